What follows belongs to an exercise in optimizing a design on an open flow for small area, a short achievable clock period and few clock cycles per item; a production flow would make more cautious choices.
RTL that was checked went through simulation tests only; none was proved equivalent to the original.
Order is by start time. A run may have started before the one above it ended, and the first run may already hold edits.
The series may have gaps, and a smaller design here may also do less where the tests do not look.
For runs 2, 3, 7 to 9, 11 and 14, only the layout was checked, not whether the RTL still works.

==> flow/design.v <==
module euler3( input logic clk,
	       input logic 	  reset,
	       input logic 	  enable,
	       input logic [63:0] max_value,
	       output logic 	  results_valid,
	       output logic [63:0] results
	       );
   logic 			   results_valid_int;
   logic [63:0] 		   product;
   logic [63:0] 		   roots;
   logic [63:0] 		   y;
   logic [63:0] 		   x;
   assign results_valid = results_valid_int;
   assign results_valid_int = (product == max_value);
   assign results = roots;
   always @(posedge clk) begin
      if (reset == 1 || enable == 0) begin
	 roots <= 0;
	 product <= 1;
	 x <= 2;
	 y <= max_value;
      end else if (enable == 1 && results_valid_int == 0) begin
	 if (y % x == 0) begin
	    roots <= x;
	    product <= product * x;
	    y <= y / x;
	 end else begin
	   x <= x + 1;
	 end
      end else if (enable == 0) begin
      end
   end
endmodule 
==> flow/run.sh <==
#!/bin/bash
# synth_recipe.tcl (not shown) runs the flow's synth.tcl, then flattens the netlist and writes it again
# the make line also repeats each setting of config.mk as NAME=value (left out here)
make -C /OpenROAD-flow-scripts/flow DESIGN_CONFIG=/design/flow/config.mk WORK_HOME=/design/flow/orfs CLKGATE_MAP_FILE= SYNTH_SCRIPT=/design/flow/synth_recipe.tcl finish
==> flow/config.mk <==
export PLATFORM = sky130hd
export DESIGN_NAME = euler3
export DESIGN_NICKNAME = euler3
export VERILOG_FILES = /design/flow/design.v
export SDC_FILE = /design/flow/constraint.sdc
export NUM_CORES = 8
export LEC_CHECK = 0
export ABC_CLOCK_PERIOD_IN_PS = 200000
export CAP_MARGIN = 20
export CORE_MARGIN = 2
export CORE_UTILIZATION = 40
export SLEW_MARGIN = 20
==> flow/constraint.sdc <==
create_clock -name core_clock -period 250.0 [get_ports {clk}]
set_input_delay 50.0000 -clock core_clock [delete_from_list [all_inputs] [get_ports {clk}]]
set_output_delay 50.0000 -clock core_clock [all_outputs]
set_load 0.01 [all_outputs]
==> flow_metrics.env, run 1 <==
export IMPL_min_period_ns=241.48
export IMPL_grt_pass1_vias=203033
export IMPL_ys_ff_latch=256
export IMPL_worstPathMaxFanout=59
export IMPL_design_core_area_mm2=0.482
export IMPL_relSlewSlack=0.0813
export IMPL_cts_buffer_depth=3
export IMPL_cts_root_buffer="clkbuf_16"
export IMPL_synth_most_common_cell="nand2_1"
export IMPL_hold_viol=0
export IMPL_cts_setup_buffers=0
export IMPL_synthFlopType="dfxtp_1"
export IMPL_routed_wl_mm=1040
export IMPL_dieHeight_um=699
export IMPL_netlist_top_cells_area="fa_1, ha_1, nand2_1"
export IMPL_yosysSeqAreaShare=0.0298
export IMPL_crit_arrival_ns=241.77
export IMPL_dp_hpwl_mm=829
export IMPL_final_nets=30656
export IMPL_required_ns=250.29
export IMPL_place_congestion=1.13
export IMPL_fin_crit_sh=0.966
export IMPL_wl_per_cell_um=31.6
export IMPL_antenna_found_initial=83
export IMPL_tritoncts="built"
export IMPL_worst_slew_pin_transition_ns=1.37
export IMPL_start_util=0.401
export IMPL_syn_inst=26817
export IMPL_vias=212465
export IMPL_synth_edff_count=64
export IMPL_cp_startpoint="x[61]$_SDFFE_PP0P_"
export IMPL_clkSlewWorstSetupHoldPaths_ns=0.07
export IMPL_die_w_um=699
export IMPL_slowest_stage="nor4_1"
export IMPL_pre_cts_ws_ns=19.35
export IMPL_maxCapViolCount=0
export IMPL_async_flop_share=0
export IMPL_rsz0062_at_grt="no"
export IMPL_min_delay_worst_endpoint="roots[14]$_SDFFE_PP0P_"
export IMPL_tns_ns=0
export IMPL_crit_reg2reg_launch="x[61]$_SDFFE_PP0P_"
export IMPL_outcome="finished clean"
export IMPL_fin_skew_ns=0.0543
export IMPL_rrSetupSlack_ns=8.52
export IMPL_worstSkewPairLatency_ns=0.70
export IMPL_viasPerCell=6.47
export IMPL_cts_buffers=40
export IMPL_clock_sinks=256
export IMPL_rows=255
export IMPL_final_max_slew_viol_count=0
export IMPL_drtPass1Iterations=9
export IMPL_synth_top_area_cell="fa_1"
export IMPL_maxClockFrequency_ghz=0.00414
export IMPL_cp_start_kind="flip-flop"
export IMPL_worstRegToRegCells=769
export IMPL_yosys_warnings=1
export IMPL_crit_cells=933
export IMPL_critPathMaxStageDelay_ns=1.09
export IMPL_avgSynthCellArea_um2=7.21
export IMPL_synthDistinctLibCells=108
export IMPL_htreeDepth=2
export IMPL_drcViolationCount=0
export IMPL_synth_cell_area_mm2=0.193
export IMPL_hp_start="roots[14]$_SDFFE_PP0P_"
export IMPL_yosys_top_cells_count="nand2_1, ha_1, inv_1"
export IMPL_cts_hold_repair_buffers=0
export IMPL_final_setup_worst_slack_ns=8.52
export IMPL_grt_usage=0.408
export IMPL_setup_viol=0
export IMPL_critPathKind="reg -> reg"
export IMPL_netlist_area_leader_share=0.190
export IMPL_hp_class="reg -> reg"
export IMPL_drive_gt1_frac=0.0509
export IMPL_n_fill_cell=50223
export IMPL_cp_common_cell="a21oi_1"
export IMPL_area_growth_pct=6.07
export IMPL_path_buf_inv=77
export IMPL_ios=132
export IMPL_grt_max_degree=123
export IMPL_port_buffers=131
export IMPL_drtAntennaViolNets=0
export IMPL_reg2reg_to="y[50]$_DFFE_PP_"
export IMPL_end_kind="flip-flop"
export IMPL_grt_pass1_wl_mm=1460
export IMPL_path_delay_family="compound AO/OA/AOI/OAI gates"
export IMPL_cts_resized=0
export IMPL_endpoint="y[50]$_DFFE_PP_"
export IMPL_die_area_mm2=0.489
export IMPL_grt_ovfl_total=0
export IMPL_hold_depth=2
export IMPL_drt_iter0_markers=27541
==> metrics by stage <==
step | hold WS, ns | instance area (µm²) | instances | util
after floorplan | 0.475 | 193000 | 26817 | -
after global placement | 0.460 | 203000 | 32734 | 0.422
after detailed placement | 0.466 | 204000 | 32746 | 0.422
after CTS | 0.474 | 205000 | 32820 | 0.425
after global routing | 0.499 | 205000 | 32823 | 0.425
final | 0.473 | 205000 | 32861 | 0.425
==> registers in the layout, summed over array words and instances (netlist names) <==
signal   flops
product     64
roots       64
y           64
x           64
==> per-layer routing <==
| layer | GRT usage | routed length [µm] | up-vias | share of wire |
|---|---|---|---|---|
| met5 | 0.00216 | 601 | - | 0.00058 |
| met4 | 0.288 | 89600 | 70 | 0.086 |
| met3 | 0.115 | 126000 | 3532 | 0.12 |
| met2 | 0.608 | 429000 | 13945 | 0.41 |
| met1 | 0.507 | 391000 | 102994 | 0.38 |
| li1 | - | - | 91924 | - |
==> layout by cell type, fill, tap and decap left out, types with 66 or more instances in the layout <==
cell,instances
o21ai_1,66
o31a_1,66
o31ai_1,167
o21a_1,402
fa_1,1832
and2_1,624
nor3_1,487
nor2b_1,330
dfxtp_1,115
nand3_1,671
o211ai_1,208
mux2i_1,97
ha_1,2393
inv_1,2222
nor2_1,2192
nand2_1,4074
a21oi_1,2016
xor2_1,630
or4_1,70
and3_1,169
a31o_2,68
or3_1,230
or2_2,146
nand4_1,274
xnor2_1,1161
and4_1,72
dfxtp_2,70
o21bai_1,203
o21ai_0,1405
mux2_2,109
a21boi_0,78
nand2b_1,228
a21o_1,898
clkdlybuf4s50_1,131
nor4_1,94
a211oi_1,186
a31oi_1,310
buf_4,589
==> logic make-up (layout without fill, tap and decap cells) <==
group | after synthesis | in the layout | share of synthesized area
adders and majority gates | 4225 | 4225 | 0.345
muxes | 210 | 210 | 0.0116
buffers and inverters | 3500 | 3079 | 0.0682
AOI/OAI and AO/OA | 6995 | 6995 | 0.232
DFF | 256 | 256 | 0.0298
xor gates and xnor gates | 1791 | 1791 | 0.0812
and+or+nand+nor | 9840 | 9840 | 0.232
other | 0 | 40 | 0
==> cell type report <==
type / count / area, µm² / share of cell area
multi-input combinational: 23061 / 175000 / 0.854
inverter: 2269 / 8570 / 0.0418
tap: 6425 / 8040 / 0.0392
timing repair buffer: 736 / 5960 / 0.0291
sequential: 256 / 5880 / 0.0287
clock buffer: 48 / 1090 / 0.00533
clock inverter: 26 / 258 / 0.00126
antenna: 40 / 100 / 0.000488
Testbench counts, summed over its fixed seeds: cycles 1,138,029, items 192.
Power of run 1 is not shown: the default activity estimate is doubtful for this run.
==> run 2, diff against run 1 <==
==> flow/design.v (replaced) <==
module e3_fa(input a, input b, input c, output s, output co);
  assign s = a ^ b ^ c;
  assign co = (a & b) | (a & c) | (b & c);
endmodule
module e3_seln(input s1, input s2, input s3, input a, input b, input c, output yn);
  assign yn = ~((s1 & a) | (s2 & b) | (s3 & c));
endmodule
module e3_low(input rn0, input rn1, input dn, input yn0, input yn1, input x1,
              output s1, output s2, output s3, output cinn, output dno, output qn0, output qn1);
  wire un0, un1, wn0, wn1;
  e3_fa f1(.a(rn0), .b(dn), .c(yn0), .s(un0), .co(un1));
  e3_fa f2(.a(un1), .b(rn1), .c(yn1), .s(wn0), .co(wn1));
  wire b = ~wn0 ^ x1;
  assign s1 = ~un0 & b;
  assign s3 = ~un0 & ~b;
  assign s2 = un0 & ~wn0;
  assign cinn = un0 & wn0 & wn1;
  assign dno = wn1 | (wn0 & un0);
  assign qn0 = un0;
  assign qn1 = ~(s2 | s3);
endmodule
module e3_row(input [12:0] rn, input dn, input yn0, input yn1,
              input [12:0] x, input [14:0] x3,
              output [12:0] rno, output dno, output [1:0] qn);
  wire s1, s2, s3;
  wire [14:2] c;
  e3_low lo(.rn0(rn[0]), .rn1(rn[1]), .dn(dn), .yn0(yn0), .yn1(yn1), .x1(x[1]),
            .s1(s1), .s2(s2), .s3(s3), .cinn(c[2]), .dno(dno), .qn0(qn[0]), .qn1(qn[1]));
  wire [14:2] mn;
  genvar j;
  generate for (j = 2; j <= 12; j = j + 1) begin : sl
    e3_seln u(.s1(s1), .s2(s2), .s3(s3), .a(x[j]), .b(x[j-1]), .c(x3[j]), .yn(mn[j]));
  end endgenerate
  assign mn[13] = ~((s2 & x[12]) | (s3 & x3[13]));
  assign mn[14] = ~(s3 & x3[14]);
  generate for (j = 2; j <= 12; j = j + 1) begin : ad
    if (j < 12) begin : f
      e3_fa u(.a(rn[j]), .b(mn[j]), .c(c[j]), .s(rno[j-2]), .co(c[j+1]));
    end else begin : l
      e3_fa u(.a(rn[j]), .b(mn[j]), .c(c[j]), .s(rno[j-2]), .co(c[j+1]));
    end
  end endgenerate
  assign rno[11] = ~(mn[13] ^ c[13]);
  assign c[14] = mn[13] | c[13];
  assign rno[12] = ~(mn[14] ^ c[14]);
endmodule
module e3_chain(input [12:0] x, input [25:0] ycn, input first,
                input [12:0] srn, input sdn,
                output [12:0] orn, output odn,
                output [25:0] qn, output div);
  wire [14:0] x3;
  wire [13:1] k;
  assign x3[0] = x[0];
  assign x3[1] = x[1] ^ x[0];
  assign k[2] = x[1] & x[0];
  genvar i;
  generate for (i = 2; i <= 12; i = i + 1) begin : tx
    e3_fa u(.a(x[i]), .b(x[i-1]), .c(k[i]), .s(x3[i]), .co(k[i+1]));
  end endgenerate
  assign x3[13] = x[12] ^ k[13];
  assign x3[14] = x[12] & k[13];
  wire [12:0] rn [0:13];
  wire        dn [0:13];
  assign rn[0] = first ? ~x : srn;
  assign dn[0] = sdn | first;
  generate for (i = 0; i < 13; i = i + 1) begin : r
    e3_row u(.rn(rn[i]), .dn(dn[i]), .yn0(ycn[2*i]), .yn1(ycn[2*i+1]), .x(x), .x3(x3),
             .rno(rn[i+1]), .dno(dn[i+1]), .qn(qn[2*i+1:2*i]));
  end endgenerate
  assign orn = rn[13];
  assign odn = dn[13];
  assign div = (&(orn[12:1] ^ x[12:1])) & (orn[0] ^ odn);
endmodule
module e3_rom(input [7:0] a, output reg [103:0] d);
  always @(*) begin
    case (a)
      8'd0: d = 104'hb804c02200d005801c00a003;
      8'd1: d = 104'h1d80d405e02b014809403e01d;
      8'd2: d = 104'h3081640a604f024811c08603d;
      8'd3: d = 104'h44820c0fe07103681ac0ce065;
      8'd4: d = 104'h5982b414e0a304e825c12a08b;
      8'd5: d = 104'h71837c1a60c7062830417e0b5;
      8'd6: d = 104'h86841c2020fb07883bc1d20e5;
      8'd7: d = 104'h9c84dc26612508d846422a10f;
      8'd8: d = 104'hb7859c2c215d0ad854429613d;
      8'd9: d = 104'hd1866432218d0c285fc2f6175;
      8'd10: d = 104'he687243821bb0db86c435e1a5;
      8'd11: d = 104'hfe87dc3e61eb0f3877c3a61cf;
      8'd12: d = 104'h11d88e446622d1118874416209;
      8'd13: d = 104'h13489944be25912b8944496241;
      8'd14: d = 104'h14a8a4c51a2871418a044ee26b;
      8'd15: d = 104'h16b8b3c58a2bd1598aac54a2a1;
      8'd16: d = 104'h1828c045f22f51778b9c5c62dd;
      8'd17: d = 104'h19e8cec66e3351958ca463a313;
      8'd18: d = 104'h1b98dc46da35f1ad8d646aa347;
      8'd19: d = 104'h1d98eb47523a11cb8e3c716377;
      8'd20: d = 104'h1f88f947be3d71e88f2c78e3b9;
      8'd21: d = 104'h20d906481e4092038ff47f63f5;
      8'd22: d = 104'h227912488a44321f90b484e425;
      8'd23: d = 104'h249922c90247f234918c8ba455;
      8'd24: d = 104'h266931c9824bd25892a494649d;
      8'd25: d = 104'h284940c9fe4fd27593849aa4cf;
      8'd26: d = 104'h29794a4a4e51b28b9454a2250b;
      8'd27: d = 104'h2c9963cb025772b29574aae551;
      8'd28: d = 104'h2df96ccb5a5ab2d3967cb32595;
      8'd29: d = 104'h2f9979cbb65d52e8973cb965c9;
      8'd30: d = 104'h315988cc3e6173089834c0e5fb;
      8'd31: d = 104'h32a994cc9a6493239904c7a62f;
      8'd32: d = 104'h3509a74d0a68333f99e4cca65b;
      8'd33: d = 104'h36c9b4cd9a6c535d9ae4d5a6a3;
      8'd34: d = 104'h38f9c4ce126fd37d9bdcde26df;
      8'd35: d = 104'h3ab9d54ea274f3a59d14e6e727;
      8'd36: d = 104'h3cf9e74f1a78b3bc9dcceda761;
      8'd37: d = 104'h3ed9f4cf9e7cd3e49f0cf767b5;
      8'd38: d = 104'h410a05501e8053fb9fb4fd67e1;
      8'd39: d = 104'h429a14508283f419a0a504e823;
      8'd40: d = 104'h44fa26d106871434a17d0ba859;
      8'd41: d = 104'h46ea36d1968c345fa2f515a8a5;
      8'd42: d = 104'h48ea41d20a8f947aa3bd1d28e1;
      8'd43: d = 104'h4a6a525286935497a4ad24a923;
      8'd44: d = 104'h4c2a5dd2e296b4afa5652aa94f;
      8'd45: d = 104'h4eca71d35a9a94d1a66d31e989;
      8'd46: d = 104'h50fa84d3fa9f74faa7bd3d69e3;
      8'd47: d = 104'h531a9854aea4951ea8e5462a21;
      8'd48: d = 104'h545aa15502a7f53da9d54dea67;
      8'd49: d = 104'h55eaad5556aa954faa6552ea93;
      8'd50: d = 104'h579abc55daae7572ab6559eac1;
      8'd51: d = 104'h59facb5652b2358dac55622b03;
      8'd52: d = 104'h5c4aded6deb655aead5d6a2b47;
      8'd53: d = 104'h5e5af0d772bb75cdae65726b8d;
      8'd54: d = 104'h605b01d7f6bf55f4af857babcf;
      8'd55: d = 104'h630b17d8b6c41618b0bd84ac11;
      8'd56: d = 104'h64eb255922c89641b1dd8e6c6d;
      8'd57: d = 104'h675b3959c6cc765db2e596acb3;
      8'd58: d = 104'h68fb44da1ed03680b3ed9eecf1;
      8'd59: d = 104'h6b4b555a9ed3f69eb4b5a56d21;
      8'd60: d = 104'h6d5b68db1ad8b6c3b615b02d79;
      8'd61: d = 104'h6edb755ba6dcd6e4b71db7adb7;
      8'd62: d = 104'h70eb85dc12dff6feb7cdbcede5;
      8'd63: d = 104'h72cb95dc96e3b71ab8bdc4ee21;
      8'd64: d = 104'h74aba3dd0ee7d73ab9c5cd6e5d;
      8'd65: d = 104'h76dbb55da2ec375cbaddd62e9b;
      8'd66: d = 104'h792bc5de1af0b783bbe5ddeeed;
      8'd67: d = 104'h7acbd4de9ef4d7a3bd0de62f29;
      8'd68: d = 104'h7d3be8df42f957bfbdadecef5b;
      8'd69: d = 104'h7f4bf65fa6fd17ddbed5f66fad;
      8'd70: d = 104'h812c08603f00f801bff5ff6fef;
      8'd71: d = 104'h83cc1ce0d305181fc0f607302b;
      8'd72: d = 104'h852c28e13b093848c21e10b07b;
      8'd73: d = 104'h879c3c61cf0c9860c2ee1630af;
      8'd74: d = 104'h8a2c4e625b12788ac42e20b0fd;
      8'd75: d = 104'h8c1c6062df1698b1c57e2b3147;
      8'd76: d = 104'h8e2c70e3571a78d2c68633718d;
      8'd77: d = 104'h90ec8363f71f58f7c79e3af1d1;
      8'd78: d = 104'h923c90646f231915c8a644721f;
      8'd79: d = 104'h94bca3e4fb279939c9c64bf253;
      8'd80: d = 104'h968cb365832bf95ccad65672af;
      8'd81: d = 104'h99bccb664f319986cc1e5fb2df;
      8'd82: d = 104'h9b4cd9e6bb3579a7cd2668b343;
      8'd83: d = 104'h9cece4e72338b9c3ce066f736d;
      8'd84: d = 104'h9f5cf7e7b33d59e1ceee75f39f;
      8'd85: d = 104'ha19d0be84341b9ffcfe67e73ed;
      8'd86: d = 104'ha3ad1c68df46ba2cd13688b43b;
      8'd87: d = 104'ha65d2f696f4b1a50d27e93348d;
      8'd88: d = 104'ha8fd45ea2350ba82d39e9c74d5;
      8'd89: d = 104'haa4d50ea8353da9bd4aea53525;
      8'd90: d = 104'hac7d60eaff57dab5d59eacb55f;
      8'd91: d = 104'hae6d716b835bbadad66eb2f591;
      8'd92: d = 104'hb0cd856c2760fb04d81ebef5d7;
      8'd93: d = 104'hb2ad93ec8b63db1cd8cec4b61b;
      8'd94: d = 104'hb54da7ed2f693b3ad9becdb669;
      8'd95: d = 104'hb6ddb66da76cfb61daf6d6b6af;
      8'd96: d = 104'hb87dc26df36f7b76dbaedcb6e1;
      8'd97: d = 104'hbbddddeec775dba0dccee4f723;
      8'd98: d = 104'hbdfdee6f677a5bcfde6ef2b78d;
      8'd99: d = 104'hbffdfd6fe77e9bf0df56f977c9;
      8'd100: d = 104'hc24e10f077837c1ae077027807;
      8'd101: d = 104'hc42e1ff0fb877c38e19f0ab84d;
      8'd102: d = 104'hc60e2e71678adc53e27713788f;
      8'd103: d = 104'hc7ae3af1cb8dfc6ce35f1a38c7;
      8'd104: d = 104'hca8e52728b933c98e46f22b8fd;
      8'd105: d = 104'hcd4e68f333997cc9e6072f395b;
      8'd106: d = 104'hcfee7b73b79cfce3e6d73639ab;
      8'd107: d = 104'hd17e8b7447a21d0be84740ba03;
      8'd108: d = 104'hd3ee9ef4d7a69d28e93747fa35;
      8'd109: d = 104'hd5ceac755baabd53ea4f513a87;
      8'd110: d = 104'hd7febef5e7ae3d6beb5759fac9;
      8'd111: d = 104'hda0ecef66fb31d97ec97647b05;
      8'd112: d = 104'hdbfedcf6d7b65daced5769fb47;
      8'd113: d = 104'hdebef4778bbbfdd3ee77723b83;
      8'd114: d = 104'he15f09f833c13e04efdf7dfbd9;
      8'd115: d = 104'he39f15789fc4be22f0f7867c2d;
      8'd116: d = 104'he5bf2d794bca3e4cf237917c81;
      8'd117: d = 104'he91f487a37d09e7cf3cf9c3cc9;
      8'd118: d = 104'heb1f577aa7d4bea0f4ffa73d35;
      8'd119: d = 104'hecaf627b0fd7debdf5d7ae3d69;
      8'd120: d = 104'heebf717b6fdb3ed3f697b3fd99;
      8'd121: d = 104'hf09f82fc0fe01efcf7d7bc3ddb;
      8'd122: d = 104'hf27f937c93e3df17f8afc4be17;
      8'd123: d = 104'hf5dfab7d43e95f47fa27ce3e6d;
      8'd124: d = 104'hf7bfbbfdc7eddf65fb1fd8bec1;
      8'd125: d = 104'hfa5fd27e73f1bf87fc37e03efd;
      8'd126: d = 104'hfccfe5ff23f85fbdfdd7ecff51;
      8'd127: d = 104'hff3ff87fa7fbbfdafebff4bf9d;
      8'd128: d = 104'hfffffffffffffffffffffe7feb;
      default: d = 104'hffffffffffffffffffffffffff;
    endcase
  end
endmodule
module euler3( input logic clk,
               input logic        reset,
               input logic        enable,
               input logic [63:0] max_value,
               output logic       results_valid,
               output logic [63:0] results
               );
  localparam C = 8;
  reg [63:0] y;
  reg        done;
  reg [1:0]  p;         
  reg        dv;        
  reg [C-1:0] fr;       
  reg        wide;      
  reg [7:0] addr;
  reg [32:0] x0;        
  reg [12:0] x1;
  reg [12:0] x2;
  reg [12:0] x3;
  reg [12:0] x4;
  reg [12:0] x5;
  reg [12:0] x6;
  reg [12:0] x7;
  reg [12:0] srn0; reg sdn0;
  reg [12:0] srn1; reg sdn1;
  reg [12:0] srn2; reg sdn2;
  reg [12:0] srn3; reg sdn3;
  reg [12:0] srn4; reg sdn4;
  reg [12:0] srn5; reg sdn5;
  reg [12:0] srn6; reg sdn6;
  reg [12:0] srn7; reg sdn7;
  reg [32:0] wr;        
  reg [5:0]  wcnt;
  reg        wrun, wp2;
  assign results = y;
  assign results_valid = done;
  wire idle = reset | ~enable;
  wire hi2 = |y[63:52];
  wire hi1 = |y[51:26];
  wire first = (p == 2'd0);
  wire last = hi2 ? (p == 2'd2) : hi1 ? (p == 2'd1) : 1'b1;
  wire [25:0] ycn = ~((p == 2'd0) ? y[25:0] : (p == 2'd1) ? y[51:26] : {14'b0, y[63:52]});
  wire [C-1:0] div;
  wire [12:0] orn0; wire odn0; wire [25:0] qn0;
  e3_chain ch0(.x(x0[12:0]), .ycn(ycn), .first(first), .srn(srn0), .sdn(sdn0),
               .orn(orn0), .odn(odn0), .qn(qn0), .div(div[0]));
  wire [12:0] orn1; wire odn1; wire [25:0] qn1;
  e3_chain ch1(.x(x1), .ycn(ycn), .first(first), .srn(srn1), .sdn(sdn1),
               .orn(orn1), .odn(odn1), .qn(qn1), .div(div[1]));
  wire [12:0] orn2; wire odn2; wire [25:0] qn2;
  e3_chain ch2(.x(x2), .ycn(ycn), .first(first), .srn(srn2), .sdn(sdn2),
               .orn(orn2), .odn(odn2), .qn(qn2), .div(div[2]));
  wire [12:0] orn3; wire odn3; wire [25:0] qn3;
  e3_chain ch3(.x(x3), .ycn(ycn), .first(first), .srn(srn3), .sdn(sdn3),
               .orn(orn3), .odn(odn3), .qn(qn3), .div(div[3]));
  wire [12:0] orn4; wire odn4; wire [25:0] qn4;
  e3_chain ch4(.x(x4), .ycn(ycn), .first(first), .srn(srn4), .sdn(sdn4),
               .orn(orn4), .odn(odn4), .qn(qn4), .div(div[4]));
  wire [12:0] orn5; wire odn5; wire [25:0] qn5;
  e3_chain ch5(.x(x5), .ycn(ycn), .first(first), .srn(srn5), .sdn(sdn5),
               .orn(orn5), .odn(odn5), .qn(qn5), .div(div[5]));
  wire [12:0] orn6; wire odn6; wire [25:0] qn6;
  e3_chain ch6(.x(x6), .ycn(ycn), .first(first), .srn(srn6), .sdn(sdn6),
               .orn(orn6), .odn(odn6), .qn(qn6), .div(div[6]));
  wire [12:0] orn7; wire odn7; wire [25:0] qn7;
  e3_chain ch7(.x(x7), .ycn(ycn), .first(first), .srn(srn7), .sdn(sdn7),
               .orn(orn7), .odn(odn7), .qn(qn7), .div(div[7]));
  wire divany = |div;
  wire [C-1:0] fsel = div & ~(div - 1'b1);    
  wire [C-1:0] usel = dv ? fr : fsel;
  reg  [25:0] qn;              
  always @(*) begin
    qn = 0;
    if (usel[0]) qn = qn | qn0;
    if (usel[1]) qn = qn | qn1;
    if (usel[2]) qn = qn | qn2;
    if (usel[3]) qn = qn | qn3;
    if (usel[4]) qn = qn | qn4;
    if (usel[5]) qn = qn | qn5;
    if (usel[6]) qn = qn | qn6;
    if (usel[7]) qn = qn | qn7;
  end
  wire qone = (qn == 26'd1);
  wire [32:1] z;
  genvar g;
  generate for (g = 1; g <= 32; g = g + 1) begin : zz
    if (g == 32) begin : t assign z[g] = 1'b1; end
    else begin : n assign z[g] = z[g+1] & ~y[2*g+1] & ~y[2*g]; end
  end endgenerate
  wire yevbig = ~y[0] & (|y[63:2]);
  wire stop = (|(x0[32:1] & z)) & ~yevbig;
  wire [103:0] rom;
  e3_rom ur(.a(addr), .d(rom));
  wire wq = wr[0] ^ y[0];
  wire [32:0] wadd = wr[32:1] + (x0[32:1] & {32{wq}}) + {32'b0, wr[0] | y[0]};
  wire wmatch = (wadd == x0);
  wire winb = wp2 ? ~wq : y[0];
  always @(posedge clk) begin
    srn0 <= orn0; sdn0 <= odn0;
    srn1 <= orn1; sdn1 <= odn1;
    srn2 <= orn2; sdn2 <= odn2;
    srn3 <= orn3; sdn3 <= odn3;
    srn4 <= orn4; sdn4 <= odn4;
    srn5 <= orn5; sdn5 <= odn5;
    srn6 <= orn6; sdn6 <= odn6;
    srn7 <= orn7; sdn7 <= odn7;
    if (idle) begin
      y <= max_value;
      done <= 1'b0;
      p <= 2'd0;
      dv <= 1'b0;
      wide <= 1'b0;
      wrun <= 1'b0;
      wp2 <= 1'b0;
      addr <= 8'd1;
      x0 <= 33'd3;
      x1 <= 13'd5;
      x2 <= 13'd7;
      x3 <= 13'd11;
      x4 <= 13'd13;
      x5 <= 13'd17;
      x6 <= 13'd19;
      x7 <= 13'd23;
    end else if (!done) begin
      if (!wide) begin
        if (dv) begin
          case (p)
            2'd0: y[25:0] <= qn;
            2'd1: y[51:26] <= qn;
            default: y[63:52] <= qn[11:0];
          endcase
          if (last) begin dv <= 1'b0; p <= 2'd0; end
          else p <= p + 2'd1;
        end else if (first && stop) begin
          done <= 1'b1;
        end else if (!last) begin
          p <= p + 2'd1;
        end else begin
          p <= 2'd0;
          if (divany && yevbig) begin
            y <= {1'b0, y[63:1]};    
          end else if (divany) begin
            if (first) begin
              if (qone) done <= 1'b1;
              else y[25:0] <= qn;
            end else begin
              dv <= 1'b1;
              fr <= fsel;
            end
          end else begin
            if (addr == 8'd129) begin
              wide <= 1'b1;
              x0 <= 33'd8193;
            end else begin
              addr <= addr + 1'b1;
              x0 <= {20'b0, rom[12:0]};
              x1 <= rom[25:13];
              x2 <= rom[38:26];
              x3 <= rom[51:39];
              x4 <= rom[64:52];
              x5 <= rom[77:65];
              x6 <= rom[90:78];
              x7 <= rom[103:91];
            end
            if (yevbig) y <= {1'b0, y[63:1]};
          end
        end
      end else begin
        if (!wrun) begin
          if (stop) done <= 1'b1;
          else begin
            wrun <= 1'b1;
            wcnt <= 6'd0;
            wr <= x0;
          end
        end else begin
          wr <= wadd;
          y <= {winb, y[63:1]};
          wcnt <= wcnt + 6'd1;
          if (wcnt == 6'd63) begin
            if (!wp2) begin
              if (wmatch) begin wp2 <= 1'b1; wr <= x0; end
              else begin wrun <= 1'b0; x0 <= x0 + 33'd2; end
            end else begin
              wp2 <= 1'b0;
              wrun <= 1'b0;
            end
          end
        end
      end
    end
  end
endmodule
--- a/flow/config.mk
+++ b/flow/config.mk
@@ -10,3 +10,6 @@
 export CORE_MARGIN = 2
 export CORE_UTILIZATION = 40
 export SLEW_MARGIN = 20
+export SYNTH_HIERARCHICAL = 1
+export SYNTH_MEMORY_MAX_BITS = 65536
+export SYNTH_MINIMUM_KEEP_SIZE = 0
==> flow_metrics.env, run 2 <==
export IMPL_outcome="finished clean"
export IMPL_wl_per_cell_um=34.9
export IMPL_vias=80885
export IMPL_use_met2=0.526
export IMPL_pre_cts_ws_ns=197.13
export IMPL_tritoncts="built"
export IMPL_yosys_warnings=9
export IMPL_ys_ff_latch=362
export IMPL_min_period_ns=52.22
export IMPL_fin_crit_sh=0.209
export IMPL_seqCellArea_mm2=0.00839
export IMPL_synth_fa_ha_area_frac=0.375
export IMPL_yosys_top_cells_count="fa_1, a222oi_1, nand2_1"
export IMPL_synthDistinctLibCells=116
export IMPL_antenna_found_initial=18
export IMPL_dp_hpwl_mm=276
export IMPL_netlist_top_cells_area="fa_1, a222oi_1, dfxtp_1"
export IMPL_critPathMaxStageDelay_ns=0.83
export IMPL_final_setup_worst_slack_ns=197.78
export IMPL_avgSynthCellArea_um2=10.1
export IMPL_synth_top_area_cell="fa_1"
export IMPL_grt_pass1_vias=79801
export IMPL_reg_top3="y (64), wr (33), x0 (33)"
export IMPL_reg2reg_to="y[16]$_DFFE_PP_"
export IMPL_drtAntennaViolNets=0
export IMPL_final_nets=9971
export IMPL_synth_edff_count=111
export IMPL_cts_root_buffer="clkbuf_16"
export IMPL_setup_viol=0
export IMPL_cts_buffer_depth=3
export IMPL_drive_gt1_frac=0.121
export IMPL_ios=132
export IMPL_rows=167
export IMPL_cp_startpoint="reset"
export IMPL_end_kind="flip-flop"
export IMPL_cts_hold_repair_buffers=0
export IMPL_yosys_area_share_simple=0.139
export IMPL_maxClockFrequency_ghz=0.0192
export IMPL_multi_input_area_mm2=0.0715
export IMPL_grt_pass1_wl_mm=562
export IMPL_clkSlewWorstSetupHoldPaths_ns=0.07
export IMPL_critPathKind="in -> reg"
export IMPL_n_fill_cell=19976
export IMPL_final_common_cell="fa_1"
export IMPL_die_area_mm2=0.211
export IMPL_yosysSeqAreaShare=0.101
export IMPL_drcViolationCount=0
export IMPL_worstPathMaxFanout=74
export IMPL_cts_setup_buffers=0
export IMPL_worstRegToRegCells=110
export IMPL_hp_class="reg -> reg"
export IMPL_grt_ovfl_total=0
export IMPL_cp_start_kind="input port"
export IMPL_required_ns=250.60
export IMPL_endpoint="x0[8]$_SDFFE_PP0P_"
export IMPL_rsz0062_at_grt="no"
export IMPL_drtPass1Iterations=17
export IMPL_slowest_stage="buf_4"
export IMPL_hold_viol=0
export IMPL_busiest_layer="met2"
export IMPL_worst_slew_pin_transition_ns=1.39
export IMPL_syn_inst=8237
export IMPL_port_buffers=131
export IMPL_worstSkewPairLatency_ns=0.72
export IMPL_start_util=0.401
export IMPL_area_growth_pct=8.42
export IMPL_synth_top_family_by_area="adder cells"
export IMPL_crit_arrival_ns=52.82
export IMPL_hold_ws_ns=0.494
export IMPL_fin_skew_ns=0.0594
export IMPL_viasPerCell=7.33
export IMPL_routed_wl_mm=385
export IMPL_clock_sinks=362
export IMPL_synth_xor_area_share=0.0542
export IMPL_tns_ns=0
export IMPL_final_max_slew_viol_count=0
export IMPL_final_cell_mix="fa_1, a222oi_1, nand2_1, nor2_1, inv_1"
export IMPL_hp_start="x3[0]$_SDFFE_PP1P_"
export IMPL_grt_usage=0.356
export IMPL_grt_max_degree=173
export IMPL_die_w_um=459
export IMPL_synth_cell_area_mm2=0.0830
export IMPL_htreeDepth=2
export IMPL_synth_most_common_cell="fa_1"
export IMPL_maxCapViolCount=0
export IMPL_grtUsageMet3=0.131
export IMPL_path_cells="clkdlybuf4s50_1 > nand2b_4 > buf_4 > nor2_1 > o311a_1 > a211o_1"
export IMPL_synthFlopType="dfxtp_1"
export IMPL_netlist_area_leader_share=0.348
export IMPL_crit_reg2reg_launch="p[0]$_SDFFE_PP0P_"
export IMPL_design_core_area_mm2=0.207
export IMPL_drt_iter0_markers=17575
export IMPL_async_flop_share=0
export IMPL_synth_compound_area_share=0.262
export IMPL_cts_buffers=52
export IMPL_place_congestion=1.07
export IMPL_rrSetupSlack_ns=201.15
export IMPL_dieHeight_um=459
export IMPL_largest_register="y"
export IMPL_yosys_mux_area_fraction=0.0275
export IMPL_use_met1=0.455
export IMPL_cts_resized=0
export IMPL_relSlewSlack=0.0755
export IMPL_largest_reg_flops=64
run 2: changes by cell type in the layout (fill, tap and decap cells not counted), sizes merged, moves of 390 or more:
cell / before / now
a21o: 901 / 131
a21oi: 2023 / 372
a222oi: 4 / 1171
and2: 635 / 57
fa: 1832 / 1442
ha: 2393 / 182
inv: 2263 / 355
nand2: 4082 / 704
nand3: 672 / 117
nor2: 2204 / 536
o21ai: 1480 / 248
xnor2: 1161 / 149
run 2: cell families (layout without fill, tap and decap cells):
kind of cell,Yosys count,in the layout
buf+inv,784,863
mux,205,205
compound gates,2604,2604
xor+xnor,496,496
other cells,1,19
simple gates,2161,2161
fa+ha+maj,1624,1624
flops,362,362
run 2: worst min path at each step:
| stage | to | cells past startpoint |
|---|---|---|
| 3_3_place_gp | x3[0]$_SDFFE_PP1P_ | 2 |
| 6_report | x3[0]$_SDFFE_PP1P_ | 2 |
| 2_1_floorplan | x1[0]$_SDFFE_PP1P_ | 2 |
| 4_1_cts | x3[0]$_SDFFE_PP1P_ | 2 |
| 3_5_place_dp | x3[0]$_SDFFE_PP1P_ | 2 |
| 5_1_grt | x3[0]$_SDFFE_PP1P_ | 2 |
run 2: worst max-delay path: cells and delay by family:
kind	cells	cell delay, ns
AOI/OAI and AO/OA	2	0.48
buffers and inverters	2	1.36
and+or+nand+nor	2	0.92
run 2: layout make-up:
cell class	count	area share
Clock inverter	31	0.00359
Multi-Input combinational cell	7098	0.795
Timing Repair Buffer	416	0.0390
Antenna cell	11	0.000306
Sequential cell	362	0.0933
Inverter	350	0.0146
Clock buffer	66	0.0163
Tap cell	2704	0.0376
run 2: through the flow:
step                std cells  instance area, µm²  utilization
floorplan                8244               83000            -
finish                  11038               90000        0.435
global route            11027               89900        0.435
CTS                     11026               89900        0.435
detailed placement      10929               88100        0.426
global placement        10927               88100        0.426
run 2: layer usage:
layer	wire length [µm]	share of wire
met1	142000	0.37
met2	164000	0.43
met3	55300	0.14
met4	23000	0.060
met5	326	0.00085
run 2: Yosys stat by module, one instance, submodules excluded, a selection:
module    flip-flops and latches  copies in the design  cells inside  cell area, µm²
e3_fa                          0                  1440             1            20.0
euler3                       362                     1          2166           19200
e3_row                         0                   104             6            41.3
e3_chain                       0                     8            49             373
e3_seln                        0                  1144             1            10.0
e3_rom                         0                     1          1639            9620
Power of run 2 is left out: the tool's default activity adds up to more than one toggle a clock period on the data nets, which glitch-free logic cannot reach.
==> run 3, diff against run 2 <==
==> flow/design.v (replaced) <==
module e3_fa(input a, input b, input c, output s, output co);
  assign s = a ^ b ^ c;
  assign co = (a & b) | (a & c) | (b & c);
endmodule
module e3_seln(input s1, input s2, input s3, input a, input b, input c, output yn);
  assign yn = ~((s1 & a) | (s2 & b) | (s3 & c));
endmodule
module e3_low(input rn0, input rn1, input dn, input yn0, input yn1, input x1,
              output s1, output s2, output s3, output cinn, output dno, output qn0, output qn1);
  wire un0, un1, wn0, wn1;
  e3_fa f1(.a(rn0), .b(dn), .c(yn0), .s(un0), .co(un1));
  e3_fa f2(.a(un1), .b(rn1), .c(yn1), .s(wn0), .co(wn1));
  wire b = ~wn0 ^ x1;
  assign s1 = ~un0 & b;
  assign s3 = ~un0 & ~b;
  assign s2 = un0 & ~wn0;
  assign cinn = un0 & wn0 & wn1;
  assign dno = wn1 | (wn0 & un0);
  assign qn0 = un0;
  assign qn1 = ~(s2 | s3);
endmodule
module e3_row(input [12:0] rn, input dn, input yn0, input yn1,
              input [12:0] x, input [14:0] x3,
              output [12:0] rno, output dno, output [1:0] qn);
  wire s1, s2, s3;
  wire [14:2] c;
  e3_low lo(.rn0(rn[0]), .rn1(rn[1]), .dn(dn), .yn0(yn0), .yn1(yn1), .x1(x[1]),
            .s1(s1), .s2(s2), .s3(s3), .cinn(c[2]), .dno(dno), .qn0(qn[0]), .qn1(qn[1]));
  wire [14:2] mn;
  genvar j;
  generate for (j = 2; j <= 12; j = j + 1) begin : sl
    e3_seln u(.s1(s1), .s2(s2), .s3(s3), .a(x[j]), .b(x[j-1]), .c(x3[j]), .yn(mn[j]));
  end endgenerate
  assign mn[13] = ~((s2 & x[12]) | (s3 & x3[13]));
  assign mn[14] = ~(s3 & x3[14]);
  generate for (j = 2; j <= 12; j = j + 1) begin : ad
    if (j < 12) begin : f
      e3_fa u(.a(rn[j]), .b(mn[j]), .c(c[j]), .s(rno[j-2]), .co(c[j+1]));
    end else begin : l
      e3_fa u(.a(rn[j]), .b(mn[j]), .c(c[j]), .s(rno[j-2]), .co(c[j+1]));
    end
  end endgenerate
  assign rno[11] = ~(mn[13] ^ c[13]);
  assign c[14] = mn[13] | c[13];
  assign rno[12] = ~(mn[14] ^ c[14]);
endmodule
module e3_chain(input [12:0] x, input [25:0] ycn, input first,
                input [12:0] srn, input sdn,
                output [12:0] orn, output odn,
                output [25:0] qn, output div);
  wire [14:0] x3;
  wire [13:1] k;
  assign x3[0] = x[0];
  assign x3[1] = x[1] ^ x[0];
  assign k[2] = x[1] & x[0];
  genvar i;
  generate for (i = 2; i <= 12; i = i + 1) begin : tx
    e3_fa u(.a(x[i]), .b(x[i-1]), .c(k[i]), .s(x3[i]), .co(k[i+1]));
  end endgenerate
  assign x3[13] = x[12] ^ k[13];
  assign x3[14] = x[12] & k[13];
  wire [12:0] rn [0:13];
  wire        dn [0:13];
  assign rn[0] = first ? ~x : srn;
  assign dn[0] = sdn | first;
  generate for (i = 0; i < 13; i = i + 1) begin : r
    e3_row u(.rn(rn[i]), .dn(dn[i]), .yn0(ycn[2*i]), .yn1(ycn[2*i+1]), .x(x), .x3(x3),
             .rno(rn[i+1]), .dno(dn[i+1]), .qn(qn[2*i+1:2*i]));
  end endgenerate
  assign orn = rn[13];
  assign odn = dn[13];
  assign div = (&(orn[12:1] ^ x[12:1])) & (orn[0] ^ odn);
endmodule
module e3_rom(input [7:0] a, output reg [31:0] g);
  always @(*) begin
    case (a)
      8'd1: g = 32'h22101202;
      8'd2: g = 32'h32120120;
      8'd3: g = 32'h21610101;
      8'd4: g = 32'h22122040;
      8'd5: g = 32'h15501040;
      8'd6: g = 32'h22240210;
      8'd7: g = 32'h1640120;
      8'd8: g = 32'h32104261;
      8'd9: g = 32'h43132122;
      8'd10: g = 32'h13212040;
      8'd11: g = 32'h21313510;
      8'd12: g = 32'h2242805;
      8'd13: g = 32'h12202242;
      8'd14: g = 32'h2210450;
      8'd15: g = 32'h34343215;
      8'd16: g = 32'h13123122;
      8'd17: g = 32'h1040546;
      8'd18: g = 32'h1610164;
      8'd19: g = 32'h21343191;
      8'd20: g = 32'h52322162;
      8'd21: g = 32'h4204021;
      8'd22: g = 32'h21018204;
      8'd23: g = 32'h340a2232;
      8'd24: g = 32'h22153224;
      8'd25: g = 32'h21084520;
      8'd26: g = 32'h20510120;
      8'd27: g = 32'h6483220f;
      8'd28: g = 32'h20132101;
      8'd29: g = 32'h52101045;
      8'd30: g = 32'h13212535;
      8'd31: g = 32'h21021613;
      8'd32: g = 32'hb0129420;
      8'd33: g = 32'h23405401;
      8'd34: g = 32'h45012822;
      8'd35: g = 32'h10126735;
      8'd36: g = 32'h70822540;
      8'd37: g = 32'h101232a0;
      8'd38: g = 32'h24640423;
      8'd39: g = 32'h70540105;
      8'd40: g = 32'hb8340120;
      8'd41: g = 32'h73107321;
      8'd42: g = 32'h5122310;
      8'd43: g = 32'h2621202a;
      8'd44: g = 32'h22521201;
      8'd45: g = 32'hc1235216;
      8'd46: g = 32'ha2021348;
      8'd47: g = 32'h46513705;
      8'd48: g = 32'h10122310;
      8'd49: g = 32'h40420132;
      8'd50: g = 32'h12054613;
      8'd51: g = 32'h12321670;
      8'd52: g = 32'h54322438;
      8'd53: g = 32'h40d02216;
      8'd54: g = 32'h52531613;
      8'd55: g = 32'h1c704921;
      8'd56: g = 32'h13251250;
      8'd57: g = 32'hd5010a3;
      8'd58: g = 32'h15021222;
      8'd59: g = 32'h27070405;
      8'd60: g = 32'ha0101379;
      8'd61: g = 32'h2104253;
      8'd62: g = 32'h64045042;
      8'd63: g = 32'h57223212;
      8'd64: g = 32'h34312610;
      8'd65: g = 32'h16402a22;
      8'd66: g = 32'h40164082;
      8'd67: g = 32'h10218316;
      8'd68: g = 32'h5a91502;
      8'd69: g = 32'h20a20221;
      8'd70: g = 32'h7520527;
      8'd71: g = 32'h4b801621;
      8'd72: g = 32'h24040402;
      8'd73: g = 32'h4e324040;
      8'd74: g = 32'h52842340;
      8'd75: g = 32'h82212805;
      8'd76: g = 32'hb1012640;
      8'd77: g = 32'h82237250;
      8'd78: g = 32'h42202107;
      8'd79: g = 32'h81208552;
      8'd80: g = 32'h502101b3;
      8'd81: g = 32'h26524e61;
      8'd82: g = 32'h42321054;
      8'd83: g = 32'h2122610;
      8'd84: g = 32'h21835704;
      8'd85: g = 32'h62d22205;
      8'd86: g = 32'h1853431;
      8'd87: g = 32'h227025b1;
      8'd88: g = 32'h222e1646;
      8'd89: g = 32'h1250123;
      8'd90: g = 32'h108102a2;
      8'd91: g = 32'h122c1205;
      8'd92: g = 32'h1207f43;
      8'd93: g = 32'h43126401;
      8'd94: g = 32'h31e20192;
      8'd95: g = 32'h21523224;
      8'd96: g = 32'h70402120;
      8'd97: g = 32'h92d65192;
      8'd98: g = 32'h26212381;
      8'd99: g = 32'h4354042;
      8'd100: g = 32'h310b4534;
      8'd101: g = 32'h2248312;
      8'd102: g = 32'h22240542;
      8'd103: g = 32'h22202423;
      8'd104: g = 32'h180a2b34;
      8'd105: g = 32'h40183e43;
      8'd106: g = 32'h85381202;
      8'd107: g = 32'h40425027;
      8'd108: g = 32'h70b16420;
      8'd109: g = 32'h10194040;
      8'd110: g = 32'h37502273;
      8'd111: g = 32'h12040e21;
      8'd112: g = 32'h32512322;
      8'd113: g = 32'h52b45615;
      8'd114: g = 32'h62483a02;
      8'd115: g = 32'h21234201;
      8'd116: g = 32'h7045046e;
      8'd117: g = 32'h28728b80;
      8'd118: g = 32'h43402180;
      8'd119: g = 32'h4021322;
      8'd120: g = 32'h61502215;
      8'd121: g = 32'h12319218;
      8'd122: g = 32'h15612613;
      8'd123: g = 32'h5522b1e0;
      8'd124: g = 32'h52810126;
      8'd125: g = 32'h7e505123;
      8'd126: g = 32'h25426a20;
      8'd127: g = 32'h6b224310;
      8'd128: g = 32'h10015312;
      default: g = 32'h0;
    endcase
  end
endmodule
module e3_gadd(input [12:0] prev, input [3:0] g, output [12:0] nxt);
  wire [4:0] k;
  assign k[0] = 1'b1;
  genvar i;
  generate for (i = 0; i < 4; i = i + 1) begin : f
    e3_fa u(.a(prev[i+1]), .b(g[i]), .c(k[i]), .s(nxt[i+1]), .co(k[i+1]));
  end endgenerate
  wire [12:5] h;
  assign h[5] = k[4];
  generate for (i = 5; i < 12; i = i + 1) begin : hh
    assign h[i+1] = h[i] & prev[i];
  end endgenerate
  assign nxt[12:5] = prev[12:5] ^ h[12:5];
  assign nxt[0] = prev[0];
endmodule
module euler3( input logic clk,
               input logic        reset,
               input logic        enable,
               input logic [63:0] max_value,
               output logic       results_valid,
               output logic [63:0] results
               );
  localparam C = 8;
  reg [63:0] y;
  reg        done;
  reg [1:0]  p;         
  reg        dv;        
  reg [C-1:0] fr;       
  reg        wide;      
  reg [7:0] addr;
  reg [12:0] x0;        
  reg [12:0] x1;        
  reg [12:0] x2;        
  reg [12:0] x3;        
  reg [12:0] x4;        
  reg [12:0] x5;        
  reg [12:0] x6;        
  reg [12:0] x7;        
  wire [32:0] xw = {x2[6:0], x1, x0};    
  reg [12:0] srn0; reg sdn0;
  reg [12:0] srn1; reg sdn1;
  reg [12:0] srn2; reg sdn2;
  reg [12:0] srn3; reg sdn3;
  reg [12:0] srn4; reg sdn4;
  reg [12:0] srn5; reg sdn5;
  reg [12:0] srn6; reg sdn6;
  reg [12:0] srn7; reg sdn7;
  wire [32:0] wr = {srn2[6:0], srn1, srn0};   
  reg        wrun, wp2, winc;
  assign results = y;
  assign results_valid = done;
  wire idle = reset | ~enable;
  wire hi2 = |y[63:52];
  wire hi1 = |y[51:26];
  wire first = (p == 2'd0);
  wire last = hi2 ? (p == 2'd2) : hi1 ? (p == 2'd1) : 1'b1;
  wire [25:0] ycn = ~((p == 2'd0) ? y[25:0] : (p == 2'd1) ? y[51:26] : {14'b0, y[63:52]});
  wire [C-1:0] div;
  wire [12:0] orn0; wire odn0; wire [25:0] qn0;
  e3_chain ch0(.x(x0), .ycn(ycn), .first(first), .srn(srn0), .sdn(sdn0),
               .orn(orn0), .odn(odn0), .qn(qn0), .div(div[0]));
  wire [12:0] orn1; wire odn1; wire [25:0] qn1;
  e3_chain ch1(.x(x1), .ycn(ycn), .first(first), .srn(srn1), .sdn(sdn1),
               .orn(orn1), .odn(odn1), .qn(qn1), .div(div[1]));
  wire [12:0] orn2; wire odn2; wire [25:0] qn2;
  e3_chain ch2(.x(x2), .ycn(ycn), .first(first), .srn(srn2), .sdn(sdn2),
               .orn(orn2), .odn(odn2), .qn(qn2), .div(div[2]));
  wire [12:0] orn3; wire odn3; wire [25:0] qn3;
  e3_chain ch3(.x(x3), .ycn(ycn), .first(first), .srn(srn3), .sdn(sdn3),
               .orn(orn3), .odn(odn3), .qn(qn3), .div(div[3]));
  wire [12:0] orn4; wire odn4; wire [25:0] qn4;
  e3_chain ch4(.x(x4), .ycn(ycn), .first(first), .srn(srn4), .sdn(sdn4),
               .orn(orn4), .odn(odn4), .qn(qn4), .div(div[4]));
  wire [12:0] orn5; wire odn5; wire [25:0] qn5;
  e3_chain ch5(.x(x5), .ycn(ycn), .first(first), .srn(srn5), .sdn(sdn5),
               .orn(orn5), .odn(odn5), .qn(qn5), .div(div[5]));
  wire [12:0] orn6; wire odn6; wire [25:0] qn6;
  e3_chain ch6(.x(x6), .ycn(ycn), .first(first), .srn(srn6), .sdn(sdn6),
               .orn(orn6), .odn(odn6), .qn(qn6), .div(div[6]));
  wire [12:0] orn7; wire odn7; wire [25:0] qn7;
  e3_chain ch7(.x(x7), .ycn(ycn), .first(first), .srn(srn7), .sdn(sdn7),
               .orn(orn7), .odn(odn7), .qn(qn7), .div(div[7]));
  wire divany = |div;
  wire [C-1:0] fsel = div & ~(div - 1'b1);    
  wire [C-1:0] usel = dv ? fr : fsel;
  reg  [25:0] qn;              
  always @(*) begin
    qn = 0;
    if (usel[0]) qn = qn | qn0;
    if (usel[1]) qn = qn | qn1;
    if (usel[2]) qn = qn | qn2;
    if (usel[3]) qn = qn | qn3;
    if (usel[4]) qn = qn | qn4;
    if (usel[5]) qn = qn | qn5;
    if (usel[6]) qn = qn | qn6;
    if (usel[7]) qn = qn | qn7;
  end
  wire qone = (qn == 26'd1);
  wire [32:1] z;
  genvar g;
  generate for (g = 1; g <= 32; g = g + 1) begin : zz
    if (g == 32) begin : t assign z[g] = 1'b1; end
    else begin : n assign z[g] = z[g+1] & ~y[2*g+1] & ~y[2*g]; end
  end endgenerate
  wire yevbig = ~y[0] & (|y[63:2]);
  wire stop = ((|(x0[12:1] & z[12:1])) | (wide & (|({x2[6:0], x1} & z[32:13])))) & ~yevbig;
  wire [31:0] rg;
  e3_rom ur(.a(addr), .g(rg));
  wire [12:0] nx [0:7];
  e3_gadd ga0(.prev(x7), .g(rg[3:0]), .nxt(nx[0]));
  e3_gadd ga1(.prev(nx[0]), .g(rg[7:4]), .nxt(nx[1]));
  e3_gadd ga2(.prev(nx[1]), .g(rg[11:8]), .nxt(nx[2]));
  e3_gadd ga3(.prev(nx[2]), .g(rg[15:12]), .nxt(nx[3]));
  e3_gadd ga4(.prev(nx[3]), .g(rg[19:16]), .nxt(nx[4]));
  e3_gadd ga5(.prev(nx[4]), .g(rg[23:20]), .nxt(nx[5]));
  e3_gadd ga6(.prev(nx[5]), .g(rg[27:24]), .nxt(nx[6]));
  e3_gadd ga7(.prev(nx[6]), .g(rg[31:28]), .nxt(nx[7]));
  wire wq = wr[0] ^ y[0];
  wire [31:0] wa = wr[32:1] & {32{~winc}};
  wire [31:0] wb = xw[32:1] & {32{wq | winc}};
  wire [32:0] wk;
  wire [32:0] wadd;
  assign wk[0] = winc | wr[0] | y[0];
  genvar h;
  generate for (h = 0; h < 32; h = h + 1) begin : wa_
    e3_fa u(.a(wa[h]), .b(wb[h]), .c(wk[h]), .s(wadd[h]), .co(wk[h+1]));
  end endgenerate
  assign wadd[32] = wk[32];
  wire wmatch = (wadd == xw);
  wire winb = wp2 ? ~wq : y[0];
  always @(posedge clk) begin
    if (!wide) srn0 <= orn0;
    sdn0 <= odn0;
    if (!wide) srn1 <= orn1;
    sdn1 <= odn1;
    if (!wide) srn2 <= orn2;
    sdn2 <= odn2;
    srn3 <= orn3;
    sdn3 <= odn3;
    srn4 <= orn4;
    sdn4 <= odn4;
    srn5 <= orn5;
    sdn5 <= odn5;
    srn6 <= orn6;
    sdn6 <= odn6;
    srn7 <= orn7;
    sdn7 <= odn7;
    if (idle) begin
      y <= max_value;
      done <= 1'b0;
      p <= 2'd0;
      dv <= 1'b0;
      wide <= 1'b0;
      wrun <= 1'b0;
      wp2 <= 1'b0;
      winc <= 1'b0;
      addr <= 8'd1;
      x0 <= 13'd3;
      x1 <= 13'd5;
      x2 <= 13'd7;
      x3 <= 13'd11;
      x4 <= 13'd13;
      x5 <= 13'd17;
      x6 <= 13'd19;
      x7 <= 13'd23;
    end else if (!done) begin
      if (!wide) begin
        if (dv) begin
          case (p)
            2'd0: y[25:0] <= qn;
            2'd1: y[51:26] <= qn;
            default: y[63:52] <= qn[11:0];
          endcase
          if (last) begin dv <= 1'b0; p <= 2'd0; end
          else p <= p + 2'd1;
        end else if (first && stop) begin
          done <= 1'b1;
        end else if (!last) begin
          p <= p + 2'd1;
        end else begin
          p <= 2'd0;
          if (divany && yevbig) begin
            y <= {1'b0, y[63:1]};    
          end else if (divany) begin
            if (first) begin
              if (qone) done <= 1'b1;
              else y[25:0] <= qn;
            end else begin
              dv <= 1'b1;
              fr <= fsel;
            end
          end else begin
            if (addr == 8'd129) begin
              wide <= 1'b1;
              {x2[6:0], x1, x0} <= 33'd8193;
            end else begin
              addr <= addr + 1'b1;
              x0 <= nx[0];
              x1 <= nx[1];
              x2 <= nx[2];
              x3 <= nx[3];
              x4 <= nx[4];
              x5 <= nx[5];
              x6 <= nx[6];
              x7 <= nx[7];
            end
            if (yevbig) y <= {1'b0, y[63:1]};
          end
        end
      end else begin
        if (winc) begin
          winc <= 1'b0;
          {x2[6:0], x1, x0} <= {wadd[31:0], 1'b1};
        end else if (!wrun) begin
          if (stop) done <= 1'b1;
          else begin
            wrun <= 1'b1;
            addr <= 0;
            {srn2[6:0], srn1, srn0} <= xw;
          end
        end else begin
          {srn2[6:0], srn1, srn0} <= wadd;
          y <= {winb, y[63:1]};
          addr <= addr + 1'b1;
          if (addr[5:0] == 6'd63) begin
            if (!wp2) begin
              if (wmatch) begin wp2 <= 1'b1; {srn2[6:0], srn1, srn0} <= xw; end
              else begin wrun <= 1'b0; winc <= 1'b1; end
            end else begin
              wp2 <= 1'b0;
              wrun <= 1'b0;
            end
          end
        end
      end
    end
  end
endmodule
--- a/flow/config.mk
+++ b/flow/config.mk
@@ -9,6 +9,7 @@
 export CAP_MARGIN = 20
 export CORE_MARGIN = 2
 export CORE_UTILIZATION = 40
+export PLACE_DENSITY = 0.45
 export SLEW_MARGIN = 20
 export SYNTH_HIERARCHICAL = 1
 export SYNTH_MEMORY_MAX_BITS = 65536
==> flow_metrics.env, run 3 <==
export IMPL_outcome="finished clean"
export IMPL_fin_skew_ns=0.0814
export IMPL_cp_startpoint="reset"
export IMPL_crit_reg2reg_launch="p[1]$_SDFFE_PN0P_"
export IMPL_min_period_ns=52.69
export IMPL_largest_reg_flops=64
export IMPL_required_ns=250.61
export IMPL_drt_iter0_markers=13542
export IMPL_cts_resized=0
export IMPL_synth_most_common_cell="fa_1"
export IMPL_final_cell_mix="fa_1, a222oi_1, nand2_1, nor2_1, xor2_1"
export IMPL_wl_met2_mm=158
export IMPL_setup_viol=0
export IMPL_synth_top_area_cell="fa_1"
export IMPL_worstSkewPairLatency_ns=0.73
export IMPL_relSlewSlack=0.161
export IMPL_grt_pass1_wl_mm=516
export IMPL_worstPathMaxFanout=22
export IMPL_final_util=0.443
export IMPL_fin_crit_sh=0.211
export IMPL_cts_buffers=46
export IMPL_dp_cells=9753
export IMPL_maxCapViolCount=0
export IMPL_slowest_stage="nor3_2"
export IMPL_final_nets=9059
export IMPL_cts_buffer_depth=3
export IMPL_topRoutingLayerUsed="met4"
export IMPL_dp_hpwl_mm=266
export IMPL_routed_wl_mm=358
export IMPL_yosys_warnings=9
export IMPL_crit_arrival_ns=53.30
export IMPL_cts_setup_buffers=0
export IMPL_grt_usage=0.363
export IMPL_wl_met3_mm=37.0
export IMPL_drtAntennaViolNets=0
export IMPL_post_dp_cell_area_mm2=0.0823
export IMPL_drcViolationCount=0
export IMPL_cp_common_cell="o21a_1"
export IMPL_critPathMaxStageDelay_ns=0.81
export IMPL_cts_hold_repair_buffers=0
export IMPL_netlist_area_leader_share=0.394
export IMPL_cp_start_kind="input port"
export IMPL_end_kind="flip-flop"
export IMPL_hp_class="reg -> reg"
export IMPL_path_cells="clkdlybuf4s50_1 > nand2b_4 > nor3_2 > o21a_1 > o21a_1 > a221o_1"
export IMPL_dieHeight_um=441
export IMPL_endpoint="srn2[1]$_DFF_P_"
export IMPL_ios=132
export IMPL_drive_gt1_frac=0.132
export IMPL_yosys_mux_area_fraction=0.0276
export IMPL_rrSetupSlack_ns=202.10
export IMPL_synthFlopType="dfxtp_1"
export IMPL_critPathKind="in -> reg"
export IMPL_design_core_area_mm2=0.190
export IMPL_synth_xor_area_share=0.0536
export IMPL_start_util=0.402
export IMPL_hold_viol=0
export IMPL_wl_met1_mm=141
export IMPL_worstRegToRegCells=110
export IMPL_grt_max_degree=172
export IMPL_synth_top_family_by_area="adder cells"
export IMPL_drtPass1Iterations=14
export IMPL_fin_cells=9855
export IMPL_avgSynthCellArea_um2=10.8
export IMPL_yosys_area_share_simple=0.124
export IMPL_htreeDepth=2
export IMPL_synthDistinctLibCells=104
export IMPL_die_w_um=441
export IMPL_final_area_mm2=0.0841
export IMPL_n_fill_cell=18304
export IMPL_final_max_slew_viol_count=0
export IMPL_largest_register="y"
export IMPL_viasPerCell=7.12
export IMPL_vias=70165
export IMPL_grt_pass1_vias=70161
export IMPL_clock_sinks=304
export IMPL_clkSlewWorstSetupHoldPaths_ns=0.07
export IMPL_maxClockFrequency_ghz=0.0190
export IMPL_antenna_found_initial=11
export IMPL_synth_fa_ha_area_frac=0.426
export IMPL_tritoncts="built"
export IMPL_netlist_top_cells_area="fa_1, a222oi_1, dfxtp_1"
export IMPL_area_growth_pct=9.99
export IMPL_synth_edff_count=78
export IMPL_wl_per_cell_um=36.3
export IMPL_cts_root_buffer="clkbuf_16"
export IMPL_reg2reg_to="y[21]$_DFFE_PP_"
export IMPL_ys_ff_latch=304
export IMPL_rsz0062_at_grt="no"
export IMPL_rows=160
export IMPL_synth_cell_area_mm2=0.0765
export IMPL_grt_ovfl_total=0
export IMPL_synth_compound_area_share=0.246
export IMPL_die_area_mm2=0.195
export IMPL_tns_ns=0
export IMPL_place_congestion=0.991
export IMPL_yosys_top_cells_count="fa_1, a222oi_1, nand2_1"
export IMPL_port_buffers=131
export IMPL_syn_inst=7074
export IMPL_final_common_cell="fa_1"
export IMPL_async_flop_share=0
export IMPL_yosysSeqAreaShare=0.0898
export IMPL_worst_slew_pin_transition_ns=1.25
## run 3: cell count changes after synthesis, moves of 62 or more
cell / previous run / this run
fa_1: 1442 / 1504
nor2_1: 529 / 426
o21ai_0: 234 / 124
a21oi_1: 367 / 219
buf_2: 147 / 58
nand2_1: 699 / 454
## run 3: area by class of cell
cell class | instances | area, µm² | share of cell area
Sequential cell | 304 | 6890 | 0.0820
Clock buffer | 51 | 1240 | 0.0148
Multi-Input combinational cell | 6185 | 67500 | 0.803
Antenna cell | 13 | 32.5 | 0.000387
Inverter | 330 | 1240 | 0.0147
Tap cell | 2511 | 3140 | 0.0374
Timing Repair Buffer | 426 | 3580 | 0.0426
Clock inverter | 35 | 437 | 0.00519
## run 3: logic make-up (layout without fill, tap and decap cells)
logic type / Yosys count / in the layout
AO/OA/AOI/OAI: 2141 / 2141
XOR/XNOR: 461 / 461
adder cells (fa/ha/maj): 1699 / 1699
buffers and inverters: 585 / 842
flip-flops: 304 / 304
multiplexers: 201 / 201
other: 8 / 21
AND/OR/NAND/NOR: 1675 / 1675
## run 3: through the flow
stage / setup slack (ns) / hold slack, ns
final: 197.31 / 0.491
after CTS: 197.33 / 0.492
after floorplan: 197.65 / 0.465
after global routing: 197.16 / 0.531
after global placement: 196.67 / 0.481
after detailed placement: 196.63 / 0.483
## run 3: how the worst min path moves through the flow
stage                         endpoint  depth (start not counted)  slack [ns]               start
finish              x5[1]$_SDFFE_PN0P_                          2        0.49  x5[1]$_SDFFE_PN0P_
floorplan           x3[0]$_SDFFE_PN1P_                          2        0.46  x3[0]$_SDFFE_PN1P_
global route        x5[1]$_SDFFE_PN0P_                          2        0.53  x5[1]$_SDFFE_PN0P_
global placement    x5[1]$_SDFFE_PN0P_                          2        0.48  x5[1]$_SDFFE_PN0P_
CTS                 x5[1]$_SDFFE_PN0P_                          2        0.49  x5[1]$_SDFFE_PN0P_
detailed placement  x5[1]$_SDFFE_PN0P_                          2        0.48  x5[1]$_SDFFE_PN0P_
## run 3: modules after synthesis (local to each module, per instance)
module,copies in the design,flip-flops and latches
euler3,1,304
e3_rom,1,0
e3_chain,8,0
e3_gadd,8,0
e3_low,104,0
e3_row,104,0
e3_fa,1504,0
e3_seln,1144,0
## run 3: critical path, delay by kind of cell
family | cells | cell delay (ns)
simple gates | 2 | 0.98
compound gates | 3 | 1.83
buf+inv | 1 | 0.46
## run 3: per-layer routing
metal	GRT usage	vias to the layer above
li1	-	28527
met1	0.482	36503
met2	0.552	4513
met3	0.0817	622
met4	0.189	0
met5	0	-
Power of run 3 is left out for the same reason.
==> run 4, diff against run 3 <==
--- a/flow/design.v
+++ b/flow/design.v
@@ -257,7 +257,7 @@
   reg        wrun, wp2, winc;
   assign results = y;
   assign results_valid = done;
-  wire idle = reset | ~enable;
+  reg idle;
   wire hi2 = |y[63:52];
   wire hi1 = |y[51:26];
   wire first = (p == 2'd0);
@@ -336,7 +336,15 @@
   assign wadd[32] = wk[32];
   wire wmatch = (wadd == xw);
   wire winb = wp2 ? ~wq : y[0];
+  wire stop_adv = ~yevbig & (|(nx[0][12:1] & z[12:1]));
+  wire [12:1] zq;
+  generate for (g = 1; g <= 12; g = g + 1) begin : zqq
+    if (g == 12) begin : t assign zq[g] = ~qn[25] & ~qn[24]; end
+    else begin : n assign zq[g] = zq[g+1] & ~qn[2*g+1] & ~qn[2*g]; end
+  end endgenerate
+  wire stop_div = |(x0[12:1] & zq);
   always @(posedge clk) begin
+    idle <= reset | ~enable;
     if (!wide) srn0 <= orn0;
     sdn0 <= odn0;
     if (!wide) srn1 <= orn1;
@@ -392,7 +400,10 @@
           end else if (divany) begin
             if (first) begin
               if (qone) done <= 1'b1;
-              else y[25:0] <= qn;
+              else begin
+                y[25:0] <= qn;
+                if (stop_div) done <= 1'b1;
+              end
             end else begin
               dv <= 1'b1;
               fr <= fsel;
@@ -411,6 +422,7 @@
               x5 <= nx[5];
               x6 <= nx[6];
               x7 <= nx[7];
+              if (stop_adv) done <= 1'b1;
             end
             if (yevbig) y <= {1'b0, y[63:1]};
           end
==> flow_metrics.env, run 4 <==
export IMPL_tritoncts="built"
export IMPL_slowest_stage="edfxtp_1"
export IMPL_cts_root_buffer="clkbuf_16"
export IMPL_cts_resized=0
export IMPL_hp_start="p[0]$_SDFFE_PP0P_"
export IMPL_final_area_mm2=0.0842
export IMPL_path_cells="clkdlybuf4s50_1"
export IMPL_critPathKind="reg -> out"
export IMPL_wl_per_cell_um=37.3
export IMPL_drt_iter0_markers=14271
export IMPL_final_nets=9101
export IMPL_rsz0062_at_grt="no"
export IMPL_yosys_top_cells_count="fa_1, a222oi_1, nand2_1"
export IMPL_place_congestion=1.01
export IMPL_drtPass1Iterations=15
export IMPL_ys_ff_latch=305
export IMPL_die_w_um=441
export IMPL_hp_class="reg -> reg"
export IMPL_fin_crit_sh=0.209
export IMPL_netlist_top_cells_area="fa_1, a222oi_1, dfxtp_1"
export IMPL_syn_inst=7093
export IMPL_maxCapViolCount=0
export IMPL_cts_setup_buffers=0
export IMPL_viasPerCell=7.19
export IMPL_area_growth_pct=10.2
export IMPL_relSlewSlack=0.134
export IMPL_rrSetupSlack_ns=201.63
export IMPL_yosysSeqAreaShare=0.0901
export IMPL_maxClockFrequency_ghz=0.0192
export IMPL_drcViolationCount=0
export IMPL_cp_start_kind="flip-flop"
export IMPL_final_common_cell="fa_1"
export IMPL_worst_slew_pin_transition_ns=1.29
export IMPL_n_fill_cell=18317
export IMPL_setup_viol=0
export IMPL_synth_most_common_cell="fa_1"
export IMPL_clkSlewWorstSetupHoldPaths_ns=0.06
export IMPL_final_cell_mix="fa_1, a222oi_1, nand2_1, nor2_1, inv_1"
export IMPL_final_max_slew_viol_count=0
export IMPL_hold_depth=2
export IMPL_routed_wl_mm=369
export IMPL_antenna_found_initial=18
export IMPL_yosys_warnings=9
export IMPL_rows=160
export IMPL_path_delay_family="flip-flops"
export IMPL_netlist_area_leader_share=0.394
export IMPL_post_dp_cell_area_mm2=0.0824
export IMPL_hold_viol=0
export IMPL_synth_edff_count=78
export IMPL_worstPathMaxFanout=5
export IMPL_fin_skew_ns=0.0758
export IMPL_start_util=0.402
export IMPL_path_buf_inv=1
export IMPL_ios=132
export IMPL_required_ns=200.00
export IMPL_synth_cell_area_mm2=0.0764
export IMPL_drtAntennaViolNets=0
export IMPL_port_buffers=131
export IMPL_critPathMaxStageDelay_ns=0.79
export IMPL_grt_pass1_wl_mm=529
export IMPL_worstRegToRegCells=110
export IMPL_crit_arrival_ns=2.19
export IMPL_tns_ns=0
export IMPL_outcome="finished clean"
export IMPL_drive_gt1_frac=0.134
export IMPL_cts_buffers=51
export IMPL_htreeDepth=2
export IMPL_min_delay_worst_endpoint="p[0]$_SDFFE_PP0P_"
export IMPL_vias=71231
export IMPL_avgSynthCellArea_um2=10.8
export IMPL_crit_reg2reg_launch="p[0]$_SDFFE_PP0P_"
export IMPL_min_period_ns=52.19
export IMPL_multi_input_area_mm2=0.0674
export IMPL_grt_usage=0.374
export IMPL_grt_ovfl_total=0
export IMPL_synthFlopType="dfxtp_1"
export IMPL_worstSkewPairLatency_ns=0.74
export IMPL_synth_top_area_cell="fa_1"
export IMPL_seqCellArea_mm2=0.00692
export IMPL_cts_hold_repair_buffers=0
export IMPL_dieHeight_um=441
export IMPL_end_kind="primary output"
export IMPL_die_area_mm2=0.195
export IMPL_grt_pass1_vias=71174
export IMPL_async_flop_share=0
export IMPL_hold_ws_ns=0.478
export IMPL_dp_hpwl_mm=273
export IMPL_synthDistinctLibCells=96
export IMPL_largest_register="y"
export IMPL_clock_sinks=305
export IMPL_cts_buffer_depth=3
export IMPL_largest_reg_flops=64
export IMPL_design_core_area_mm2=0.190
export IMPL_reg2reg_to="y[14]$_DFFE_PP_"
export IMPL_grt_max_degree=96
==> run 4: modules after synthesis (local to each module, per instance) <==
module	area (µm²)	cells	flip-flops and latches
e3_chain	373	49	0
e3_fa	20.0	1	0
e3_gadd	108	10	0
e3_low	63.8	8	0
e3_rom	4890	806	0
e3_row	41.3	6	0
e3_seln	10.0	1	0
euler3	15200	1711	305
==> run 4: final cells by class <==
type,count,share of cell area
tap,2511,0.0373
inverter,336,0.0150
clock buffer,69,0.0175
clock inverter,27,0.00316
antenna,16,0.000475
multi-input combinational,6197,0.801
timing repair buffer,444,0.0435
sequential,305,0.0821
==> run 4: worst max path at each step <==
stage,startpoint,endpoint,slack (ns),cells past startpoint
final,y[51]$_DFFE_PP_,results[51],197.81,1
after floorplan,y[0]$_DFFE_PP_,results[0],199.52,0
after global routing,y[51]$_DFFE_PP_,results[51],197.78,1
after detailed placement,y[51]$_DFFE_PP_,results[51],198.54,1
after global placement,y[51]$_DFFE_PP_,results[51],198.55,1
after CTS,y[51]$_DFFE_PP_,results[51],197.74,1
==> run 4: through the flow <==
| step | instances | utilization | setup WS [ns] |
|---|---|---|---|
| finish | 9905 | 0.443 | 197.81 |
| global route | 9899 | 0.443 | 197.78 |
| global placement | 9789 | 0.434 | 198.55 |
| CTS | 9887 | 0.443 | 197.74 |
| detailed placement | 9791 | 0.434 | 198.54 |
| floorplan | 7093 | - | 199.52 |
==> run 4: kinds of logic (layout without fill, tap and decap cells) <==
group / Yosys count / in the layout / synth area share
AO/OA/AOI/OAI: 2174 / 2174 / 0.249
adder cells (fa/ha/maj): 1699 / 1699 / 0.426
AND/OR/NAND/NOR: 1663 / 1663 / 0.123
buffers and inverters: 591 / 876 / 0.0319
XOR/XNOR: 461 / 461 / 0.0536
flip-flops: 305 / 305 / 0.0901
multiplexers: 192 / 192 / 0.0264
other: 8 / 24 / 0.000393
==> run 4: per-layer routing <==
layer	share of wire	track usage	vias to the layer above
li1	-	-	28659
met2	0.46	0.600	4472
met5	0.00012	0	-
met3	0.095	0.0703	845
met4	0.076	0.241	8
met1	0.36	0.462	37247
Testbench counts for the RTL of run 4, summed over its fixed seeds: cycles 22,952, items 192.
Power of run 4 is left out for the same reason.
==> run 5, diff against run 4 <==
--- a/flow/design.v
+++ b/flow/design.v
@@ -234,6 +234,7 @@
   reg [1:0]  p;         
   reg        dv;        
   reg [C-1:0] fr;       
+  reg [1:0]  rl;        
   reg        wide;      
   reg [7:0] addr;
   reg [12:0] x0;        
@@ -324,8 +325,8 @@
   e3_gadd ga6(.prev(nx[5]), .g(rg[27:24]), .nxt(nx[6]));
   e3_gadd ga7(.prev(nx[6]), .g(rg[31:28]), .nxt(nx[7]));
   wire wq = wr[0] ^ y[0];
-  wire [31:0] wa = wr[32:1] & {32{~winc}};
-  wire [31:0] wb = xw[32:1] & {32{wq | winc}};
+  wire [31:0] wa = wr[32:1];
+  wire [31:0] wb = xw[32:1] & {32{wq & ~winc}};
   wire [32:0] wk;
   wire [32:0] wadd;
   assign wk[0] = winc | wr[0] | y[0];
@@ -387,7 +388,7 @@
             2'd1: y[51:26] <= qn;
             default: y[63:52] <= qn[11:0];
           endcase
-          if (last) begin dv <= 1'b0; p <= 2'd0; end
+          if (p == rl) begin dv <= 1'b0; p <= 2'd0; end
           else p <= p + 2'd1;
         end else if (first && stop) begin
           done <= 1'b1;
@@ -405,8 +406,13 @@
                 if (stop_div) done <= 1'b1;
               end
             end else begin
+              case (p)
+                2'd1: y[51:26] <= qn;
+                default: y[63:52] <= qn[11:0];
+              endcase
               dv <= 1'b1;
               fr <= fsel;
+              rl <= p - 2'd1;
             end
           end else begin
             if (addr == 8'd129) begin
@@ -444,7 +450,8 @@
           addr <= addr + 1'b1;
           if (addr[5:0] == 6'd63) begin
             if (!wp2) begin
-              if (wmatch) begin wp2 <= 1'b1; {srn2[6:0], srn1, srn0} <= xw; end
+              {srn2[6:0], srn1, srn0} <= xw;
+              if (wmatch) wp2 <= 1'b1;
               else begin wrun <= 1'b0; winc <= 1'b1; end
             end else begin
               wp2 <= 1'b0;
==> flow/config.mk (replaced) <==
export PLATFORM = sky130hd
export DESIGN_NAME = euler3
export DESIGN_NICKNAME = euler3
export VERILOG_FILES = /design/flow/design.v
export SDC_FILE = /design/flow/constraint.sdc
export NUM_CORES = 8
export LEC_CHECK = 0
export ABC_CLOCK_PERIOD_IN_PS = 200000
export CAP_MARGIN = 0
export CORE_MARGIN = 2
export CORE_UTILIZATION = 55
export PLACE_DENSITY = 0.6
export SLEW_MARGIN = 0
export SYNTH_HIERARCHICAL = 1
export SYNTH_MEMORY_MAX_BITS = 65536
export SYNTH_MINIMUM_KEEP_SIZE = 0
==> flow_metrics.env, run 5 <==
export IMPL_drt_iter0_markers=18098
export IMPL_critPathKind="reg -> out"
export IMPL_worstSkewPairLatency_ns=0.66
export IMPL_drtAntennaViolNets=0
export IMPL_relSlewSlack=-0.171
export IMPL_yosys_top_cells_count="fa_1, a222oi_1, nand2_1"
export IMPL_post_dp_cell_area_mm2=0.0810
export IMPL_cp_startpoint="done$_SDFF_PP0_"
export IMPL_avgSynthCellArea_um2=10.7
export IMPL_htreeDepth=2
export IMPL_so_violations="max-slew violations"
export IMPL_start_util=0.556
export IMPL_final_nets=9083
export IMPL_crit_arrival_ns=2.08
export IMPL_path_delay_family="buffers and inverters"
export IMPL_min_delay_worst_endpoint="x4[0]$_SDFFE_PP1P_"
export IMPL_largest_reg_flops=64
export IMPL_ys_ff_latch=307
export IMPL_cts_setup_buffers=0
export IMPL_final_util=0.598
export IMPL_area_growth_pct=7.58
export IMPL_vias=73359
export IMPL_netlist_top_cells_area="fa_1, a222oi_1, dfxtp_1"
export IMPL_synth_edff_count=80
export IMPL_cts_buffer_depth=3
export IMPL_cts_buffers=43
export IMPL_viasPerCell=8.02
export IMPL_hold_depth=2
export IMPL_yosysSeqAreaShare=0.0906
export IMPL_cts_root_buffer="clkbuf_16"
export IMPL_port_buffers=131
export IMPL_ios=132
export IMPL_min_period_ns=52.07
export IMPL_synth_most_common_cell="fa_1"
export IMPL_cp_start_kind="flip-flop"
export IMPL_reg2reg_to="y[16]$_DFFE_PP_"
export IMPL_yosys_warnings=9
export IMPL_grt_pass1_wl_mm=488
export IMPL_rows=136
export IMPL_required_ns=200.00
export IMPL_drcViolationCount=0
export IMPL_synthFlopType="dfxtp_1"
export IMPL_path_cells="clkdlybuf4s50_1"
export IMPL_largest_register="y"
export IMPL_synth_cell_area_mm2=0.0766
export IMPL_final_area_mm2=0.0825
export IMPL_synthDistinctLibCells=97
export IMPL_slowest_stage="clkdlybuf4s50_1"
export IMPL_grt_max_degree=97
export IMPL_final_common_cell="fa_1"
export IMPL_pre_cts_ws_ns=198.66
export IMPL_worst_slew_pin_transition_ns=1.76
export IMPL_netlist_area_leader_share=0.393
export IMPL_fin_crit_sh=0.208
export IMPL_tns_ns=0
export IMPL_wl_per_cell_um=36.3
export IMPL_clock_sinks=307
export IMPL_grt_pass1_vias=71204
export IMPL_setup_viol=0
export IMPL_design_core_area_mm2=0.138
export IMPL_outcome="finished with violations"
export IMPL_antenna_found_initial=14
export IMPL_fin_skew_ns=0.0360
export IMPL_cts_resized=0
export IMPL_path_buf_inv=1
export IMPL_synth_top_area_cell="fa_1"
export IMPL_final_setup_worst_slack_ns=197.93
export IMPL_maxClockFrequency_ghz=0.0192
export IMPL_routed_wl_mm=332
export IMPL_hold_viol=0
export IMPL_hp_class="reg -> reg"
export IMPL_drive_gt1_frac=0.114
export IMPL_critPathMaxStageDelay_ns=0.89
export IMPL_async_flop_share=0
export IMPL_clkSlewWorstSetupHoldPaths_ns=0.06
export IMPL_die_w_um=377
export IMPL_tritoncts="built"
export IMPL_syn_inst=7163
export IMPL_die_area_mm2=0.142
export IMPL_place_congestion=1.03
export IMPL_rsz0062_at_grt="no"
export IMPL_drtPass1Iterations=17
export IMPL_final_cell_mix="fa_1, a222oi_1, nand2_1, nor2_1, inv_1"
export IMPL_maxCapViolCount=0
export IMPL_dp_hpwl_mm=241
export IMPL_worstPathMaxFanout=7
export IMPL_grt_ovfl_total=0
export IMPL_hp_start="x4[0]$_SDFFE_PP1P_"
export IMPL_end_kind="primary output"
export IMPL_cts_hold_repair_buffers=0
export IMPL_worstRegToRegCells=109
export IMPL_grt_usage=0.462
export IMPL_final_max_slew_viol_count=1
export IMPL_rrSetupSlack_ns=201.80
export IMPL_crit_reg2reg_launch="p[0]$_SDFFE_PP0P_"
export IMPL_dieHeight_um=377
==> run 5: cell count changes after synthesis, sizes merged, moves of 19 or more <==
cell	change
nand3	-34
a311oi	+19
a31oi	+22
a32o	+35
o211ai	-21
clkbuf	+25
o21ai	-29
a211oi	+34
nor3	+42
and2	+19
nor2b	-57
inv	+25
==> run 5: routing by layer <==
layer,track usage,vias to the layer above,wire (µm)
met3,0.179,1084,55500
met4,0.274,12,24000
li1,-,28801,-
met2,0.645,6614,135000
met5,0,-,139
met1,0.605,36848,118000
==> run 5: stage by stage <==
step / hold slack (ns) / cells
CTS: 0.503 / 9138
global placement: 0.487 / 9059
finish: 0.509 / 9151
floorplan: 0.465 / 7163
global route: 0.551 / 9138
detailed placement: 0.498 / 9059
==> run 5: how the worst max path moves through the flow <==
stage	endpoint	slack [ns]	cells after the start
after floorplan	results[0]	199.52	0
after global placement	results_valid	198.67	1
after detailed placement	results_valid	198.66	1
after CTS	results_valid	197.97	1
after global routing	results_valid	197.90	1
final	results_valid	197.93	1
==> run 5: area by class of cell <==
| class | count | area, µm² |
|---|---|---|
| fill | 11920 | 55400 |
| antenna | 13 | 32.5 |
| clock buffer | 57 | 1200 |
| multi-input combinational | 6225 | 67300 |
| inverter | 360 | 1350 |
| clock inverter | 22 | 220 |
| timing repair buffer | 373 | 3130 |
| sequential | 307 | 6980 |
| tap | 1794 | 2240 |
==> run 5: modules after synthesis, one instance, submodules excluded <==
module	flip-flops and latches	times used	area [µm²]	cells
e3_rom	0	1	4760	773
e3_chain	0	8	373	49
e3_fa	0	1504	20.0	1
e3_seln	0	1144	10.0	1
euler3	307	1	15500	1814
e3_gadd	0	8	108	10
e3_low	0	104	63.8	8
e3_row	0	104	41.3	6
==> run 5: logic make-up after synthesis <==
group,Yosys count,share of synthesized area
compound gates,2214,0.251
xor+xnor,463,0.0537
fa+ha+maj,1706,0.426
buf+inv,631,0.0335
flops,307,0.0906
mux,171,0.0232
other cells,8,0.000392
simple gates,1663,0.122
Testbench counts for the RTL of run 5, summed over its fixed seeds: cycles 22,634, items 192.
Power of run 5 is left out for the same reason.
==> run 6, diff against run 5 <==
==> flow/flow/run.sh (new file) <==
#!/bin/bash
# The standard layout (standard.sh, unchanged synthesis and steps), with one
# difference: the port buffers that buffer_ports inserts are sky130_fd_sc_hd__buf_2
# cells instead of the delay buffers it picks by default.
set -euo pipefail
export BUFFER_PORTS_ARGS="-buffer_cell sky130_fd_sc_hd__buf_2"
bash standard.sh > standard.log 2>&1
==> flow/standard.sh (new file) <==
#!/bin/bash
# synth_recipe.tcl (not shown) runs the flow's synth.tcl, then flattens the netlist and writes it again
# the make line also repeats each setting of config.mk as NAME=value (left out here)
make -C /OpenROAD-flow-scripts/flow DESIGN_CONFIG=/design/flow/config.mk WORK_HOME=/design/flow/orfs CLKGATE_MAP_FILE= SYNTH_SCRIPT=/design/flow/synth_recipe.tcl "${@:-finish}"
==> flow/config.mk (replaced) <==
export PLATFORM = sky130hd
export DESIGN_NAME = euler3
export DESIGN_NICKNAME = euler3
export VERILOG_FILES = /design/flow/design.v
export SDC_FILE = /design/flow/constraint.sdc
export NUM_CORES = 8
export LEC_CHECK = 0
export ABC_CLOCK_PERIOD_IN_PS = 200000
export CAP_MARGIN = 10
export CORE_MARGIN = 2
export CORE_UTILIZATION = 40
export CTS_BUF_LIST = sky130_fd_sc_hd__clkbuf_16
export CTS_CLUSTER_DIAMETER = 80
export CTS_CLUSTER_SIZE = 20
export PLACE_DENSITY = 0.45
export SLEW_MARGIN = 10
export SYNTH_HIERARCHICAL = 1
export SYNTH_MEMORY_MAX_BITS = 65536
export SYNTH_MINIMUM_KEEP_SIZE = 0
removed: flow/run.sh
==> flow_metrics.env, run 6 <==
export IMPL_outcome="finished clean"
export IMPL_required_ns=200.00
export IMPL_cts_buffer_depth=3
export IMPL_drtAntennaViolNets=0
export IMPL_synth_top_area_cell="fa_1"
export IMPL_cts_hold_repair_buffers=0
export IMPL_cts_resized=0
export IMPL_relSlewSlack=0.108
export IMPL_avgSynthCellArea_um2=10.7
export IMPL_port_buffers=131
export IMPL_wl_per_cell_um=37.8
export IMPL_antenna_found_initial=26
export IMPL_vias=72126
export IMPL_netlist_area_leader_share=0.393
export IMPL_final_max_slew_viol_count=0
export IMPL_start_util=0.403
export IMPL_grt_ovfl_total=0
export IMPL_end_kind="primary output"
export IMPL_synth_cell_area_mm2=0.0766
export IMPL_cts_root_buffer="clkbuf_16"
export IMPL_hp_class="reg -> reg"
export IMPL_grt_max_degree=86
export IMPL_die_w_um=442
export IMPL_grt_usage=0.374
export IMPL_synthFlopType="dfxtp_1"
export IMPL_tns_ns=0
export IMPL_grt_pass1_vias=70866
export IMPL_ys_ff_latch=307
export IMPL_fin_crit_sh=0.207
export IMPL_die_area_mm2=0.195
export IMPL_worstRegToRegCells=109
export IMPL_largest_register="y"
export IMPL_routed_wl_mm=375
export IMPL_cts_setup_buffers=0
export IMPL_maxClockFrequency_ghz=0.0194
export IMPL_syn_inst=7163
export IMPL_final_nets=9137
export IMPL_tritoncts="built"
export IMPL_final_cell_mix="fa_1, a222oi_1, nand2_1, nor2_1, inv_1"
export IMPL_rsz0062_at_grt="no"
export IMPL_path_cells="buf_2"
export IMPL_grt_pass1_wl_mm=536
export IMPL_synth_most_common_cell="fa_1"
export IMPL_netlist_top_cells_area="fa_1, a222oi_1, dfxtp_1"
export IMPL_synthDistinctLibCells=97
export IMPL_worst_slew_pin_transition_ns=1.34
export IMPL_hold_viol=0
export IMPL_htreeDepth=2
export IMPL_worstPathMaxFanout=5
export IMPL_yosys_warnings=9
export IMPL_largest_reg_flops=64
export IMPL_cts_buffers=39
export IMPL_path_buf_inv=1
export IMPL_ios=132
export IMPL_area_growth_pct=8.64
export IMPL_design_core_area_mm2=0.190
export IMPL_rows=160
export IMPL_viasPerCell=7.27
export IMPL_setup_viol=0
export IMPL_place_congestion=1.03
export IMPL_cp_start_kind="flip-flop"
export IMPL_yosys_top_cells_count="fa_1, a222oi_1, nand2_1"
export IMPL_critPathMaxStageDelay_ns=0.77
export IMPL_worstSkewPairLatency_ns=0.66
export IMPL_drcViolationCount=0
export IMPL_critPathKind="reg -> out"
export IMPL_crit_cells=1
export IMPL_min_period_ns=51.65
export IMPL_clkSlewWorstSetupHoldPaths_ns=0.07
export IMPL_drtPass1Iterations=15
export IMPL_slowest_stage="edfxtp_1"
export IMPL_crit_arrival_ns=1.65
export IMPL_clock_sinks=307
export IMPL_dieHeight_um=442
export IMPL_async_flop_share=0
export IMPL_yosysSeqAreaShare=0.0906
export IMPL_maxCapViolCount=0
export IMPL_drive_gt1_frac=0.140
export IMPL_final_common_cell="fa_1"
export IMPL_fin_skew_ns=0.0435
export IMPL_dp_hpwl_mm=277
export IMPL_path_delay_family="flip-flops"
export IMPL_drt_iter0_markers=15251
export IMPL_hold_depth=2
export IMPL_synth_edff_count=80
run 6: area by class of cell:
type | instances | area (µm²)
fill | 18566 | 107000
multi-input combinational | 6225 | 67500
sequential | 307 | 6980
tap | 2511 | 3140
timing repair buffer | 431 | 2910
inverter | 360 | 1350
clock buffer | 42 | 1050
clock inverter | 29 | 314
antenna | 18 | 45.0
run 6: per-stage QoR:
step / utilization / cell area [µm²] / setup slack (ns) / hold WS [ns] / std cells
2_1_floorplan: - / 76600 / 199.52 / 0.465 / 7163
3_3_place_gp: 0.430 / 81800 / 199.07 / 0.448 / 9834
3_5_place_dp: 0.430 / 81800 / 199.04 / 0.451 / 9834
4_1_cts: 0.438 / 83200 / 198.36 / 0.459 / 9905
5_1_grt: 0.438 / 83200 / 198.34 / 0.494 / 9906
6_report: 0.438 / 83300 / 198.35 / 0.460 / 9923
run 6: final timing paths:
check,from,to,slack [ns]
max,y[17]$_DFFE_PP_,results[17],198.35
min,x3[12]$_SDFFE_PP0P_,x3[12]$_SDFFE_PP0P_,0.46
max reg2reg,p[0]$_SDFFE_PP0P_,y[12]$_DFFE_PP_,201.42
min reg2reg,x3[12]$_SDFFE_PP0P_,x3[12]$_SDFFE_PP0P_,0.46
run 6: logic make-up after synthesis:
| group | synth area share |
|---|---|
| AO/OA/AOI/OAI | 0.251 |
| adder cells (fa/ha/maj) | 0.426 |
| AND/OR/NAND/NOR | 0.122 |
| buffers and inverters | 0.0335 |
| XOR/XNOR | 0.0537 |
| flip-flops | 0.0906 |
| multiplexers | 0.0232 |
| other | 0.000392 |
run 6: Yosys stat by module, one instance, submodules excluded:
module / flops+latches / cell area (µm²) / times used
e3_fa: 0 / 20.0 / 1504
e3_row: 0 / 41.3 / 104
e3_seln: 0 / 10.0 / 1144
euler3: 307 / 15500 / 1
e3_low: 0 / 63.8 / 104
e3_gadd: 0 / 108 / 8
e3_chain: 0 / 373 / 8
e3_rom: 0 / 4760 / 1
run 6: routing by layer:
metal	track usage	up-vias	share of wire
met4	0.194	14	0.061
met5	0	-	0.00039
met3	0.0794	762	0.11
met2	0.571	4878	0.44
li1	-	28919	-
met1	0.501	37553	0.39
Power of run 6 is left out for the same reason.
==> run 7, diff against run 6 <==
--- a/flow/design.v
+++ b/flow/design.v
@@ -5,6 +5,12 @@
 module e3_seln(input s1, input s2, input s3, input a, input b, input c, output yn);
   assign yn = ~((s1 & a) | (s2 & b) | (s3 & c));
 endmodule
+module e3_xnor2(input a, input b, output y);
+  assign y = ~(a ^ b);
+endmodule
+module e3_p14(input mn13, input cn13, input mn14, output y);
+  assign y = ~(mn14 ^ (mn13 | cn13));
+endmodule
 module e3_low(input rn0, input rn1, input dn, input yn0, input yn1, input x1,
               output s1, output s2, output s3, output cinn, output dno, output qn0, output qn1);
   wire un0, un1, wn0, wn1;
@@ -23,7 +29,7 @@
               input [12:0] x, input [14:0] x3,
               output [12:0] rno, output dno, output [1:0] qn);
   wire s1, s2, s3;
-  wire [14:2] c;
+  wire [13:2] c;
   e3_low lo(.rn0(rn[0]), .rn1(rn[1]), .dn(dn), .yn0(yn0), .yn1(yn1), .x1(x[1]),
             .s1(s1), .s2(s2), .s3(s3), .cinn(c[2]), .dno(dno), .qn0(qn[0]), .qn1(qn[1]));
   wire [14:2] mn;
@@ -40,9 +46,8 @@
       e3_fa u(.a(rn[j]), .b(mn[j]), .c(c[j]), .s(rno[j-2]), .co(c[j+1]));
     end
   end endgenerate
-  assign rno[11] = ~(mn[13] ^ c[13]);
-  assign c[14] = mn[13] | c[13];
-  assign rno[12] = ~(mn[14] ^ c[14]);
+  e3_xnor2 p13(.a(mn[13]), .b(c[13]), .y(rno[11]));
+  e3_p14 p14(.mn13(mn[13]), .cn13(c[13]), .mn14(mn[14]), .y(rno[12]));
 endmodule
 module e3_chain(input [12:0] x, input [25:0] ycn, input first,
                 input [12:0] srn, input sdn,
==> flow_metrics.env, run 7 <==
export IMPL_post_dp_cell_area_mm2=0.0815
export IMPL_grt_usage=0.376
export IMPL_place_congestion=1.04
export IMPL_fin_skew_ns=0.0849
export IMPL_die_area_mm2=0.194
export IMPL_cp_startpoint="y[0]$_DFFE_PP_"
export IMPL_die_w_um=441
export IMPL_synthDistinctLibCells=98
export IMPL_final_common_cell="fa_1"
export IMPL_setup_viol=0
export IMPL_final_max_slew_viol_count=0
export IMPL_avgSynthCellArea_um2=10.8
export IMPL_endpoint="results[0]"
export IMPL_fin_crit_sh=0.207
export IMPL_viasPerCell=7.30
export IMPL_drive_gt1_frac=0.159
export IMPL_cts_root_buffer="clkbuf_16"
export IMPL_dp_hpwl_mm=275
export IMPL_worstSkewPairLatency_ns=0.72
export IMPL_port_buffers=131
export IMPL_path_delay_family="flip-flops"
export IMPL_yosysSeqAreaShare=0.0911
export IMPL_rsz0062_at_grt="no"
export IMPL_final_util=0.438
export IMPL_rrSetupSlack_ns=200.37
export IMPL_start_util=0.402
export IMPL_path_cells="buf_2"
export IMPL_wl_per_cell_um=37.7
export IMPL_cts_resized=0
export IMPL_rows=160
export IMPL_cts_buffer_depth=3
export IMPL_maxClockFrequency_ghz=0.0193
export IMPL_outcome="finished clean"
export IMPL_maxCapViolCount=0
export IMPL_routed_wl_mm=371
export IMPL_cp_start_kind="flip-flop"
export IMPL_worst_slew_pin_transition_ns=1.32
export IMPL_worstRegToRegCells=108
export IMPL_yosys_top_cells_count="fa_1, a222oi_1, nor2_1"
export IMPL_synth_most_common_cell="fa_1"
export IMPL_synth_edff_count=80
export IMPL_end_kind="primary output"
export IMPL_pre_cts_ws_ns=198.92
export IMPL_synth_top_area_cell="fa_1"
export IMPL_area_growth_pct=9.12
export IMPL_cts_setup_buffers=0
export IMPL_synthFlopType="dfxtp_1"
export IMPL_largest_register="y"
export IMPL_min_period_ns=51.85
export IMPL_drt_iter0_markers=15382
export IMPL_design_core_area_mm2=0.190
export IMPL_final_nets=8945
export IMPL_largest_reg_flops=64
export IMPL_cts_hold_repair_buffers=0
export IMPL_htreeDepth=2
export IMPL_worstPathMaxFanout=7
export IMPL_ys_ff_latch=307
export IMPL_crit_reg2reg_launch="p[0]$_SDFFE_PP0P_"
export IMPL_path_buf_inv=1
export IMPL_grt_pass1_vias=70471
export IMPL_hp_start="x5[9]$_SDFFE_PP0P_"
export IMPL_async_flop_share=0
export IMPL_tns_ns=0
export IMPL_crit_cells=1
export IMPL_slowest_stage="edfxtp_1"
export IMPL_critPathMaxStageDelay_ns=0.88
export IMPL_clkSlewWorstSetupHoldPaths_ns=0.08
export IMPL_critPathKind="reg -> out"
export IMPL_netlist_area_leader_share=0.395
export IMPL_grt_pass1_wl_mm=533
export IMPL_cts_buffers=44
export IMPL_drcViolationCount=0
export IMPL_netlist_top_cells_area="fa_1, a222oi_1, dfxtp_1"
export IMPL_hp_class="reg -> reg"
export IMPL_relSlewSlack=0.116
export IMPL_synth_cell_area_mm2=0.0763
export IMPL_drtAntennaViolNets=0
export IMPL_hold_viol=0
export IMPL_final_setup_worst_slack_ns=198.15
export IMPL_grt_ovfl_total=0
export IMPL_tritoncts="built"
export IMPL_grt_max_degree=168
export IMPL_reg2reg_to="y[24]$_DFFE_PP_"
export IMPL_syn_inst=7059
export IMPL_ios=132
export IMPL_dieHeight_um=441
export IMPL_drtPass1Iterations=13
export IMPL_vias=71813
export IMPL_final_area_mm2=0.0832
export IMPL_clock_sinks=307
export IMPL_antenna_found_initial=32
export IMPL_yosys_warnings=9
export IMPL_final_cell_mix="fa_1, a222oi_1, nor2_1, nand2_1, xor2_1"
export IMPL_crit_arrival_ns=1.85
export IMPL_required_ns=200.00
[run 7: worst min-delay path: stages (launching register included)]
cell	delay (ns)
dfxtp_1	0.32
nand2_1	0.05
a21oi_1	0.05
[run 7: logic make-up after synthesis]
| logic type | synth area share |
|---|---|
| xor gates and xnor gates | 0.0659 |
| and+or+nand+nor | 0.128 |
| DFF | 0.0911 |
| AOI/OAI and AO/OA | 0.257 |
| buffers and inverters | 0.0234 |
| other | 0.000394 |
| adders and majority gates | 0.411 |
| muxes | 0.0233 |
[run 7: per-layer routing]
| layer | track usage | share of wire | vias to the layer above |
|---|---|---|---|
| li1 | - | - | 28737 |
| met1 | 0.525 | 0.40 | 37287 |
| met2 | 0.545 | 0.42 | 5003 |
| met3 | 0.0741 | 0.11 | 772 |
| met4 | 0.206 | 0.064 | 14 |
| met5 | 0 | 0.00027 | - |
[run 7: worst min path at each step]
stage                               to  slack, ns  depth (start not counted)
global route        x5[9]$_SDFFE_PP0P_       0.50                          2
floorplan           x3[0]$_SDFFE_PP1P_       0.46                          2
global placement    x5[9]$_SDFFE_PP0P_       0.45                          2
CTS                 x5[9]$_SDFFE_PP0P_       0.47                          2
finish              x5[9]$_SDFFE_PP0P_       0.47                          2
detailed placement  x5[9]$_SDFFE_PP0P_       0.46                          2
[run 7: stage by stage]
stage               cells  hold WS (ns)
floorplan            7059         0.465
global placement     9740         0.447
CTS                  9822         0.468
global route         9826         0.505
detailed placement   9740         0.457
finish               9843         0.469
[run 7: modules after synthesis, one instance, submodules excluded]
module    copies in the design  area, µm²  cells inside  flip-flops and latches
e3_chain                     8        373            49                       0
e3_fa                     1504       20.0             1                       0
e3_gadd                      8        108            10                       0
e3_low                     104       63.8             8                       0
e3_p14                     104       12.5             2                       0
e3_rom                       1       4760           773                       0
e3_row                     104       16.3             2                       0
e3_seln                   1144       10.0             1                       0
e3_xnor2                   104       8.76             1                       0
euler3                       1      15500          1814                     307
[run 7: cell type report]
class                      count  area (µm²)
fill                       18355      107000
multi-input combinational   6329       67900
sequential                   307        6990
tap                         2511        3140
timing repair buffer         442        3000
clock buffer                  44        1100
inverter                     152         571
clock inverter                38         488
antenna                       20        50.0
Power of run 7 is left out for the same reason.
==> run 8, diff against run 7 <==
--- a/flow/design.v
+++ b/flow/design.v
@@ -76,138 +76,112 @@
   assign odn = dn[13];
   assign div = (&(orn[12:1] ^ x[12:1])) & (orn[0] ^ odn);
 endmodule
-module e3_rom(input [7:0] a, output reg [31:0] g);
+module e3_rom(input [6:0] a, output reg [39:0] g);
   always @(*) begin
     case (a)
-      8'd1: g = 32'h22101202;
-      8'd2: g = 32'h32120120;
-      8'd3: g = 32'h21610101;
-      8'd4: g = 32'h22122040;
-      8'd5: g = 32'h15501040;
-      8'd6: g = 32'h22240210;
-      8'd7: g = 32'h1640120;
-      8'd8: g = 32'h32104261;
-      8'd9: g = 32'h43132122;
-      8'd10: g = 32'h13212040;
-      8'd11: g = 32'h21313510;
-      8'd12: g = 32'h2242805;
-      8'd13: g = 32'h12202242;
-      8'd14: g = 32'h2210450;
-      8'd15: g = 32'h34343215;
-      8'd16: g = 32'h13123122;
-      8'd17: g = 32'h1040546;
-      8'd18: g = 32'h1610164;
-      8'd19: g = 32'h21343191;
-      8'd20: g = 32'h52322162;
-      8'd21: g = 32'h4204021;
-      8'd22: g = 32'h21018204;
-      8'd23: g = 32'h340a2232;
-      8'd24: g = 32'h22153224;
-      8'd25: g = 32'h21084520;
-      8'd26: g = 32'h20510120;
-      8'd27: g = 32'h6483220f;
-      8'd28: g = 32'h20132101;
-      8'd29: g = 32'h52101045;
-      8'd30: g = 32'h13212535;
-      8'd31: g = 32'h21021613;
-      8'd32: g = 32'hb0129420;
-      8'd33: g = 32'h23405401;
-      8'd34: g = 32'h45012822;
-      8'd35: g = 32'h10126735;
-      8'd36: g = 32'h70822540;
-      8'd37: g = 32'h101232a0;
-      8'd38: g = 32'h24640423;
-      8'd39: g = 32'h70540105;
-      8'd40: g = 32'hb8340120;
-      8'd41: g = 32'h73107321;
-      8'd42: g = 32'h5122310;
-      8'd43: g = 32'h2621202a;
-      8'd44: g = 32'h22521201;
-      8'd45: g = 32'hc1235216;
-      8'd46: g = 32'ha2021348;
-      8'd47: g = 32'h46513705;
-      8'd48: g = 32'h10122310;
-      8'd49: g = 32'h40420132;
-      8'd50: g = 32'h12054613;
-      8'd51: g = 32'h12321670;
-      8'd52: g = 32'h54322438;
-      8'd53: g = 32'h40d02216;
-      8'd54: g = 32'h52531613;
-      8'd55: g = 32'h1c704921;
-      8'd56: g = 32'h13251250;
-      8'd57: g = 32'hd5010a3;
-      8'd58: g = 32'h15021222;
-      8'd59: g = 32'h27070405;
-      8'd60: g = 32'ha0101379;
-      8'd61: g = 32'h2104253;
-      8'd62: g = 32'h64045042;
-      8'd63: g = 32'h57223212;
-      8'd64: g = 32'h34312610;
-      8'd65: g = 32'h16402a22;
-      8'd66: g = 32'h40164082;
-      8'd67: g = 32'h10218316;
-      8'd68: g = 32'h5a91502;
-      8'd69: g = 32'h20a20221;
-      8'd70: g = 32'h7520527;
-      8'd71: g = 32'h4b801621;
-      8'd72: g = 32'h24040402;
-      8'd73: g = 32'h4e324040;
-      8'd74: g = 32'h52842340;
-      8'd75: g = 32'h82212805;
-      8'd76: g = 32'hb1012640;
-      8'd77: g = 32'h82237250;
-      8'd78: g = 32'h42202107;
-      8'd79: g = 32'h81208552;
-      8'd80: g = 32'h502101b3;
-      8'd81: g = 32'h26524e61;
-      8'd82: g = 32'h42321054;
-      8'd83: g = 32'h2122610;
-      8'd84: g = 32'h21835704;
-      8'd85: g = 32'h62d22205;
-      8'd86: g = 32'h1853431;
-      8'd87: g = 32'h227025b1;
-      8'd88: g = 32'h222e1646;
-      8'd89: g = 32'h1250123;
-      8'd90: g = 32'h108102a2;
-      8'd91: g = 32'h122c1205;
-      8'd92: g = 32'h1207f43;
-      8'd93: g = 32'h43126401;
-      8'd94: g = 32'h31e20192;
-      8'd95: g = 32'h21523224;
-      8'd96: g = 32'h70402120;
-      8'd97: g = 32'h92d65192;
-      8'd98: g = 32'h26212381;
-      8'd99: g = 32'h4354042;
-      8'd100: g = 32'h310b4534;
-      8'd101: g = 32'h2248312;
-      8'd102: g = 32'h22240542;
-      8'd103: g = 32'h22202423;
-      8'd104: g = 32'h180a2b34;
-      8'd105: g = 32'h40183e43;
-      8'd106: g = 32'h85381202;
-      8'd107: g = 32'h40425027;
-      8'd108: g = 32'h70b16420;
-      8'd109: g = 32'h10194040;
-      8'd110: g = 32'h37502273;
-      8'd111: g = 32'h12040e21;
-      8'd112: g = 32'h32512322;
-      8'd113: g = 32'h52b45615;
-      8'd114: g = 32'h62483a02;
-      8'd115: g = 32'h21234201;
-      8'd116: g = 32'h7045046e;
-      8'd117: g = 32'h28728b80;
-      8'd118: g = 32'h43402180;
-      8'd119: g = 32'h4021322;
-      8'd120: g = 32'h61502215;
-      8'd121: g = 32'h12319218;
-      8'd122: g = 32'h15612613;
-      8'd123: g = 32'h5522b1e0;
-      8'd124: g = 32'h52810126;
-      8'd125: g = 32'h7e505123;
-      8'd126: g = 32'h25426a20;
-      8'd127: g = 32'h6b224310;
-      8'd128: g = 32'h10015312;
-      default: g = 32'h0;
+      7'd1: g = 40'h120221012;
+      7'd2: g = 40'h6101013212;
+      7'd3: g = 40'h2212204021;
+      7'd4: g = 40'h1015501040;
+      7'd5: g = 40'h120222402;
+      7'd6: g = 40'h1042610164;
+      7'd7: g = 40'h4313212232;
+      7'd8: g = 40'h1013212040;
+      7'd9: g = 40'h2805213135;
+      7'd10: g = 40'h2022420224;
+      7'd11: g = 40'h221045012;
+      7'd12: g = 40'h2234343215;
+      7'd13: g = 40'h546131231;
+      7'd14: g = 40'h6101640104;
+      7'd15: g = 40'h2134319101;
+      7'd16: g = 40'h2152322162;
+      7'd17: g = 40'h8204042040;
+      7'd18: g = 40'ha22322101;
+      7'd19: g = 40'h2215322434;
+      7'd20: g = 40'h2021084520;
+      7'd21: g = 40'h220f205101;
+      7'd22: g = 40'h1321016483;
+      7'd23: g = 40'h5210104520;
+      7'd24: g = 40'h1313212535;
+      7'd25: g = 40'h9420210216;
+      7'd26: g = 40'h405401b012;
+      7'd27: g = 40'h4501282223;
+      7'd28: g = 40'h4010126735;
+      7'd29: g = 40'h32a0708225;
+      7'd30: g = 40'h6404231012;
+      7'd31: g = 40'h7054010524;
+      7'd32: g = 40'h21b8340120;
+      7'd33: g = 40'h2310731073;
+      7'd34: g = 40'h21202a0512;
+      7'd35: g = 40'h2252120126;
+      7'd36: g = 40'h48c1235216;
+      7'd37: g = 40'h3705a20213;
+      7'd38: g = 40'h1223104651;
+      7'd39: g = 40'h4042013210;
+      7'd40: g = 40'h7012054613;
+      7'd41: g = 40'h2438123216;
+      7'd42: g = 40'hd022165432;
+      7'd43: g = 40'h5253161340;
+      7'd44: g = 40'h501c704921;
+      7'd45: g = 40'h10a3132512;
+      7'd46: g = 40'h212220d50;
+      7'd47: g = 40'h2707040515;
+      7'd48: g = 40'h53a0101379;
+      7'd49: g = 40'h5042021042;
+      7'd50: g = 40'h2232126404;
+      7'd51: g = 40'h3431261057;
+      7'd52: g = 40'h8216402a22;
+      7'd53: g = 40'h8316401640;
+      7'd54: g = 40'ha915021021;
+      7'd55: g = 40'h20a2022105;
+      7'd56: g = 40'h2107520527;
+      7'd57: g = 40'h4024b8016;
+      7'd58: g = 40'h3240402404;
+      7'd59: g = 40'h528423404e;
+      7'd60: g = 40'h4082212805;
+      7'd61: g = 40'h7250b10126;
+      7'd62: g = 40'h2021078223;
+      7'd63: g = 40'h8120855242;
+      7'd64: g = 40'h61502101b3;
+      7'd65: g = 40'h105426524e;
+      7'd66: g = 40'h1226104232;
+      7'd67: g = 40'h2183570402;
+      7'd68: g = 40'h3162d22205;
+      7'd69: g = 40'h25b1018534;
+      7'd70: g = 40'h2e16462270;
+      7'd71: g = 40'h125012322;
+      7'd72: g = 40'h5108102a2;
+      7'd73: g = 40'h7f43122c12;
+      7'd74: g = 40'h1264010120;
+      7'd75: g = 40'h31e2019243;
+      7'd76: g = 40'h2021523224;
+      7'd77: g = 40'h5192704021;
+      7'd78: g = 40'h21238192d6;
+      7'd79: g = 40'h435404226;
+      7'd80: g = 40'h12310b4534;
+      7'd81: g = 40'h542022483;
+      7'd82: g = 40'h2024232224;
+      7'd83: g = 40'h180a2b3422;
+      7'd84: g = 40'h240183e43;
+      7'd85: g = 40'h5027853812;
+      7'd86: g = 40'hb164204042;
+      7'd87: g = 40'h1019404070;
+      7'd88: g = 40'h2137502273;
+      7'd89: g = 40'h232212040e;
+      7'd90: g = 40'hb456153251;
+      7'd91: g = 40'h62483a0252;
+      7'd92: g = 40'h6e21234201;
+      7'd93: g = 40'h8b80704504;
+      7'd94: g = 40'h4021802872;
+      7'd95: g = 40'h402132243;
+      7'd96: g = 40'h1861502215;
+      7'd97: g = 40'h2613123192;
+      7'd98: g = 40'h22b1e01561;
+      7'd99: g = 40'h5281012655;
+      7'd100: g = 40'h207e505123;
+      7'd101: g = 40'h431025426a;
+      7'd102: g = 40'h153126b22;
+      default: g = 40'h0;
     endcase
   end
 endmodule
@@ -233,7 +207,7 @@
                output logic       results_valid,
                output logic [63:0] results
                );
-  localparam C = 8;
+  localparam C = 10;
   reg [63:0] y;
   reg        done;
   reg [1:0]  p;         
@@ -241,7 +215,7 @@
   reg [C-1:0] fr;       
   reg [1:0]  rl;        
   reg        wide;      
-  reg [7:0] addr;
+  reg [6:0] addr;
   reg [12:0] x0;        
   reg [12:0] x1;        
   reg [12:0] x2;        
@@ -250,6 +224,8 @@
   reg [12:0] x5;        
   reg [12:0] x6;        
   reg [12:0] x7;        
+  reg [12:0] x8;        
+  reg [12:0] x9;        
   wire [32:0] xw = {x2[6:0], x1, x0};    
   reg [12:0] srn0; reg sdn0;
   reg [12:0] srn1; reg sdn1;
@@ -259,6 +235,8 @@
   reg [12:0] srn5; reg sdn5;
   reg [12:0] srn6; reg sdn6;
   reg [12:0] srn7; reg sdn7;
+  reg [12:0] srn8; reg sdn8;
+  reg [12:0] srn9; reg sdn9;
   wire [32:0] wr = {srn2[6:0], srn1, srn0};   
   reg        wrun, wp2, winc;
   assign results = y;
@@ -294,6 +272,12 @@
   wire [12:0] orn7; wire odn7; wire [25:0] qn7;
   e3_chain ch7(.x(x7), .ycn(ycn), .first(first), .srn(srn7), .sdn(sdn7),
                .orn(orn7), .odn(odn7), .qn(qn7), .div(div[7]));
+  wire [12:0] orn8; wire odn8; wire [25:0] qn8;
+  e3_chain ch8(.x(x8), .ycn(ycn), .first(first), .srn(srn8), .sdn(sdn8),
+               .orn(orn8), .odn(odn8), .qn(qn8), .div(div[8]));
+  wire [12:0] orn9; wire odn9; wire [25:0] qn9;
+  e3_chain ch9(.x(x9), .ycn(ycn), .first(first), .srn(srn9), .sdn(sdn9),
+               .orn(orn9), .odn(odn9), .qn(qn9), .div(div[9]));
   wire divany = |div;
   wire [C-1:0] fsel = div & ~(div - 1'b1);    
   wire [C-1:0] usel = dv ? fr : fsel;
@@ -308,6 +292,8 @@
     if (usel[5]) qn = qn | qn5;
     if (usel[6]) qn = qn | qn6;
     if (usel[7]) qn = qn | qn7;
+    if (usel[8]) qn = qn | qn8;
+    if (usel[9]) qn = qn | qn9;
   end
   wire qone = (qn == 26'd1);
   wire [32:1] z;
@@ -318,10 +304,10 @@
   end endgenerate
   wire yevbig = ~y[0] & (|y[63:2]);
   wire stop = ((|(x0[12:1] & z[12:1])) | (wide & (|({x2[6:0], x1} & z[32:13])))) & ~yevbig;
-  wire [31:0] rg;
+  wire [39:0] rg;
   e3_rom ur(.a(addr), .g(rg));
-  wire [12:0] nx [0:7];
-  e3_gadd ga0(.prev(x7), .g(rg[3:0]), .nxt(nx[0]));
+  wire [12:0] nx [0:9];
+  e3_gadd ga0(.prev(x9), .g(rg[3:0]), .nxt(nx[0]));
   e3_gadd ga1(.prev(nx[0]), .g(rg[7:4]), .nxt(nx[1]));
   e3_gadd ga2(.prev(nx[1]), .g(rg[11:8]), .nxt(nx[2]));
   e3_gadd ga3(.prev(nx[2]), .g(rg[15:12]), .nxt(nx[3]));
@@ -329,6 +315,8 @@
   e3_gadd ga5(.prev(nx[4]), .g(rg[23:20]), .nxt(nx[5]));
   e3_gadd ga6(.prev(nx[5]), .g(rg[27:24]), .nxt(nx[6]));
   e3_gadd ga7(.prev(nx[6]), .g(rg[31:28]), .nxt(nx[7]));
+  e3_gadd ga8(.prev(nx[7]), .g(rg[35:32]), .nxt(nx[8]));
+  e3_gadd ga9(.prev(nx[8]), .g(rg[39:36]), .nxt(nx[9]));
   wire wq = wr[0] ^ y[0];
   wire [31:0] wa = wr[32:1];
   wire [31:0] wb = xw[32:1] & {32{wq & ~winc}};
@@ -367,6 +355,10 @@
     sdn6 <= odn6;
     srn7 <= orn7;
     sdn7 <= odn7;
+    srn8 <= orn8;
+    sdn8 <= odn8;
+    srn9 <= orn9;
+    sdn9 <= odn9;
     if (idle) begin
       y <= max_value;
       done <= 1'b0;
@@ -376,7 +368,7 @@
       wrun <= 1'b0;
       wp2 <= 1'b0;
       winc <= 1'b0;
-      addr <= 8'd1;
+      addr <= 7'd1;
       x0 <= 13'd3;
       x1 <= 13'd5;
       x2 <= 13'd7;
@@ -385,6 +377,8 @@
       x5 <= 13'd17;
       x6 <= 13'd19;
       x7 <= 13'd23;
+      x8 <= 13'd29;
+      x9 <= 13'd31;
     end else if (!done) begin
       if (!wide) begin
         if (dv) begin
@@ -420,7 +414,7 @@
               rl <= p - 2'd1;
             end
           end else begin
-            if (addr == 8'd129) begin
+            if (addr == 7'd103) begin
               wide <= 1'b1;
               {x2[6:0], x1, x0} <= 33'd8193;
             end else begin
@@ -433,6 +427,8 @@
               x5 <= nx[5];
               x6 <= nx[6];
               x7 <= nx[7];
+              x8 <= nx[8];
+              x9 <= nx[9];
               if (stop_adv) done <= 1'b1;
             end
             if (yevbig) y <= {1'b0, y[63:1]};
==> flow_metrics.env, run 8 <==
export IMPL_critPathKind="reg -> out"
export IMPL_drtPass1Iterations=17
export IMPL_path_cells="buf_2"
export IMPL_synthFlopType="dfxtp_1"
export IMPL_largest_register="y"
export IMPL_ios=132
export IMPL_synth_xor_area_share=0.0665
export IMPL_required_ns=200.00
export IMPL_worstSkewPairLatency_ns=0.80
export IMPL_vias=88176
export IMPL_end_kind="primary output"
export IMPL_final_area_mm2=0.102
export IMPL_drcViolationCount=0
export IMPL_htreeDepth=2
export IMPL_ys_ff_latch=362
export IMPL_avgSynthCellArea_um2=10.9
export IMPL_synth_most_common_cell="fa_1"
export IMPL_relSlewSlack=0.152
export IMPL_viasPerCell=7.40
export IMPL_synth_cell_area_mm2=0.0932
export IMPL_worst_slew_pin_transition_ns=1.27
export IMPL_final_common_cell="fa_1"
export IMPL_critPathMaxStageDelay_ns=0.86
export IMPL_clock_sinks=362
export IMPL_final_max_slew_viol_count=0
export IMPL_synth_compound_area_share=0.258
export IMPL_hold_viol=0
export IMPL_cts_hold_repair_buffers=0
export IMPL_place_congestion=1.02
export IMPL_tritoncts="built"
export IMPL_maxClockFrequency_ghz=0.0193
export IMPL_crit_reg2reg_launch="p[1]$_SDFFE_PP0P_"
export IMPL_rrSetupSlack_ns=199.46
export IMPL_cp_start_kind="flip-flop"
export IMPL_multi_input_area_mm2=0.0835
export IMPL_fin_skew_ns=0.0839
export IMPL_cts_resized=0
export IMPL_drt_iter0_markers=18950
export IMPL_path_delay_family="flip-flops"
export IMPL_n_fill_cell=22258
export IMPL_start_util=0.402
export IMPL_setup_viol=0
export IMPL_path_buf_inv=1
export IMPL_netlist_area_leader_share=0.402
export IMPL_synthDistinctLibCells=110
export IMPL_clkSlewWorstSetupHoldPaths_ns=0.08
export IMPL_slowest_stage="edfxtp_1"
export IMPL_synth_edff_count=82
export IMPL_cts_root_buffer="clkbuf_16"
export IMPL_outcome="finished clean"
export IMPL_dp_hpwl_mm=355
export IMPL_synth_top_area_cell="fa_1"
export IMPL_synth_top_family_by_area="adder cells"
export IMPL_wl_per_cell_um=39.8
export IMPL_fin_crit_sh=0.208
export IMPL_drive_gt1_frac=0.162
export IMPL_yosys_area_share_simple=0.124
export IMPL_yosys_warnings=9
export IMPL_final_nets=10845
export IMPL_worstPathMaxFanout=5
export IMPL_grt_pass1_vias=87036
export IMPL_drtAntennaViolNets=0
export IMPL_yosys_mux_area_fraction=0.0259
export IMPL_antenna_found_initial=35
export IMPL_crit_arrival_ns=1.92
export IMPL_final_cell_mix="fa_1, a222oi_1, nor2_1, nand2_1, xor2_1"
export IMPL_final_setup_worst_slack_ns=198.08
export IMPL_grt_usage=0.393
export IMPL_port_buffers=131
export IMPL_yosysSeqAreaShare=0.0866
export IMPL_rsz0062_at_grt="no"
export IMPL_dieHeight_um=487
export IMPL_routed_wl_mm=474
export IMPL_grt_ovfl_total=0
export IMPL_die_area_mm2=0.237
export IMPL_hp_class="reg -> reg"
export IMPL_die_w_um=487
export IMPL_cts_buffers=52
export IMPL_rows=177
export IMPL_largest_reg_flops=64
export IMPL_cts_buffer_depth=3
export IMPL_design_core_area_mm2=0.232
export IMPL_maxCapViolCount=0
export IMPL_cts_setup_buffers=0
export IMPL_synth_fa_ha_area_frac=0.416
export IMPL_tns_ns=0
export IMPL_yosys_top_cells_count="fa_1, a222oi_1, nor2_1"
export IMPL_pre_cts_ws_ns=198.93
export IMPL_min_period_ns=51.92
export IMPL_final_util=0.438
export IMPL_grt_max_degree=79
export IMPL_seqCellArea_mm2=0.00811
export IMPL_grt_pass1_wl_mm=674
export IMPL_area_growth_pct=9.10
export IMPL_syn_inst=8532
export IMPL_cp_startpoint="y[38]$_DFFE_PP_"
export IMPL_post_dp_cell_area_mm2=0.0998
export IMPL_hp_start="x5[0]$_SDFFE_PP1P_"
export IMPL_async_flop_share=0
export IMPL_netlist_top_cells_area="fa_1, a222oi_1, dfxtp_1"
-- run 8: changes by cell type after synthesis, moves of 53 or more --
cell / before / now
fa_1: 1504 / 1872
a222oi_1: 1187 / 1467
nor2_1: 534 / 642
xor2_1: 329 / 410
mux2i_1: 161 / 225
nand2_1: 460 / 518
dfxtp_1: 227 / 280
-- run 8: metal layers --
metal | global-route usage | share of wire
met1 | 0.510 | 0.38
met2 | 0.593 | 0.44
met3 | 0.104 | 0.11
met4 | 0.221 | 0.066
met5 | 0 | 0.00038
-- run 8: cell families (layout without fill, tap and decap cells) --
kind of cell               Yosys count  after routing
muxes                              237            237
AOI/OAI and AO/OA                 2710           2710
xor gates and xnor gates           699            699
buffers and inverters              492            808
other                               10             33
and+or+nand+nor                   2048           2048
DFF                                362            362
adders and majority gates         1974           1974
-- run 8: per-stage QoR --
| step | instances | hold WS (ns) |
|---|---|---|
| final | 11914 | 0.501 |
| after global placement | 11793 | 0.482 |
| after floorplan | 8532 | 0.462 |
| after global routing | 11893 | 0.540 |
| after detailed placement | 11793 | 0.497 |
| after CTS | 11891 | 0.501 |
-- run 8: area by class of cell --
cell class,instances,area share
Sequential cell,362,0.0797
Inverter,175,0.00646
Antenna cell,23,0.000566
Clock buffer,52,0.0128
Multi-Input combinational cell,7678,0.821
Timing Repair Buffer,535,0.0364
Tap cell,3043,0.0374
Clock inverter,46,0.00567
-- run 8: Yosys stat by module (local to each module, per instance), a selection --
module,flip-flops and latches,area [µm²],times used,cells inside
e3_rom,0,4920,1,810
euler3,362,18500,1,2140
e3_p14,0,12.5,130,2
e3_low,0,63.8,130,8
e3_gadd,0,108,10,10
e3_row,0,16.3,130,2
e3_seln,0,10.0,1430,1
-- run 8: worst paths after layout --
path | endpoint | cells after the start
worst max register to register | y[12]$_DFFE_PP_ | 111
worst min register to register | x5[0]$_SDFFE_PP1P_ | 2
worst max-delay path | results[38] | 1
worst min-delay path | x5[0]$_SDFFE_PP1P_ | 2
Power of run 8 is left out for the same reason.
==> run 9, diff against run 8 <==
==> flow/design.v: back to that of run 7 <==
--- a/flow/config.mk
+++ b/flow/config.mk
@@ -12,6 +12,7 @@
 export CTS_BUF_LIST = sky130_fd_sc_hd__clkbuf_16
 export CTS_CLUSTER_DIAMETER = 80
 export CTS_CLUSTER_SIZE = 20
+export GPL_TIMING_DRIVEN = 0
 export PLACE_DENSITY = 0.45
 export SLEW_MARGIN = 10
 export SYNTH_HIERARCHICAL = 1
==> flow_metrics.env, run 9 <==
export IMPL_outcome="finished clean"
export IMPL_critPathKind="reg -> out"
export IMPL_dp_cells=9784
export IMPL_netlist_area_leader_share=0.395
export IMPL_crit_arrival_ns=1.90
export IMPL_synth_top_area_cell="fa_1"
export IMPL_cts_resized=0
export IMPL_wl_met1_mm=148
export IMPL_yosys_warnings=9
export IMPL_wl_met3_mm=41.3
export IMPL_maxClockFrequency_ghz=0.0193
export IMPL_min_period_ns=51.90
export IMPL_n_fill_cell=18414
export IMPL_final_util=0.439
export IMPL_final_cell_mix="fa_1, a222oi_1, nor2_1, nand2_1, xor2_1"
export IMPL_antenna_found_initial=19
export IMPL_wl_per_cell_um=38.9
export IMPL_port_buffers=131
export IMPL_htreeDepth=1
export IMPL_clkSlewWorstSetupHoldPaths_ns=0.08
export IMPL_pre_cts_ws_ns=198.85
export IMPL_final_common_cell="fa_1"
export IMPL_area_growth_pct=9.24
export IMPL_drtPass1Iterations=14
export IMPL_tritoncts="built"
export IMPL_drcViolationCount=0
export IMPL_worst_slew_pin_transition_ns=1.49
export IMPL_fin_cells=9850
export IMPL_drt_iter0_markers=14788
export IMPL_path_delay_family="flip-flops"
export IMPL_path_buf_inv=1
export IMPL_rsz0062_at_grt="no"
export IMPL_fin_skew_ns=0.0868
export IMPL_synthDistinctLibCells=98
export IMPL_grt_ovfl_total=0
export IMPL_ys_ff_latch=307
export IMPL_place_congestion=1.06
export IMPL_required_ns=200.00
export IMPL_clock_sinks=307
export IMPL_cts_root_buffer="clkbuf_16"
export IMPL_relSlewSlack=0.00546
export IMPL_routed_wl_mm=383
export IMPL_die_w_um=441
export IMPL_largest_register="y"
export IMPL_dp_hpwl_mm=290
export IMPL_critPathMaxStageDelay_ns=0.91
export IMPL_worstSkewPairLatency_ns=0.74
export IMPL_syn_inst=7059
export IMPL_rrSetupSlack_ns=200.42
export IMPL_grt_pass1_wl_mm=542
export IMPL_path_cells="buf_2"
export IMPL_dieHeight_um=441
export IMPL_grt_usage=0.386
export IMPL_drive_gt1_frac=0.147
export IMPL_largest_reg_flops=64
export IMPL_maxCapViolCount=0
export IMPL_synthFlopType="dfxtp_1"
export IMPL_worstPathMaxFanout=7
export IMPL_slowest_stage="edfxtp_1"
export IMPL_cp_start_kind="flip-flop"
export IMPL_netlist_top_cells_area="fa_1, a222oi_1, dfxtp_1"
export IMPL_rows=160
export IMPL_cts_buffer_depth=3
export IMPL_die_area_mm2=0.194
export IMPL_cts_hold_repair_buffers=0
export IMPL_start_util=0.402
export IMPL_design_core_area_mm2=0.190
export IMPL_tns_ns=0
export IMPL_topRoutingLayerUsed="met5"
export IMPL_synth_edff_count=80
export IMPL_synth_cell_area_mm2=0.0763
export IMPL_hp_class="reg -> reg"
export IMPL_setup_viol=0
export IMPL_final_setup_worst_slack_ns=198.10
export IMPL_yosysSeqAreaShare=0.0911
export IMPL_grt_max_degree=51
export IMPL_async_flop_share=0
export IMPL_cts_setup_buffers=0
export IMPL_hold_viol=0
export IMPL_cts_buffers=30
export IMPL_end_kind="primary output"
export IMPL_final_nets=8978
export IMPL_yosys_top_cells_count="fa_1, a222oi_1, nor2_1"
export IMPL_vias=72274
export IMPL_synth_most_common_cell="fa_1"
export IMPL_avgSynthCellArea_um2=10.8
export IMPL_viasPerCell=7.34
export IMPL_fin_crit_sh=0.208
export IMPL_final_max_slew_viol_count=0
export IMPL_grt_pass1_vias=71185
export IMPL_wl_met2_mm=168
export IMPL_ios=132
export IMPL_drtAntennaViolNets=0
run 9: metal layers:
layer | vias up | global-route usage
met4 | 10 | 0.211
li1 | 28798 | -
met5 | - | 0.00124
met2 | 4914 | 0.582
met3 | 796 | 0.0897
met1 | 37756 | 0.511
run 9: cell families after synthesis:
kind of cell	share of synthesized area
AO/OA/AOI/OAI	0.257
XOR/XNOR	0.0659
adder cells (fa/ha/maj)	0.411
buffers and inverters	0.0234
flip-flops	0.0911
multiplexers	0.0233
other	0.000394
AND/OR/NAND/NOR	0.128
run 9: Yosys stat by module, one instance, submodules excluded:
module,copies in the design,flip-flops and latches,cells,area (µm²)
e3_chain,8,0,49,373
e3_fa,1504,0,1,20.0
e3_gadd,8,0,10,108
e3_low,104,0,8,63.8
e3_p14,104,0,2,12.5
e3_rom,1,0,773,4760
e3_row,104,0,2,16.3
e3_seln,1144,0,1,10.0
e3_xnor2,104,0,1,8.76
euler3,1,307,1814,15500
run 9: path summary, 6_finish.rpt:
check / from / endpoint / cells past startpoint
max: y[0]$_DFFE_PP_ / results[0] / 1
min: x5[12]$_SDFFE_PP0P_ / x5[12]$_SDFFE_PP0P_ / 2
max reg2reg: p[0]$_SDFFE_PP0P_ / y[2]$_DFFE_PP_ / 109
min reg2reg: x5[12]$_SDFFE_PP0P_ / x5[12]$_SDFFE_PP0P_ / 2
run 9: cell type report:
cell class,instances,area [µm²],area share
diodes,6,15.0,0.000180
plain buffers,271,1220,0.0146
clock buffers,30,751,0.00901
clock inverters,26,289,0.00347
inverters,152,571,0.00685
multi-input cells,6329,67900,0.815
flip-flops and latches,307,7080,0.0850
well taps,2511,3140,0.0377
repair buffers,218,2370,0.0285
run 9: worst register-to-register path: cells and delay by family, from the launching register on:
family | cells | cell delay, ns
simple gates | 23 | 12.74
fa+ha+maj | 50 | 26.73
xor+xnor | 15 | 2.20
compound gates | 15 | 4.89
buf+inv | 6 | 2.32
flops | 1 | 0.37
run 9: metrics by stage:
stage / hold WS, ns / area [µm²]
2_1_floorplan: 0.465 / 76300
3_3_place_gp: 0.509 / 80000
3_5_place_dp: 0.468 / 82200
4_1_cts: 0.480 / 83200
5_1_grt: 0.502 / 83300
6_report: 0.477 / 83300
Power of run 9 is left out for the same reason.
==> run 10, diff against run 9 <==
--- a/flow/design.v
+++ b/flow/design.v
@@ -49,7 +49,40 @@
   e3_xnor2 p13(.a(mn[13]), .b(c[13]), .y(rno[11]));
   e3_p14 p14(.mn13(mn[13]), .cn13(c[13]), .mn14(mn[14]), .y(rno[12]));
 endmodule
-module e3_chain(input [12:0] x, input [25:0] ycn, input first,
+module e3_or2(input a, input b, output y);
+  assign y = a | b;
+endmodule
+module e3_rowt(input [12:0] rn, input dn, input yn0, input yn1,
+               input [12:0] x, input [14:0] x3, input [12:0] ytn,
+               output [13:0] rno, output dno, output [1:0] qn);
+  wire s1, s2, s3, cinn;
+  e3_low lo(.rn0(rn[0]), .rn1(rn[1]), .dn(dn), .yn0(yn0), .yn1(yn1), .x1(x[1]),
+            .s1(s1), .s2(s2), .s3(s3), .cinn(cinn), .dno(dno), .qn0(qn[0]), .qn1(qn[1]));
+  wire [14:2] mn;
+  genvar j;
+  generate for (j = 2; j <= 12; j = j + 1) begin : sl
+    e3_seln u(.s1(s1), .s2(s2), .s3(s3), .a(x[j]), .b(x[j-1]), .c(x3[j]), .yn(mn[j]));
+  end endgenerate
+  assign mn[13] = ~((s2 & x[12]) | (s3 & x3[13]));
+  assign mn[14] = ~(s3 & x3[14]);
+  wire [14:2] sn;
+  wire [15:3] kn;
+  generate for (j = 2; j <= 12; j = j + 1) begin : cs
+    e3_fa u(.a(rn[j]), .b(mn[j]), .c(ytn[j-2]), .s(sn[j]), .co(kn[j+1]));
+  end endgenerate
+  e3_xnor2 s13(.a(mn[13]), .b(ytn[11]), .y(sn[13]));
+  e3_or2   k14(.a(mn[13]), .b(ytn[11]), .y(kn[14]));
+  e3_xnor2 s14(.a(mn[14]), .b(ytn[12]), .y(sn[14]));
+  e3_or2   k15(.a(mn[14]), .b(ytn[12]), .y(kn[15]));
+  wire [15:3] c;
+  e3_xnor2 r2(.a(sn[2]), .b(cinn), .y(rno[0]));
+  e3_or2   c3(.a(sn[2]), .b(cinn), .y(c[3]));
+  generate for (j = 3; j <= 14; j = j + 1) begin : ad
+    e3_fa u(.a(sn[j]), .b(kn[j]), .c(c[j]), .s(rno[j-2]), .co(c[j+1]));
+  end endgenerate
+  e3_xnor2 r15(.a(kn[15]), .b(c[15]), .y(rno[13]));
+endmodule
+module e3_chain(input [12:0] x, input [25:0] ycn, input [12:0] ytn, input first,
                 input [12:0] srn, input sdn,
                 output [12:0] orn, output odn,
                 output [25:0] qn, output div);
@@ -68,13 +101,16 @@
   wire        dn [0:13];
   assign rn[0] = first ? ~x : srn;
   assign dn[0] = sdn | first;
-  generate for (i = 0; i < 13; i = i + 1) begin : r
+  generate for (i = 0; i < 12; i = i + 1) begin : r
     e3_row u(.rn(rn[i]), .dn(dn[i]), .yn0(ycn[2*i]), .yn1(ycn[2*i+1]), .x(x), .x3(x3),
              .rno(rn[i+1]), .dno(dn[i+1]), .qn(qn[2*i+1:2*i]));
   end endgenerate
-  assign orn = rn[13];
+  wire [13:0] rt;
+  e3_rowt ul(.rn(rn[12]), .dn(dn[12]), .yn0(ycn[24]), .yn1(ycn[25]), .x(x), .x3(x3), .ytn(ytn),
+             .rno(rt), .dno(dn[13]), .qn(qn[25:24]));
+  assign orn = rt[12:0];
   assign odn = dn[13];
-  assign div = (&(orn[12:1] ^ x[12:1])) & (orn[0] ^ odn);
+  assign div = rt[13] & (&(rt[12:1] ^ x[12:1])) & (rt[0] ^ odn);
 endmodule
 module e3_rom(input [7:0] a, output reg [31:0] g);
   always @(*) begin
@@ -264,35 +300,37 @@
   assign results = y;
   assign results_valid = done;
   reg idle;
-  wire hi2 = |y[63:52];
-  wire hi1 = |y[51:26];
+  wire n1 = ~(|y[63:39]) & (y[38:26] < x0);
+  wire n2 = ({1'b0, y[63:52]} < x0);
   wire first = (p == 2'd0);
-  wire last = hi2 ? (p == 2'd2) : hi1 ? (p == 2'd1) : 1'b1;
+  wire last = n1 ? (p == 2'd0) : n2 ? (p == 2'd1) : (p == 2'd2);
+  wire [12:0] yt = (last & ~dv) ? ((p == 2'd0) ? y[38:26] : (p == 2'd1) ? {1'b0, y[63:52]} : 13'd0) : 13'd0;
+  wire [12:0] ytn = ~yt;
   wire [25:0] ycn = ~((p == 2'd0) ? y[25:0] : (p == 2'd1) ? y[51:26] : {14'b0, y[63:52]});
   wire [C-1:0] div;
   wire [12:0] orn0; wire odn0; wire [25:0] qn0;
-  e3_chain ch0(.x(x0), .ycn(ycn), .first(first), .srn(srn0), .sdn(sdn0),
+  e3_chain ch0(.x(x0), .ycn(ycn), .ytn(ytn), .first(first), .srn(srn0), .sdn(sdn0),
                .orn(orn0), .odn(odn0), .qn(qn0), .div(div[0]));
   wire [12:0] orn1; wire odn1; wire [25:0] qn1;
-  e3_chain ch1(.x(x1), .ycn(ycn), .first(first), .srn(srn1), .sdn(sdn1),
+  e3_chain ch1(.x(x1), .ycn(ycn), .ytn(ytn), .first(first), .srn(srn1), .sdn(sdn1),
                .orn(orn1), .odn(odn1), .qn(qn1), .div(div[1]));
   wire [12:0] orn2; wire odn2; wire [25:0] qn2;
-  e3_chain ch2(.x(x2), .ycn(ycn), .first(first), .srn(srn2), .sdn(sdn2),
+  e3_chain ch2(.x(x2), .ycn(ycn), .ytn(ytn), .first(first), .srn(srn2), .sdn(sdn2),
                .orn(orn2), .odn(odn2), .qn(qn2), .div(div[2]));
   wire [12:0] orn3; wire odn3; wire [25:0] qn3;
-  e3_chain ch3(.x(x3), .ycn(ycn), .first(first), .srn(srn3), .sdn(sdn3),
+  e3_chain ch3(.x(x3), .ycn(ycn), .ytn(ytn), .first(first), .srn(srn3), .sdn(sdn3),
                .orn(orn3), .odn(odn3), .qn(qn3), .div(div[3]));
   wire [12:0] orn4; wire odn4; wire [25:0] qn4;
-  e3_chain ch4(.x(x4), .ycn(ycn), .first(first), .srn(srn4), .sdn(sdn4),
+  e3_chain ch4(.x(x4), .ycn(ycn), .ytn(ytn), .first(first), .srn(srn4), .sdn(sdn4),
                .orn(orn4), .odn(odn4), .qn(qn4), .div(div[4]));
   wire [12:0] orn5; wire odn5; wire [25:0] qn5;
-  e3_chain ch5(.x(x5), .ycn(ycn), .first(first), .srn(srn5), .sdn(sdn5),
+  e3_chain ch5(.x(x5), .ycn(ycn), .ytn(ytn), .first(first), .srn(srn5), .sdn(sdn5),
                .orn(orn5), .odn(odn5), .qn(qn5), .div(div[5]));
   wire [12:0] orn6; wire odn6; wire [25:0] qn6;
-  e3_chain ch6(.x(x6), .ycn(ycn), .first(first), .srn(srn6), .sdn(sdn6),
+  e3_chain ch6(.x(x6), .ycn(ycn), .ytn(ytn), .first(first), .srn(srn6), .sdn(sdn6),
                .orn(orn6), .odn(odn6), .qn(qn6), .div(div[6]));
   wire [12:0] orn7; wire odn7; wire [25:0] qn7;
-  e3_chain ch7(.x(x7), .ycn(ycn), .first(first), .srn(srn7), .sdn(sdn7),
+  e3_chain ch7(.x(x7), .ycn(ycn), .ytn(ytn), .first(first), .srn(srn7), .sdn(sdn7),
                .orn(orn7), .odn(odn7), .qn(qn7), .div(div[7]));
   wire divany = |div;
   wire [C-1:0] fsel = div & ~(div - 1'b1);    
@@ -408,11 +446,12 @@
               if (qone) done <= 1'b1;
               else begin
                 y[25:0] <= qn;
+                y[38:26] <= 0;
                 if (stop_div) done <= 1'b1;
               end
             end else begin
               case (p)
-                2'd1: y[51:26] <= qn;
+                2'd1: begin y[51:26] <= qn; y[63:52] <= 0; end
                 default: y[63:52] <= qn[11:0];
               endcase
               dv <= 1'b1;
--- a/flow/config.mk
+++ b/flow/config.mk
@@ -12,7 +12,6 @@
 export CTS_BUF_LIST = sky130_fd_sc_hd__clkbuf_16
 export CTS_CLUSTER_DIAMETER = 80
 export CTS_CLUSTER_SIZE = 20
-export GPL_TIMING_DRIVEN = 0
 export PLACE_DENSITY = 0.45
 export SLEW_MARGIN = 10
 export SYNTH_HIERARCHICAL = 1
==> flow_metrics.env, run 10 <==
export IMPL_cts_root_buffer="clkbuf_16"
export IMPL_antenna_found_initial=30
export IMPL_setup_viol=0
export IMPL_netlist_top_cells_area="fa_1, a222oi_1, dfxtp_1"
export IMPL_design_core_area_mm2=0.197
export IMPL_reg2reg_to="y[25]$_DFFE_PP_"
export IMPL_fin_crit_sh=0.207
export IMPL_grt_max_degree=98
export IMPL_fin_skew_ns=0.0692
export IMPL_start_util=0.402
export IMPL_drcViolationCount=0
export IMPL_worstRegToRegCells=110
export IMPL_cts_setup_buffers=0
export IMPL_die_area_mm2=0.202
export IMPL_vias=74149
export IMPL_drt_iter0_markers=16216
export IMPL_dieHeight_um=449
export IMPL_hold_depth=2
export IMPL_worst_slew_pin_transition_ns=1.45
export IMPL_viasPerCell=7.27
export IMPL_async_flop_share=0
export IMPL_cts_hold_repair_buffers=0
export IMPL_drtPass1Iterations=13
export IMPL_relSlewSlack=0.0326
export IMPL_final_nets=9275
export IMPL_clock_sinks=307
export IMPL_area_growth_pct=8.91
export IMPL_place_congestion=1.02
export IMPL_final_util=0.438
export IMPL_final_max_slew_viol_count=0
export IMPL_crit_arrival_ns=1.79
export IMPL_ios=132
export IMPL_hold_viol=0
export IMPL_tritoncts="built"
export IMPL_clkSlewWorstSetupHoldPaths_ns=0.07
export IMPL_htreeDepth=2
export IMPL_tns_ns=0
export IMPL_grt_ovfl_total=0
export IMPL_rrSetupSlack_ns=200.80
export IMPL_cts_buffers=39
export IMPL_ys_ff_latch=307
export IMPL_final_common_cell="fa_1"
export IMPL_critPathMaxStageDelay_ns=0.85
export IMPL_critPathKind="reg -> out"
export IMPL_rows=163
export IMPL_worstSkewPairLatency_ns=0.68
export IMPL_maxClockFrequency_ghz=0.0193
export IMPL_rsz0062_at_grt="no"
export IMPL_final_cell_mix="fa_1, a222oi_1, nor2_1, nand2_1, buf_4"
export IMPL_dp_cells=10091
export IMPL_yosysSeqAreaShare=0.0877
export IMPL_drtAntennaViolNets=0
export IMPL_n_fill_cell=19054
export IMPL_routed_wl_mm=407
export IMPL_cts_buffer_depth=3
export IMPL_wl_per_cell_um=40.0
export IMPL_worstPathMaxFanout=6
export IMPL_path_cells="buf_2"
export IMPL_dp_hpwl_mm=304
export IMPL_yosys_top_cells_count="fa_1, a222oi_1, nor2_1"
export IMPL_required_ns=200.00
export IMPL_yosys_warnings=9
export IMPL_netlist_area_leader_share=0.404
export IMPL_path_buf_inv=1
export IMPL_maxCapViolCount=0
export IMPL_hp_start="x7[4]$_SDFFE_PP1P_"
export IMPL_min_delay_worst_endpoint="x7[4]$_SDFFE_PP1P_"
export IMPL_die_w_um=449
export IMPL_synth_cell_area_mm2=0.0792
export IMPL_avgSynthCellArea_um2=10.9
export IMPL_hp_class="reg -> reg"
export IMPL_largest_register="y"
export IMPL_min_period_ns=51.79
export IMPL_end_kind="primary output"
export IMPL_syn_inst=7243
export IMPL_grt_pass1_wl_mm=575
export IMPL_cp_start_kind="flip-flop"
export IMPL_path_delay_family="flip-flops"
export IMPL_synth_edff_count=80
export IMPL_synth_top_area_cell="fa_1"
export IMPL_synthFlopType="dfxtp_1"
export IMPL_grt_usage=0.396
export IMPL_slowest_stage="edfxtp_1"
export IMPL_outcome="finished clean"
export IMPL_port_buffers=131
export IMPL_crit_reg2reg_launch="p[0]$_SDFFE_PP0P_"
export IMPL_cts_resized=0
export IMPL_fin_cells=10193
export IMPL_synth_most_common_cell="fa_1"
export IMPL_grt_pass1_vias=72871
export IMPL_drive_gt1_frac=0.164
export IMPL_synthDistinctLibCells=109
export IMPL_largest_reg_flops=64
run 10: cell types whose count changed in the layout (fill, tap and decap cells not counted), sizes merged, moves of 28 or more:
cell / before / now
buf: 318 / 482
mux2i: 161 / 192
o21ai: 112 / 141
or2: 16 / 45
fa: 1504 / 1600
a32o: 38 / 8
nand2: 461 / 422
o22ai: 12 / 40
clkbuf: 201 / 41
run 10: cells by family after synthesis:
logic type | Yosys count | synth area share
XOR/XNOR | 588 | 0.0658
AO/OA/AOI/OAI | 2221 | 0.247
flip-flops | 307 | 0.0877
adder cells (fa/ha/maj) | 1714 | 0.422
other | 8 | 0.000379
buffers and inverters | 434 | 0.0248
AND/OR/NAND/NOR | 1755 | 0.123
multiplexers | 216 | 0.0287
run 10: layer usage:
| metal | global-route usage | vias up | share of wire |
|---|---|---|---|
| met5 | 0 | - | 0.00021 |
| met4 | 0.288 | 10 | 0.088 |
| met3 | 0.0911 | 939 | 0.11 |
| met2 | 0.592 | 5237 | 0.44 |
| met1 | 0.502 | 38523 | 0.37 |
| li1 | - | 29440 | - |
run 10: stage by stage:
| step | hold slack (ns) | instance area [µm²] | setup WS, ns |
|---|---|---|---|
| after floorplan | 0.465 | 79200 | 199.52 |
| after global routing | 0.540 | 86200 | 198.23 |
| after detailed placement | 0.490 | 84800 | 198.91 |
| after CTS | 0.506 | 86200 | 198.21 |
| after global placement | 0.479 | 84800 | 198.92 |
| final | 0.499 | 86300 | 198.21 |
run 10: final cells by class:
cell class / instances / area, µm² / area share
multi-input cells: 6502 / 70700 / 0.819
flip-flops and latches: 307 / 6980 / 0.0809
diodes: 28 / 70.1 / 0.000812
repair buffers: 483 / 3300 / 0.0382
clock inverters: 32 / 322 / 0.00373
clock buffers: 40 / 1000 / 0.0116
well taps: 2640 / 3300 / 0.0383
inverters: 161 / 604 / 0.00701
run 10: per-module statistics from Yosys, one instance, submodules excluded, excerpt:
module	times used	area (µm²)	flops+latches	cells
e3_rom	1	4830	0	778
euler3	1	16200	307	1865
e3_fa	1600	20.0	0	1
e3_p14	96	12.5	0	2
e3_chain	8	374	0	49
e3_rowt	8	16.3	0	2
e3_gadd	8	108	0	10
e3_or2	24	6.26	0	1
run 10: how the worst max path moves through the flow:
stage                               start          end  slack (ns)  cells past startpoint
after floorplan            y[0]$_DFFE_PP_   results[0]      199.52                      0
final                      y[0]$_DFFE_PP_   results[0]      198.21                      1
after detailed placement  y[45]$_DFFE_PP_  results[45]      198.91                      1
after global routing       y[0]$_DFFE_PP_   results[0]      198.23                      1
after global placement    y[45]$_DFFE_PP_  results[45]      198.92                      1
after CTS                 y[45]$_DFFE_PP_  results[45]      198.21                      1
run 10: worst min-delay path: stages (launching register included):
cell and delay, ns:
dfxtp_1 0.33, nand2_1 0.06, nand3_1 0.07
Testbench counts for the RTL of run 10, summed over its fixed seeds: cycles 19,068, items 192.
Power of run 10 is left out for the same reason.
==> run 11, diff against run 10 <==
--- a/flow/design.v
+++ b/flow/design.v
@@ -53,8 +53,8 @@
   assign y = a | b;
 endmodule
 module e3_rowt(input [12:0] rn, input dn, input yn0, input yn1,
-               input [12:0] x, input [14:0] x3, input [12:0] ytn,
-               output [13:0] rno, output dno, output [1:0] qn);
+               input [12:0] x, input [14:0] x3, input [13:0] ytn,
+               output [14:0] rno, output dno, output [1:0] qn);
   wire s1, s2, s3, cinn;
   e3_low lo(.rn0(rn[0]), .rn1(rn[1]), .dn(dn), .yn0(yn0), .yn1(yn1), .x1(x[1]),
             .s1(s1), .s2(s2), .s3(s3), .cinn(cinn), .dno(dno), .qn0(qn[0]), .qn1(qn[1]));
@@ -65,7 +65,7 @@
   end endgenerate
   assign mn[13] = ~((s2 & x[12]) | (s3 & x3[13]));
   assign mn[14] = ~(s3 & x3[14]);
-  wire [14:2] sn;
+  wire [15:2] sn;
   wire [15:3] kn;
   generate for (j = 2; j <= 12; j = j + 1) begin : cs
     e3_fa u(.a(rn[j]), .b(mn[j]), .c(ytn[j-2]), .s(sn[j]), .co(kn[j+1]));
@@ -74,18 +74,19 @@
   e3_or2   k14(.a(mn[13]), .b(ytn[11]), .y(kn[14]));
   e3_xnor2 s14(.a(mn[14]), .b(ytn[12]), .y(sn[14]));
   e3_or2   k15(.a(mn[14]), .b(ytn[12]), .y(kn[15]));
-  wire [15:3] c;
+  assign sn[15] = ytn[13];
+  wire [16:3] c;
   e3_xnor2 r2(.a(sn[2]), .b(cinn), .y(rno[0]));
   e3_or2   c3(.a(sn[2]), .b(cinn), .y(c[3]));
-  generate for (j = 3; j <= 14; j = j + 1) begin : ad
+  generate for (j = 3; j <= 15; j = j + 1) begin : ad
     e3_fa u(.a(sn[j]), .b(kn[j]), .c(c[j]), .s(rno[j-2]), .co(c[j+1]));
   end endgenerate
-  e3_xnor2 r15(.a(kn[15]), .b(c[15]), .y(rno[13]));
+  assign rno[14] = c[16];
 endmodule
-module e3_chain(input [12:0] x, input [25:0] ycn, input [12:0] ytn, input first,
+module e3_chain(input [12:0] x, input [25:0] ycn, input [13:0] ytn, input first,
                 input [12:0] srn, input sdn,
                 output [12:0] orn, output odn,
-                output [25:0] qn, output div);
+                output [25:0] qn, output div, output k2);
   wire [14:0] x3;
   wire [13:1] k;
   assign x3[0] = x[0];
@@ -105,12 +106,14 @@
     e3_row u(.rn(rn[i]), .dn(dn[i]), .yn0(ycn[2*i]), .yn1(ycn[2*i+1]), .x(x), .x3(x3),
              .rno(rn[i+1]), .dno(dn[i+1]), .qn(qn[2*i+1:2*i]));
   end endgenerate
-  wire [13:0] rt;
+  wire [14:0] rt;
   e3_rowt ul(.rn(rn[12]), .dn(dn[12]), .yn0(ycn[24]), .yn1(ycn[25]), .x(x), .x3(x3), .ytn(ytn),
              .rno(rt), .dno(dn[13]), .qn(qn[25:24]));
   assign orn = rt[12:0];
   assign odn = dn[13];
-  assign div = rt[13] & (&(rt[12:1] ^ x[12:1])) & (rt[0] ^ odn);
+  wire k1 = rt[14] & rt[13] & (&(rt[12:1] ^ x[12:1])) & (rt[0] ^ odn);
+  assign k2 = rt[14] & (&(rt[13:2] ^ x[12:1])) & (rt[1] ^ odn) & ~(rt[0] ^ odn);
+  assign div = k1 | k2;
 endmodule
 module e3_rom(input [7:0] a, output reg [31:0] g);
   always @(*) begin
@@ -273,6 +276,7 @@
   reg [63:0] y;
   reg        done;
   reg [1:0]  p;         
+  reg        f0;        
   reg        dv;        
   reg [C-1:0] fr;       
   reg [1:0]  rl;        
@@ -300,38 +304,38 @@
   assign results = y;
   assign results_valid = done;
   reg idle;
-  wire n1 = ~(|y[63:39]) & (y[38:26] < x0);
-  wire n2 = ({1'b0, y[63:52]} < x0);
-  wire first = (p == 2'd0);
+  wire n1 = ~(|y[63:40]) & (y[39:27] < x0);    
+  wire n2 = ({2'b0, y[63:53]} < x0);           
+  wire first = f0;
   wire last = n1 ? (p == 2'd0) : n2 ? (p == 2'd1) : (p == 2'd2);
-  wire [12:0] yt = (last & ~dv) ? ((p == 2'd0) ? y[38:26] : (p == 2'd1) ? {1'b0, y[63:52]} : 13'd0) : 13'd0;
-  wire [12:0] ytn = ~yt;
+  wire [13:0] yt = (last & ~dv) ? ((p == 2'd0) ? y[39:26] : (p == 2'd1) ? {2'b0, y[63:52]} : 14'd0) : 14'd0;
+  wire [13:0] ytn = ~yt;
   wire [25:0] ycn = ~((p == 2'd0) ? y[25:0] : (p == 2'd1) ? y[51:26] : {14'b0, y[63:52]});
-  wire [C-1:0] div;
+  wire [C-1:0] div, k2;
   wire [12:0] orn0; wire odn0; wire [25:0] qn0;
   e3_chain ch0(.x(x0), .ycn(ycn), .ytn(ytn), .first(first), .srn(srn0), .sdn(sdn0),
-               .orn(orn0), .odn(odn0), .qn(qn0), .div(div[0]));
+               .orn(orn0), .odn(odn0), .qn(qn0), .div(div[0]), .k2(k2[0]));
   wire [12:0] orn1; wire odn1; wire [25:0] qn1;
   e3_chain ch1(.x(x1), .ycn(ycn), .ytn(ytn), .first(first), .srn(srn1), .sdn(sdn1),
-               .orn(orn1), .odn(odn1), .qn(qn1), .div(div[1]));
+               .orn(orn1), .odn(odn1), .qn(qn1), .div(div[1]), .k2(k2[1]));
   wire [12:0] orn2; wire odn2; wire [25:0] qn2;
   e3_chain ch2(.x(x2), .ycn(ycn), .ytn(ytn), .first(first), .srn(srn2), .sdn(sdn2),
-               .orn(orn2), .odn(odn2), .qn(qn2), .div(div[2]));
+               .orn(orn2), .odn(odn2), .qn(qn2), .div(div[2]), .k2(k2[2]));
   wire [12:0] orn3; wire odn3; wire [25:0] qn3;
   e3_chain ch3(.x(x3), .ycn(ycn), .ytn(ytn), .first(first), .srn(srn3), .sdn(sdn3),
-               .orn(orn3), .odn(odn3), .qn(qn3), .div(div[3]));
+               .orn(orn3), .odn(odn3), .qn(qn3), .div(div[3]), .k2(k2[3]));
   wire [12:0] orn4; wire odn4; wire [25:0] qn4;
   e3_chain ch4(.x(x4), .ycn(ycn), .ytn(ytn), .first(first), .srn(srn4), .sdn(sdn4),
-               .orn(orn4), .odn(odn4), .qn(qn4), .div(div[4]));
+               .orn(orn4), .odn(odn4), .qn(qn4), .div(div[4]), .k2(k2[4]));
   wire [12:0] orn5; wire odn5; wire [25:0] qn5;
   e3_chain ch5(.x(x5), .ycn(ycn), .ytn(ytn), .first(first), .srn(srn5), .sdn(sdn5),
-               .orn(orn5), .odn(odn5), .qn(qn5), .div(div[5]));
+               .orn(orn5), .odn(odn5), .qn(qn5), .div(div[5]), .k2(k2[5]));
   wire [12:0] orn6; wire odn6; wire [25:0] qn6;
   e3_chain ch6(.x(x6), .ycn(ycn), .ytn(ytn), .first(first), .srn(srn6), .sdn(sdn6),
-               .orn(orn6), .odn(odn6), .qn(qn6), .div(div[6]));
+               .orn(orn6), .odn(odn6), .qn(qn6), .div(div[6]), .k2(k2[6]));
   wire [12:0] orn7; wire odn7; wire [25:0] qn7;
   e3_chain ch7(.x(x7), .ycn(ycn), .ytn(ytn), .first(first), .srn(srn7), .sdn(sdn7),
-               .orn(orn7), .odn(odn7), .qn(qn7), .div(div[7]));
+               .orn(orn7), .odn(odn7), .qn(qn7), .div(div[7]), .k2(k2[7]));
   wire divany = |div;
   wire [C-1:0] fsel = div & ~(div - 1'b1);    
   wire [C-1:0] usel = dv ? fr : fsel;
@@ -347,7 +351,44 @@
     if (usel[6]) qn = qn | qn6;
     if (usel[7]) qn = qn | qn7;
   end
-  wire qone = (qn == 26'd1);
+  wire qk2 = |(usel & k2);     
+  reg [4:0] lpf5;
+  always @(*) begin
+    case (y[4:0])
+      5'd0: lpf5 = 5'd0;
+      5'd1: lpf5 = 5'd1;
+      5'd2: lpf5 = 5'd2;
+      5'd3: lpf5 = 5'd3;
+      5'd4: lpf5 = 5'd2;
+      5'd5: lpf5 = 5'd5;
+      5'd6: lpf5 = 5'd3;
+      5'd7: lpf5 = 5'd7;
+      5'd8: lpf5 = 5'd2;
+      5'd9: lpf5 = 5'd3;
+      5'd10: lpf5 = 5'd5;
+      5'd11: lpf5 = 5'd11;
+      5'd12: lpf5 = 5'd3;
+      5'd13: lpf5 = 5'd13;
+      5'd14: lpf5 = 5'd7;
+      5'd15: lpf5 = 5'd5;
+      5'd16: lpf5 = 5'd2;
+      5'd17: lpf5 = 5'd17;
+      5'd18: lpf5 = 5'd3;
+      5'd19: lpf5 = 5'd19;
+      5'd20: lpf5 = 5'd5;
+      5'd21: lpf5 = 5'd7;
+      5'd22: lpf5 = 5'd11;
+      5'd23: lpf5 = 5'd23;
+      5'd24: lpf5 = 5'd3;
+      5'd25: lpf5 = 5'd5;
+      5'd26: lpf5 = 5'd13;
+      5'd27: lpf5 = 5'd3;
+      5'd28: lpf5 = 5'd7;
+      5'd29: lpf5 = 5'd29;
+      5'd30: lpf5 = 5'd5;
+      5'd31: lpf5 = 5'd31;
+    endcase
+  end
   wire [32:1] z;
   genvar g;
   generate for (g = 1; g <= 32; g = g + 1) begin : zz
@@ -355,6 +396,7 @@
     else begin : n assign z[g] = z[g+1] & ~y[2*g+1] & ~y[2*g]; end
   end endgenerate
   wire yevbig = ~y[0] & (|y[63:2]);
+  wire ysmall = z[3] & ~y[5];           
   wire stop = ((|(x0[12:1] & z[12:1])) | (wide & (|({x2[6:0], x1} & z[32:13])))) & ~yevbig;
   wire [31:0] rg;
   e3_rom ur(.a(addr), .g(rg));
@@ -386,7 +428,7 @@
     if (g == 12) begin : t assign zq[g] = ~qn[25] & ~qn[24]; end
     else begin : n assign zq[g] = zq[g+1] & ~qn[2*g+1] & ~qn[2*g]; end
   end endgenerate
-  wire stop_div = |(x0[12:1] & zq);
+  wire stop_div = (|(x0[12:1] & zq)) & ~qk2;
   always @(posedge clk) begin
     idle <= reset | ~enable;
     if (!wide) srn0 <= orn0;
@@ -409,6 +451,7 @@
       y <= max_value;
       done <= 1'b0;
       p <= 2'd0;
+      f0 <= 1'b1;
       dv <= 1'b0;
       wide <= 1'b0;
       wrun <= 1'b0;
@@ -431,27 +474,30 @@
             2'd1: y[51:26] <= qn;
             default: y[63:52] <= qn[11:0];
           endcase
-          if (p == rl) begin dv <= 1'b0; p <= 2'd0; end
-          else p <= p + 2'd1;
-        end else if (first && stop) begin
+          if (p == rl) begin dv <= 1'b0; p <= 2'd0; f0 <= 1'b1; end
+          else begin p <= p + 2'd1; f0 <= 1'b0; end
+        end else if (first && (stop || (ysmall && addr == 8'd1))) begin
           done <= 1'b1;
+          if (ysmall) y[4:0] <= lpf5;    
         end else if (!last) begin
           p <= p + 2'd1;
+          f0 <= 1'b0;
         end else begin
           p <= 2'd0;
+          f0 <= 1'b1;
           if (divany && yevbig) begin
             y <= {1'b0, y[63:1]};    
           end else if (divany) begin
             if (first) begin
-              if (qone) done <= 1'b1;
-              else begin
+              begin
                 y[25:0] <= qn;
-                y[38:26] <= 0;
+                y[26] <= qk2;
+                y[39:27] <= 0;
                 if (stop_div) done <= 1'b1;
               end
             end else begin
               case (p)
-                2'd1: begin y[51:26] <= qn; y[63:52] <= 0; end
+                2'd1: begin y[51:26] <= qn; y[52] <= qk2; y[63:53] <= 0; end
                 default: y[63:52] <= qn[11:0];
               endcase
               dv <= 1'b1;
--- a/flow/config.mk
+++ b/flow/config.mk
@@ -6,14 +6,14 @@
 export NUM_CORES = 8
 export LEC_CHECK = 0
 export ABC_CLOCK_PERIOD_IN_PS = 200000
-export CAP_MARGIN = 10
+export CAP_MARGIN = 20
 export CORE_MARGIN = 2
 export CORE_UTILIZATION = 40
 export CTS_BUF_LIST = sky130_fd_sc_hd__clkbuf_16
 export CTS_CLUSTER_DIAMETER = 80
 export CTS_CLUSTER_SIZE = 20
 export PLACE_DENSITY = 0.45
-export SLEW_MARGIN = 10
+export SLEW_MARGIN = 20
 export SYNTH_HIERARCHICAL = 1
 export SYNTH_MEMORY_MAX_BITS = 65536
 export SYNTH_MINIMUM_KEEP_SIZE = 0
==> flow_metrics.env, run 11 <==
export IMPL_outcome="finished clean"
export IMPL_grt_pass1_vias=75358
export IMPL_multi_input_area_mm2=0.0732
export IMPL_htreeDepth=2
export IMPL_routed_wl_mm=424
export IMPL_die_area_mm2=0.208
export IMPL_worstPathMaxFanout=8
export IMPL_fin_crit_sh=0.207
export IMPL_end_kind="primary output"
export IMPL_cts_resized=0
export IMPL_clkSlewWorstSetupHoldPaths_ns=0.08
export IMPL_async_flop_share=0
export IMPL_start_util=0.403
export IMPL_place_congestion=1.08
export IMPL_vias=76823
export IMPL_grt_pass1_wl_mm=599
export IMPL_yosys_warnings=9
export IMPL_synthDistinctLibCells=110
export IMPL_port_buffers=131
export IMPL_hp_class="reg -> reg"
export IMPL_cts_root_buffer="clkbuf_16"
export IMPL_grt_usage=0.400
export IMPL_rsz0062_at_grt="no"
export IMPL_n_fill_cell=19528
export IMPL_ys_ff_latch=313
export IMPL_worstSkewPairLatency_ns=0.69
export IMPL_seqCellArea_mm2=0.00711
export IMPL_netlist_area_leader_share=0.394
export IMPL_dp_hpwl_mm=320
export IMPL_tritoncts="built"
export IMPL_path_cells="buf_2"
export IMPL_drcViolationCount=0
export IMPL_dieHeight_um=456
export IMPL_crit_arrival_ns=1.84
export IMPL_avgSynthCellArea_um2=10.7
export IMPL_drive_gt1_frac=0.164
export IMPL_synth_top_area_cell="fa_1"
export IMPL_ios=132
export IMPL_critPathKind="reg -> out"
export IMPL_synth_most_common_cell="fa_1"
export IMPL_drt_iter0_markers=17383
export IMPL_critPathMaxStageDelay_ns=0.84
export IMPL_drtAntennaViolNets=0
export IMPL_relSlewSlack=0.138
export IMPL_final_max_slew_viol_count=0
export IMPL_hold_viol=0
export IMPL_design_core_area_mm2=0.203
export IMPL_syn_inst=7605
export IMPL_tns_ns=0
export IMPL_synth_cell_area_mm2=0.0817
export IMPL_yosys_top_cells_count="fa_1, a222oi_1, nor2_1"
export IMPL_final_cell_mix="fa_1, a222oi_1, nor2_1, nand2_1, buf_4"
export IMPL_grt_ovfl_total=0
export IMPL_viasPerCell=7.26
export IMPL_area_growth_pct=9.09
export IMPL_maxCapViolCount=0
export IMPL_grt_max_degree=114
export IMPL_path_buf_inv=1
export IMPL_drtPass1Iterations=14
export IMPL_yosysSeqAreaShare=0.0865
export IMPL_cts_hold_repair_buffers=0
export IMPL_required_ns=200.00
export IMPL_setup_viol=0
export IMPL_clock_sinks=313
export IMPL_maxClockFrequency_ghz=0.0193
export IMPL_rows=165
export IMPL_wl_per_cell_um=40.1
export IMPL_path_delay_family="flip-flops"
export IMPL_netlist_top_cells_area="fa_1, a222oi_1, dfxtp_1"
export IMPL_largest_register="y"
export IMPL_worst_slew_pin_transition_ns=1.28
export IMPL_antenna_found_initial=33
export IMPL_fin_skew_ns=0.0407
export IMPL_slowest_stage="edfxtp_1"
export IMPL_final_nets=9655
export IMPL_cts_setup_buffers=0
export IMPL_synth_edff_count=80
export IMPL_cts_buffer_depth=3
export IMPL_cts_buffers=38
export IMPL_synthFlopType="dfxtp_1"
export IMPL_min_period_ns=51.84
export IMPL_cp_start_kind="flip-flop"
export IMPL_final_common_cell="fa_1"
export IMPL_largest_reg_flops=64
export IMPL_die_w_um=456
## run 11: cell types whose count changed in the layout (fill, tap and decap cells not counted), moves of 21 or more
| cell | change |
|---|---|
| a221o_1 | +22 |
| nand2_1 | +88 |
| a21oi_1 | +29 |
| nor4_1 | +27 |
| o21ai_0 | +49 |
| a31oi_1 | -35 |
| mux2_2 | +28 |
| xnor2_1 | +91 |
| a222oi_1 | -28 |
| mux2i_1 | -21 |
## run 11: cell type report
cell class | count | share of cell area
repair buffers | 497 | 0.0387
well taps | 2672 | 0.0375
clock buffers | 42 | 0.0118
clock inverters | 28 | 0.00359
inverters | 157 | 0.00661
flip-flops and latches | 313 | 0.0798
diodes | 20 | 0.000562
multi-input cells | 6853 | 0.821
## run 11: final timing paths
kind,slack (ns),from,end,depth (start not counted)
hold reg to reg,0.49,x3[12]$_SDFFE_PP0P_,x3[12]$_SDFFE_PP0P_,2
setup reg to reg,199.38,p[1]$_SDFFE_PP0P_,lpf5[1]$_DFF_P_,117
hold / removal,0.49,x3[12]$_SDFFE_PP0P_,x3[12]$_SDFFE_PP0P_,2
setup / recovery,198.16,y[0]$_DFFE_PN_,results[0],1
## run 11: metrics by stage
step | hold WS [ns] | instance area [µm²] | instances | util | setup WS (ns)
final | 0.486 | 89100 | 10582 | 0.440 | 198.16
after global routing | 0.518 | 89100 | 10570 | 0.440 | 196.86
after CTS | 0.485 | 88900 | 10558 | 0.439 | 198.15
after detailed placement | 0.474 | 87600 | 10488 | 0.432 | 197.74
after global placement | 0.457 | 87600 | 10488 | 0.432 | 197.73
after floorplan | 0.465 | 81700 | 7605 | - | 198.28
## run 11: cells by family (layout without fill, tap and decap cells)
group	Yosys count	count (layout)	share of synthesized area
xor+xnor	678	678	0.0727
other cells	8	28	0.000368
mux	222	222	0.0290
simple gates	1922	1922	0.131
fa+ha+maj	1728	1728	0.412
compound gates	2295	2295	0.245
buf+inv	439	724	0.0232
flops	313	313	0.0865
## run 11: worst min-delay path, delay by kind of cell, from the launching register on
family             cells  cell delay, ns
AOI/OAI and AO/OA      1            0.06
DFF                    1            0.32
and+or+nand+nor        1            0.06
## run 11: metal layers
layer	up-vias	GRT usage	routed length (µm)
met4	12	0.252	33100
met1	39892	0.536	164000
met2	5444	0.571	177000
met3	836	0.105	49700
met5	-	0	330
li1	30639	-	-
## run 11: per-module statistics from Yosys, one instance, submodules excluded
module    cells inside  copies in the design
euler3            2040                     1
e3_rom             805                     1
e3_chain            68                     8
e3_gadd             10                     8
e3_low               8                   104
e3_rowt              3                     8
e3_fa                1                  1608
e3_row               2                    96
e3_p14               2                    96
e3_seln              1                  1144
e3_xnor2             1                   120
e3_or2               1                    24
Power of run 11 is left out for the same reason.
==> run 12, diff against run 11 <==
--- a/flow/design.v
+++ b/flow/design.v
@@ -352,43 +352,6 @@
     if (usel[7]) qn = qn | qn7;
   end
   wire qk2 = |(usel & k2);     
-  reg [4:0] lpf5;
-  always @(*) begin
-    case (y[4:0])
-      5'd0: lpf5 = 5'd0;
-      5'd1: lpf5 = 5'd1;
-      5'd2: lpf5 = 5'd2;
-      5'd3: lpf5 = 5'd3;
-      5'd4: lpf5 = 5'd2;
-      5'd5: lpf5 = 5'd5;
-      5'd6: lpf5 = 5'd3;
-      5'd7: lpf5 = 5'd7;
-      5'd8: lpf5 = 5'd2;
-      5'd9: lpf5 = 5'd3;
-      5'd10: lpf5 = 5'd5;
-      5'd11: lpf5 = 5'd11;
-      5'd12: lpf5 = 5'd3;
-      5'd13: lpf5 = 5'd13;
-      5'd14: lpf5 = 5'd7;
-      5'd15: lpf5 = 5'd5;
-      5'd16: lpf5 = 5'd2;
-      5'd17: lpf5 = 5'd17;
-      5'd18: lpf5 = 5'd3;
-      5'd19: lpf5 = 5'd19;
-      5'd20: lpf5 = 5'd5;
-      5'd21: lpf5 = 5'd7;
-      5'd22: lpf5 = 5'd11;
-      5'd23: lpf5 = 5'd23;
-      5'd24: lpf5 = 5'd3;
-      5'd25: lpf5 = 5'd5;
-      5'd26: lpf5 = 5'd13;
-      5'd27: lpf5 = 5'd3;
-      5'd28: lpf5 = 5'd7;
-      5'd29: lpf5 = 5'd29;
-      5'd30: lpf5 = 5'd5;
-      5'd31: lpf5 = 5'd31;
-    endcase
-  end
   wire [32:1] z;
   genvar g;
   generate for (g = 1; g <= 32; g = g + 1) begin : zz
@@ -397,6 +360,8 @@
   end endgenerate
   wire yevbig = ~y[0] & (|y[63:2]);
   wire ysmall = z[3] & ~y[5];           
+  wire [31:0] pm32 = 32'ha08a28ac;         
+  wire yprime32 = ysmall & pm32[y[4:0]];
   wire stop = ((|(x0[12:1] & z[12:1])) | (wide & (|({x2[6:0], x1} & z[32:13])))) & ~yevbig;
   wire [31:0] rg;
   e3_rom ur(.a(addr), .g(rg));
@@ -476,9 +441,8 @@
           endcase
           if (p == rl) begin dv <= 1'b0; p <= 2'd0; f0 <= 1'b1; end
           else begin p <= p + 2'd1; f0 <= 1'b0; end
-        end else if (first && (stop || (ysmall && addr == 8'd1))) begin
+        end else if (first && (stop || (yprime32 && addr == 8'd1))) begin
           done <= 1'b1;
-          if (ysmall) y[4:0] <= lpf5;    
         end else if (!last) begin
           p <= p + 2'd1;
           f0 <= 1'b0;
--- a/flow/config.mk
+++ b/flow/config.mk
@@ -6,14 +6,14 @@
 export NUM_CORES = 8
 export LEC_CHECK = 0
 export ABC_CLOCK_PERIOD_IN_PS = 200000
-export CAP_MARGIN = 20
+export CAP_MARGIN = 10
 export CORE_MARGIN = 2
 export CORE_UTILIZATION = 40
 export CTS_BUF_LIST = sky130_fd_sc_hd__clkbuf_16
 export CTS_CLUSTER_DIAMETER = 80
 export CTS_CLUSTER_SIZE = 20
 export PLACE_DENSITY = 0.45
-export SLEW_MARGIN = 20
+export SLEW_MARGIN = 10
 export SYNTH_HIERARCHICAL = 1
 export SYNTH_MEMORY_MAX_BITS = 65536
 export SYNTH_MINIMUM_KEEP_SIZE = 0
==> flow_metrics.env, run 12 <==
export IMPL_final_area_mm2=0.0878
export IMPL_cts_resized=0
export IMPL_multi_input_area_mm2=0.0726
export IMPL_grt_pass1_wl_mm=589
export IMPL_antenna_found_initial=23
export IMPL_worstSkewPairLatency_ns=0.71
export IMPL_async_flop_share=0
export IMPL_clkSlewWorstSetupHoldPaths_ns=0.09
export IMPL_rsz0062_at_grt="no"
export IMPL_worstPathMaxFanout=4
export IMPL_hold_viol=0
export IMPL_final_common_cell="fa_1"
export IMPL_crit_arrival_ns=1.91
export IMPL_fin_crit_sh=0.208
export IMPL_min_period_ns=51.91
export IMPL_synth_edff_count=80
export IMPL_path_delay_family="flip-flops"
export IMPL_yosys_top_cells_count="fa_1, a222oi_1, nor2_1"
export IMPL_design_core_area_mm2=0.202
export IMPL_cp_start_kind="flip-flop"
export IMPL_drcViolationCount=0
export IMPL_required_ns=200.00
export IMPL_drt_iter0_markers=16295
export IMPL_grt_usage=0.397
export IMPL_place_congestion=1.04
export IMPL_cts_buffers=29
export IMPL_final_nets=9571
export IMPL_routed_wl_mm=417
export IMPL_syn_inst=7565
export IMPL_vias=76604
export IMPL_avgSynthCellArea_um2=10.7
export IMPL_path_buf_inv=1
export IMPL_netlist_area_leader_share=0.396
export IMPL_grt_ovfl_total=0
export IMPL_cts_root_buffer="clkbuf_16"
export IMPL_yosysSeqAreaShare=0.0858
export IMPL_synth_cell_area_mm2=0.0812
export IMPL_die_w_um=455
export IMPL_post_dp_cell_area_mm2=0.0868
export IMPL_largest_register="y"
export IMPL_port_buffers=131
export IMPL_cts_buffer_depth=3
export IMPL_fin_skew_ns=0.0366
export IMPL_dp_cells=10422
export IMPL_ios=132
export IMPL_relSlewSlack=0.0718
export IMPL_drtPass1Iterations=15
export IMPL_slowest_stage="edfxtp_1"
export IMPL_grt_max_degree=131
export IMPL_seqCellArea_mm2=0.00701
export IMPL_critPathKind="reg -> out"
export IMPL_final_max_slew_viol_count=0
export IMPL_dieHeight_um=455
export IMPL_tritoncts="built"
export IMPL_cts_setup_buffers=0
export IMPL_tns_ns=0
export IMPL_synth_most_common_cell="fa_1"
export IMPL_rows=165
export IMPL_maxCapViolCount=0
export IMPL_largest_reg_flops=64
export IMPL_path_cells="buf_2"
export IMPL_ys_ff_latch=308
export IMPL_final_cell_mix="fa_1, a222oi_1, nor2_1, nand2_1, buf_4"
export IMPL_synthFlopType="dfxtp_1"
export IMPL_fin_cells=10487
export IMPL_start_util=0.402
export IMPL_synthDistinctLibCells=104
export IMPL_synth_top_area_cell="fa_1"
export IMPL_cts_hold_repair_buffers=0
export IMPL_setup_viol=0
export IMPL_clock_sinks=308
export IMPL_maxClockFrequency_ghz=0.0193
export IMPL_wl_per_cell_um=39.8
export IMPL_outcome="finished clean"
export IMPL_netlist_top_cells_area="fa_1, a222oi_1, dfxtp_1"
export IMPL_n_fill_cell=19554
export IMPL_worst_slew_pin_transition_ns=1.39
export IMPL_area_growth_pct=8.16
export IMPL_drtAntennaViolNets=0
export IMPL_grt_pass1_vias=74945
export IMPL_yosys_warnings=9
export IMPL_die_area_mm2=0.207
export IMPL_critPathMaxStageDelay_ns=0.95
export IMPL_htreeDepth=1
export IMPL_dp_hpwl_mm=313
export IMPL_drive_gt1_frac=0.151
export IMPL_hp_class="reg -> reg"
export IMPL_end_kind="primary output"
export IMPL_viasPerCell=7.30
run 12: cell types whose count changed after synthesis, sizes merged, moves of 24 or more:
cell and delta:
and3 -28, a221o -24, o21ai -30, mux2 -28, a21oi +65, or3 +34
nor2 -40, a221oi +44
run 12: area by class of cell:
| type | count | area share |
|---|---|---|
| diodes | 11 | 0.000313 |
| clock buffers | 29 | 0.00826 |
| clock inverters | 24 | 0.00303 |
| inverters | 158 | 0.00675 |
| multi-input cells | 6813 | 0.827 |
| flip-flops and latches | 308 | 0.0798 |
| well taps | 2672 | 0.0381 |
| repair buffers | 472 | 0.0368 |
run 12: cell families (layout without fill, tap and decap cells):
| kind of cell | after synthesis | in the layout | synth area share |
|---|---|---|---|
| other | 8 | 19 | 0.000370 |
| AOI/OAI and AO/OA | 2329 | 2329 | 0.248 |
| adders and majority gates | 1722 | 1722 | 0.414 |
| xor gates and xnor gates | 670 | 670 | 0.0723 |
| muxes | 210 | 210 | 0.0263 |
| DFF | 308 | 308 | 0.0858 |
| and+or+nand+nor | 1874 | 1874 | 0.128 |
| buffers and inverters | 444 | 683 | 0.0246 |
run 12: path summary, 6_finish.rpt:
check	cells past startpoint	slack, ns	start	to
min reg2reg	2	0.47	x4[4]$_SDFFE_PP0P_	x4[4]$_SDFFE_PP0P_
max reg2reg	113	199.74	p[1]$_SDFFE_PP0P_	done$_SDFF_PP0_
min	2	0.47	x4[4]$_SDFFE_PP0P_	x4[4]$_SDFFE_PP0P_
max	1	198.09	y[24]$_DFFE_PP_	results[24]
run 12: routing by layer:
metal,routed length [µm],GRT usage
met3,46800,0.0935
met5,100,0
met4,34100,0.265
met1,160000,0.526
met2,177000,0.577
run 12: stage by stage:
step | hold WS [ns] | util | setup slack (ns)
3_5_place_dp | 0.450 | 0.430 | 198.86
2_1_floorplan | 0.465 | - | 199.52
6_report | 0.473 | 0.435 | 198.09
3_3_place_gp | 0.444 | 0.430 | 198.87
4_1_cts | 0.469 | 0.435 | 198.13
5_1_grt | 0.502 | 0.435 | 197.89
run 12: per-module statistics from Yosys (local to each module, per instance), a selection:
| module | flops+latches | cell area, µm² | cells |
|---|---|---|---|
| e3_rom | 0 | 5010 | 813 |
| e3_chain | 0 | 523 | 68 |
| e3_low | 0 | 63.8 | 8 |
| e3_rowt | 0 | 23.8 | 3 |
| e3_fa | 0 | 20.0 | 1 |
| e3_row | 0 | 16.3 | 2 |
| e3_seln | 0 | 10.0 | 1 |
| e3_xnor2 | 0 | 8.76 | 1 |
| e3_or2 | 0 | 6.26 | 1 |
Testbench counts for the RTL of run 12, summed over its fixed seeds: cycles 18,181, items 192.
Power of run 12 is left out for the same reason.
==> run 13, diff against run 12 <==
--- a/flow/config.mk
+++ b/flow/config.mk
@@ -6,14 +6,14 @@
 export NUM_CORES = 8
 export LEC_CHECK = 0
 export ABC_CLOCK_PERIOD_IN_PS = 200000
-export CAP_MARGIN = 10
+export CAP_MARGIN = 20
 export CORE_MARGIN = 2
 export CORE_UTILIZATION = 40
 export CTS_BUF_LIST = sky130_fd_sc_hd__clkbuf_16
 export CTS_CLUSTER_DIAMETER = 80
 export CTS_CLUSTER_SIZE = 20
 export PLACE_DENSITY = 0.45
-export SLEW_MARGIN = 10
+export SLEW_MARGIN = 20
 export SYNTH_HIERARCHICAL = 1
 export SYNTH_MEMORY_MAX_BITS = 65536
 export SYNTH_MINIMUM_KEEP_SIZE = 0
==> flow_metrics.env, run 13 <==
export IMPL_outcome="finished clean"
export IMPL_grt_pass1_wl_mm=589
export IMPL_pre_cts_ws_ns=198.86
export IMPL_drt_iter0_markers=16466
export IMPL_yosys_warnings=9
export IMPL_drive_gt1_frac=0.151
export IMPL_hold_viol=0
export IMPL_fin_crit_sh=0.208
export IMPL_final_nets=9571
export IMPL_routed_wl_mm=417
export IMPL_hp_class="reg -> reg"
export IMPL_tns_ns=0
export IMPL_place_congestion=1.04
export IMPL_drtAntennaViolNets=0
export IMPL_path_cells="buf_2"
export IMPL_die_area_mm2=0.207
export IMPL_dp_hpwl_mm=313
export IMPL_slowest_stage="edfxtp_1"
export IMPL_synth_cell_area_mm2=0.0812
export IMPL_cts_buffers=28
export IMPL_grt_ovfl_total=0
export IMPL_vias=76663
export IMPL_syn_inst=7565
export IMPL_rows=165
export IMPL_largest_reg_flops=64
export IMPL_final_cell_mix="fa_1, a222oi_1, nor2_1, nand2_1, buf_4"
export IMPL_drcViolationCount=0
export IMPL_relSlewSlack=0.133
export IMPL_cts_resized=0
export IMPL_setup_viol=0
export IMPL_synthFlopType="dfxtp_1"
export IMPL_maxClockFrequency_ghz=0.0192
export IMPL_crit_arrival_ns=1.97
export IMPL_synth_top_area_cell="fa_1"
export IMPL_drtPass1Iterations=15
export IMPL_synth_most_common_cell="fa_1"
export IMPL_required_ns=200.00
export IMPL_fin_cells=10487
export IMPL_rsz0062_at_grt="no"
export IMPL_cts_setup_buffers=0
export IMPL_netlist_area_leader_share=0.396
export IMPL_critPathKind="reg -> out"
export IMPL_worstSkewPairLatency_ns=0.70
export IMPL_final_area_mm2=0.0878
export IMPL_post_dp_cell_area_mm2=0.0868
export IMPL_largest_register="y"
export IMPL_yosysSeqAreaShare=0.0858
export IMPL_ys_ff_latch=308
export IMPL_design_core_area_mm2=0.202
export IMPL_yosys_top_cells_count="fa_1, a222oi_1, nor2_1"
export IMPL_dieHeight_um=455
export IMPL_cts_buffer_depth=3
export IMPL_viasPerCell=7.31
export IMPL_avgSynthCellArea_um2=10.7
export IMPL_n_fill_cell=19588
export IMPL_synthDistinctLibCells=104
export IMPL_htreeDepth=1
export IMPL_worst_slew_pin_transition_ns=1.30
export IMPL_path_delay_family="flip-flops"
export IMPL_ios=132
export IMPL_path_buf_inv=1
export IMPL_critPathMaxStageDelay_ns=1.01
export IMPL_tritoncts="built"
export IMPL_clkSlewWorstSetupHoldPaths_ns=0.09
export IMPL_end_kind="primary output"
export IMPL_port_buffers=131
export IMPL_clock_sinks=308
export IMPL_grt_max_degree=131
export IMPL_worstPathMaxFanout=4
export IMPL_final_common_cell="fa_1"
export IMPL_maxCapViolCount=0
export IMPL_cp_start_kind="flip-flop"
export IMPL_dp_cells=10423
export IMPL_final_max_slew_viol_count=0
export IMPL_fin_skew_ns=0.0431
export IMPL_antenna_found_initial=25
export IMPL_final_setup_worst_slack_ns=198.03
export IMPL_cts_root_buffer="clkbuf_16"
export IMPL_wl_per_cell_um=39.8
export IMPL_cts_hold_repair_buffers=0
export IMPL_start_util=0.402
export IMPL_grt_usage=0.397
export IMPL_min_period_ns=51.97
export IMPL_grt_pass1_vias=74545
export IMPL_die_w_um=455
export IMPL_synth_edff_count=80
export IMPL_netlist_top_cells_area="fa_1, a222oi_1, dfxtp_1"
export IMPL_async_flop_share=0
export IMPL_area_growth_pct=8.18
## run 13: changes by cell type in the layout (fill, tap and decap cells not counted), moves of 2 or more
cell      before  now
inv_1        159  157
inv_6          4    2
inv_12         3    1
clkinv_1       3    5
clkinv_8       3    6
## run 13: cells by family (layout without fill, tap and decap cells)
logic type	count (synthesis)	in the layout	share of synthesized area
and+or+nand+nor	1874	1874	0.128
xor gates and xnor gates	670	670	0.0723
adders and majority gates	1722	1722	0.414
muxes	210	210	0.0263
DFF	308	308	0.0858
buffers and inverters	444	683	0.0246
other	8	19	0.000370
AOI/OAI and AO/OA	2329	2329	0.248
## run 13: metrics by stage
stage / util / hold WS, ns
detailed placement: 0.430 / 0.449
finish: 0.435 / 0.476
floorplan: - / 0.465
global route: 0.435 / 0.508
global placement: 0.430 / 0.444
CTS: 0.435 / 0.471
## run 13: modules after synthesis (local to each module, per instance)
module	copies in the design	area, µm²	flip-flops and latches
e3_chain	8	523	0
e3_fa	1608	20.0	0
e3_gadd	8	108	0
e3_low	104	63.8	0
e3_or2	24	6.26	0
e3_p14	96	12.5	0
e3_rom	1	5010	0
e3_row	96	16.3	0
e3_rowt	8	23.8	0
e3_seln	1144	10.0	0
e3_xnor2	120	8.76	0
euler3	1	16700	308
## run 13: final cells by class
type	instances	area, µm²	area share
multi-input combinational	6813	72600	0.827
sequential	308	7010	0.0798
tap	2672	3340	0.0381
timing repair buffer	473	3240	0.0369
clock buffer	29	726	0.00826
inverter	158	593	0.00675
clock inverter	23	265	0.00302
antenna	11	27.5	0.000313
## run 13: final timing paths
check	slack, ns	cells past startpoint	endpoint	from
worst min register to register	0.48	2	x5[5]$_SDFFE_PP0P_	x5[5]$_SDFFE_PP0P_
worst min-delay path	0.48	2	x5[5]$_SDFFE_PP0P_	x5[5]$_SDFFE_PP0P_
worst max register to register	199.58	113	done$_SDFF_PP0_	p[1]$_SDFFE_PP0P_
worst max-delay path	198.03	1	results[24]	y[24]$_DFFE_PP_
## run 13: layer usage
metal | share of wire | GRT usage | vias to the layer above
met3 | 0.11 | 0.0866 | 964
li1 | - | - | 30489
met2 | 0.43 | 0.582 | 5470
met5 | 0.00033 | 0 | -
met1 | 0.39 | 0.532 | 39720
met4 | 0.079 | 0.250 | 20
Power of run 13 is left out for the same reason.
==> run 14, diff against run 13 <==
--- a/flow/design.v
+++ b/flow/design.v
@@ -115,138 +115,112 @@
   assign k2 = rt[14] & (&(rt[13:2] ^ x[12:1])) & (rt[1] ^ odn) & ~(rt[0] ^ odn);
   assign div = k1 | k2;
 endmodule
-module e3_rom(input [7:0] a, output reg [31:0] g);
+module e3_rom(input [6:0] a, output reg [39:0] g);
   always @(*) begin
     case (a)
-      8'd1: g = 32'h22101202;
-      8'd2: g = 32'h32120120;
-      8'd3: g = 32'h21610101;
-      8'd4: g = 32'h22122040;
-      8'd5: g = 32'h15501040;
-      8'd6: g = 32'h22240210;
-      8'd7: g = 32'h1640120;
-      8'd8: g = 32'h32104261;
-      8'd9: g = 32'h43132122;
-      8'd10: g = 32'h13212040;
-      8'd11: g = 32'h21313510;
-      8'd12: g = 32'h2242805;
-      8'd13: g = 32'h12202242;
-      8'd14: g = 32'h2210450;
-      8'd15: g = 32'h34343215;
-      8'd16: g = 32'h13123122;
-      8'd17: g = 32'h1040546;
-      8'd18: g = 32'h1610164;
-      8'd19: g = 32'h21343191;
-      8'd20: g = 32'h52322162;
-      8'd21: g = 32'h4204021;
-      8'd22: g = 32'h21018204;
-      8'd23: g = 32'h340a2232;
-      8'd24: g = 32'h22153224;
-      8'd25: g = 32'h21084520;
-      8'd26: g = 32'h20510120;
-      8'd27: g = 32'h6483220f;
-      8'd28: g = 32'h20132101;
-      8'd29: g = 32'h52101045;
-      8'd30: g = 32'h13212535;
-      8'd31: g = 32'h21021613;
-      8'd32: g = 32'hb0129420;
-      8'd33: g = 32'h23405401;
-      8'd34: g = 32'h45012822;
-      8'd35: g = 32'h10126735;
-      8'd36: g = 32'h70822540;
-      8'd37: g = 32'h101232a0;
-      8'd38: g = 32'h24640423;
-      8'd39: g = 32'h70540105;
-      8'd40: g = 32'hb8340120;
-      8'd41: g = 32'h73107321;
-      8'd42: g = 32'h5122310;
-      8'd43: g = 32'h2621202a;
-      8'd44: g = 32'h22521201;
-      8'd45: g = 32'hc1235216;
-      8'd46: g = 32'ha2021348;
-      8'd47: g = 32'h46513705;
-      8'd48: g = 32'h10122310;
-      8'd49: g = 32'h40420132;
-      8'd50: g = 32'h12054613;
-      8'd51: g = 32'h12321670;
-      8'd52: g = 32'h54322438;
-      8'd53: g = 32'h40d02216;
-      8'd54: g = 32'h52531613;
-      8'd55: g = 32'h1c704921;
-      8'd56: g = 32'h13251250;
-      8'd57: g = 32'hd5010a3;
-      8'd58: g = 32'h15021222;
-      8'd59: g = 32'h27070405;
-      8'd60: g = 32'ha0101379;
-      8'd61: g = 32'h2104253;
-      8'd62: g = 32'h64045042;
-      8'd63: g = 32'h57223212;
-      8'd64: g = 32'h34312610;
-      8'd65: g = 32'h16402a22;
-      8'd66: g = 32'h40164082;
-      8'd67: g = 32'h10218316;
-      8'd68: g = 32'h5a91502;
-      8'd69: g = 32'h20a20221;
-      8'd70: g = 32'h7520527;
-      8'd71: g = 32'h4b801621;
-      8'd72: g = 32'h24040402;
-      8'd73: g = 32'h4e324040;
-      8'd74: g = 32'h52842340;
-      8'd75: g = 32'h82212805;
-      8'd76: g = 32'hb1012640;
-      8'd77: g = 32'h82237250;
-      8'd78: g = 32'h42202107;
-      8'd79: g = 32'h81208552;
-      8'd80: g = 32'h502101b3;
-      8'd81: g = 32'h26524e61;
-      8'd82: g = 32'h42321054;
-      8'd83: g = 32'h2122610;
-      8'd84: g = 32'h21835704;
-      8'd85: g = 32'h62d22205;
-      8'd86: g = 32'h1853431;
-      8'd87: g = 32'h227025b1;
-      8'd88: g = 32'h222e1646;
-      8'd89: g = 32'h1250123;
-      8'd90: g = 32'h108102a2;
-      8'd91: g = 32'h122c1205;
-      8'd92: g = 32'h1207f43;
-      8'd93: g = 32'h43126401;
-      8'd94: g = 32'h31e20192;
-      8'd95: g = 32'h21523224;
-      8'd96: g = 32'h70402120;
-      8'd97: g = 32'h92d65192;
-      8'd98: g = 32'h26212381;
-      8'd99: g = 32'h4354042;
-      8'd100: g = 32'h310b4534;
-      8'd101: g = 32'h2248312;
-      8'd102: g = 32'h22240542;
-      8'd103: g = 32'h22202423;
-      8'd104: g = 32'h180a2b34;
-      8'd105: g = 32'h40183e43;
-      8'd106: g = 32'h85381202;
-      8'd107: g = 32'h40425027;
-      8'd108: g = 32'h70b16420;
-      8'd109: g = 32'h10194040;
-      8'd110: g = 32'h37502273;
-      8'd111: g = 32'h12040e21;
-      8'd112: g = 32'h32512322;
-      8'd113: g = 32'h52b45615;
-      8'd114: g = 32'h62483a02;
-      8'd115: g = 32'h21234201;
-      8'd116: g = 32'h7045046e;
-      8'd117: g = 32'h28728b80;
-      8'd118: g = 32'h43402180;
-      8'd119: g = 32'h4021322;
-      8'd120: g = 32'h61502215;
-      8'd121: g = 32'h12319218;
-      8'd122: g = 32'h15612613;
-      8'd123: g = 32'h5522b1e0;
-      8'd124: g = 32'h52810126;
-      8'd125: g = 32'h7e505123;
-      8'd126: g = 32'h25426a20;
-      8'd127: g = 32'h6b224310;
-      8'd128: g = 32'h10015312;
-      default: g = 32'h0;
+      7'd1: g = 40'h120221012;
+      7'd2: g = 40'h6101013212;
+      7'd3: g = 40'h2212204021;
+      7'd4: g = 40'h1015501040;
+      7'd5: g = 40'h120222402;
+      7'd6: g = 40'h1042610164;
+      7'd7: g = 40'h4313212232;
+      7'd8: g = 40'h1013212040;
+      7'd9: g = 40'h2805213135;
+      7'd10: g = 40'h2022420224;
+      7'd11: g = 40'h221045012;
+      7'd12: g = 40'h2234343215;
+      7'd13: g = 40'h546131231;
+      7'd14: g = 40'h6101640104;
+      7'd15: g = 40'h2134319101;
+      7'd16: g = 40'h2152322162;
+      7'd17: g = 40'h8204042040;
+      7'd18: g = 40'ha22322101;
+      7'd19: g = 40'h2215322434;
+      7'd20: g = 40'h2021084520;
+      7'd21: g = 40'h220f205101;
+      7'd22: g = 40'h1321016483;
+      7'd23: g = 40'h5210104520;
+      7'd24: g = 40'h1313212535;
+      7'd25: g = 40'h9420210216;
+      7'd26: g = 40'h405401b012;
+      7'd27: g = 40'h4501282223;
+      7'd28: g = 40'h4010126735;
+      7'd29: g = 40'h32a0708225;
+      7'd30: g = 40'h6404231012;
+      7'd31: g = 40'h7054010524;
+      7'd32: g = 40'h21b8340120;
+      7'd33: g = 40'h2310731073;
+      7'd34: g = 40'h21202a0512;
+      7'd35: g = 40'h2252120126;
+      7'd36: g = 40'h48c1235216;
+      7'd37: g = 40'h3705a20213;
+      7'd38: g = 40'h1223104651;
+      7'd39: g = 40'h4042013210;
+      7'd40: g = 40'h7012054613;
+      7'd41: g = 40'h2438123216;
+      7'd42: g = 40'hd022165432;
+      7'd43: g = 40'h5253161340;
+      7'd44: g = 40'h501c704921;
+      7'd45: g = 40'h10a3132512;
+      7'd46: g = 40'h212220d50;
+      7'd47: g = 40'h2707040515;
+      7'd48: g = 40'h53a0101379;
+      7'd49: g = 40'h5042021042;
+      7'd50: g = 40'h2232126404;
+      7'd51: g = 40'h3431261057;
+      7'd52: g = 40'h8216402a22;
+      7'd53: g = 40'h8316401640;
+      7'd54: g = 40'ha915021021;
+      7'd55: g = 40'h20a2022105;
+      7'd56: g = 40'h2107520527;
+      7'd57: g = 40'h4024b8016;
+      7'd58: g = 40'h3240402404;
+      7'd59: g = 40'h528423404e;
+      7'd60: g = 40'h4082212805;
+      7'd61: g = 40'h7250b10126;
+      7'd62: g = 40'h2021078223;
+      7'd63: g = 40'h8120855242;
+      7'd64: g = 40'h61502101b3;
+      7'd65: g = 40'h105426524e;
+      7'd66: g = 40'h1226104232;
+      7'd67: g = 40'h2183570402;
+      7'd68: g = 40'h3162d22205;
+      7'd69: g = 40'h25b1018534;
+      7'd70: g = 40'h2e16462270;
+      7'd71: g = 40'h125012322;
+      7'd72: g = 40'h5108102a2;
+      7'd73: g = 40'h7f43122c12;
+      7'd74: g = 40'h1264010120;
+      7'd75: g = 40'h31e2019243;
+      7'd76: g = 40'h2021523224;
+      7'd77: g = 40'h5192704021;
+      7'd78: g = 40'h21238192d6;
+      7'd79: g = 40'h435404226;
+      7'd80: g = 40'h12310b4534;
+      7'd81: g = 40'h542022483;
+      7'd82: g = 40'h2024232224;
+      7'd83: g = 40'h180a2b3422;
+      7'd84: g = 40'h240183e43;
+      7'd85: g = 40'h5027853812;
+      7'd86: g = 40'hb164204042;
+      7'd87: g = 40'h1019404070;
+      7'd88: g = 40'h2137502273;
+      7'd89: g = 40'h232212040e;
+      7'd90: g = 40'hb456153251;
+      7'd91: g = 40'h62483a0252;
+      7'd92: g = 40'h6e21234201;
+      7'd93: g = 40'h8b80704504;
+      7'd94: g = 40'h4021802872;
+      7'd95: g = 40'h402132243;
+      7'd96: g = 40'h1861502215;
+      7'd97: g = 40'h2613123192;
+      7'd98: g = 40'h22b1e01561;
+      7'd99: g = 40'h5281012655;
+      7'd100: g = 40'h207e505123;
+      7'd101: g = 40'h431025426a;
+      7'd102: g = 40'h153126b22;
+      default: g = 40'h0;
     endcase
   end
 endmodule
@@ -272,7 +246,7 @@
                output logic       results_valid,
                output logic [63:0] results
                );
-  localparam C = 8;
+  localparam C = 10;
   reg [63:0] y;
   reg        done;
   reg [1:0]  p;         
@@ -281,7 +255,7 @@
   reg [C-1:0] fr;       
   reg [1:0]  rl;        
   reg        wide;      
-  reg [7:0] addr;
+  reg [6:0] addr;
   reg [12:0] x0;        
   reg [12:0] x1;        
   reg [12:0] x2;        
@@ -290,6 +264,8 @@
   reg [12:0] x5;        
   reg [12:0] x6;        
   reg [12:0] x7;        
+  reg [12:0] x8;        
+  reg [12:0] x9;        
   wire [32:0] xw = {x2[6:0], x1, x0};    
   reg [12:0] srn0; reg sdn0;
   reg [12:0] srn1; reg sdn1;
@@ -299,6 +275,8 @@
   reg [12:0] srn5; reg sdn5;
   reg [12:0] srn6; reg sdn6;
   reg [12:0] srn7; reg sdn7;
+  reg [12:0] srn8; reg sdn8;
+  reg [12:0] srn9; reg sdn9;
   wire [32:0] wr = {srn2[6:0], srn1, srn0};   
   reg        wrun, wp2, winc;
   assign results = y;
@@ -336,6 +314,12 @@
   wire [12:0] orn7; wire odn7; wire [25:0] qn7;
   e3_chain ch7(.x(x7), .ycn(ycn), .ytn(ytn), .first(first), .srn(srn7), .sdn(sdn7),
                .orn(orn7), .odn(odn7), .qn(qn7), .div(div[7]), .k2(k2[7]));
+  wire [12:0] orn8; wire odn8; wire [25:0] qn8;
+  e3_chain ch8(.x(x8), .ycn(ycn), .ytn(ytn), .first(first), .srn(srn8), .sdn(sdn8),
+               .orn(orn8), .odn(odn8), .qn(qn8), .div(div[8]), .k2(k2[8]));
+  wire [12:0] orn9; wire odn9; wire [25:0] qn9;
+  e3_chain ch9(.x(x9), .ycn(ycn), .ytn(ytn), .first(first), .srn(srn9), .sdn(sdn9),
+               .orn(orn9), .odn(odn9), .qn(qn9), .div(div[9]), .k2(k2[9]));
   wire divany = |div;
   wire [C-1:0] fsel = div & ~(div - 1'b1);    
   wire [C-1:0] usel = dv ? fr : fsel;
@@ -350,6 +334,8 @@
     if (usel[5]) qn = qn | qn5;
     if (usel[6]) qn = qn | qn6;
     if (usel[7]) qn = qn | qn7;
+    if (usel[8]) qn = qn | qn8;
+    if (usel[9]) qn = qn | qn9;
   end
   wire qk2 = |(usel & k2);     
   wire [32:1] z;
@@ -363,10 +349,10 @@
   wire [31:0] pm32 = 32'ha08a28ac;         
   wire yprime32 = ysmall & pm32[y[4:0]];
   wire stop = ((|(x0[12:1] & z[12:1])) | (wide & (|({x2[6:0], x1} & z[32:13])))) & ~yevbig;
-  wire [31:0] rg;
+  wire [39:0] rg;
   e3_rom ur(.a(addr), .g(rg));
-  wire [12:0] nx [0:7];
-  e3_gadd ga0(.prev(x7), .g(rg[3:0]), .nxt(nx[0]));
+  wire [12:0] nx [0:9];
+  e3_gadd ga0(.prev(x9), .g(rg[3:0]), .nxt(nx[0]));
   e3_gadd ga1(.prev(nx[0]), .g(rg[7:4]), .nxt(nx[1]));
   e3_gadd ga2(.prev(nx[1]), .g(rg[11:8]), .nxt(nx[2]));
   e3_gadd ga3(.prev(nx[2]), .g(rg[15:12]), .nxt(nx[3]));
@@ -374,6 +360,8 @@
   e3_gadd ga5(.prev(nx[4]), .g(rg[23:20]), .nxt(nx[5]));
   e3_gadd ga6(.prev(nx[5]), .g(rg[27:24]), .nxt(nx[6]));
   e3_gadd ga7(.prev(nx[6]), .g(rg[31:28]), .nxt(nx[7]));
+  e3_gadd ga8(.prev(nx[7]), .g(rg[35:32]), .nxt(nx[8]));
+  e3_gadd ga9(.prev(nx[8]), .g(rg[39:36]), .nxt(nx[9]));
   wire wq = wr[0] ^ y[0];
   wire [31:0] wa = wr[32:1];
   wire [31:0] wb = xw[32:1] & {32{wq & ~winc}};
@@ -412,6 +400,10 @@
     sdn6 <= odn6;
     srn7 <= orn7;
     sdn7 <= odn7;
+    srn8 <= orn8;
+    sdn8 <= odn8;
+    srn9 <= orn9;
+    sdn9 <= odn9;
     if (idle) begin
       y <= max_value;
       done <= 1'b0;
@@ -422,7 +414,7 @@
       wrun <= 1'b0;
       wp2 <= 1'b0;
       winc <= 1'b0;
-      addr <= 8'd1;
+      addr <= 7'd1;
       x0 <= 13'd3;
       x1 <= 13'd5;
       x2 <= 13'd7;
@@ -431,6 +423,8 @@
       x5 <= 13'd17;
       x6 <= 13'd19;
       x7 <= 13'd23;
+      x8 <= 13'd29;
+      x9 <= 13'd31;
     end else if (!done) begin
       if (!wide) begin
         if (dv) begin
@@ -441,7 +435,7 @@
           endcase
           if (p == rl) begin dv <= 1'b0; p <= 2'd0; f0 <= 1'b1; end
           else begin p <= p + 2'd1; f0 <= 1'b0; end
-        end else if (first && (stop || (yprime32 && addr == 8'd1))) begin
+        end else if (first && (stop || (yprime32 && addr == 7'd1))) begin
           done <= 1'b1;
         end else if (!last) begin
           p <= p + 2'd1;
@@ -469,7 +463,7 @@
               rl <= p - 2'd1;
             end
           end else begin
-            if (addr == 8'd129) begin
+            if (addr == 7'd103) begin
               wide <= 1'b1;
               {x2[6:0], x1, x0} <= 33'd8193;
             end else begin
@@ -482,6 +476,8 @@
               x5 <= nx[5];
               x6 <= nx[6];
               x7 <= nx[7];
+              x8 <= nx[8];
+              x9 <= nx[9];
               if (stop_adv) done <= 1'b1;
             end
             if (yevbig) y <= {1'b0, y[63:1]};
==> flow_metrics.env, run 14 <==
export IMPL_dp_hpwl_mm=395
export IMPL_synth_top_area_cell="fa_1"
export IMPL_largest_reg_flops=64
export IMPL_yosysSeqAreaShare=0.0820
export IMPL_synth_most_common_cell="fa_1"
export IMPL_area_growth_pct=9.31
export IMPL_routed_wl_mm=531
export IMPL_fin_skew_ns=0.0587
export IMPL_fin_crit_sh=0.209
export IMPL_async_flop_share=0
export IMPL_drcViolationCount=0
export IMPL_final_nets=11575
export IMPL_antenna_found_initial=42
export IMPL_hold_viol=0
export IMPL_port_buffers=131
export IMPL_vias=93615
export IMPL_netlist_top_cells_area="fa_1, a222oi_1, dfxtp_1"
export IMPL_cts_setup_buffers=0
export IMPL_tns_ns=0
export IMPL_wl_per_cell_um=41.9
export IMPL_tritoncts="built"
export IMPL_worstSkewPairLatency_ns=0.76
export IMPL_path_delay_family="flip-flops"
export IMPL_cts_buffers=52
export IMPL_end_kind="primary output"
export IMPL_cp_start_kind="flip-flop"
export IMPL_largest_register="y"
export IMPL_grt_max_degree=80
export IMPL_start_util=0.402
export IMPL_maxCapViolCount=0
export IMPL_yosys_warnings=9
export IMPL_cts_hold_repair_buffers=0
export IMPL_cts_resized=0
export IMPL_drtPass1Iterations=17
export IMPL_worst_slew_pin_transition_ns=1.32
export IMPL_maxClockFrequency_ghz=0.0192
export IMPL_multi_input_area_mm2=0.0890
export IMPL_ios=132
export IMPL_outcome="finished clean"
export IMPL_n_fill_cell=23551
export IMPL_final_max_slew_viol_count=0
export IMPL_grt_ovfl_total=0
export IMPL_relSlewSlack=0.114
export IMPL_crit_arrival_ns=2.18
export IMPL_yosys_top_cells_count="fa_1, a222oi_1, nor2_1"
export IMPL_design_core_area_mm2=0.245
export IMPL_hold_ws_ns=0.495
export IMPL_place_congestion=1.11
export IMPL_hp_class="reg -> reg"
export IMPL_critPathMaxStageDelay_ns=1.14
export IMPL_viasPerCell=7.39
export IMPL_dieHeight_um=501
export IMPL_cts_buffer_depth=3
export IMPL_syn_inst=9086
export IMPL_drtAntennaViolNets=0
export IMPL_critPathKind="reg -> out"
export IMPL_die_area_mm2=0.251
export IMPL_grt_pass1_vias=92756
export IMPL_worstPathMaxFanout=5
export IMPL_path_cells="buf_2"
export IMPL_grt_pass1_wl_mm=742
export IMPL_path_buf_inv=1
export IMPL_grt_usage=0.417
export IMPL_required_ns=200.00
export IMPL_die_w_um=501
export IMPL_cts_root_buffer="clkbuf_16"
export IMPL_htreeDepth=2
export IMPL_synth_cell_area_mm2=0.0986
export IMPL_synthDistinctLibCells=101
export IMPL_min_period_ns=52.18
export IMPL_rsz0062_at_grt="no"
export IMPL_clock_sinks=363
export IMPL_clkSlewWorstSetupHoldPaths_ns=0.07
export IMPL_synthFlopType="dfxtp_1"
export IMPL_slowest_stage="edfxtp_1"
export IMPL_ys_ff_latch=363
export IMPL_drive_gt1_frac=0.162
export IMPL_setup_viol=0
export IMPL_final_cell_mix="fa_1, a222oi_1, nor2_1, nand2_1, buf_4"
export IMPL_final_common_cell="fa_1"
export IMPL_avgSynthCellArea_um2=10.9
export IMPL_netlist_area_leader_share=0.406
export IMPL_drt_iter0_markers=19626
export IMPL_seqCellArea_mm2=0.00815
export IMPL_synth_edff_count=82
export IMPL_rows=182
run 14: cell types whose count changed after synthesis, sizes merged, moves of 78 or more:
cell	delta
a222oi	+300
fa	+394
nor2	+148
nand2	+80
xnor2	+78
xor2	+81
run 14: worst paths after layout:
check        slack (ns)  depth (start not counted)            endpoint          startpoint
min                0.49                          2  x3[3]$_SDFFE_PP1P_  x3[3]$_SDFFE_PP1P_
max              197.82                          1         results[10]     y[10]$_DFFE_PP_
max reg2reg      200.29                        109     y[42]$_DFFE_PP_     f0$_SDFFE_PP1P_
min reg2reg        0.49                          2  x3[3]$_SDFFE_PP1P_  x3[3]$_SDFFE_PP1P_
run 14: kinds of logic (layout without fill, tap and decap cells):
| family | count (synthesis) | count (layout) | share of synthesized area |
|---|---|---|---|
| compound gates | 2802 | 2802 | 0.249 |
| simple gates | 2201 | 2201 | 0.125 |
| fa+ha+maj | 2137 | 2137 | 0.424 |
| xor+xnor | 829 | 829 | 0.0736 |
| buf+inv | 507 | 835 | 0.0223 |
| flops | 363 | 363 | 0.0820 |
| mux | 237 | 237 | 0.0242 |
| other cells | 10 | 40 | 0.000381 |
run 14: cell type report:
class / count / share of cell area
flip-flops and latches: 363 / 0.0756
inverters: 170 / 0.00592
clock inverters: 43 / 0.00564
well taps: 3220 / 0.0374
repair buffers: 568 / 0.0367
diodes: 30 / 0.000696
multi-input cells: 8216 / 0.826
clock buffers: 54 / 0.0125
run 14: metal layers:
layer / GRT usage / vias up / share of wire
met5: 0.00135 / - / 0.00031
met4: 0.313 / 20 / 0.089
met3: 0.122 / 1432 / 0.11
met2: 0.633 / 6674 / 0.44
met1: 0.499 / 48713 / 0.36
li1: - / 36776 / -
run 14: per-stage QoR:
stage / utilization / cells / setup slack, ns / instance area, µm²
5_1_grt: 0.439 / 12634 / 197.85 / 108000
6_report: 0.439 / 12664 / 197.82 / 108000
4_1_cts: 0.438 / 12625 / 198.04 / 108000
3_5_place_dp: 0.430 / 12528 / 198.85 / 106000
3_3_place_gp: 0.430 / 12525 / 198.85 / 106000
2_1_floorplan: - / 9086 / 199.39 / 98600
run 14: per-module statistics from Yosys, one instance, submodules excluded, excerpt:
module / copies in the design / cell area (µm²)
e3_row: 120 / 16.3
e3_fa: 2002 / 20.0
e3_gadd: 10 / 108
e3_chain: 10 / 523
e3_rom: 1 / 4840
e3_p14: 120 / 12.5
e3_or2: 30 / 6.26
e3_low: 130 / 63.8
Power of run 14 is left out for the same reason.
==> run 15, diff against run 14 <==
==> flow/design.v: back to that of run 12 <==
--- a/flow/config.mk
+++ b/flow/config.mk
@@ -8,11 +8,11 @@
 export ABC_CLOCK_PERIOD_IN_PS = 200000
 export CAP_MARGIN = 20
 export CORE_MARGIN = 2
-export CORE_UTILIZATION = 40
+export CORE_UTILIZATION = 55
 export CTS_BUF_LIST = sky130_fd_sc_hd__clkbuf_16
 export CTS_CLUSTER_DIAMETER = 80
 export CTS_CLUSTER_SIZE = 20
-export PLACE_DENSITY = 0.45
+export PLACE_DENSITY = 0.6
 export SLEW_MARGIN = 20
 export SYNTH_HIERARCHICAL = 1
 export SYNTH_MEMORY_MAX_BITS = 65536
==> flow_metrics.env, run 15 <==
export IMPL_rsz0062_at_grt="no"
export IMPL_cts_buffer_depth=3
export IMPL_routed_wl_mm=371
export IMPL_die_w_um=388
export IMPL_dieHeight_um=388
export IMPL_setup_viol=0
export IMPL_dp_hpwl_mm=276
export IMPL_crit_cells=1
export IMPL_grt_pass1_wl_mm=534
export IMPL_viasPerCell=8.08
export IMPL_yosys_warnings=9
export IMPL_cts_buffers=34
export IMPL_drive_gt1_frac=0.146
export IMPL_path_delay_family="flip-flops"
export IMPL_clock_sinks=308
export IMPL_hp_class="reg -> reg"
export IMPL_yosysSeqAreaShare=0.0858
export IMPL_ios=132
export IMPL_cts_hold_repair_buffers=0
export IMPL_tritoncts="built"
export IMPL_yosys_top_cells_count="fa_1, a222oi_1, nor2_1"
export IMPL_largest_register="y"
export IMPL_maxClockFrequency_ghz=0.0193
export IMPL_critPathKind="reg -> out"
export IMPL_fin_cells=9725
export IMPL_min_period_ns=51.78
export IMPL_tns_ns=0
export IMPL_grt_ovfl_total=0
export IMPL_rows=140
export IMPL_drtAntennaViolNets=0
export IMPL_crit_reg2reg_launch="p[0]$_SDFFE_PP0P_"
export IMPL_fin_crit_sh=0.207
export IMPL_final_util=0.594
export IMPL_grt_usage=0.481
export IMPL_cp_start_kind="flip-flop"
export IMPL_final_cell_mix="fa_1, a222oi_1, nor2_1, nand2_1, xnor2_1"
export IMPL_endpoint="results[57]"
export IMPL_place_congestion=1.07
export IMPL_die_area_mm2=0.151
export IMPL_synth_top_area_cell="fa_1"
export IMPL_end_kind="primary output"
export IMPL_antenna_found_initial=39
export IMPL_relSlewSlack=0.104
export IMPL_clkSlewWorstSetupHoldPaths_ns=0.08
export IMPL_largest_reg_flops=64
export IMPL_synth_edff_count=80
export IMPL_async_flop_share=0
export IMPL_start_util=0.556
export IMPL_slowest_stage="edfxtp_1"
export IMPL_final_max_slew_viol_count=0
export IMPL_rrSetupSlack_ns=200.11
export IMPL_htreeDepth=2
export IMPL_cts_root_buffer="clkbuf_16"
export IMPL_cts_resized=0
export IMPL_port_buffers=131
export IMPL_grt_pass1_vias=74872
export IMPL_drt_iter0_markers=19865
export IMPL_maxCapViolCount=0
export IMPL_synth_cell_area_mm2=0.0812
export IMPL_path_buf_inv=1
export IMPL_drtPass1Iterations=22
export IMPL_outcome="finished clean"
export IMPL_synthDistinctLibCells=104
export IMPL_worstPathMaxFanout=6
export IMPL_cp_startpoint="y[57]$_DFFE_PP_"
export IMPL_wl_per_cell_um=38.2
export IMPL_dp_cells=9624
export IMPL_worstSkewPairLatency_ns=0.63
export IMPL_required_ns=200.00
export IMPL_synth_most_common_cell="fa_1"
export IMPL_netlist_area_leader_share=0.396
export IMPL_crit_arrival_ns=1.78
export IMPL_path_cells="buf_2"
export IMPL_reg2reg_to="done$_SDFF_PP0_"
export IMPL_netlist_top_cells_area="fa_1, a222oi_1, dfxtp_1"
export IMPL_critPathMaxStageDelay_ns=0.90
export IMPL_cts_setup_buffers=0
export IMPL_ys_ff_latch=308
export IMPL_grt_max_degree=74
export IMPL_worstRegToRegCells=111
export IMPL_worst_slew_pin_transition_ns=1.34
export IMPL_area_growth_pct=6.88
export IMPL_vias=78556
export IMPL_avgSynthCellArea_um2=10.7
export IMPL_syn_inst=7565
export IMPL_hold_viol=0
export IMPL_final_nets=9534
export IMPL_final_common_cell="fa_1"
export IMPL_drcViolationCount=0
export IMPL_synthFlopType="dfxtp_1"
export IMPL_fin_skew_ns=0.0482
export IMPL_design_core_area_mm2=0.146
run 15: routing by layer:
layer | vias to the layer above | part of all wire | track usage
li1 | 30500 | - | -
met1 | 39360 | 0.36 | 0.646
met2 | 7549 | 0.39 | 0.636
met3 | 1121 | 0.18 | 0.224
met4 | 26 | 0.066 | 0.264
met5 | - | 0.00070 | 0.00478
run 15: area by class of cell:
type	count	area, µm²
clock inverter	25	324
antenna	37	92.6
clock buffer	37	926
multi-input combinational	6813	72500
tap	1917	2400
sequential	308	7000
fill	12572	59300
inverter	158	593
timing repair buffer	430	2920
run 15: tightest hold or removal path, stage by stage (launching register included):
cell and delay (ns):
dfxtp_1 0.32, nand2_1 0.05, a21oi_1 0.05
run 15: cells by family (layout without fill, tap and decap cells):
group / count (synthesis) / after routing / synth area share
adder cells (fa/ha/maj): 1722 / 1722 / 0.414
XOR/XNOR: 670 / 670 / 0.0723
multiplexers: 210 / 210 / 0.0263
flip-flops: 308 / 308 / 0.0858
buffers and inverters: 444 / 650 / 0.0246
AND/OR/NAND/NOR: 1874 / 1874 / 0.128
other: 8 / 45 / 0.000370
AO/OA/AOI/OAI: 2329 / 2329 / 0.248
run 15: Yosys stat by module (local to each module, per instance), excerpt:
module | flops+latches | area [µm²] | copies in the design | cells
e3_fa | 0 | 20.0 | 1608 | 1
e3_low | 0 | 63.8 | 104 | 8
e3_or2 | 0 | 6.26 | 24 | 1
e3_p14 | 0 | 12.5 | 96 | 2
e3_rom | 0 | 5010 | 1 | 813
e3_row | 0 | 16.3 | 96 | 2
e3_rowt | 0 | 23.8 | 8 | 3
e3_xnor2 | 0 | 8.76 | 120 | 1
euler3 | 308 | 16700 | 1 | 1992
run 15: worst min-delay path by stage:
stage                                  start                  to  slack [ns]  cells past startpoint
after CTS                 x7[3]$_SDFFE_PP0P_  x7[3]$_SDFFE_PP0P_        0.46                      2
after floorplan           x3[0]$_SDFFE_PP1P_  x3[0]$_SDFFE_PP1P_        0.46                      2
after detailed placement  x7[3]$_SDFFE_PP0P_  x7[3]$_SDFFE_PP0P_        0.45                      2
final                     x7[3]$_SDFFE_PP0P_  x7[3]$_SDFFE_PP0P_        0.46                      2
after global placement    x7[3]$_SDFFE_PP0P_  x7[3]$_SDFFE_PP0P_        0.45                      2
after global routing      x7[3]$_SDFFE_PP0P_  x7[3]$_SDFFE_PP0P_        0.48                      2
run 15: metrics by stage:
step / hold slack, ns / instance area, µm² / setup slack, ns
floorplan: 0.465 / 81200 / 199.52
global placement: 0.449 / 85400 / 198.97
detailed placement: 0.450 / 85400 / 198.97
CTS: 0.459 / 86700 / 198.32
global route: 0.483 / 86700 / 198.26
finish: 0.462 / 86800 / 198.22
Testbench counts for the RTL of run 15, summed over its fixed seeds: cycles 18,181, items 192.
Power of run 15 is left out for the same reason.

-- re-timing with driven ports --
The flow's constraints put no driver on any port. The routed layouts listed below were extracted and timed again, unchanged, in two steps.
Step 1, drivers: a clkbuf_16 drives clk and a buf_2 each remaining input, both assumed.
Step 2, shift: input delay + t, output delay - t, t = (earliest + latest rising clock arrival at the registers) / 2. This alone moves slack from input paths to output paths.
a / b / c = ideal ports / drivers / drivers and shift; a / b = the first two.
run | t (ns) | setup WS [ns] | worst register clock-pin slew, ns | pins driven straight from the clock port
run 1 | 0.784 | 8.521 / 8.521 / 8.521 | 0.08 / 0.08 | 1
run 2 | 0.780 | 197.781 / 197.840 / 197.061 | 0.08 / 0.08 | 1
run 3 | 0.772 | 197.306 / 197.363 / 196.591 | 0.07 / 0.07 | 1
run 4 | 0.780 | 197.810 / 197.729 / 198.350 | 0.08 / 0.08 | 1
run 5 | 0.720 | 197.925 / 197.846 / 198.565 | 0.08 / 0.08 | 1
run 6 | 0.726 | 198.346 / 198.261 / 198.986 | 0.09 / 0.09 | 1
run 7 | 0.760 | 198.152 / 198.066 / 198.826 | 0.09 / 0.09 | 1
run 8 | 0.842 | 198.084 / 197.996 / 198.838 | 0.08 / 0.08 | 1
run 9 | 0.792 | 198.096 / 198.000 / 198.792 | 0.10 / 0.10 | 1
run 10 | 0.720 | 198.214 / 198.139 / 198.859 | 0.09 / 0.09 | 1
run 11 | 0.742 | 198.158 / 198.083 / 197.663 | 0.10 / 0.10 | 1
run 12 | 0.770 | 198.092 / 198.009 / 198.780 | 0.10 / 0.10 | 1
run 13 | 0.758 | 198.028 / 197.950 / 198.708 | 0.10 / 0.10 | 1
run 14 | 0.836 | 197.816 / 197.712 / 198.547 | 0.08 / 0.08 | 1
run 15 | 0.673 | 198.222 / 198.157 / 198.830 | 0.09 / 0.09 | 1
For run 2, which loses most, drivers alone change the setup slack by +0.059 ns; drivers and shift together by -0.720 ns.
